Context: an optimization exercise on an open-source flow, tuned for small area and few clock cycles. The choices shown serve that exercise and are no tape-out recipe. At most, simulation tests tie the RTL to the original design; equivalence was not proved. The runs stand in the order in which they began. Some may have run side by side, so a run need not build on the results above it, and the first need not be the original design. Some runs may be left out. An edit can pass the tests and still lose a function that they never use. Function not checked in runs 3 to 8, 10, 11 and 21: the RTL went through the layout flow alone. The clock cells of runs 17 to 21 come from the design's own scripts or RTL, not from TritonCTS. The clock input has no modelled driver; a real chip could not lean on it and would need a root buffer or a full tree. Power and IR drop assume default switching activity.

==> flow/design.v <==
`timescale 1ns/1ps
module fifo_hdl_verb #(
	parameter				DSIZE		= 8,
	parameter				DEPTH		= 16,
	parameter				ALMOST		= 3,
	parameter[DSIZE-1:0]	DEF_VALUE	= 0,
    parameter               FIRST_WORD_FALL_THROUGH = "ON"
)(
	input				wr_clk 			,
	input				wr_rst_n        ,
	input				wr_en           ,
	input [DSIZE-1:0]	wr_data         ,
	output[4:0]			wr_count        ,
	output				full            ,
	output				almost_full     ,
	input				rd_clk			,
	input				rd_rst_n        ,
	input				rd_en           ,
	output[DSIZE-1:0]	rd_data         ,
	output[4:0]			rd_count        ,
	output				empty           ,
	output				almost_empty
);
reg     inner_rd_en;
wire    rd_en_tri;
wire    buf_vld;
generate
if(FIRST_WORD_FALL_THROUGH=="ON")
    assign rd_en_tri = (rd_en && buf_vld) || inner_rd_en;
else
    assign rd_en_tri = rd_en;
endgenerate
localparam	RSIZE	= 	(DEPTH<16)?  4 :
						(DEPTH<32)?  5 :
      					(DEPTH<64)?  6 :
						(DEPTH<128)? 7 : 8;
reg	[RSIZE-1:0]	wr_point,rd_point;
wire	rst_n;
assign	rst_n	= wr_rst_n && rd_rst_n;
reg 	full_flag,empty_flag;
reg 	wr_step,rd_step;
reg [DEPTH-1:0]     rd_b_flag;
reg [DEPTH-1:0]     wr_b_flag;
always@(posedge wr_clk,negedge rst_n)begin
    if(~rst_n)  wr_b_flag   <= {DEPTH{1'b0}};
    else begin
        if(wr_en && !full_flag)begin
            if(wr_b_flag[wr_point] == rd_b_flag[wr_point])
                    wr_b_flag[wr_point] <= !wr_b_flag[wr_point];
            else    wr_b_flag[wr_point] <= wr_b_flag[wr_point];
        end else    wr_b_flag           <= wr_b_flag;
end end
always@(posedge rd_clk,negedge rst_n)begin
    if(~rst_n)  rd_b_flag   <= {DEPTH{1'b0}};
    else begin
        if(( rd_en_tri) && !empty_flag)begin
            if(rd_b_flag[rd_point] != wr_b_flag[rd_point])
                    rd_b_flag[rd_point] <= ~rd_b_flag[rd_point];
            else    rd_b_flag[rd_point] <= rd_b_flag[rd_point];
        end else    rd_b_flag           <= rd_b_flag;
end end
always@(posedge wr_clk,negedge rst_n)
	if(~rst_n)		wr_point	<= {RSIZE{1'b0}};
	else begin
		if(wr_en && !full_flag)begin
			if(wr_point == DEPTH-1)
					wr_point	<= {RSIZE{1'b0}};
			else	wr_point	<= wr_point + 1'b1;
		end else 	wr_point	<= wr_point;
	end
always@(posedge rd_clk,negedge rst_n)
	if(~rst_n)		rd_point	<= {RSIZE{1'b0}};
	else begin
		if(( rd_en_tri) && !empty_flag)begin
			if(rd_point == DEPTH-1)
					rd_point	<= {RSIZE{1'b0}};
			else	rd_point	<= rd_point + 1'b1;
		end else	rd_point	<= rd_point;
	end
always@(posedge wr_clk,negedge rst_n)
	if(~rst_n)		wr_step	<= 1'b0;
	else begin
		if(wr_point == DEPTH-1 && wr_en && !full_flag)
					wr_step	<= ~wr_step;
		else		wr_step	<= wr_step;
	end
always@(posedge rd_clk,negedge rst_n)
	if(~rst_n)		rd_step	<= 1'b0;
	else begin
		if(rd_point == DEPTH-1 && ( rd_en_tri) && !empty_flag)
					rd_step	<= ~rd_step;
		else		rd_step	<= rd_step;
	end
reg	[RSIZE-1:0]	next_wr_point;
always@(posedge wr_clk,negedge rst_n)
	if(~rst_n)		next_wr_point	<= {RSIZE{1'b0}}+1'b1;
	else begin
		if(wr_en &&   !full_flag)begin
			if(next_wr_point == DEPTH-1)
					next_wr_point	<= {RSIZE{1'b0}};
			else	next_wr_point	<= next_wr_point + 1'b1;
		end else 	next_wr_point	<= next_wr_point;
	end
reg	[RSIZE-1:0]	next_rd_point;
always@(posedge rd_clk,negedge rst_n)
	if(~rst_n)		next_rd_point	<= {RSIZE{1'b0}}+1'b1;
	else begin
		if(( rd_en_tri) &&   !empty_flag)begin
			if(next_rd_point == DEPTH-1)
					next_rd_point	<= {RSIZE{1'b0}};
			else	next_rd_point	<= next_rd_point + 1'b1;
		end else 	next_rd_point	<= next_rd_point;
	end
always@(posedge wr_clk,negedge rst_n)
	if(~rst_n)	full_flag	<= 1'b0;
    else begin
        if(wr_en && !full_flag)
                full_flag	<= wr_b_flag[next_wr_point] != rd_b_flag[next_wr_point];
        else    full_flag	<= wr_b_flag[wr_point] != rd_b_flag[wr_point];
    end
    always@(posedge rd_clk,negedge rst_n)
    	if(~rst_n)	empty_flag	<= 1'b1;
    	else begin
            if((rd_en_tri) && !empty_flag && FIRST_WORD_FALL_THROUGH=="ON")
                    empty_flag	<= rd_b_flag[next_rd_point] == wr_b_flag[next_rd_point];
         	else    empty_flag	<= rd_b_flag[rd_point] == wr_b_flag[rd_point];
        end
reg 	almost_full_flag,almost_empty_flag;
always@(posedge wr_clk,negedge rst_n)
	if(~rst_n)	almost_full_flag	<= 1'b0;
	else 		almost_full_flag	<= {wr_step^rd_step,wr_point} >= ((DEPTH-ALMOST) + rd_point);
always@(posedge rd_clk,negedge rst_n)
	if(~rst_n)	almost_empty_flag	<= 1'b1;
	else 		almost_empty_flag	<= {wr_step^rd_step,wr_point} <= (ALMOST+rd_point);
reg [DSIZE-1:0]	data [DEPTH-1:0];
always@(posedge wr_clk,negedge rst_n)begin:MEM_BLOCK
integer	II;
	if(~rst_n)begin
		for(II=0;II<DEPTH;II=II+1)
			data[II]	<= DEF_VALUE;
	end else begin
		if(wr_en && !full_flag)
				data[wr_point]	<= wr_data;
		else	data[wr_point]	<= data[wr_point];
end end
reg [DSIZE-1:0]		rd_data_reg;
always@(posedge rd_clk,negedge rst_n)
	if(~rst_n)		rd_data_reg	<= DEF_VALUE;
	else
    	if(rd_en)
                rd_data_reg	<= data[rd_point];
        else    rd_data_reg <= rd_data_reg;
reg [4:0]	wr_cnt_reg,rd_cnt_reg;
always@(posedge wr_clk,negedge rst_n)
	if(~rst_n)	wr_cnt_reg	<= 5'd0;
	else if(full_flag)
				wr_cnt_reg	<= DEPTH;
	else if(wr_step^rd_step)
				wr_cnt_reg	<= (DEPTH+wr_point)-rd_point;
	else		wr_cnt_reg	<= wr_point - rd_point;
always@(posedge rd_clk,negedge rst_n)
	if(~rst_n)	rd_cnt_reg	<= 5'd0;
	else if(empty_flag)
				rd_cnt_reg	<= 5'd0;
	else if(wr_step^rd_step)
				rd_cnt_reg	<= (DEPTH+wr_point)-rd_point;
	else		rd_cnt_reg	<= wr_point - rd_point;
logic[DSIZE-1:0]        ff_rd_data;
logic                   ff_rd_data_vld;
logic[9-1:0]            ff_rd_count;
logic                   ff_empty;
logic                   first_ff_vld_exec;
always@(posedge rd_clk,negedge rst_n)
    if(~rst_n)      ff_rd_data_vld  <= 1'b0;
    else begin
        case({ff_rd_data_vld,rd_en,!empty_flag})
        3'b000: ff_rd_data_vld  <= 1'b0;
        3'b001: ff_rd_data_vld  <= 1'b1;
        3'b010: ff_rd_data_vld  <= 1'b0;
        3'b011: ff_rd_data_vld  <= 1'b1;
        3'b100: ff_rd_data_vld  <= 1'b1;
        3'b101: ff_rd_data_vld  <= 1'b1;
        3'b110: ff_rd_data_vld  <= 1'b0;
        3'b111: ff_rd_data_vld  <= 1'b1;
        default:ff_rd_data_vld  <= 1'b0;
        endcase
    end
always@(posedge rd_clk,negedge rst_n)
    if(~rst_n)      first_ff_vld_exec  <= 1'b0;
    else begin
        case({ff_rd_data_vld,rd_en,!empty_flag})
        3'b000: first_ff_vld_exec  <= first_ff_vld_exec;
        3'b001: first_ff_vld_exec  <= 1'b1;
        3'b010: first_ff_vld_exec  <= first_ff_vld_exec;
        3'b011: first_ff_vld_exec  <= 1'b1;
        3'b100: first_ff_vld_exec  <= 1'b1;
        3'b101: first_ff_vld_exec  <= 1'b1;
        3'b110: first_ff_vld_exec  <= first_ff_vld_exec;
        3'b111: first_ff_vld_exec  <= 1'b1;
        default:first_ff_vld_exec  <= first_ff_vld_exec;
        endcase
    end
always@(posedge rd_clk,negedge rst_n)
    if(~rst_n)      ff_empty  <= 1'b1;
    else begin
        case({ff_rd_data_vld,rd_en,!empty_flag})
        3'b000: ff_empty  <= ~(1'b0) || 1'b0 ;   
        3'b001: ff_empty  <= ~(1'b1) || 1'b1 ;  
        3'b010: ff_empty  <= ~(1'b0) || 1'b0 ;  
        3'b011: ff_empty  <= ~(1'b1) || 1'b1 ;  
        3'b100: ff_empty  <= ~(1'b1) || 1'b0 ;  
        3'b101: ff_empty  <= ~(1'b1) || 1'b0 ;  
        3'b110: ff_empty  <= ~(1'b0) || 1'b0 ;  
        3'b111: ff_empty  <= ~(1'b1) || 1'b0 ;  
        default:ff_empty  <= ~(1'b0) || 1'b0 ;  
        endcase
    end
always@(posedge rd_clk,negedge rst_n)
    if(~rst_n)      ff_rd_data  <= 1'b0;
    else begin
        case({ff_rd_data_vld,rd_en,!empty_flag})
        3'b000: ff_rd_data  <= ff_rd_data;
        3'b001: ff_rd_data  <= data[rd_point];
        3'b010: ff_rd_data  <= ff_rd_data;
        3'b011: ff_rd_data  <= data[rd_point];
        3'b100: ff_rd_data  <= ff_rd_data;
        3'b101: ff_rd_data  <= ff_rd_data;
        3'b110: ff_rd_data  <= ff_rd_data;
        3'b111: ff_rd_data  <= data[rd_point];
        default:ff_rd_data  <= ff_rd_data;
        endcase
    end
generate
if(FIRST_WORD_FALL_THROUGH == "ON")
always@(posedge rd_clk,negedge rst_n)
    if(~rst_n)      inner_rd_en  <= 1'b0;
    else begin
        case({ff_rd_data_vld,rd_en,!empty_flag})
        3'b000: inner_rd_en  <= 1'b0;
        3'b001: inner_rd_en  <= 1'b1;
        3'b010: inner_rd_en  <= 1'b0;
        3'b011: inner_rd_en  <= 1'b1;
        3'b100: inner_rd_en  <= 1'b0;
        3'b101: inner_rd_en  <= 1'b0;
        3'b110: inner_rd_en  <= 1'b0;
        3'b111: inner_rd_en  <= 1'b0;
        default:inner_rd_en  <= 1'b0;
        endcase
    end
else
assign inner_rd_en = rd_en;
endgenerate
assign	rd_data	= ff_rd_data;
assign buf_vld = ff_rd_data_vld;
assign	full		= full_flag;
assign	empty		= FIRST_WORD_FALL_THROUGH=="OFF"? empty_flag : ff_empty;
assign	almost_full	= almost_full_flag;
assign	almost_empty= almost_empty_flag;
assign	rd_data		= FIRST_WORD_FALL_THROUGH=="OFF"? rd_data_reg : ff_rd_data;
assign	wr_count	= wr_cnt_reg;
assign	rd_count	= rd_cnt_reg;
endmodule
`timescale 1ns/1ps
module data_pipe_nto1 #(
    parameter   DSIZE   = 8,
    parameter   NSIZE   = 8
)(
    input                           clock,
    input                           rst_n,
    input [DSIZE*NSIZE-1:0]         wr_data,
    input                           wr_vld,
    output logic                    wr_ready,
    output logic[DSIZE-1:0]         rd_data,
    output logic                    rd_vld,
    input                           rd_ready
);
localparam CW = 3;    
logic [CW-1:0]              cnt;
logic [DSIZE*(NSIZE-1)-1:0] st;
logic                       empty;
logic [DSIZE*NSIZE-1:0]     sel;
assign empty    = (cnt == {CW{1'b0}});
assign wr_ready = empty && rd_ready && rst_n;
assign rd_vld   = !empty || (wr_vld && wr_ready);
assign sel      = {st, wr_data[DSIZE*NSIZE-1 -: DSIZE]};
assign rd_data  = sel[DSIZE*cnt +: DSIZE];
always @(posedge clock, negedge rst_n)
    if (!rst_n)                 cnt <= {CW{1'b0}};
    else if (empty) begin
        if (wr_vld && rd_ready) cnt <= NSIZE-1;
    end else if (rd_ready)      cnt <= cnt - 1'b1;
always @(posedge clock)
    if (empty) st <= wr_data[DSIZE*(NSIZE-1)-1:0];
endmodule
==> flow/run.sh <==
#!/bin/bash
# synth_recipe.tcl (not shown) runs the flow's synth.tcl, then flattens the netlist and writes it again
# the make line also repeats each setting of config.mk as NAME=value (left out here)
make -C /OpenROAD-flow-scripts/flow DESIGN_CONFIG=/design/flow/config.mk WORK_HOME=/design/flow/orfs CLKGATE_MAP_FILE= SYNTH_SCRIPT=/design/flow/synth_recipe.tcl finish
==> flow/config.mk <==
export PLATFORM = sky130hd
export DESIGN_NAME = data_pipe_nto1
export DESIGN_NICKNAME = data_pipe_nto1
export VERILOG_FILES = /design/flow/design.v
export SDC_FILE = /design/flow/constraint.sdc
export NUM_CORES = 4
export LEC_CHECK = 0
export CAP_MARGIN = 20
export CORE_MARGIN = 2
export CORE_UTILIZATION = 40
export PLACE_DENSITY = 0.6
export SLEW_MARGIN = 20
==> flow/constraint.sdc <==
create_clock -name core_clock -period 5.0 [get_ports {clock}]
set_input_delay 1.0000 -clock core_clock [delete_from_list [all_inputs] [get_ports {clock}]]
set_output_delay 1.0000 -clock core_clock [all_outputs]
set_load 0.01 [all_outputs]
==> results.json, run 1 <==
{
  "status": "complete, no violations",
  "portBuffers": 77,
  "critical_path_class": "flop to output pin",
  "diodes": 0,
  "worst-path-max-fanout": 18,
  "syn_area_um2": 2391,
  "worstMarginPinSlew_ns": 0.9814,
  "final-seq-area_um2": 1757,
  "cts_resized": 0,
  "ant_nets": 0,
  "synthArstFlopShare": 0.05085,
  "syn_inst": 120,
  "areaGrowthSynthToFinish_pct": 41.81,
  "clk_pin_slew_ns": 0.06,
  "synth_top_cell_by_area": "edfxtp_1",
  "routed_wl_um": 4692,
  "synth_common_cells": "edfxtp_1 (56), nand2_1 (25), mux4_1 (8), mux4_2 (8)",
  "holdBufCountCts": 0,
  "core_area_um2": 5851,
  "cpLargestDelayFamily": "flip-flops",
  "finish.utilization": 0.5796,
  "timing.hold.ws_ns": 0.8631,
  "reg2reg_setup_slack_ns": 2.55,
  "fin_nets": 274,
  "crit_arrival_ns": 2.75,
  "slew_violations": 0,
  "ys_ff_latch": 59,
  "grt_use_total": 0.1577,
  "row_count": 28,
  "ys_seq_area_frac": 0.7347,
  "slowest_delay_ns": 0.99,
  "finalSetupViolations": 0,
  "die-area_um2": 6612,
  "multi_input_area_um2": 576.8,
  "worstSetupEndpointType": "output pin",
  "routabilityCongestion": 0.7793,
  "grt_pass1_vias": 1538,
  "grt_pass1_wl_um": 7182,
  "antenna_found_initial": 0,
  "drive_gt1_frac": 0.1106,
  "p_per_area_nw_per_um2": 478.2,
  "htree_levels": 3,
  "start_kind": "flop",
  "synth_edf_count": 56,
  "slew_headroom": 0.3457,
  "synth.avg_cell_area_um2": 19.93,
  "synth_flop_cell": "edfxtp_1",
  "fp.dieH_um": 81.32,
  "final.setup.tns_ns": 0,
  "vias": 1383,
  "skew_ns": 0.003947,
  "crit_chain": "inv_1 > ha_1 > nand2b_1 > inv_2 > and3_1 > clkdlybuf4s50_1",
  "dr.pass1.iters": 4,
  "yosysUniqueCellTypes": 20,
  "period_minus_slack_ns": 3.749,
  "slowest_stage": "dfrtp_1",
  "place_inst": 268,
  "yosysTopAreaCellShare": 0.7033,
  "clock-root-buffer": "clkbuf_8",
  "max-clock-path-buffers": 2,
  "grt_max_degree": 49,
  "hold_violations": 0,
  "hold_class": "input pin to asynchronous set/reset pin",
  "tritoncts": "yes",
  "ir_drop_mv": 0.2522,
  "cts_sinks": 59,
  "start_util": 0.4087,
  "p_leak_uw": 0.001211,
  "vias_per_cell": 4.887,
  "yosysWarnings": 1,
  "numCtsBuffers": 9,
  "wl_per_cell_um": 16.58,
  "fin_crit_sh": 0.7499,
  "fmax_mhz": 266.7,
  "io_pins": 78,
  "fill_cells": 448,
  "first_iter_violations": 95,
  "ys_top_cells_by_area": "edfxtp_1 (70%), mux4_1 (8.8%), mux4_2 (7.5%)",
  "yosysMostFrequentCell": "edfxtp_1",
  "cts_setup_buffers": 0,
  "clk_latency_ns": 0.33,
  "die_w_um": 81.32,
  "required_ns": 4.00,
  "cap_violations": 0,
  "rsz0062_at_grt": "no",
  "drc": 0,
  "worst-path-buf-inv": 3,
  "final_cells": 283,
  "grt.overflow.total": 0
}
-- layout by cell type, fill, tap and decap left out --
master           Yosys  routed
mux4_1               8       8
clkinv_2             0       1
clkbuf_8             0       9
bufinv_16            0       1
nand3_1              1       1
ha_1                 2       2
clkdlybuf4s50_1      0      77
and3_1               1       1
inv_1                2       1
a21oi_1              2       2
a31oi_1              1       1
mux2i_1              1       1
buf_4                0       1
mux2_2               1       1
inv_2                0       1
mux4_2               8       8
dfrtp_1              3       3
clkinv_1             1       3
nand2_1             25      25
clkbuf_1             0       2
o21ai_1              1       1
edfxtp_1            56      56
and3_2               1       1
nand2b_1             1       1
-- worst paths after layout --
check / to / startpoint / cells after the start
max in group asynchronous: cnt[1]$_DFFE_PN0P_ / rst_n / 1
setup reg to reg: st[0]$_DFFE_PP_ / cnt[0]$_DFFE_PN0P_ / 5
min in group core_clock: cnt[1]$_DFFE_PN0P_ / cnt[1]$_DFFE_PN0P_ / 2
setup / recovery: wr_ready / cnt[0]$_DFFE_PN0P_ / 6
hold reg to reg: cnt[1]$_DFFE_PN0P_ / cnt[1]$_DFFE_PN0P_ / 2
hold / removal: cnt[2]$_DFFE_PN0P_ / rst_n / 1
-- where the power goes --
group	internal (uW)	leakage, uW	switching, uW	total, uW
registers	645	0.000544	88.1	733
logic	298	0.000579	197	495
clock network	223	0.0000882	171	394
total	1170	0.00121	456	1620
-- layer usage --
metal	global-route usage	wire, um	share of wire
met1	0.1864	1873	0.40
met5	0	0	0
met3	0.06556	549	0.12
met4	0.08644	96	0.020
met2	0.2443	2173	0.46
-- registers in the layout, indices dropped and copies added (netlist names) --
name	flops
cnt	3
st	56
-- worst register-to-register path: cells and delay by family (launching register included) --
kind / cells / cell delay, ns
fa+ha+maj: 1 / 0.21
simple gates: 1 / 0.10
flops: 1 / 0.74
buf+inv: 3 / 0.99
-- cells by family after synthesis --
group	after synthesis	synth area share
flops	59	0.7347
compound gates	4	0.008896
mux	18	0.1722
simple gates	29	0.04971
buf+inv	8	0.02407
fa+ha+maj	2	0.01046
-- final cells by class --
type / count / share of cell area
Timing Repair Buffer: 78 / 0.2295
Multi-Input combinational cell: 53 / 0.1701
Clock buffer: 11 / 0.03875
Clock inverter: 4 / 0.01255
Tap cell: 75 / 0.02768
Inverter: 3 / 0.003321
Sequential cell: 59 / 0.5181
-- metrics by stage --
step | setup slack [ns] | total power (uW) | cell area (um^2)
floorplan | 1.555 | 1030 | 2391
global placement | 1.462 | 1241 | 3217
detailed placement | 1.453 | 1251 | 3217
CTS | 1.155 | 1646 | 3391
global route | 0.9634 | 1713 | 3391
finish | 1.251 | 1622 | 3391
Testbench counts, summed over its fixed seeds: cycles 25,600.
==> run 2, diff against run 1 <==
==> flow/flow/run.sh (new file) <==
#!/bin/bash
set -o pipefail
cp standard.sh standard_sh_copy.log
export BUFFER_PORTS_ARGS="-buffer_cell sky130_fd_sc_hd__buf_1"
bash standard.sh > standard.log 2>&1
==> flow/standard.sh (new file) <==
#!/bin/bash
# synth_recipe.tcl (not shown) runs the flow's synth.tcl, then flattens the netlist and writes it again
# the make line also repeats each setting of config.mk as NAME=value (left out here)
make -C /OpenROAD-flow-scripts/flow DESIGN_CONFIG=/design/flow/config.mk WORK_HOME=/design/flow/orfs CLKGATE_MAP_FILE= SYNTH_SCRIPT=/design/flow/synth_recipe.tcl "${@:-finish}"
removed: flow/run.sh
==> results.json, run 2 <==
{
  "first_iter_violations": 65,
  "slew_violations": 0,
  "grt_pass1_wl_um": 6651,
  "grt_use_total": 0.1456,
  "fin_nets": 274,
  "grt.overflow.total": 0,
  "grt_max_degree": 56,
  "ys_ff_latch": 59,
  "power_uw": 1615,
  "crit_chain": "inv_1 > ha_1 > nand2b_1 > inv_2 > and3_1 > buf_1",
  "rsz0062_at_grt": "no",
  "yosysMostFrequentCell": "edfxtp_1",
  "start_util": 0.4087,
  "grt_pass1_vias": 1409,
  "clk_pin_slew_ns": 0.06,
  "dr.pass1.iters": 4,
  "r2r_cells": 5,
  "synth_flop_cell": "edfxtp_1",
  "drive_gt1_frac": 0.1196,
  "yosysUniqueCellTypes": 20,
  "antenna_found_initial": 0,
  "registers.top_by_ff_count": "st",
  "holdBufCountCts": 0,
  "top_usage_layer": "met2",
  "final_cell_mix": "buf_1 (77), edfxtp_1 (56), nand2_1 (25)",
  "status": "complete, no violations",
  "largest_register_ff_count": 56,
  "required_ns": 4.00,
  "routed_wl_um": 4244,
  "cts_sinks": 59,
  "routabilityCongestion": 0.7231,
  "row_count": 28,
  "skew_ns": 0.004771,
  "finish.utilization": 0.5073,
  "vias_per_cell": 4.831,
  "dp_hpwl_um": 2969,
  "die_w_um": 81.32,
  "reg2reg_setup_slack_ns": 2.70,
  "worstSetupEndpointType": "output pin",
  "syn_area_um2": 2391,
  "core_area_um2": 5851,
  "p_per_area_nw_per_um2": 544.1,
  "ys_seq_area_frac": 0.7347,
  "setup_ws_ns": 1.740,
  "yosysTopAreaCellShare": 0.7033,
  "finalSetupViolations": 0,
  "worst-path-max-fanout": 18,
  "drc": 0,
  "grt.met3_usage": 0.08778,
  "io_pins": 78,
  "synthArstFlopShare": 0.05085,
  "cts_resized": 0,
  "fmax_mhz": 306.7,
  "yosysWarnings": 1,
  "synth.avg_cell_area_um2": 19.93,
  "ir_drop_mv": 0.2749,
  "areaGrowthSynthToFinish_pct": 24.12,
  "p_leak_uw": 0.001024,
  "final_common_cell": "buf_1",
  "wl_per_cell_um": 14.94,
  "syn_inst": 120,
  "cts_setup_buffers": 0,
  "htree_levels": 3,
  "r2r_start": "cnt[0]$_DFFE_PN0P_",
  "crit_arrival_ns": 2.26,
  "hold_class": "input pin to asynchronous set/reset pin",
  "tritoncts": "yes",
  "cap_violations": 0,
  "vias": 1372,
  "fp.dieH_um": 81.32,
  "slowest_stage": "dfrtp_1",
  "synth_top_cell_by_area": "edfxtp_1",
  "die-area_um2": 6612,
  "synth_common_cells": "edfxtp_1 (56), nand2_1 (25), mux4_1 (8), mux4_2 (8)",
  "worstMarginPinSlew_ns": 0.9172,
  "ant_nets": 0,
  "diodes": 0,
  "slew_headroom": 0.3885,
  "start_kind": "flop",
  "period_minus_slack_ns": 3.260,
  "hold_violations": 0,
  "largestRegisters": "st: 56 flops, cnt: 3 flops",
  "place_ws_ns": 2.024,
  "r2r_end": "st[0]$_DFFE_PP_",
  "critical_path_class": "flop to output pin",
  "max-clock-path-buffers": 2,
  "ys_top_cells_by_area": "edfxtp_1 (70%), mux4_1 (8.8%), mux4_2 (7.5%)",
  "clk_latency_ns": 0.33,
  "portBuffers": 77,
  "fin_crit_sh": 0.6521,
  "slowest_delay_ns": 0.94,
  "use_met1": 0.1644,
  "numCtsBuffers": 9,
  "use_met2": 0.2303,
  "clock-root-buffer": "clkbuf_8",
  "synth_edf_count": 56,
  "final.setup.tns_ns": 0
}
[run 2: cell types whose count changed in the layout (fill, tap and decap cells not counted), sizes merged]
cell | before | now
bufinv | 1 | 3
clkinv | 4 | 2
buf | 1 | 78
clkdlybuf4s50 | 77 | 0
clkinvlp | 0 | 1
[run 2: critical path, delay by kind of cell (launching register included)]
family                   cells  cell delay [ns]
adder cells (fa/ha/maj)      1             0.27
buffers and inverters        3             0.40
AND/OR/NAND/NOR              2             0.33
flip-flops                   1             0.94
[run 2: power breakdown]
part	switching (uW)	internal (uW)
registers	82.9	645
logic	193	193
clock network	171	330
total	447	1170
[run 2: metal layers]
| metal | vias to the layer above | part of all wire |
|---|---|---|
| li1 | 649 | - |
| met4 | 0 | 0.012 |
| met1 | 648 | 0.41 |
| met2 | 69 | 0.47 |
| met3 | 6 | 0.11 |
| met5 | - | 0 |
[run 2: cell type report]
cell class,count,area (um^2)
timing repair buffer,78,296.5
tap,75,93.84
clock inverter,5,101.3
multi-input combinational,53,576.8
clock buffer,11,131.4
sequential,59,1757
fill,504,2883
inverter,3,11.26
[run 2: worst max path at each step]
stage	from	endpoint	slack (ns)
after detailed placement	cnt[0]$_DFFE_PN0P_	wr_ready	2.02
after global placement	cnt[0]$_DFFE_PN0P_	wr_ready	2.01
after CTS	cnt[0]$_DFFE_PN0P_	wr_ready	1.66
after global routing	cnt[0]$_DFFE_PN0P_	wr_ready	1.45
after floorplan	cnt[0]$_DFFE_PN0P_	wr_ready	1.55
final	cnt[0]$_DFFE_PN0P_	wr_ready	1.74
[run 2: cells by family after synthesis]
kind of cell	count (synthesis)	share of synthesized area
compound gates	4	0.008896
fa+ha+maj	2	0.01046
buf+inv	8	0.02407
flops	59	0.7347
mux	18	0.1722
simple gates	29	0.04971
[run 2: per-stage QoR]
step / area, um^2 / hold slack [ns] / instances
finish: 2968 / 0.5123 / 284
global route: 2968 / 0.4896 / 284
CTS: 2968 / 0.4841 / 284
detailed placement: 2735 / 0.8507 / 268
global placement: 2735 / 0.8571 / 268
floorplan: 2391 / 0.7044 / 120
==> run 3, diff against run 2 <==
--- a/flow/design.v
+++ b/flow/design.v
@@ -280,3 +280,3 @@
 logic                       empty;
-logic [DSIZE*NSIZE-1:0]     sel;
+logic [NSIZE-1:0]           oh;
 assign empty    = (cnt == {CW{1'b0}});
@@ -284,9 +284,18 @@
 assign rd_vld   = !empty || (wr_vld && wr_ready);
-assign sel      = {st, wr_data[DSIZE*NSIZE-1 -: DSIZE]};
-assign rd_data  = sel[DSIZE*cnt +: DSIZE];
+genvar K;
+generate for (K = 0; K < NSIZE; K++) begin : g_oh
+    assign oh[K] = (cnt == K);
+end endgenerate
+byte_sel #(.DSIZE(DSIZE), .NSIZE(NSIZE)) u_sel (
+    .oh     (oh),
+    .din    ({st, wr_data[DSIZE*NSIZE-1 -: DSIZE]}),
+    .dout   (rd_data)
+);
+logic [CW-1:0] cnt_nxt;
+assign cnt_nxt[0] = empty ? (wr_vld && rd_ready) : (cnt[0] ^ rd_ready);
+assign cnt_nxt[1] = empty ? (wr_vld && rd_ready) : (cnt[1] ^ (rd_ready && !cnt[0]));
+assign cnt_nxt[2] = empty ? (wr_vld && rd_ready) : (cnt[2] ^ (rd_ready && !cnt[0] && !cnt[1]));
 always @(posedge clock, negedge rst_n)
-    if (!rst_n)                 cnt <= {CW{1'b0}};
-    else if (empty) begin
-        if (wr_vld && rd_ready) cnt <= NSIZE-1;
-    end else if (rd_ready)      cnt <= cnt - 1'b1;
+    if (!rst_n) cnt <= {CW{1'b0}};
+    else        cnt <= cnt_nxt;
 always @(posedge clock)
@@ -294 +303,15 @@
 endmodule
+module byte_sel #(
+    parameter   DSIZE   = 8,
+    parameter   NSIZE   = 8
+)(
+    input  [NSIZE-1:0]          oh,
+    input  [DSIZE*NSIZE-1:0]    din,
+    output logic [DSIZE-1:0]    dout
+);
+always_comb begin
+    dout = {DSIZE{1'b0}};
+    for (int k = 0; k < NSIZE; k++)
+        dout = dout | (din[DSIZE*k +: DSIZE] & {DSIZE{oh[k]}});
+end
+endmodule
==> flow/flow/run.sh (replaced) <==
#!/bin/bash
export BUFFER_PORTS_ARGS="-buffer_cell sky130_fd_sc_hd__buf_1"
bash standard.sh > standard.log 2>&1
--- a/flow/config.mk
+++ b/flow/config.mk
@@ -10,3 +10,7 @@
 export CORE_UTILIZATION = 40
+export CTS_BUF_LIST = sky130_fd_sc_hd__clkbuf_4
+export CTS_CLUSTER_DIAMETER = 100
+export CTS_CLUSTER_SIZE = 30
 export PLACE_DENSITY = 0.6
 export SLEW_MARGIN = 20
+export SYNTH_HIERARCHICAL = 1
==> results.json, run 3 <==
{
  "routed_wl_um": 4593,
  "fin_crit_sh": 0.6938,
  "fp.dieH_um": 78.87,
  "slew_violations": 0,
  "yosysTopAreaCellShare": 0.7500,
  "fin_nets": 281,
  "cts_sinks": 59,
  "grt_pass1_wl_um": 6824,
  "period_minus_slack_ns": 3.469,
  "final_common_cell": "buf_1",
  "yosysMostFrequentCell": "edfxtp_1",
  "fmax_mhz": 288.3,
  "vias": 1448,
  "start_kind": "flop",
  "first_iter_violations": 120,
  "synth_flop_cell": "edfxtp_1",
  "worstMarginPinSlew_ns": 1.155,
  "grt_use_total": 0.1582,
  "drive_gt1_frac": 0.08372,
  "place_ws_ns": 1.997,
  "numCtsBuffers": 9,
  "yosysWarnings": 8,
  "routabilityCongestion": 0.7993,
  "required_ns": 4.00,
  "synth-compound-area-share": 0.1144,
  "dp_hpwl_um": 3314,
  "hold_class": "input pin to asynchronous set/reset pin",
  "synthSimpleGateAreaFrac": 0.06306,
  "syn_area_um2": 2242,
  "largest_register_ff_count": 56,
  "final_cell_mix": "buf_1 (77), edfxtp_1 (56), a22oi_1 (32)",
  "synthArstFlopShare": 0.05085,
  "vias_per_cell": 5.045,
  "clock-root-buffer": "clkbuf_4",
  "status": "complete, no violations",
  "worst-path-max-fanout": 8,
  "final.setup.tns_ns": 0,
  "tritoncts": "yes",
  "synth_top_cell_by_area": "edfxtp_1",
  "cap_violations": 0,
  "synth_edf_count": 56,
  "clk_pin_slew_ns": 0.09,
  "max-clock-path-buffers": 2,
  "skew_ns": 0.009517,
  "grt.overflow.total": 0,
  "setup_ws_ns": 1.531,
  "p_leak_uw": 0.0008550,
  "hold_violations": 0,
  "crit_arrival_ns": 2.47,
  "largestRegisters": "st: 56 flops, cnt: 3 flops",
  "drc": 0,
  "syn_inst": 130,
  "htree_levels": 3,
  "core_area_um2": 5473,
  "io_pins": 78,
  "cts_resized": 0,
  "areaGrowthSynthToFinish_pct": 21.60,
  "synth.avg_cell_area_um2": 17.25,
  "grt_pass1_vias": 1441,
  "slew_headroom": 0.2243,
  "ant_nets": 0,
  "synth_common_cells": "edfxtp_1 (56), a22oi_1 (32), nand4_1 (8)",
  "wl_per_cell_um": 16.00,
  "critical_path_class": "flop to output pin",
  "synth_xor_area_frac": 0,
  "start_util": 0.4097,
  "synth_top_family_by_area": "compound AO/OA/AOI/OAI gates",
  "cts_setup_buffers": 0,
  "antenna_found_initial": 0,
  "ys_top_cells_by_area": "edfxtp_1 (75%), a22oi_1 (11%), dfrtp_1 (3.3%)",
  "finalSetupViolations": 0,
  "p_per_area_nw_per_um2": 543.3,
  "holdBufCountCts": 0,
  "dr.pass1.iters": 4,
  "ir_drop_mv": 0.2379,
  "die-area_um2": 6220,
  "die_w_um": 78.87,
  "grt_max_degree": 46,
  "row_count": 27,
  "synthMuxAreaShare": 0.008929,
  "clk_latency_ns": 0.40,
  "ys_seq_area_frac": 0.7835,
  "rsz0062_at_grt": "no",
  "synthAdderAreaFrac": 0.01116,
  "portBuffers": 77,
  "registers.top_by_ff_count": "st",
  "worstSetupEndpointType": "output pin",
  "ys_ff_latch": 59,
  "diodes": 0,
  "yosysUniqueCellTypes": 19
}
==> run 3: changes by cell type after synthesis, sizes merged, moves of 2 or more <==
cell    delta
a22oi     +32
nand2     -22
mux4      -16
nand4      +8
clkbuf     +4
nor3       +4
and3       +3
a21oi      -2
==> run 3: final timing paths <==
check | endpoint | cells after the start | from | slack (ns)
worst max register to register | st[5]$_DFFE_PP_ | 2 | cnt[0]$_DFF_PN0_ | 3.47
min in group core_clock | cnt[2]$_DFF_PN0_ | 2 | cnt[2]$_DFF_PN0_ | 0.75
max in group asynchronous | cnt[1]$_DFF_PN0_ | 1 | rst_n | 4.38
worst min-delay path | cnt[2]$_DFF_PN0_ | 1 | rst_n | 0.43
worst min register to register | cnt[2]$_DFF_PN0_ | 2 | cnt[2]$_DFF_PN0_ | 0.75
worst max-delay path | rd_data[5] | 5 | cnt[0]$_DFF_PN0_ | 1.53
==> run 3: through the flow <==
step                cell area (um^2)  cells  hold slack, ns    util  total power, uW
floorplan                       2242    130          0.6479       -             1033
global placement                2601    272          0.7029  0.4753             1186
detailed placement              2601    272          0.7217  0.4753             1190
CTS                             2726    287          0.3946  0.4982             1502
global route                    2726    287          0.4215  0.4982             1569
finish                          2726    287          0.4279  0.4982             1481
==> run 3: kinds of logic after synthesis <==
kind of cell             after synthesis
flip-flops                            59
AO/OA/AOI/OAI                         34
AND/OR/NAND/NOR                       22
buffers and inverters                 11
multiplexers                           2
adder cells (fa/ha/maj)                2
==> run 3: where the power goes <==
| part | total (uW) | internal, uW | switching (uW) | leakage (uW) |
|---|---|---|---|---|
| registers | 736 | 682 | 53.9 | 0.000548 |
| clock network | 308 | 145 | 163 | 0.0000629 |
| logic | 437 | 152 | 285 | 0.000244 |
| total | 1480 | 980 | 502 | 0.000855 |
==> run 3: area by class of cell <==
cell class                 instances  area (um^2)
fill                             514         2746
sequential                        59         1757
tap                               72        90.09
clock inverter                     6        57.56
multi-input combinational         60        442.9
inverter                           2        7.507
clock buffer                       9        67.56
timing repair buffer              79        304.0
==> run 3: metal layers <==
| metal | vias to the layer above | GRT usage | wire [um] |
|---|---|---|---|
| met5 | - | 0 | 0 |
| met4 | 0 | 0.07414 | 88 |
| met3 | 8 | 0.07955 | 417 |
| met2 | 67 | 0.2359 | 2147 |
| met1 | 670 | 0.1923 | 1941 |
| li1 | 703 | - | - |
==> run 3: worst max-delay path, stage by stage (launching register included) <==
cell and delay (ns):
dfrtp_1 0.47, inv_1 0.13, nor3_1 0.94, a22oi_1 0.18, nand4_1 0.19, buf_1 0.17
==> run 4, diff against run 3 <==
==> flow/flow/run.sh (replaced) <==
#!/bin/bash
export BUFFER_PORTS_ARGS="-buffer_cell sky130_fd_sc_hd__buf_1"
export CTS_ARGS="-sink_clustering_enable -repair_clock_nets -dont_use_dummy_load"
bash standard.sh > standard.log 2>&1
--- a/flow/config.mk
+++ b/flow/config.mk
@@ -10,5 +10,2 @@
 export CORE_UTILIZATION = 40
-export CTS_BUF_LIST = sky130_fd_sc_hd__clkbuf_4
-export CTS_CLUSTER_DIAMETER = 100
-export CTS_CLUSTER_SIZE = 30
 export PLACE_DENSITY = 0.6
==> results.json, run 4 <==
{
  "slowest_delay_ns": 0.87,
  "holdBufCountCts": 0,
  "ir_drop_mv": 0.3099,
  "final_common_cell": "buf_1",
  "finalSetupViolations": 0,
  "die_w_um": 78.87,
  "portBuffers": 77,
  "largest_register_ff_count": 56,
  "final_cells": 281,
  "areaGrowthSynthToFinish_pct": 21.54,
  "ys_seq_area_frac": 0.7835,
  "grt_pass1_vias": 1419,
  "yosysMostFrequentCell": "edfxtp_1",
  "cap_violations": 0,
  "dp_hpwl_um": 3314,
  "routed_wl_um": 4581,
  "synth_edf_count": 56,
  "worstMarginPinSlew_ns": 1.052,
  "antenna_found_initial": 0,
  "synth.avg_cell_area_um2": 17.25,
  "syn_inst": 130,
  "dr.pass1.iters": 4,
  "crit_arrival_ns": 2.31,
  "setup_ws_ns": 1.694,
  "synth_top_cell_by_area": "edfxtp_1",
  "critical_path_class": "flop to output pin",
  "yosysWarnings": 8,
  "drive_gt1_frac": 0.06699,
  "grt_pass1_wl_um": 6844,
  "worstSetupEndpointType": "output pin",
  "finalInstanceArea_um2": 2725,
  "largestRegisters": "st: 56 flops, cnt: 3 flops",
  "tritoncts": "yes",
  "synthArstFlopShare": 0.05085,
  "core_area_um2": 5473,
  "wl_per_cell_um": 16.30,
  "slew_violations": 0,
  "status": "complete, no violations",
  "dpl_cell_area_um2": 2601,
  "yosysTopAreaCellShare": 0.7500,
  "registers.top_by_ff_count": "st",
  "final_cell_mix": "buf_1 (77), edfxtp_1 (56), a22oi_1 (32)",
  "hold_violations": 0,
  "required_ns": 4.00,
  "start_kind": "flop",
  "grt_max_degree": 46,
  "grt_use_total": 0.1567,
  "htree_levels": 3,
  "p_per_area_nw_per_um2": 543.6,
  "diodes": 0,
  "max-clock-path-buffers": 2,
  "slowest_stage": "nor3_1",
  "ys_ff_latch": 59,
  "fmax_mhz": 302.5,
  "clock-root-buffer": "clkbuf_8",
  "die-area_um2": 6220,
  "fin_nets": 281,
  "routabilityCongestion": 0.7993,
  "synth_flop_cell": "edfxtp_1",
  "synth_common_cells": "edfxtp_1 (56), a22oi_1 (32), nand4_1 (8)",
  "worst-path-max-fanout": 8,
  "place_ws_ns": 1.997,
  "row_count": 27,
  "cpLargestDelayFamily": "simple AND/OR/NAND/NOR gates",
  "cts_sinks": 59,
  "vias": 1433,
  "vias_per_cell": 5.100,
  "crit_chain": "inv_1 > nor3_1 > a22oi_1 > nand4_1 > buf_1",
  "ys_top_cells_by_area": "edfxtp_1 (75%), a22oi_1 (11%), dfrtp_1 (3.3%)",
  "yosysUniqueCellTypes": 19,
  "rsz0062_at_grt": "no",
  "skew_ns": 0.01926,
  "hold_class": "input pin to asynchronous set/reset pin",
  "numCtsBuffers": 9,
  "fin_crit_sh": 0.6612,
  "period_minus_slack_ns": 3.306,
  "grt.overflow.total": 0,
  "drc": 0,
  "fp.dieH_um": 78.87,
  "start_util": 0.4097,
  "timing.hold.ws_ns": 0.5123,
  "slew_headroom": 0.2930,
  "clk_pin_slew_ns": 0.04,
  "worst-path-buf-inv": 2,
  "ant_nets": 0,
  "cts_resized": 0,
  "syn_area_um2": 2242,
  "final.setup.tns_ns": 0,
  "first_iter_violations": 62,
  "p_leak_uw": 0.0008568,
  "cts_setup_buffers": 0,
  "clk_latency_ns": 0.33,
  "place_inst": 272,
  "io_pins": 78
}
-- run 4: cell counts after synthesis --
No cell type changed its count.
-- run 4: metrics by stage --
step                utilization  total power, uW
floorplan                     -             1033
global placement         0.4753             1186
detailed placement       0.4753             1190
CTS                      0.4979             1501
global route             0.4979             1567
finish                   0.4979             1481
-- run 4: power by group --
part           total (uW)  switching, uW  internal [uW]  leakage [uW]
sequential            738           54.0            684      0.000548
clock                 307            148            159     0.0000647
combinational         436            284            152      0.000244
total                1480            486            995      0.000857
-- run 4: layout make-up --
| type | count | area [um^2] |
|---|---|---|
| Multi-Input combinational cell | 60 | 442.9 |
| Clock buffer | 9 | 123.9 |
| Timing Repair Buffer | 79 | 304.0 |
| Fill cell | 507 | 2748 |
| Inverter | 2 | 7.507 |
| Tap cell | 72 | 90.09 |
| Sequential cell | 59 | 1757 |
-- run 4: cells by family (layout without fill, tap and decap cells) --
group / after synthesis / in the layout / synth area share
flops: 59 / 59 / 0.7835
compound gates: 34 / 34 / 0.1144
simple gates: 22 / 22 / 0.06306
buf+inv: 11 / 90 / 0.01897
fa+ha+maj: 2 / 2 / 0.01116
mux: 2 / 2 / 0.008929
-- run 4: metal layers --
layer  vias to the layer above  track usage  wire (um)
li1                        694            -          -
met1                       670       0.1963       1961
met2                        61       0.2427       2157
met3                         8      0.07273        397
met4                         0      0.05172         65
met5                         -            0          0
-- run 4: final timing paths --
check | slack [ns] | depth (start not counted) | startpoint | to
max in group asynchronous | 4.29 | 1 | rst_n | cnt[1]$_DFF_PN0_
hold reg to reg | 0.75 | 2 | cnt[2]$_DFF_PN0_ | cnt[2]$_DFF_PN0_
setup / recovery | 1.69 | 5 | cnt[0]$_DFF_PN0_ | rd_data[5]
setup reg to reg | 3.48 | 2 | cnt[0]$_DFF_PN0_ | st[43]$_DFFE_PP_
min in group core_clock | 0.75 | 2 | cnt[2]$_DFF_PN0_ | cnt[2]$_DFF_PN0_
hold / removal | 0.51 | 1 | rst_n | cnt[2]$_DFF_PN0_
-- run 4: worst reg2reg max path, delay by kind of cell (launching register included) --
family | cells | cell delay, ns
buffers and inverters | 1 | 0.48
DFF | 1 | 0.45
and+or+nand+nor | 1 | 0.21
==> run 5, diff against run 4 <==
==> flow/flow/run.sh (replaced) <==
#!/bin/bash
export BUFFER_PORTS_ARGS="-buffer_cell sky130_fd_sc_hd__buf_1"
export CTS_ARGS="-sink_clustering_enable -repair_clock_nets -dont_use_dummy_load -sink_clustering_size 64 -sink_clustering_max_diameter 500 -buf_list sky130_fd_sc_hd__clkbuf_8 -root_buf sky130_fd_sc_hd__clkbuf_8"
bash standard.sh > standard.log 2>&1
==> results.json, run 5 <==
{
  "status": "complete, no violations",
  "cts_setup_buffers": 0,
  "io_pins": 78,
  "grt_pass1_vias": 1419,
  "final_common_cell": "buf_1",
  "ant_nets": 0,
  "skew_ns": 0.01926,
  "row_count": 27,
  "synthAdderAreaFrac": 0.01116,
  "portBuffers": 77,
  "vias_per_cell": 5.100,
  "areaGrowthSynthToFinish_pct": 21.54,
  "rsz0062_at_grt": "no",
  "grt_use_total": 0.1567,
  "crit_arrival_ns": 2.31,
  "timing.hold.ws_ns": 0.5123,
  "synth_top_cell_by_area": "edfxtp_1",
  "dr.pass1.iters": 4,
  "drc": 0,
  "synth_edf_count": 56,
  "slew_violations": 0,
  "required_ns": 4.00,
  "ir_drop_mv": 0.3099,
  "slew_headroom": 0.2930,
  "final-seq-area_um2": 1757,
  "ys_top_cells_by_area": "edfxtp_1 (75%), a22oi_1 (11%), dfrtp_1 (3.3%)",
  "die-area_um2": 6220,
  "grt.overflow.total": 0,
  "largestRegisters": "st: 56 flops, cnt: 3 flops",
  "die_w_um": 78.87,
  "p_leak_uw": 0.0008568,
  "place_ws_ns": 1.997,
  "first_iter_violations": 62,
  "drive_gt1_frac": 0.06699,
  "synthSimpleGateAreaFrac": 0.06306,
  "antenna_found_initial": 0,
  "fin_crit_sh": 0.6612,
  "ys_ff_latch": 59,
  "final.setup.tns_ns": 0,
  "synth_common_cells": "edfxtp_1 (56), a22oi_1 (32), nand4_1 (8)",
  "finish.utilization": 0.4979,
  "hold_class": "input pin to asynchronous set/reset pin",
  "clk_pin_slew_ns": 0.04,
  "synth_xor_area_frac": 0,
  "start_util": 0.4097,
  "ys_seq_area_frac": 0.7835,
  "cap_violations": 0,
  "cts_resized": 0,
  "numCtsBuffers": 9,
  "clock-root-buffer": "clkbuf_8",
  "r2r_start": "cnt[0]$_DFF_PN0_",
  "routed_wl_um": 4581,
  "worstMarginPinSlew_ns": 1.052,
  "yosysTopAreaCellShare": 0.7500,
  "synthMuxAreaShare": 0.008929,
  "syn_inst": 130,
  "hold_violations": 0,
  "start_kind": "flop",
  "dp_hpwl_um": 3314,
  "registers.top_by_ff_count": "st",
  "yosysUniqueCellTypes": 19,
  "fp.dieH_um": 78.87,
  "reg2reg_setup_slack_ns": 3.48,
  "syn_area_um2": 2242,
  "worst-path-max-fanout": 8,
  "period_minus_slack_ns": 3.306,
  "synth_top_family_by_area": "compound AO/OA/AOI/OAI gates",
  "critical_path_class": "flop to output pin",
  "core_area_um2": 5473,
  "vias": 1433,
  "multi_input_area_um2": 442.9,
  "yosysMostFrequentCell": "edfxtp_1",
  "routabilityCongestion": 0.7993,
  "grt_max_degree": 46,
  "fin_nets": 281,
  "cts_sinks": 59,
  "worstSetupEndpointType": "output pin",
  "largest_register_ff_count": 56,
  "holdBufCountCts": 0,
  "synth_flop_cell": "edfxtp_1",
  "fill_cells": 507,
  "diodes": 0,
  "wl_per_cell_um": 16.30,
  "tritoncts": "yes",
  "synth.avg_cell_area_um2": 17.25,
  "grt_pass1_wl_um": 6844,
  "p_per_area_nw_per_um2": 543.6,
  "final_cell_mix": "buf_1 (77), edfxtp_1 (56), a22oi_1 (32)",
  "synth-compound-area-share": 0.1144,
  "setup_ws_ns": 1.694,
  "finalSetupViolations": 0,
  "fmax_mhz": 302.5,
  "yosysWarnings": 8,
  "clk_latency_ns": 0.33,
  "htree_levels": 3,
  "max-clock-path-buffers": 2,
  "critPathLaunch": "cnt[0]$_DFF_PN0_",
  "synthArstFlopShare": 0.05085,
  "power_uw": 1481
}
-- run 5: cell counts in the layout (fill, tap and decap cells not counted) --
No cell type changed its count.
-- run 5: final timing paths --
path                                    end  cells past startpoint
max                              rd_data[5]                      5
max in group asynchronous  cnt[1]$_DFF_PN0_                      1
min                        cnt[2]$_DFF_PN0_                      1
min reg2reg                cnt[2]$_DFF_PN0_                      2
min in group core_clock    cnt[2]$_DFF_PN0_                      2
max reg2reg                st[43]$_DFFE_PP_                      2
-- run 5: cell families (layout without fill, tap and decap cells) --
group / after synthesis / count (layout)
buf+inv: 11 / 90
simple gates: 22 / 22
mux: 2 / 2
fa+ha+maj: 2 / 2
flops: 59 / 59
compound gates: 34 / 34
-- run 5: metal layers --
| metal | vias to the layer above | wire [um] | track usage |
|---|---|---|---|
| li1 | 694 | - | - |
| met1 | 670 | 1961 | 0.1963 |
| met2 | 61 | 2157 | 0.2427 |
| met3 | 8 | 397 | 0.07273 |
| met4 | 0 | 65 | 0.05172 |
| met5 | - | 0 | 0 |
-- run 5: worst max-delay path: stages (launching register included) --
cell and delay, ns:
dfrtp_1 0.46, inv_1 0.14, nor3_1 0.87, a22oi_1 0.17
nand4_1 0.19, buf_1 0.17
-- run 5: where the power goes --
part           total [uW]  switching [uW]  internal [uW]
Combinational         436             284            152
Sequential            738            54.0            684
Clock                 307             148            159
-- run 5: layout make-up --
type / count / area share
Sequential cell: 59 / 0.6446
Multi-Input combinational cell: 60 / 0.1625
Clock buffer: 9 / 0.04545
Tap cell: 72 / 0.03306
Inverter: 2 / 0.002755
Timing Repair Buffer: 79 / 0.1116
-- run 5: metrics by stage --
stage | cells | area (um^2)
2_1_floorplan | 130 | 2242
3_3_place_gp | 272 | 2601
3_5_place_dp | 272 | 2601
4_1_cts | 281 | 2725
5_1_grt | 281 | 2725
6_report | 281 | 2725
==> run 6, diff against run 5 <==
==> flow/flow/run.sh (replaced) <==
#!/bin/bash
export BUFFER_PORTS_ARGS="-buffer_cell sky130_fd_sc_hd__buf_1"
export CTS_ARGS="-sink_clustering_enable -repair_clock_nets -dont_use_dummy_load -sink_clustering_size 32 -sink_clustering_max_diameter 200 -sink_clustering_levels 1 -buf_list sky130_fd_sc_hd__clkbuf_4 -root_buf sky130_fd_sc_hd__clkbuf_4"
bash standard.sh > standard.log 2>&1
==> results.json, run 6 <==
{
  "cts_setup_buffers": 0,
  "vias_per_cell": 5.117,
  "first_iter_violations": 114,
  "ys_ff_latch": 59,
  "hold_class": "input pin to asynchronous set/reset pin",
  "syn_area_um2": 2242,
  "core_area_um2": 5473,
  "slew_headroom": 0.2411,
  "die-area_um2": 6220,
  "routed_wl_um": 4554,
  "synth.avg_cell_area_um2": 17.25,
  "cap_violations": 0,
  "synth_flop_cell": "edfxtp_1",
  "registers.top_by_ff_count": "st",
  "cts_sinks": 59,
  "holdBufCountCts": 0,
  "areaGrowthSynthToFinish_pct": 19.03,
  "ys_seq_area_frac": 0.7835,
  "vias": 1438,
  "r2r_end": "st[43]$_DFFE_PP_",
  "power_switching_uw": 476.2,
  "required_ns": 4.00,
  "r2r_cells": 2,
  "yosysUniqueCellTypes": 19,
  "numCtsBuffers": 9,
  "clk_pin_slew_ns": 0.06,
  "fin_crit_sh": 0.6859,
  "drive_gt1_frac": 0.06699,
  "synthArstFlopShare": 0.05085,
  "dr.pass1.iters": 4,
  "r2r_start": "cnt[0]$_DFF_PN0_",
  "cpLargestDelayFamily": "simple AND/OR/NAND/NOR gates",
  "place_ws_ns": 1.997,
  "fp.dieH_um": 78.87,
  "worst-path-buf-inv": 2,
  "grt.overflow.total": 0,
  "htree_levels": 3,
  "comb_power_share": 0.313,
  "final.setup.tns_ns": 0,
  "grt_use_total": 0.1569,
  "crit_chain": "inv_1 > nor3_1 > a22oi_1 > nand4_1 > buf_1",
  "dp_hpwl_um": 3314,
  "status": "complete, no violations",
  "synth_top_cell_by_area": "edfxtp_1",
  "setup_ws_ns": 1.570,
  "ys_top_cells_by_area": "edfxtp_1 (75%), a22oi_1 (11%), dfrtp_1 (3.3%)",
  "routabilityCongestion": 0.7993,
  "p_int_uw": 917.8,
  "syn_inst": 130,
  "period_minus_slack_ns": 3.430,
  "hold_violations": 0,
  "reg2reg_setup_slack_ns": 3.48,
  "slowest_stage": "nor3_1",
  "worstMarginPinSlew_ns": 1.130,
  "max-clock-path-buffers": 2,
  "crit_arrival_ns": 2.43,
  "worstSetupEndpointType": "output pin",
  "slew_violations": 0,
  "ir_drop_mv": 0.2351,
  "grt_pass1_wl_um": 6782,
  "largest_register_ff_count": 56,
  "start_kind": "flop",
  "clock-root-buffer": "clkbuf_4",
  "synth_edf_count": 56,
  "portBuffers": 77,
  "yosysWarnings": 8,
  "skew_ns": 0.03121,
  "largestRegisters": "st: 56 flops, cnt: 3 flops",
  "final_cell_mix": "buf_1 (77), edfxtp_1 (56), a22oi_1 (32)",
  "diodes": 0,
  "final_common_cell": "buf_1",
  "ant_nets": 0,
  "start_util": 0.4097,
  "power_switching_share": 0.3416,
  "critical_path_class": "flop to output pin",
  "drc": 0,
  "finalSetupViolations": 0,
  "fin_nets": 281,
  "io_pins": 78,
  "yosysMostFrequentCell": "edfxtp_1",
  "worst-path-max-fanout": 8,
  "tritoncts": "yes",
  "clk_latency_ns": 0.40,
  "wl_per_cell_um": 16.21,
  "yosysTopAreaCellShare": 0.7500,
  "cts_resized": 0,
  "antenna_found_initial": 0,
  "clock_power_share": 0.159,
  "grt_max_degree": 46,
  "row_count": 27,
  "p_seq_frac": 0.528,
  "die_w_um": 78.87,
  "p_per_area_nw_per_um2": 522.3,
  "rsz0062_at_grt": "no",
  "fmax_mhz": 291.6,
  "synth_common_cells": "edfxtp_1 (56), a22oi_1 (32), nand4_1 (8)",
  "grt_pass1_vias": 1429,
  "p_leak_uw": 0.0008335,
  "slowest_delay_ns": 0.92
}
run 6: cell counts after synthesis:
No cell type changed its count.
run 6: power by group through the flow:
stage / Combinational (uW) / Sequential [uW] / Clock (uW)
detailed placement: 444 / 747 / 0
finish: 436 / 736 / 222
floorplan: 303 / 730 / 0
global route: 478 / 747 / 255
CTS: 445 / 737 / 234
global placement: 441 / 744 / 0
run 6: worst max-delay path by stage:
stage,cells after the start,end,slack (ns),from
after detailed placement,5,rd_data[5],2.00,cnt[0]$_DFF_PN0_
final,5,rd_data[5],1.57,cnt[0]$_DFF_PN0_
after floorplan,4,rd_data[6],1.46,cnt[0]$_DFF_PN0_
after CTS,5,rd_data[5],1.55,cnt[0]$_DFF_PN0_
after global placement,5,rd_data[5],2.03,cnt[0]$_DFF_PN0_
after global routing,5,rd_data[5],1.40,cnt[0]$_DFF_PN0_
run 6: kinds of logic (layout without fill, tap and decap cells):
kind of cell,after synthesis,after routing,share of synthesized area
compound gates,34,34,0.1144
fa+ha+maj,2,2,0.01116
buf+inv,11,90,0.01897
flops,59,59,0.7835
mux,2,2,0.008929
simple gates,22,22,0.06306
run 6: through the flow:
stage,instances,power [uW],hold WS (ns),area [um^2],util
4_1_cts,281,1415,0.4221,2669,0.4877
2_1_floorplan,130,1033,0.6479,2242,-
3_3_place_gp,272,1186,0.7029,2601,0.4753
5_1_grt,281,1480,0.4527,2669,0.4877
3_5_place_dp,272,1190,0.7217,2601,0.4753
6_report,281,1394,0.4478,2669,0.4877
run 6: area by class of cell:
| cell class | instances | area, um^2 |
|---|---|---|
| inverters | 2 | 7.507 |
| multi-input cells | 60 | 442.9 |
| well taps | 72 | 90.09 |
| repair buffers | 79 | 304.0 |
| clock buffers | 9 | 67.56 |
| fillers | 514 | 2804 |
| flip-flops and latches | 59 | 1757 |
run 6: routing by layer:
layer	share of wire	routed length [um]	global-route usage	up-vias
li1	-	-	-	695
met1	0.42	1909	0.1931	662
met2	0.46	2098	0.2333	70
met3	0.097	444	0.07955	11
met4	0.022	102	0.06897	0
met5	0	0	0	-
==> run 7, diff against run 6 <==
--- a/flow/design.v
+++ b/flow/design.v
@@ -311,7 +311,20 @@
 );
-always_comb begin
-    dout = {DSIZE{1'b0}};
-    for (int k = 0; k < NSIZE; k++)
-        dout = dout | (din[DSIZE*k +: DSIZE] & {DSIZE{oh[k]}});
-end
+genvar B;
+generate for (B = 0; B < DSIZE; B++) begin : g_bit
+    wire [NSIZE-1:0] d;
+    wire n0, n1, n2;
+    for (genvar K = 0; K < NSIZE; K++) begin : g_k
+        assign d[K] = din[DSIZE*K + B];
+    end
+    aoi222 u0 (.a(d[0]), .sa(oh[0]), .b(d[1]), .sb(oh[1]), .c(d[2]), .sc(oh[2]), .y(n0));
+    aoi222 u1 (.a(d[3]), .sa(oh[3]), .b(d[4]), .sb(oh[4]), .c(d[5]), .sc(oh[5]), .y(n1));
+    aoi222 u2 (.a(d[6]), .sa(oh[6]), .b(d[7]), .sb(oh[7]), .c(1'b0), .sc(1'b0), .y(n2));
+    assign dout[B] = !(n0 && n1 && n2);
+end endgenerate
+endmodule
+module aoi222 (
+    input   a, sa, b, sb, c, sc,
+    output  y
+);
+assign y = !((a && sa) || (b && sb) || (c && sc));
 endmodule
==> results.json, run 7 <==
{
  "synth-compound-area-share": 0.1163,
  "clock-root-buffer": "clkbuf_4",
  "vias_per_cell": 5.208,
  "fp.dieH_um": 78.26,
  "numCtsBuffers": 9,
  "required_ns": 4.00,
  "synthMuxAreaShare": 0.009075,
  "hold_violations": 0,
  "power_uw": 1379,
  "registers.top_by_ff_count": "st",
  "r2r_end": "st[4]$_DFFE_PP_",
  "rsz0062_at_grt": "no",
  "p_per_area_nw_per_um2": 505.2,
  "cts_setup_buffers": 0,
  "fin_nets": 289,
  "synth_top_cell_by_area": "edfxtp_1",
  "ir_drop_mv": 0.2028,
  "period_minus_slack_ns": 3.384,
  "die_w_um": 78.26,
  "fmax_mhz": 295.5,
  "largest_register_ff_count": 56,
  "final_cell_mix": "buf_1 (77), edfxtp_1 (56), a222oi_1 (24)",
  "dp_hpwl_um": 3579,
  "critical_path_class": "flop to output pin",
  "finalSetupViolations": 0,
  "largestRegisters": "st: 56 flops, cnt: 3 flops",
  "yosysMostFrequentCell": "edfxtp_1",
  "yosysWarnings": 7,
  "cts_sinks": 59,
  "io_pins": 78,
  "dr.pass1.iters": 6,
  "clk_pin_slew_ns": 0.08,
  "crit_arrival_ns": 2.38,
  "grt.overflow.total": 0,
  "drc": 0,
  "synth.avg_cell_area_um2": 19.18,
  "htree_levels": 3,
  "r2r_cells": 2,
  "grt_max_degree": 44,
  "final_common_cell": "buf_1",
  "grt_pass1_wl_um": 7500,
  "drive_gt1_frac": 0.07373,
  "grt_pass1_vias": 1553,
  "fin_crit_sh": 0.6768,
  "yosysUniqueCellTypes": 17,
  "synthArstFlopShare": 0.05085,
  "worstSetupEndpointType": "output pin",
  "synthAdderAreaFrac": 0.01134,
  "routabilityCongestion": 0.7860,
  "start_util": 0.4081,
  "wl_per_cell_um": 16.76,
  "ys_top_cells_by_area": "edfxtp_1 (76%), a222oi_1 (11%), dfrtp_1 (3.4%)",
  "final.setup.tns_ns": 0,
  "grt_use_total": 0.1712,
  "routed_wl_um": 4845,
  "antenna_found_initial": 0,
  "ys_seq_area_frac": 0.7964,
  "row_count": 27,
  "portBuffers": 77,
  "vias": 1505,
  "skew_ns": 0.01305,
  "cts_resized": 0,
  "synth_xor_area_frac": 0,
  "holdBufCountCts": 0,
  "worst-path-max-fanout": 8,
  "status": "complete, no violations",
  "slew_violations": 0,
  "cap_violations": 0,
  "areaGrowthSynthToFinish_pct": 23.71,
  "ys_ff_latch": 59,
  "worstMarginPinSlew_ns": 0.9424,
  "core_area_um2": 5405,
  "max-clock-path-buffers": 2,
  "r2r_start": "cnt[0]$_DFF_PN0_",
  "synth_flop_cell": "edfxtp_1",
  "synth_top_family_by_area": "compound AO/OA/AOI/OAI gates",
  "syn_area_um2": 2206,
  "hold_class": "input pin to asynchronous set/reset pin",
  "clk_latency_ns": 0.39,
  "synthSimpleGateAreaFrac": 0.05956,
  "slew_headroom": 0.3669,
  "syn_inst": 115,
  "p_leak_uw": 0.0008949,
  "reg2reg_setup_slack_ns": 3.45,
  "diodes": 0,
  "synth_edf_count": 56,
  "critPathLaunch": "cnt[0]$_DFF_PN0_",
  "die-area_um2": 6125,
  "cp-endpoint": "rd_data[1]",
  "synth_common_cells": "edfxtp_1 (56), a222oi_1 (24), nand3_1 (9)",
  "ant_nets": 0,
  "first_iter_violations": 154,
  "yosysTopAreaCellShare": 0.7623,
  "start_kind": "flop",
  "tritoncts": "yes"
}
[run 7: cell count changes after synthesis, sizes merged]
cell and delta:
buf -4, a222oi +24, clkbuf -4, nand4 -8, nand3 +8, a22oi -32
conb +1
[run 7: Yosys stat by module (local to each module, per instance), excerpt]
| module | cells inside | flops+latches | area (um^2) |
|---|---|---|---|
| data_pipe_nto1 | 82 | 59 | 1922 |
| aoi222 | 1 | 0 | 10.01 |
[run 7: logic make-up (layout without fill, tap and decap cells)]
kind of cell,count (synthesis),in the layout
compound gates,26,26
fa+ha+maj,2,2
buf+inv,3,90
flops,59,59
mux,2,2
other cells,1,16
simple gates,22,22
[run 7: worst min-delay path by stage]
stage                                  end  cells after the start
after floorplan           cnt[2]$_DFF_PN0_                      2
after global placement    cnt[2]$_DFF_PN0_                      2
after detailed placement  cnt[2]$_DFF_PN0_                      2
after CTS                 cnt[2]$_DFF_PN0_                      1
after global routing      cnt[2]$_DFF_PN0_                      1
final                     cnt[2]$_DFF_PN0_                      1
[run 7: final cells by class]
cell class	instances	area, um^2
Tap cell	72	90.09
Clock buffer	9	67.56
Timing Repair Buffer	79	304.0
Fill cell	511	2676
Multi-Input combinational cell	68	503.0
Inverter	2	7.507
Sequential cell	59	1757
[run 7: through the flow]
step	instance area (um^2)	hold WS [ns]	worst slack (ns)	util	std cells
6_report	2729	0.4499	1.616	0.5049	289
5_1_grt	2729	0.4549	1.453	0.5049	289
4_1_cts	2719	0.4379	1.555	0.5030	289
3_5_place_dp	2651	0.7262	1.984	0.4905	280
3_3_place_gp	2651	0.7050	2.006	0.4905	280
2_1_floorplan	2262	0.6479	1.374	-	130
[run 7: power by group]
part           switching, uW  total, uW  internal (uW)
Clock                    140        223           83.4
Combinational            261        409            147
Sequential              63.5        747            684
[run 7: worst max-delay path, stage by stage (launching register included)]
cell and delay (ns):
dfrtp_1 0.50, inv_1 0.15, nor3_1 0.79, a222oi_1 0.28
nand3_1 0.14, buf_1 0.16
[run 7: per-layer routing]
metal / routed length [um] / part of all wire / global-route usage
met1: 1997 / 0.41 / 0.2131
met2: 2358 / 0.49 / 0.2776
met3: 377 / 0.078 / 0.03793
met4: 112 / 0.023 / 0.09649
met5: 0 / 0 / 0
==> run 8, diff against run 7 <==
==> flow/flow/run.sh (replaced) <==
#!/bin/bash
export BUFFER_PORTS_ARGS="-buffer_cell sky130_fd_sc_hd__buf_1"
export CTS_ARGS="-sink_clustering_enable -repair_clock_nets -dont_use_dummy_load -sink_clustering_size 32 -sink_clustering_max_diameter 200 -sink_clustering_levels 1 -buf_list sky130_fd_sc_hd__clkbuf_2 -root_buf sky130_fd_sc_hd__clkbuf_4"
bash standard.sh > standard.log 2>&1
==> results.json, run 8 <==
{
  "crit_arrival_ns": 2.38,
  "fill_cells": 511,
  "period_minus_slack_ns": 3.384,
  "yosysMostFrequentCell": "edfxtp_1",
  "grt_pass1_vias": 1553,
  "critPathLaunch": "cnt[0]$_DFF_PN0_",
  "synth.avg_cell_area_um2": 19.18,
  "core_area_um2": 5405,
  "io_pins": 78,
  "p_leak_uw": 0.0008949,
  "synth_common_cells": "edfxtp_1 (56), a222oi_1 (24), nand3_1 (9)",
  "finalSetupViolations": 0,
  "fin_nets": 289,
  "p_per_area_nw_per_um2": 505.2,
  "clock-root-buffer": "clkbuf_4",
  "power_switching_uw": 464.7,
  "dp_hpwl_um": 3579,
  "die-area_um2": 6125,
  "rsz0062_at_grt": "no",
  "yosysWarnings": 7,
  "worst-path-buf-inv": 2,
  "status": "complete, no violations",
  "final_common_cell": "buf_1",
  "ys_top_cells_by_area": "edfxtp_1 (76%), a222oi_1 (11%), dfrtp_1 (3.4%)",
  "r2r_end": "st[4]$_DFFE_PP_",
  "fmax_mhz": 295.5,
  "cts_resized": 0,
  "ys_ff_latch": 59,
  "ir_drop_mv": 0.2028,
  "critical_path_class": "flop to output pin",
  "clk_pin_slew_ns": 0.08,
  "synthArstFlopShare": 0.05085,
  "tritoncts": "yes",
  "syn_area_um2": 2206,
  "required_ns": 4.00,
  "reg2reg_setup_slack_ns": 3.45,
  "start_kind": "flop",
  "antenna_found_initial": 0,
  "setup_ws_ns": 1.616,
  "grt_pass1_wl_um": 7500,
  "dr.pass1.iters": 6,
  "final.setup.tns_ns": 0,
  "slew_headroom": 0.3669,
  "max-clock-path-buffers": 2,
  "skew_ns": 0.01305,
  "hold_class": "input pin to asynchronous set/reset pin",
  "worstMarginPinSlew_ns": 0.9424,
  "routabilityCongestion": 0.7860,
  "drc": 0,
  "place_ws_ns": 1.984,
  "slew_violations": 0,
  "row_count": 27,
  "grt.overflow.total": 0,
  "synth_top_cell_by_area": "edfxtp_1",
  "slowest_delay_ns": 0.79,
  "synth_edf_count": 56,
  "clk_latency_ns": 0.39,
  "grt_max_degree": 44,
  "clock_power_share": 0.162,
  "syn_inst": 115,
  "r2r_start": "cnt[0]$_DFF_PN0_",
  "portBuffers": 77,
  "slowest_stage": "nor3_1",
  "fin_crit_sh": 0.6768,
  "comb_power_share": 0.296,
  "fp.dieH_um": 78.26,
  "diodes": 0,
  "worstSetupEndpointType": "output pin",
  "r2r_cells": 2,
  "vias_per_cell": 5.208,
  "numCtsBuffers": 9,
  "worst-path-max-fanout": 8,
  "yosysTopAreaCellShare": 0.7623,
  "synth_flop_cell": "edfxtp_1",
  "ys_seq_area_frac": 0.7964,
  "power_switching_share": 0.3370,
  "final_cell_mix": "buf_1 (77), edfxtp_1 (56), a222oi_1 (24)",
  "die_w_um": 78.26,
  "cap_violations": 0,
  "p_seq_frac": 0.542,
  "registers.top_by_ff_count": "st",
  "start_util": 0.4081,
  "crit_chain": "inv_1 > nor3_1 > a222oi_1 > nand3_1 > buf_1",
  "holdBufCountCts": 0,
  "cts_setup_buffers": 0,
  "ant_nets": 0,
  "cts_sinks": 59,
  "first_iter_violations": 154,
  "yosysUniqueCellTypes": 17,
  "p_int_uw": 914.1,
  "grt_use_total": 0.1712,
  "drive_gt1_frac": 0.07373,
  "hold_violations": 0,
  "routed_wl_um": 4845,
  "vias": 1505,
  "largest_register_ff_count": 56,
  "largestRegisters": "st: 56 flops, cnt: 3 flops",
  "htree_levels": 3,
  "cpLargestDelayFamily": "simple AND/OR/NAND/NOR gates",
  "areaGrowthSynthToFinish_pct": 23.71,
  "wl_per_cell_um": 16.76
}
[run 8: cell families (layout without fill, tap and decap cells)]
| kind of cell | Yosys count | count (layout) | synth area share |
|---|---|---|---|
| mux | 2 | 2 | 0.009076 |
| buf+inv | 3 | 90 | 0.005671 |
| simple gates | 22 | 22 | 0.05955 |
| other cells | 1 | 16 | 0.001700 |
| fa+ha+maj | 2 | 2 | 0.01134 |
| compound gates | 26 | 26 | 0.1163 |
| flops | 59 | 59 | 0.7964 |
[run 8: power groups by stage]
stage,Sequential (uW),Clock [uW],Combinational (uW)
3_3_place_gp,753,0,404
3_5_place_dp,755,0,408
2_1_floorplan,730,0,277
6_report,747,223,409
4_1_cts,745,234,408
5_1_grt,756,249,454
[run 8: cell type report]
class	count	area, um^2	share of cell area
multi-input cells	68	503.0	0.1843
flip-flops and latches	59	1757	0.6437
inverters	2	7.507	0.002751
repair buffers	79	304.0	0.1114
well taps	72	90.09	0.03301
clock buffers	9	67.56	0.02476
[run 8: layer usage]
metal,share of wire,track usage,up-vias
met1,0.41,0.2131,700
li1,-,-,713
met5,0,0,-
met4,0.023,0.09649,0
met2,0.49,0.2776,81
met3,0.078,0.03793,11
[run 8: how the worst max path moves through the flow]
stage                       to  slack [ns]  cells past startpoint
floorplan           rd_data[0]        1.37                      3
global placement    rd_data[6]        2.01                      5
detailed placement  rd_data[5]        1.98                      5
CTS                 rd_data[5]        1.55                      5
global route        rd_data[3]        1.45                      5
finish              rd_data[1]        1.62                      5
[run 8: metrics by stage]
stage	utilization	power [uW]	std cells	cell area, um^2	hold WS [ns]
detailed placement	0.4905	1163	280	2651	0.7262
global placement	0.4905	1157	280	2651	0.7050
finish	0.5049	1379	289	2729	0.4499
CTS	0.5030	1387	289	2719	0.4379
global route	0.5049	1460	289	2729	0.4549
floorplan	-	1007	130	2262	0.6479
[run 8: per-module statistics from Yosys, one instance, submodules excluded, excerpt]
module / flops+latches / cells inside
data_pipe_nto1: 59 / 82
aoi222: 0 / 1
==> run 9, diff against run 8 <==
--- a/flow/design.v
+++ b/flow/design.v
@@ -320,3 +320,3 @@
     aoi222 u1 (.a(d[3]), .sa(oh[3]), .b(d[4]), .sb(oh[4]), .c(d[5]), .sc(oh[5]), .y(n1));
-    aoi222 u2 (.a(d[6]), .sa(oh[6]), .b(d[7]), .sb(oh[7]), .c(1'b0), .sc(1'b0), .y(n2));
+    assign n2 = !((d[6] && oh[6]) || (d[7] && oh[7]));
     assign dout[B] = !(n0 && n1 && n2);
==> flow/flow/run.sh (replaced) <==
#!/bin/bash
export BUFFER_PORTS_ARGS="-buffer_cell sky130_fd_sc_hd__buf_1"
export CTS_ARGS="-sink_clustering_enable -repair_clock_nets -dont_use_dummy_load -sink_clustering_size 32 -sink_clustering_max_diameter 200 -sink_clustering_levels 1 -buf_list sky130_fd_sc_hd__clkbuf_4 -root_buf sky130_fd_sc_hd__clkbuf_4"
bash standard.sh > standard.log 2>&1
==> results.json, run 9 <==
{
  "status": "complete, no violations",
  "dr.pass1.iters": 7,
  "ys_seq_area_frac": 0.7932,
  "vias_per_cell": 5.308,
  "final_cell_mix": "buf_1 (77), edfxtp_1 (56), a222oi_1 (16)",
  "syn_area_um2": 2215,
  "die_w_um": 78.41,
  "rsz0062_at_grt": "no",
  "hold_violations": 0,
  "critical_path_class": "flop to output pin",
  "largest_register_ff_count": 56,
  "vias": 1449,
  "start_util": 0.4072,
  "required_ns": 4.00,
  "grt_pass1_vias": 1480,
  "finalInstanceArea_um2": 2649,
  "syn_inst": 116,
  "grt_max_degree": 31,
  "clock_power_share": 0.159,
  "dpl_cell_area_um2": 2581,
  "clock-root-buffer": "clkbuf_4",
  "yosysTopAreaCellShare": 0.7593,
  "slowest_delay_ns": 0.72,
  "first_iter_violations": 112,
  "yosysMostFrequentCell": "edfxtp_1",
  "synth_top_cell_by_area": "edfxtp_1",
  "p_leak_uw": 0.0008433,
  "ys_top_cells_by_area": "edfxtp_1 (76%), a222oi_1 (7.2%), dfrtp_1 (3.4%)",
  "dp_hpwl_um": 3464,
  "power_switching_share": 0.3442,
  "final_common_cell": "buf_1",
  "cpLargestDelayFamily": "simple AND/OR/NAND/NOR gates",
  "p_seq_frac": 0.524,
  "r2r_start": "cnt[1]$_DFF_PN0_",
  "start_kind": "flop",
  "power_switching_uw": 484.5,
  "ir_drop_mv": 0.2166,
  "numCtsBuffers": 9,
  "slowest_stage": "nor3_4",
  "yosysUniqueCellTypes": 19,
  "skew_ns": 0.02379,
  "cts_resized": 0,
  "diodes": 0,
  "registers.top_by_ff_count": "st",
  "yosysWarnings": 7,
  "fin_crit_sh": 0.7168,
  "tritoncts": "yes",
  "routed_wl_um": 4722,
  "core_area_um2": 5439,
  "die-area_um2": 6148,
  "cts_sinks": 59,
  "p_per_area_nw_per_um2": 531.5,
  "areaGrowthSynthToFinish_pct": 19.60,
  "fp.dieH_um": 78.41,
  "cts_setup_buffers": 0,
  "r2r_cells": 2,
  "grt_pass1_wl_um": 7203,
  "worstSetupEndpointType": "output pin",
  "final.setup.tns_ns": 0,
  "drc": 0,
  "synth_common_cells": "edfxtp_1 (56), a222oi_1 (16), nand3_1 (9)",
  "fmax_mhz": 279.0,
  "p_int_uw": 923.2,
  "finalSetupViolations": 0,
  "crit_arrival_ns": 2.58,
  "drive_gt1_frac": 0.07960,
  "hold_class": "input pin to asynchronous set/reset pin",
  "comb_power_share": 0.317,
  "fin_nets": 273,
  "ys_ff_latch": 59,
  "largestRegisters": "st: 56 flops, cnt: 3 flops",
  "slew_violations": 0,
  "htree_levels": 3,
  "max-clock-path-buffers": 2,
  "row_count": 27,
  "clk_latency_ns": 0.39,
  "ant_nets": 0,
  "io_pins": 78,
  "worst-path-max-fanout": 30,
  "wl_per_cell_um": 17.30,
  "grt.overflow.total": 0,
  "worstMarginPinSlew_ns": 0.9818,
  "synth_edf_count": 56,
  "antenna_found_initial": 0,
  "slew_headroom": 0.3404,
  "synthArstFlopShare": 0.05085,
  "worst-path-buf-inv": 2,
  "cap_violations": 0,
  "reg2reg_setup_slack_ns": 2.97,
  "r2r_end": "st[38]$_DFFE_PP_",
  "synth_flop_cell": "edfxtp_1",
  "crit_chain": "nor3_4 > buf_4 > a222oi_1 > nand3_1 > buf_1",
  "synth.avg_cell_area_um2": 19.09,
  "holdBufCountCts": 0,
  "grt_use_total": 0.1631,
  "portBuffers": 77,
  "period_minus_slack_ns": 3.584,
  "routabilityCongestion": 0.7960,
  "clk_pin_slew_ns": 0.08
}
[run 9: cell types whose count changed after synthesis, sizes merged]
cell / previous run / this run
a222oi: 24 / 16
conb: 1 / 0
buf: 1 / 3
a22oi: 0 / 8
[run 9: cells by family (layout without fill, tap and decap cells)]
kind of cell,count (synthesis),after routing,share of synthesized area
flops,59,59,0.7932
compound gates,26,26,0.1113
simple gates,22,22,0.05932
buf+inv,5,90,0.01582
fa+ha+maj,2,2,0.01130
mux,2,2,0.009040
[run 9: routing by layer]
| layer | up-vias | track usage | part of all wire |
|---|---|---|---|
| met3 | 12 | 0.04138 | 0.065 |
| met5 | - | 0 | 0 |
| met1 | 696 | 0.2020 | 0.40 |
| li1 | 678 | - | - |
| met4 | 0 | 0.1000 | 0.023 |
| met2 | 63 | 0.2578 | 0.51 |
[run 9: per-stage QoR]
step / worst slack, ns / hold slack [ns] / power, uW / std cells / utilization
6_report: 1.416 / 0.4351 / 1408 / 273 / 0.4870
5_1_grt: 1.180 / 0.4082 / 1507 / 273 / 0.4870
4_1_cts: 1.366 / 0.4124 / 1424 / 273 / 0.4870
3_5_place_dp: 1.783 / 0.7202 / 1200 / 264 / 0.4746
3_3_place_gp: 1.951 / 0.6781 / 1178 / 264 / 0.4746
2_1_floorplan: 1.374 / 0.6479 / 1042 / 116 / -
[run 9: worst register-to-register path: cells and delay by family, from the launching register on]
kind                   cells  cell delay, ns
AND/OR/NAND/NOR            1            0.72
buffers and inverters      1            0.48
flip-flops                 1            0.47
[run 9: worst max-delay path by stage]
stage | start | end | cells past startpoint
detailed placement | cnt[0]$_DFF_PN0_ | rd_data[5] | 5
CTS | cnt[1]$_DFF_PN0_ | rd_data[5] | 5
finish | cnt[1]$_DFF_PN0_ | rd_data[5] | 5
global placement | cnt[0]$_DFF_PN0_ | rd_data[4] | 5
floorplan | cnt[0]$_DFF_PN0_ | rd_data[0] | 3
global route | cnt[1]$_DFF_PN0_ | rd_data[5] | 5
[run 9: layout make-up]
| cell class | count | area, um^2 |
|---|---|---|
| fill | 486 | 2790 |
| sequential | 59 | 1757 |
| multi-input combinational | 52 | 422.9 |
| timing repair buffer | 79 | 304.0 |
| tap | 72 | 90.09 |
| clock buffer | 9 | 67.56 |
| inverter | 2 | 7.507 |
[run 9: modules after synthesis (local to each module, per instance), excerpt]
module	flops+latches	copies in the design	cells
aoi222	0	16	1
data_pipe_nto1	59	1	82
[run 9: power groups by stage]
stage | clock network, uW | logic [uW] | registers, uW
floorplan | 0 | 311 | 731
global placement | 0 | 438 | 740
detailed placement | 0 | 450 | 750
CTS | 235 | 451 | 739
global route | 255 | 502 | 750
finish | 224 | 446 | 738
Testbench counts for the RTL of run 9, summed over its fixed seeds: cycles 25,600.
==> run 10, diff against run 9 <==
--- a/flow/design.v
+++ b/flow/design.v
@@ -280,9 +280,17 @@
 logic                       empty;
+logic                       fire;
 logic [NSIZE-1:0]           oh;
-assign empty    = (cnt == {CW{1'b0}});
+logic [DSIZE*NSIZE-1:0]     bytes;
+assign empty    = oh[0];
 assign wr_ready = empty && rd_ready && rst_n;
 assign rd_vld   = !empty || (wr_vld && wr_ready);
+assign fire     = rd_vld && rd_ready;
 genvar K;
 generate for (K = 0; K < NSIZE; K++) begin : g_oh
-    assign oh[K] = (cnt == K);
+    assign oh[K] = (K & 4 ? cnt[2] : !cnt[2]) && (K & 2 ? cnt[1] : !cnt[1]) && (K & 1 ? cnt[0] : !cnt[0]);
+    if (K == 0) begin : g_pass
+        assign bytes[DSIZE*K +: DSIZE] = wr_data[DSIZE*NSIZE-1 -: DSIZE];
+    end else begin : g_st
+        assign bytes[DSIZE*K +: DSIZE] = st[DSIZE*(NSIZE-K)-1 -: DSIZE];
+    end
 end endgenerate
@@ -290,12 +298,10 @@
     .oh     (oh),
-    .din    ({st, wr_data[DSIZE*NSIZE-1 -: DSIZE]}),
+    .din    (bytes),
     .dout   (rd_data)
 );
-logic [CW-1:0] cnt_nxt;
-assign cnt_nxt[0] = empty ? (wr_vld && rd_ready) : (cnt[0] ^ rd_ready);
-assign cnt_nxt[1] = empty ? (wr_vld && rd_ready) : (cnt[1] ^ (rd_ready && !cnt[0]));
-assign cnt_nxt[2] = empty ? (wr_vld && rd_ready) : (cnt[2] ^ (rd_ready && !cnt[0] && !cnt[1]));
 always @(posedge clock, negedge rst_n)
-    if (!rst_n) cnt <= {CW{1'b0}};
-    else        cnt <= cnt_nxt;
+    if (!rst_n)     cnt <= {CW{1'b0}};
+    else            cnt <= {cnt[2] ^ (fire && cnt[1] && cnt[0]),
+                            cnt[1] ^ (fire && cnt[0]),
+                            cnt[0] ^ fire};
 always @(posedge clock)
==> results.json, run 10 <==
{
  "clk_pin_slew_ns": 0.07,
  "largest_register_ff_count": 56,
  "start_util": 0.4092,
  "yosysWarnings": 7,
  "status": "complete, no violations",
  "drc": 0,
  "start_kind": "flop",
  "core_area_um2": 5439,
  "syn_inst": 116,
  "crit_chain": "nor3b_1 > a222oi_1 > nand3_1 > buf_1",
  "period_minus_slack_ns": 3.443,
  "holdBufCountCts": 0,
  "antenna_found_initial": 0,
  "synth_flop_cell": "edfxtp_1",
  "grt_pass1_wl_um": 7210,
  "final-seq-area_um2": 1757,
  "r2r_cells": 2,
  "rsz0062_at_grt": "no",
  "yosysMostFrequentCell": "edfxtp_1",
  "synth.avg_cell_area_um2": 19.19,
  "vias_per_cell": 5.188,
  "slew_violations": 0,
  "areaGrowthSynthToFinish_pct": 18.38,
  "ant_nets": 0,
  "grt.overflow.total": 0,
  "p_leak_uw": 0.0008262,
  "worst-path-max-fanout": 11,
  "final.setup.tns_ns": 0,
  "portBuffers": 77,
  "yosysUniqueCellTypes": 20,
  "worstMarginPinSlew_ns": 1.121,
  "fin_nets": 269,
  "die_w_um": 78.60,
  "syn_area_um2": 2226,
  "worstSetupEndpointType": "output pin",
  "tritoncts": "yes",
  "multi_input_area_um2": 416.7,
  "skew_ns": 0.05276,
  "synth_top_cell_by_area": "edfxtp_1",
  "synth_edf_count": 56,
  "diodes": 0,
  "die-area_um2": 6177,
  "cpLargestDelayFamily": "simple AND/OR/NAND/NOR gates",
  "routabilityCongestion": 0.7531,
  "place_ws_ns": 1.933,
  "critical_path_class": "flop to output pin",
  "ys_top_cells_by_area": "edfxtp_1 (76%), a222oi_1 (7.2%), dfrtp_1 (3.4%)",
  "finalInstanceArea_um2": 2635,
  "max-clock-path-buffers": 2,
  "setup_ws_ns": 1.557,
  "finish.utilization": 0.4845,
  "yosysTopAreaCellShare": 0.7555,
  "p_per_area_nw_per_um2": 545.9,
  "finalSetupViolations": 0,
  "grt_max_degree": 30,
  "clk_latency_ns": 0.40,
  "dpl_cell_area_um2": 2567,
  "timing.hold.ws_ns": 0.4891,
  "largestRegisters": "st: 56 flops, cnt: 3 flops",
  "ir_drop_mv": 0.2605,
  "dr.pass1.iters": 5,
  "final_common_cell": "buf_1",
  "slew_headroom": 0.2513,
  "synthArstFlopShare": 0.05085,
  "dp_hpwl_um": 3308,
  "slowest_stage": "nor3b_1",
  "io_pins": 78,
  "hold_class": "input pin to asynchronous set/reset pin",
  "cts_setup_buffers": 0,
  "cts_sinks": 59,
  "hold_violations": 0,
  "grt_use_total": 0.1628,
  "ys_ff_latch": 59,
  "drive_gt1_frac": 0.08040,
  "grt_pass1_vias": 1505,
  "path_depth": 4,
  "crit_arrival_ns": 2.44,
  "registers.top_by_ff_count": "st",
  "fill_cells": 477,
  "fmax_mhz": 290.4,
  "htree_levels": 3,
  "slowest_delay_ns": 0.94,
  "synth_common_cells": "edfxtp_1 (56), a222oi_1 (16), nand3_1 (9)",
  "ys_seq_area_frac": 0.7892,
  "vias": 1406,
  "final_cell_mix": "buf_1 (77), edfxtp_1 (56), a222oi_1 (16)",
  "cts_resized": 0,
  "row_count": 27,
  "wl_per_cell_um": 16.57,
  "worst-path-buf-inv": 1,
  "required_ns": 4.00,
  "numCtsBuffers": 9,
  "first_iter_violations": 161,
  "fp.dieH_um": 78.60,
  "fin_crit_sh": 0.6887,
  "cap_violations": 0,
  "routed_wl_um": 4490,
  "clock-root-buffer": "clkbuf_4"
}
run 10: changes by cell type in the layout (fill, tap and decap cells not counted), sizes merged, moves of 2 or more:
cell	change
nor3b	+3
and3b	+2
nand2b	+2
nor3	-3
mux2i	-2
and3	-3
xnor2	+2
inv	-2
ha	-2
run 10: kinds of logic (layout without fill, tap and decap cells):
group           count (synthesis)  in the layout  share of synthesized area
buf+inv                         5             88                    0.02361
simple gates                   24             24                    0.07026
flops                          59             59                     0.7892
compound gates                 26             26                     0.1090
xor+xnor                        2              2                   0.007871
run 10: per-module statistics from Yosys, one instance, submodules excluded, a selection:
module,cell area [um^2],flip-flops and latches,times used,cells
aoi222,10.01,0,16,1
data_pipe_nto1,1933,59,1,82
run 10: path summary, 6_finish.rpt:
kind	from	endpoint	slack, ns
hold reg to reg	cnt[2]$_DFF_PN0_	cnt[2]$_DFF_PN0_	0.69
max in group asynchronous	rst_n	cnt[2]$_DFF_PN0_	4.27
min in group core_clock	cnt[2]$_DFF_PN0_	cnt[2]$_DFF_PN0_	0.69
hold / removal	rst_n	cnt[0]$_DFF_PN0_	0.49
setup / recovery	cnt[1]$_DFF_PN0_	rd_data[3]	1.56
setup reg to reg	cnt[1]$_DFF_PN0_	st[26]$_DFFE_PN_	3.28
run 10: layout make-up:
cell class                      instances  share of cell area
Clock buffer                            9             0.02564
Multi-Input combinational cell         52              0.1581
Sequential cell                        59              0.6667
Tap cell                               72             0.03419
Timing Repair Buffer                   79              0.1154
run 10: metrics by stage:
step | power, uW | cells
after floorplan | 1109 | 116
after global placement | 1226 | 262
after detailed placement | 1247 | 262
after CTS | 1460 | 271
after global routing | 1537 | 271
final | 1438 | 271
run 10: per-layer routing:
layer / share of wire / wire length (um) / GRT usage / vias up
li1: - / - / - / 668
met1: 0.40 / 1787 / 0.1872 / 671
met2: 0.52 / 2350 / 0.2624 / 65
met3: 0.076 / 342 / 0.08506 / 2
met4: 0.0020 / 9 / 0.05263 / 0
met5: 0 / 0 / 0 / -
run 10: power by group:
group | internal [uW] | leakage [uW] | total, uW | switching (uW)
sequential | 715 | 0.000554 | 787 | 72.6
clock | 83.1 | 0.0000414 | 212 | 129
combinational | 159 | 0.000231 | 439 | 280
total | 957 | 0.000826 | 1440 | 482
==> run 11, diff against run 10 <==
--- a/flow/design.v
+++ b/flow/design.v
@@ -306,4 +306,11 @@
                             cnt[0] ^ fire};
+logic                       ld, hd;
+logic [DSIZE*(NSIZE-1)-1:0] st_nxt;
+assign ld = empty;
+assign hd = !empty;
+generate for (K = 0; K < DSIZE*(NSIZE-1); K++) begin : g_hold
+    ao22 u_hold (.a(wr_data[K]), .sa(ld), .b(st[K]), .sb(hd), .y(st_nxt[K]));
+end endgenerate
 always @(posedge clock)
-    if (empty) st <= wr_data[DSIZE*(NSIZE-1)-1:0];
+    st <= st_nxt;
 endmodule
@@ -336 +343,7 @@
 endmodule
+module ao22 (
+    input   a, sa, b, sb,
+    output  y
+);
+assign y = (a && sa) || (b && sb);
+endmodule
==> results.json, run 11 <==
{
  "status": "complete, no violations",
  "path_depth": 5,
  "cpLargestDelayFamily": "simple AND/OR/NAND/NOR gates",
  "die-area_um2": 5989,
  "largestRegisters": "st: 56 flops, cnt: 3 flops",
  "ant_nets": 0,
  "grt.overflow.total": 0,
  "ys_seq_area_frac": 0.5552,
  "syn_area_um2": 2155,
  "syn_inst": 173,
  "skew_ns": 0.02105,
  "r2r_cells": 4,
  "crit_chain": "nor3_4 > buf_4 > a222oi_1 > nand3_1 > buf_1",
  "numCtsBuffers": 9,
  "portBuffers": 77,
  "vias": 1824,
  "final.setup.tns_ns": 0,
  "slowest_delay_ns": 0.61,
  "rsz0062_at_grt": "no",
  "htree_levels": 3,
  "io_pins": 78,
  "synth_edf_count": 0,
  "period_minus_slack_ns": 3.387,
  "synth_common_cells": "a22o_1 (56), dfxtp_1 (56), a222oi_1 (16)",
  "hold_class": "input pin to asynchronous set/reset pin",
  "p_per_area_nw_per_um2": 730.8,
  "tritoncts": "yes",
  "antenna_found_initial": 0,
  "die_w_um": 77.39,
  "multi_input_area_um2": 915.9,
  "drc": 0,
  "holdBufCountCts": 0,
  "hold_violations": 0,
  "diodes": 0,
  "fp.dieH_um": 77.39,
  "place_ws_ns": 1.966,
  "grt_pass1_wl_um": 8797,
  "fmax_mhz": 295.2,
  "final_cell_mix": "buf_1 (77), a22o_1 (56), dfxtp_1 (56)",
  "core_area_um2": 5140,
  "start_util": 0.4192,
  "slew_violations": 0,
  "final-seq-area_um2": 1196,
  "registers.top_by_ff_count": "st",
  "crit_arrival_ns": 2.39,
  "finalInstanceArea_um2": 2582,
  "largest_register_ff_count": 56,
  "yosysUniqueCellTypes": 22,
  "routabilityCongestion": 0.7477,
  "worstMarginPinSlew_ns": 0.9172,
  "wl_per_cell_um": 16.30,
  "clk_pin_slew_ns": 0.09,
  "routed_wl_um": 5331,
  "grt_use_total": 0.1883,
  "ir_drop_mv": 0.3232,
  "max-clock-path-buffers": 2,
  "clk_latency_ns": 0.37,
  "first_iter_violations": 171,
  "worstSetupEndpointType": "output pin",
  "cts_resized": 0,
  "ys_ff_latch": 59,
  "drive_gt1_frac": 0.08171,
  "cap_violations": 0,
  "setup_ws_ns": 1.613,
  "slew_headroom": 0.3872,
  "vias_per_cell": 5.578,
  "fin_crit_sh": 0.6774,
  "synth_top_cell_by_area": "dfxtp_1",
  "required_ns": 4.00,
  "dpl_cell_area_um2": 2505,
  "synthArstFlopShare": 0.05085,
  "dr.pass1.iters": 8,
  "row_count": 26,
  "fin_nets": 327,
  "power_uw": 1887,
  "cts_setup_buffers": 0,
  "grt_pass1_vias": 1787,
  "reg2reg_setup_slack_ns": 2.64,
  "synth_flop_cell": "dfxtp_1",
  "fill_cells": 513,
  "finish.utilization": 0.5024,
  "synth.avg_cell_area_um2": 12.45,
  "start_kind": "flop",
  "yosysTopAreaCellShare": 0.5203,
  "finalSetupViolations": 0,
  "dp_hpwl_um": 3702,
  "worst-path-buf-inv": 2,
  "worst-path-max-fanout": 29,
  "cts_sinks": 59,
  "yosysWarnings": 7,
  "areaGrowthSynthToFinish_pct": 19.86,
  "final_common_cell": "buf_1",
  "grt_max_degree": 37,
  "p_leak_uw": 0.001043,
  "clock-root-buffer": "clkbuf_4",
  "ys_top_cells_by_area": "dfxtp_1 (52%), a22o_1 (23%), a222oi_1 (7.4%)",
  "slowest_stage": "nor3_4",
  "critical_path_class": "flop to output pin"
}
[run 11: final timing paths]
path,startpoint,to
setup / recovery,cnt[0]$_DFF_PN0_,rd_data[7]
hold / removal,rst_n,cnt[1]$_DFF_PN0_
setup reg to reg,cnt[0]$_DFF_PN0_,st[39]$_DFF_P_
hold reg to reg,st[32]$_DFF_P_,st[32]$_DFF_P_
max in group asynchronous,rst_n,cnt[0]$_DFF_PN0_
min in group core_clock,st[32]$_DFF_P_,st[32]$_DFF_P_
[run 11: cells by family (layout without fill, tap and decap cells)]
kind of cell           Yosys count  in the layout  synth area share
buffers and inverters            6             90           0.02439
flip-flops                      59             59            0.5552
AO/OA/AOI/OAI                   82             82            0.3403
XOR/XNOR                         2              2          0.008132
AND/OR/NAND/NOR                 24             24           0.07201
[run 11: Yosys stat by module (local to each module, per instance), excerpt]
module	copies in the design	cell area, um^2	flops+latches
aoi222	16	10.01	0
data_pipe_nto1	1	1371	59
ao22	56	8.758	0
[run 11: power by group]
| group | internal (uW) | leakage, uW | total (uW) | switching, uW |
|---|---|---|---|---|
| clock network | 83.7 | 0.0000414 | 227 | 143 |
| logic | 380 | 0.000495 | 768 | 388 |
| registers | 722 | 0.000507 | 892 | 170 |
[run 11: routing by layer]
layer	share of wire	up-vias	track usage
li1	-	903	-
met1	0.50	864	0.2635
met2	0.43	55	0.2704
met3	0.061	2	0.06860
met4	0.0034	0	0.05893
met5	0	-	0
[run 11: through the flow]
step | hold slack, ns | cells
3_5_place_dp | 0.4555 | 318
6_report | 0.4739 | 327
4_1_cts | 0.4461 | 327
3_3_place_gp | 0.4573 | 318
5_1_grt | 0.4533 | 327
2_1_floorplan | 0.4418 | 173
[run 11: area by class of cell]
cell class | instances | area share
sequential | 59 | 0.4632
tap | 70 | 0.03391
clock buffer | 9 | 0.02616
multi-input combinational | 108 | 0.3547
timing repair buffer | 80 | 0.1206
inverter | 1 | 0.001453
==> run 12, diff against run 11 <==
--- a/flow/design.v
+++ b/flow/design.v
@@ -277,9 +277,11 @@
 localparam CW = 3;    
-logic [CW-1:0]              cnt;
-logic [DSIZE*(NSIZE-1)-1:0] st;
-logic                       empty;
-logic                       fire;
-logic [NSIZE-1:0]           oh;
-logic [DSIZE*NSIZE-1:0]     bytes;
-assign empty    = oh[0];
+localparam SW = DSIZE*(NSIZE-1);
+logic [CW-1:0]  cnt;
+logic [SW-1:0]  st;          
+logic [SW-1:0]  st_nxt;
+logic           inv;         
+logic           empty;
+logic           fire;
+logic           ld, sh, hd;
+assign empty    = (cnt == {CW{1'b0}});
 assign wr_ready = empty && rd_ready && rst_n;
@@ -287,16 +289,6 @@
 assign fire     = rd_vld && rd_ready;
-genvar K;
-generate for (K = 0; K < NSIZE; K++) begin : g_oh
-    assign oh[K] = (K & 4 ? cnt[2] : !cnt[2]) && (K & 2 ? cnt[1] : !cnt[1]) && (K & 1 ? cnt[0] : !cnt[0]);
-    if (K == 0) begin : g_pass
-        assign bytes[DSIZE*K +: DSIZE] = wr_data[DSIZE*NSIZE-1 -: DSIZE];
-    end else begin : g_st
-        assign bytes[DSIZE*K +: DSIZE] = st[DSIZE*(NSIZE-K)-1 -: DSIZE];
-    end
+generate for (genvar B = 0; B < DSIZE; B++) begin : g_out
+    out_bit u_out (.w(wr_data[DSIZE*(NSIZE-1) + B]), .s(st[SW-DSIZE + B]), .inv(inv),
+                   .pass(empty), .y(rd_data[B]));
 end endgenerate
-byte_sel #(.DSIZE(DSIZE), .NSIZE(NSIZE)) u_sel (
-    .oh     (oh),
-    .din    (bytes),
-    .dout   (rd_data)
-);
 always @(posedge clock, negedge rst_n)
@@ -306,32 +298,14 @@
                             cnt[0] ^ fire};
-logic                       ld, hd;
-logic [DSIZE*(NSIZE-1)-1:0] st_nxt;
 assign ld = empty;
-assign hd = !empty;
-generate for (K = 0; K < DSIZE*(NSIZE-1); K++) begin : g_hold
-    ao22 u_hold (.a(wr_data[K]), .sa(ld), .b(st[K]), .sb(hd), .y(st_nxt[K]));
-end endgenerate
-always @(posedge clock)
-    st <= st_nxt;
-endmodule
-module byte_sel #(
-    parameter   DSIZE   = 8,
-    parameter   NSIZE   = 8
-)(
-    input  [NSIZE-1:0]          oh,
-    input  [DSIZE*NSIZE-1:0]    din,
-    output logic [DSIZE-1:0]    dout
-);
-genvar B;
-generate for (B = 0; B < DSIZE; B++) begin : g_bit
-    wire [NSIZE-1:0] d;
-    wire n0, n1, n2;
-    for (genvar K = 0; K < NSIZE; K++) begin : g_k
-        assign d[K] = din[DSIZE*K + B];
-    end
-    aoi222 u0 (.a(d[0]), .sa(oh[0]), .b(d[1]), .sb(oh[1]), .c(d[2]), .sc(oh[2]), .y(n0));
-    aoi222 u1 (.a(d[3]), .sa(oh[3]), .b(d[4]), .sb(oh[4]), .c(d[5]), .sc(oh[5]), .y(n1));
-    assign n2 = !((d[6] && oh[6]) || (d[7] && oh[7]));
-    assign dout[B] = !(n0 && n1 && n2);
+assign sh = !empty && rd_ready;
+assign hd = !empty && !rd_ready;
+genvar K;
+generate for (K = 0; K < SW; K++) begin : g_st
+    aoi222 u_nxt (.a(wr_data[K]), .sa(ld), .b(st[(K+SW-DSIZE) % SW]), .sb(sh),
+                  .c(st[K]), .sc(hd), .y(st_nxt[K]));
 end endgenerate
+always @(posedge clock) begin
+    st  <= st_nxt;
+    inv <= empty || !inv;
+end
 endmodule
@@ -343,7 +317,7 @@
 endmodule
-module ao22 (
-    input   a, sa, b, sb,
+module out_bit (
+    input   w, s, inv, pass,
     output  y
 );
-assign y = (a && sa) || (b && sb);
+assign y = pass ? w : (s ^ inv);
 endmodule
==> results.json, run 12 <==
{
  "skew_ns": 0.01870,
  "ant_nets": 0,
  "reg2reg_setup_slack_ns": 2.98,
  "start_util": 0.4201,
  "p_per_area_nw_per_um2": 709.5,
  "yosysUniqueCellTypes": 15,
  "worstMarginPinSlew_ns": 0.5779,
  "period_minus_slack_ns": 2.880,
  "synth_top_cell_by_area": "dfxtp_1",
  "critical_path_class": "flop to output pin",
  "clock-root-buffer": "clkbuf_4",
  "fin_crit_sh": 0.5760,
  "finish.utilization": 0.5242,
  "worst-path-max-fanout": 52,
  "grt_max_degree": 57,
  "finalSetupViolations": 0,
  "registers.top_by_ff_count": "st",
  "grt.overflow.total": 0,
  "r2r_start": "cnt[1]$_DFF_PN0_",
  "cts_sinks": 60,
  "synth_flop_cell": "dfxtp_1",
  "comb_power_share": 0.353,
  "synthArstFlopShare": 0.05000,
  "core_area_um2": 4786,
  "drc": 0,
  "yosysTopAreaCellShare": 0.5675,
  "critPathLaunch": "cnt[1]$_DFF_PN0_",
  "holdBufCountCts": 0,
  "syn_inst": 153,
  "tritoncts": "yes",
  "final.setup.tns_ns": 0,
  "largest_register_ff_count": 56,
  "power_switching_uw": 639.9,
  "final_common_cell": "buf_1",
  "cts_setup_buffers": 0,
  "status": "complete, no violations",
  "yosysMostFrequentCell": "dfxtp_1",
  "largestRegisters": "st: 56 flops, cnt: 3 flops, inv: 1 flops",
  "fin_nets": 314,
  "antenna_found_initial": 0,
  "rsz0062_at_grt": "no",
  "hold_class": "flop to flop",
  "die-area_um2": 5610,
  "r2r_cells": 5,
  "cp-endpoint": "rd_data[1]",
  "vias_per_cell": 6.058,
  "cts_resized": 0,
  "grt_pass1_vias": 1609,
  "power_uw": 1780,
  "wl_per_cell_um": 15.81,
  "max-clock-path-buffers": 2,
  "first_iter_violations": 316,
  "clk_latency_ns": 0.38,
  "clk_pin_slew_ns": 0.09,
  "synth_common_cells": "dfxtp_1 (57), a222oi_1 (56), nand2_1 (10)",
  "vias": 1878,
  "routed_wl_um": 4902,
  "r2r_end": "st[28]$_DFF_P_",
  "timing.hold.ws_ns": 0.4230,
  "io_pins": 78,
  "power_switching_share": 0.3595,
  "slew_headroom": 0.6138,
  "slew_violations": 0,
  "cap_violations": 0,
  "ys_top_cells_by_area": "dfxtp_1 (57%), a222oi_1 (28%), xnor2_1 (3.9%)",
  "p_int_uw": 1140,
  "synth.avg_cell_area_um2": 13.14,
  "hold_violations": 0,
  "worstSetupEndpointType": "output pin",
  "ir_drop_mv": 0.3478,
  "clock_power_share": 0.126,
  "row_count": 25,
  "areaGrowthSynthToFinish_pct": 24.77,
  "dp_hpwl_um": 3078,
  "dr.pass1.iters": 7,
  "htree_levels": 3,
  "yosysWarnings": 7,
  "grt_pass1_wl_um": 7203,
  "drive_gt1_frac": 0.06584,
  "grt_use_total": 0.1728,
  "p_leak_uw": 0.0009055,
  "fmax_mhz": 347.2,
  "fp.dieH_um": 74.90,
  "p_seq_frac": 0.521,
  "portBuffers": 77,
  "numCtsBuffers": 9,
  "routabilityCongestion": 0.7565,
  "ys_seq_area_frac": 0.6049,
  "required_ns": 4.00,
  "die_w_um": 74.90,
  "final_cell_mix": "buf_1 (77), dfxtp_1 (57), a222oi_1 (56)",
  "diodes": 0,
  "ys_ff_latch": 60,
  "crit_arrival_ns": 1.88,
  "syn_area_um2": 2011,
  "synth_edf_count": 0,
  "start_kind": "flop"
}
==> run 12: changes by cell type in the layout (fill, tap and decap cells not counted), moves of 6 or more <==
cell	change
a22o_1	-56
a222oi_1	+40
nand2_1	+7
nand3_1	-7
o21ai_1	+7
xnor2_1	+7
a22oi_1	-6
==> run 12: cells by family (layout without fill, tap and decap cells) <==
family	after synthesis	count (layout)	synth area share
buffers and inverters	0	90	0
adder cells (fa/ha/maj)	1	1	0.006222
XOR/XNOR	10	10	0.04356
AND/OR/NAND/NOR	17	17	0.04295
AO/OA/AOI/OAI	65	65	0.3024
flip-flops	60	60	0.6049
==> run 12: worst min-delay path by stage <==
stage	end	from	depth (start not counted)	slack, ns
floorplan	st[10]$_DFF_P_	st[2]$_DFF_P_	1	0.42
global placement	st[36]$_DFF_P_	st[28]$_DFF_P_	1	0.43
detailed placement	st[40]$_DFF_P_	st[32]$_DFF_P_	1	0.43
CTS	st[27]$_DFF_P_	st[19]$_DFF_P_	1	0.42
global route	cnt[2]$_DFF_PN0_	rst_n	1	0.46
finish	st[27]$_DFF_P_	st[19]$_DFF_P_	1	0.42
==> run 12: stage by stage <==
stage               area [um^2]  setup WS [ns]  cells
global placement           2421          2.425    300
detailed placement         2441          2.407    301
CTS                        2509          2.093    310
floorplan                  2011          1.599    153
global route               2509          1.971    310
finish                     2509          2.120    310
==> run 12: layer usage <==
metal | track usage | part of all wire
met4 | 0.1012 | 0.0075
met1 | 0.2284 | 0.46
met5 | 0 | 0
met3 | 0.04284 | 0.075
met2 | 0.2563 | 0.45
==> run 12: layout make-up <==
cell class / instances / area, um^2
timing repair buffer: 81 / 331.6
fill: 454 / 2277
multi-input combinational: 93 / 809.5
sequential: 60 / 1216
clock buffer: 9 / 67.56
tap: 67 / 83.83
==> run 12: Yosys stat by module (local to each module, per instance) <==
module	cell area, um^2	cells inside	times used
data_pipe_nto1	1310	73	1
out_bit	17.52	3	8
aoi222	10.01	1	56
==> run 12: worst max-delay path, cell delays in order (launching register included) <==
cell and delay (ns):
dfrtp_1 0.44, nor3_4 0.21, buf_4 0.47, nand2_1 0.12, o21ai_1 0.09, buf_1 0.17
==> run 12: power groups by stage <==
stage | Combinational, uW | Clock (uW) | Sequential (uW)
3_3_place_gp | 613 | 0 | 933
4_1_cts | 634 | 234 | 924
5_1_grt | 704 | 250 | 957
6_report | 628 | 225 | 927
3_5_place_dp | 632 | 0 | 934
2_1_floorplan | 461 | 0 | 888
Testbench counts for the RTL of run 12, summed over its fixed seeds: cycles 25,600.
==> run 13, diff against run 12 <==
--- a/flow/config.mk
+++ b/flow/config.mk
@@ -7,3 +7,3 @@
 export LEC_CHECK = 0
-export CAP_MARGIN = 20
+export CAP_MARGIN = 0
 export CORE_MARGIN = 2
@@ -11,3 +11,3 @@
 export PLACE_DENSITY = 0.6
-export SLEW_MARGIN = 20
+export SLEW_MARGIN = 0
 export SYNTH_HIERARCHICAL = 1
==> results.json, run 13 <==
{
  "worstSetupEndpointType": "output pin",
  "registers.top_by_ff_count": "st",
  "clock_power_share": 0.126,
  "ys_top_cells_by_area": "dfxtp_1 (57%), a222oi_1 (28%), xnor2_1 (3.9%)",
  "synth_top_cell_by_area": "dfxtp_1",
  "fp.dieH_um": 74.90,
  "portBuffers": 77,
  "p_seq_frac": 0.524,
  "cts_sinks": 60,
  "final.setup.tns_ns": 0,
  "synthArstFlopShare": 0.05000,
  "drive_gt1_frac": 0.06198,
  "largest_register_ff_count": 56,
  "tritoncts": "yes",
  "status": "complete, no violations",
  "fin_nets": 313,
  "row_count": 25,
  "cap_violations": 0,
  "ir_drop_mv": 0.3040,
  "worst-path-buf-inv": 2,
  "grt.overflow.total": 0,
  "holdBufCountCts": 0,
  "slowest_stage": "buf_4",
  "slowest_delay_ns": 0.47,
  "die-area_um2": 5610,
  "antenna_found_initial": 0,
  "crit_arrival_ns": 1.87,
  "io_pins": 78,
  "largestRegisters": "st: 56 flops, cnt: 3 flops, inv: 1 flops",
  "die_w_um": 74.90,
  "drc": 0,
  "clock-root-buffer": "clkbuf_4",
  "fill_cells": 458,
  "worstMarginPinSlew_ns": 1.215,
  "skew_ns": 0.02271,
  "routed_wl_um": 4835,
  "grt_max_degree": 57,
  "core_area_um2": 4786,
  "diodes": 0,
  "yosysTopAreaCellShare": 0.5675,
  "start_kind": "flop",
  "dr.pass1.iters": 8,
  "period_minus_slack_ns": 2.875,
  "max-clock-path-buffers": 2,
  "synth_flop_cell": "dfxtp_1",
  "finish.utilization": 0.5200,
  "yosysUniqueCellTypes": 15,
  "clk_latency_ns": 0.37,
  "vias": 1813,
  "dp_hpwl_um": 3002,
  "cts_resized": 0,
  "areaGrowthSynthToFinish_pct": 23.77,
  "routabilityCongestion": 0.7565,
  "ys_ff_latch": 60,
  "hold_class": "flop to flop",
  "p_leak_uw": 0.0008963,
  "rsz0062_at_grt": "no",
  "syn_area_um2": 2011,
  "vias_per_cell": 5.867,
  "worst-path-max-fanout": 52,
  "hold_violations": 0,
  "p_int_uw": 1133,
  "critical_path_class": "flop to output pin",
  "yosysWarnings": 7,
  "synth_edf_count": 0,
  "syn_inst": 153,
  "synth_common_cells": "dfxtp_1 (57), a222oi_1 (56), nand2_1 (10)",
  "ys_seq_area_frac": 0.6049,
  "wl_per_cell_um": 15.65,
  "grt_use_total": 0.1731,
  "comb_power_share": 0.349,
  "grt_pass1_vias": 1629,
  "power_switching_share": 0.3585,
  "power_switching_uw": 633.2,
  "ant_nets": 0,
  "crit_chain": "nor3_4 > buf_4 > nand2_1 > o21ai_1 > buf_1",
  "htree_levels": 3,
  "fin_crit_sh": 0.5749,
  "required_ns": 4.00,
  "finalSetupViolations": 0,
  "numCtsBuffers": 9,
  "final_common_cell": "buf_1",
  "yosysMostFrequentCell": "dfxtp_1",
  "cts_setup_buffers": 0,
  "clk_pin_slew_ns": 0.09,
  "fmax_mhz": 347.9,
  "slew_violations": 0,
  "cpLargestDelayFamily": "buffers and inverters",
  "final_cell_mix": "buf_1 (77), dfxtp_1 (57), a222oi_1 (56)",
  "slew_headroom": 0.1883,
  "synth.avg_cell_area_um2": 13.14,
  "p_per_area_nw_per_um2": 709.8,
  "grt_pass1_wl_um": 7258,
  "first_iter_violations": 291,
  "start_util": 0.4201
}
==> run 13: power groups by stage <==
stage,Clock (uW),Combinational [uW],Sequential [uW]
after floorplan,0,461,888
after global placement,0,613,933
after detailed placement,0,624,931
after CTS,235,624,924
after global routing,252,692,957
final,223,617,926
==> run 13: Yosys stat by module, one instance, submodules excluded <==
module / cells inside / flops+latches / cell area, um^2
aoi222: 1 / 0 / 10.01
data_pipe_nto1: 73 / 60 / 1310
out_bit: 3 / 0 / 17.52
==> run 13: logic make-up (layout without fill, tap and decap cells) <==
kind of cell	count (synthesis)	after routing	share of synthesized area
buffers and inverters	0	89	0
AOI/OAI and AO/OA	65	65	0.3024
and+or+nand+nor	17	17	0.04295
DFF	60	60	0.6049
adders and majority gates	1	1	0.006222
xor gates and xnor gates	10	10	0.04356
==> run 13: final cells by class <==
cell class / instances / area [um^2] / area share
Multi-Input combinational cell: 93 / 809.5 / 0.3253
Clock buffer: 9 / 67.56 / 0.02715
Sequential cell: 60 / 1216 / 0.4887
Tap cell: 67 / 83.83 / 0.03369
Timing Repair Buffer: 80 / 311.5 / 0.1252
==> run 13: worst reg2reg max path: cells and delay by family, from the launching register on <==
| kind | cells | cell delay [ns] |
|---|---|---|
| compound gates | 1 | 0.23 |
| buf+inv | 1 | 0.29 |
| flops | 1 | 0.43 |
| simple gates | 2 | 1.04 |
==> run 13: worst paths after layout <==
kind | from | endpoint | slack, ns | cells after the start
max in group asynchronous | rst_n | cnt[2]$_DFF_PN0_ | 4.32 | 1
min in group asynchronous | rst_n | cnt[0]$_DFF_PN0_ | 0.48 | 1
hold reg to reg | st[34]$_DFF_P_ | st[42]$_DFF_P_ | 0.42 | 1
hold / removal | st[34]$_DFF_P_ | st[42]$_DFF_P_ | 0.42 | 1
setup / recovery | cnt[1]$_DFF_PN0_ | rd_data[3] | 2.13 | 5
setup reg to reg | cnt[1]$_DFF_PN0_ | st[11]$_DFF_P_ | 2.82 | 4
==> run 13: metrics by stage <==
step / hold slack (ns) / power [uW] / std cells / area (um^2) / setup WS, ns
2_1_floorplan: 0.4206 / 1349 / 153 / 2011 / 1.599
3_3_place_gp: 0.4286 / 1546 / 300 / 2421 / 2.425
3_5_place_dp: 0.4336 / 1555 / 300 / 2421 / 2.394
4_1_cts: 0.4220 / 1783 / 309 / 2489 / 2.060
5_1_grt: 0.4516 / 1901 / 309 / 2489 / 1.935
6_report: 0.4238 / 1766 / 309 / 2489 / 2.125
==> run 13: per-layer routing <==
metal / global-route usage / vias up / wire length, um
met1: 0.2319 / 855 / 2287
met4: 0.1052 / 0 / 74
met2: 0.2495 / 66 / 2178
li1: - / 886 / -
met5: 0 / - / 0
met3: 0.04552 / 6 / 295
==> run 14, diff against run 13 <==
--- a/flow/design.v
+++ b/flow/design.v
@@ -300,3 +300,3 @@
 assign sh = !empty && rd_ready;
-assign hd = !empty && !rd_ready;
+assign hd = !rd_ready;
 genvar K;
--- a/flow/config.mk
+++ b/flow/config.mk
@@ -7,3 +7,3 @@
 export LEC_CHECK = 0
-export CAP_MARGIN = 0
+export CAP_MARGIN = 20
 export CORE_MARGIN = 2
@@ -11,3 +11,3 @@
 export PLACE_DENSITY = 0.6
-export SLEW_MARGIN = 0
+export SLEW_MARGIN = 20
 export SYNTH_HIERARCHICAL = 1
==> results.json, run 14 <==
{
  "status": "complete, no violations",
  "vias": 1867,
  "dpl_cell_area_um2": 2436,
  "p_leak_uw": 0.0008979,
  "final_cell_mix": "buf_1 (77), dfxtp_1 (57), a222oi_1 (56)",
  "portBuffers": 77,
  "wl_per_cell_um": 15.56,
  "synth.avg_cell_area_um2": 13.11,
  "r2r_start": "cnt[1]$_DFF_PN0_",
  "skew_ns": 0.02099,
  "synthArstFlopShare": 0.05000,
  "start_kind": "flop",
  "multi_input_area_um2": 793.3,
  "first_iter_violations": 289,
  "io_pins": 78,
  "final.setup.tns_ns": 0,
  "drive_gt1_frac": 0.06173,
  "cts_resized": 0,
  "synth_xor_area_frac": 0.04367,
  "syn_inst": 153,
  "place_inst": 301,
  "fill_cells": 471,
  "yosysUniqueCellTypes": 15,
  "grt_pass1_wl_um": 7417,
  "routabilityCongestion": 0.6823,
  "hold_class": "flop to flop",
  "clk_pin_slew_ns": 0.09,
  "rsz0062_at_grt": "no",
  "r2r_cells": 5,
  "cts_sinks": 60,
  "fin_crit_sh": 0.5462,
  "largest_register_ff_count": 56,
  "core_area_um2": 4786,
  "die_w_um": 74.81,
  "crit_arrival_ns": 1.73,
  "min_to": "st[43]$_DFF_P_",
  "finalSetupViolations": 0,
  "synth_flop_cell": "dfxtp_1",
  "fin_nets": 314,
  "ys_seq_area_frac": 0.6064,
  "htree_levels": 3,
  "slowest_stage": "dfrtp_1",
  "slowest_delay_ns": 0.43,
  "final_common_cell": "buf_1",
  "synthSimpleGateAreaFrac": 0.03993,
  "final_cells": 310,
  "tritoncts": "yes",
  "die-area_um2": 5597,
  "worstMarginPinSlew_ns": 0.5887,
  "holdBufCountCts": 0,
  "numCtsBuffers": 9,
  "antenna_found_initial": 0,
  "timing.hold.ws_ns": 0.4258,
  "syn_area_um2": 2006,
  "fp.dieH_um": 74.81,
  "grt_use_total": 0.1761,
  "worstSetupEndpointType": "output pin",
  "synth_common_cells": "dfxtp_1 (57), a222oi_1 (56), nand2_1 (10)",
  "start_util": 0.4191,
  "required_ns": 4.00,
  "ys_ff_latch": 60,
  "row_count": 25,
  "dp_hpwl_um": 3022,
  "ant_nets": 0,
  "synth-compound-area-share": 0.3019,
  "fmax_mhz": 366.2,
  "registers.top_by_ff_count": "st",
  "slew_headroom": 0.6066,
  "clk_latency_ns": 0.39,
  "crit_chain": "nor3_4 > buf_4 > nand2_1 > o21ai_1 > buf_1",
  "worst-path-max-fanout": 38,
  "slew_violations": 0,
  "areaGrowthSynthToFinish_pct": 24.83,
  "max-clock-path-buffers": 2,
  "yosysWarnings": 7,
  "ys_top_cells_by_area": "dfxtp_1 (57%), a222oi_1 (28%), xnor2_1 (3.9%)",
  "cts_setup_buffers": 0,
  "reg2reg_setup_slack_ns": 3.23,
  "routed_wl_um": 4825,
  "hold_start": "st[35]$_DFF_P_",
  "cap_violations": 0,
  "clock-root-buffer": "clkbuf_4",
  "min_path_cells": 1,
  "dr.pass1.iters": 11,
  "finalInstanceArea_um2": 2504,
  "final-seq-area_um2": 1216,
  "critical_path_class": "flop to output pin",
  "worst-path-buf-inv": 2,
  "r2r_end": "st[15]$_DFF_P_",
  "grt.overflow.total": 0,
  "drc": 0,
  "grt_pass1_vias": 1656,
  "largestRegisters": "st: 56 flops, cnt: 3 flops, inv: 1 flops",
  "synth_top_family_by_area": "compound AO/OA/AOI/OAI gates",
  "period_minus_slack_ns": 2.731,
  "synthAdderAreaFrac": 0.006238,
  "yosysTopAreaCellShare": 0.5689,
  "critPathLaunch": "cnt[1]$_DFF_PN0_",
  "p_per_area_nw_per_um2": 688.8,
  "synth_top_cell_by_area": "dfxtp_1",
  "yosysMostFrequentCell": "dfxtp_1",
  "synth_edf_count": 0,
  "ir_drop_mv": 0.2783,
  "vias_per_cell": 6.023,
  "grt_max_degree": 58,
  "synthMuxAreaShare": 0,
  "hold_violations": 0,
  "diodes": 0,
  "cpLargestDelayFamily": "buffers and inverters"
}
==> run 14: cell count changes after synthesis, sizes merged <==
| cell | change |
|---|---|
| inv | +1 |
| a21boi | -1 |
| a21oi | +1 |
| nor2b | -1 |
==> run 14: per-module statistics from Yosys (local to each module, per instance) <==
module          cells inside  flops+latches  area (um^2)
aoi222                     1              0        10.01
data_pipe_nto1            73             60         1305
out_bit                    3              0        17.52
==> run 14: per-stage QoR <==
stage               power, uW  setup slack, ns    util
floorplan                1307            1.274       -
global placement         1489            2.383  0.5033
detailed placement       1510            2.436  0.5090
CTS                      1739            2.238  0.5231
global route             1852            2.125  0.5231
finish                   1725            2.269  0.5231
==> run 14: report_power, final <==
part | internal [uW] | switching [uW]
clock network | 83.4 | 143
registers | 745 | 180
logic | 291 | 281
==> run 14: kinds of logic (layout without fill, tap and decap cells) <==
group / after synthesis / after routing
flops: 60 / 60
simple gates: 16 / 16
compound gates: 65 / 65
fa+ha+maj: 1 / 1
xor+xnor: 10 / 10
buf+inv: 1 / 91
==> run 14: worst max path at each step <==
stage | endpoint | slack, ns | cells after the start
after global routing | rd_data[1] | 2.12 | 5
after global placement | st[11]$_DFF_P_ | 2.38 | 4
after detailed placement | wr_ready | 2.44 | 3
final | rd_data[4] | 2.27 | 5
after floorplan | st[0]$_DFF_P_ | 1.27 | 3
after CTS | rd_data[4] | 2.24 | 5
==> run 14: metal layers <==
metal,up-vias,wire length (um),GRT usage
li1,883,-,-
met1,895,2222,0.2319
met2,81,2140,0.2606
met3,8,392,0.06024
met4,0,70,0.08333
met5,-,0,0
==> run 14: area by class of cell <==
type,count,share of cell area
Inverter,1,0.001499
Sequential cell,60,0.4858
Timing Repair Buffer,81,0.1354
Tap cell,67,0.03348
Clock buffer,9,0.02699
Multi-Input combinational cell,92,0.3168
Testbench counts for the RTL of run 14, summed over its fixed seeds: cycles 25,600.
==> run 15, diff against run 14 <==
--- a/flow/config.mk
+++ b/flow/config.mk
@@ -7,7 +7,7 @@
 export LEC_CHECK = 0
-export CAP_MARGIN = 20
+export CAP_MARGIN = 0
 export CORE_MARGIN = 2
-export CORE_UTILIZATION = 40
-export PLACE_DENSITY = 0.6
-export SLEW_MARGIN = 20
+export CORE_UTILIZATION = 70
+export PLACE_DENSITY = 0.85
+export SLEW_MARGIN = 0
 export SYNTH_HIERARCHICAL = 1
==> results.json, run 15 <==
{
  "holdBufCountCts": 0,
  "max-clock-path-buffers": 2,
  "power_uw": 1727,
  "cts_sinks": 60,
  "slew_violations": 0,
  "synth_common_cells": "dfxtp_1 (57), a222oi_1 (56), nand2_1 (10)",
  "ys_top_cells_by_area": "dfxtp_1 (57%), a222oi_1 (28%), xnor2_1 (3.9%)",
  "period_minus_slack_ns": 2.773,
  "largest_register_ff_count": 56,
  "grt_use_total": 0.3219,
  "worst-path-max-fanout": 39,
  "skew_ns": 0.02128,
  "grt.overflow.total": 0,
  "yosysMostFrequentCell": "dfxtp_1",
  "required_ns": 4.00,
  "antenna_found_initial": 0,
  "timing.hold.ws_ns": 0.4343,
  "diodes": 0,
  "cap_violations": 0,
  "core_area_um2": 2734,
  "syn_inst": 153,
  "cts_setup_buffers": 0,
  "final.setup.tns_ns": 0,
  "synth_top_cell_by_area": "dfxtp_1",
  "tritoncts": "yes",
  "largestRegisters": "st: 56 flops, cnt: 3 flops, inv: 1 flops",
  "final_common_cell": "buf_1",
  "grt_max_degree": 59,
  "setup_ws_ns": 2.227,
  "finish.utilization": 0.8892,
  "crit_arrival_ns": 1.77,
  "finalSetupViolations": 0,
  "fin_nets": 313,
  "yosysWarnings": 7,
  "ys_ff_latch": 60,
  "p_per_area_nw_per_um2": 710.6,
  "rsz0062_at_grt": "no",
  "slew_headroom": 0.2384,
  "grt_pass1_wl_um": 7935,
  "dr.pass1.iters": 17,
  "vias_per_cell": 6.853,
  "first_iter_violations": 448,
  "synth.avg_cell_area_um2": 13.11,
  "clk_pin_slew_ns": 0.09,
  "registers.top_by_ff_count": "st",
  "routed_wl_um": 4924,
  "ys_seq_area_frac": 0.6064,
  "synth_flop_cell": "dfxtp_1",
  "die-area_um2": 3310,
  "clock-root-buffer": "clkbuf_4",
  "dp_hpwl_um": 3236,
  "grt_pass1_vias": 1746,
  "htree_levels": 3,
  "areaGrowthSynthToFinish_pct": 21.21,
  "numCtsBuffers": 9,
  "ant_nets": 0,
  "worstMarginPinSlew_ns": 1.140,
  "synthArstFlopShare": 0.05000,
  "worstSetupEndpointType": "output pin",
  "row_count": 19,
  "p_leak_uw": 0.0008891,
  "drc": 0,
  "fmax_mhz": 360.6,
  "portBuffers": 77,
  "final_cell_mix": "buf_1 (77), dfxtp_1 (57), a222oi_1 (56)",
  "cts_resized": 0,
  "start_util": 0.7336,
  "yosysUniqueCellTypes": 15,
  "drive_gt1_frac": 0.05785,
  "yosysTopAreaCellShare": 0.5689,
  "hold_class": "flop to flop",
  "place_ws_ns": 2.132,
  "fin_crit_sh": 0.5546,
  "status": "complete, no violations",
  "vias": 1871,
  "die_w_um": 57.53,
  "clk_latency_ns": 0.37,
  "synth_edf_count": 0,
  "fp.dieH_um": 57.53,
  "hold_violations": 0,
  "ir_drop_mv": 0.6473,
  "critical_path_class": "flop to output pin",
  "routabilityCongestion": 0.8022,
  "wl_per_cell_um": 18.04,
  "io_pins": 78,
  "start_kind": "flop",
  "syn_area_um2": 2006
}
## run 15: cell count changes in the layout (fill, tap and decap cells not counted)
cell      delta
clkinv_1     -1
buf_16       -1
inv_1        +1
## run 15: Yosys stat by module, one instance, submodules excluded
| module | flip-flops and latches | area [um^2] | times used |
|---|---|---|---|
| out_bit | 0 | 17.52 | 8 |
| aoi222 | 0 | 10.01 | 56 |
| data_pipe_nto1 | 60 | 1305 | 1 |
## run 15: layout make-up
type                    count  area [um^2]
clock buffers               9        67.56
fillers                   136        302.8
inverters                   1        3.754
multi-input cells          92        793.3
flip-flops and latches     60         1216
well taps                  31        38.79
repair buffers             80        311.5
## run 15: path summary, 6_finish.rpt
kind / start / end / slack (ns) / cells after the start
max in group asynchronous: rst_n / cnt[1]$_DFF_PN0_ / 4.35 / 1
worst max-delay path: cnt[1]$_DFF_PN0_ / rd_data[6] / 2.23 / 5
worst min register to register: st[31]$_DFF_P_ / st[39]$_DFF_P_ / 0.43 / 1
min in group asynchronous: rst_n / cnt[0]$_DFF_PN0_ / 0.45 / 1
worst max register to register: cnt[1]$_DFF_PN0_ / st[51]$_DFF_P_ / 2.83 / 4
worst min-delay path: st[31]$_DFF_P_ / st[39]$_DFF_P_ / 0.43 / 1
## run 15: critical path, cell delays in order, from the launching register on
cell	delay, ns
dfrtp_1	0.44
nor3_4	0.22
buf_4	0.38
nand2_1	0.10
o21ai_1	0.09
buf_1	0.16
## run 15: cell families (layout without fill, tap and decap cells)
logic type	Yosys count	count (layout)	share of synthesized area
flip-flops	60	60	0.6064
XOR/XNOR	10	10	0.04367
adder cells (fa/ha/maj)	1	1	0.006237
AND/OR/NAND/NOR	16	16	0.03993
buffers and inverters	1	90	0.001870
AO/OA/AOI/OAI	65	65	0.3019
## run 15: layer usage
| layer | GRT usage | part of all wire | vias to the layer above |
|---|---|---|---|
| met4 | 0.08970 | 0.0087 | 0 |
| met5 | 0 | 0 | - |
| met3 | 0.1315 | 0.096 | 4 |
| met2 | 0.5292 | 0.52 | 116 |
| li1 | - | - | 881 |
| met1 | 0.3905 | 0.37 | 870 |
## run 15: stage by stage
step / area [um^2] / std cells
after floorplan: 2006 / 153
after global placement: 2364 / 264
after detailed placement: 2364 / 264
after CTS: 2431 / 273
after global routing: 2431 / 273
final: 2431 / 273
## run 15: power by group
part	internal (uW)	total, uW	leakage (uW)	switching (uW)
sequential	745	937	0.000516	192
combinational	282	572	0.000332	290
clock	83.6	218	0.0000414	135
==> run 16, diff against run 15 <==
--- a/flow/config.mk
+++ b/flow/config.mk
@@ -9,4 +9,4 @@
 export CORE_MARGIN = 2
-export CORE_UTILIZATION = 70
-export PLACE_DENSITY = 0.85
+export CORE_UTILIZATION = 40
+export PLACE_DENSITY = 0.6
 export SLEW_MARGIN = 0
==> results.json, run 16 <==
{
  "slew_headroom": 0.2131,
  "areaGrowthSynthToFinish_pct": 23.46,
  "synth_top_cell_by_area": "dfxtp_1",
  "yosysUniqueCellTypes": 15,
  "diodes": 0,
  "ys_ff_latch": 60,
  "hold_violations": 0,
  "synth_flop_cell": "dfxtp_1",
  "routed_wl_um": 4812,
  "power_switching_share": 0.3510,
  "power_switching_uw": 600.1,
  "ys_seq_area_frac": 0.6064,
  "cts_sinks": 60,
  "cts_setup_buffers": 0,
  "final_common_cell": "buf_1",
  "start_kind": "flop",
  "tritoncts": "yes",
  "fin_nets": 313,
  "fmax_mhz": 366.2,
  "status": "complete, no violations",
  "yosysMostFrequentCell": "dfxtp_1",
  "p_per_area_nw_per_um2": 690.5,
  "required_ns": 4.00,
  "grt_use_total": 0.1750,
  "yosysWarnings": 7,
  "final.setup.tns_ns": 0,
  "largest_register_ff_count": 56,
  "slew_violations": 0,
  "r2r_start": "cnt[0]$_DFF_PN0_",
  "p_leak_uw": 0.0008854,
  "setup_ws_ns": 2.269,
  "period_minus_slack_ns": 2.731,
  "r2r_cells": 4,
  "ant_nets": 0,
  "final_cell_mix": "buf_1 (77), dfxtp_1 (57), a222oi_1 (56)",
  "portBuffers": 77,
  "synthArstFlopShare": 0.05000,
  "worstSetupEndpointType": "output pin",
  "start_util": 0.4191,
  "yosysTopAreaCellShare": 0.5689,
  "clk_latency_ns": 0.38,
  "synth_edf_count": 0,
  "registers.top_by_ff_count": "st",
  "holdBufCountCts": 0,
  "worst-path-max-fanout": 38,
  "syn_area_um2": 2006,
  "power_uw": 1710,
  "critical_path_class": "flop to output pin",
  "vias_per_cell": 6.097,
  "die_w_um": 74.81,
  "core_area_um2": 4786,
  "ir_drop_mv": 0.3131,
  "drive_gt1_frac": 0.05785,
  "routabilityCongestion": 0.6823,
  "rsz0062_at_grt": "no",
  "first_iter_violations": 308,
  "clock_power_share": 0.131,
  "antenna_found_initial": 0,
  "grt_pass1_wl_um": 7417,
  "comb_power_share": 0.329,
  "cp-endpoint": "rd_data[1]",
  "clock-root-buffer": "clkbuf_4",
  "syn_inst": 153,
  "vias": 1884,
  "crit_arrival_ns": 1.73,
  "die-area_um2": 5597,
  "htree_levels": 3,
  "dr.pass1.iters": 13,
  "max-clock-path-buffers": 2,
  "grt_max_degree": 58,
  "dp_hpwl_um": 2962,
  "p_int_uw": 1110,
  "wl_per_cell_um": 15.57,
  "worstMarginPinSlew_ns": 1.178,
  "numCtsBuffers": 9,
  "synth.avg_cell_area_um2": 13.11,
  "place_ws_ns": 2.374,
  "grt_pass1_vias": 1625,
  "reg2reg_setup_slack_ns": 2.95,
  "cts_resized": 0,
  "drc": 0,
  "largestRegisters": "st: 56 flops, cnt: 3 flops, inv: 1 flops",
  "fill_cells": 461,
  "p_seq_frac": 0.540,
  "fp.dieH_um": 74.81,
  "fin_crit_sh": 0.5462,
  "cap_violations": 0,
  "finish.utilization": 0.5174,
  "synth_common_cells": "dfxtp_1 (57), a222oi_1 (56), nand2_1 (10)",
  "hold_class": "flop to flop",
  "r2r_end": "st[15]$_DFF_P_",
  "critPathLaunch": "cnt[0]$_DFF_PN0_",
  "skew_ns": 0.02691,
  "ys_top_cells_by_area": "dfxtp_1 (57%), a222oi_1 (28%), xnor2_1 (3.9%)",
  "io_pins": 78,
  "clk_pin_slew_ns": 0.10,
  "finalSetupViolations": 0,
  "row_count": 25,
  "grt.overflow.total": 0
}
[run 16: per-stage QoR]
stage,hold slack (ns),cell area (um^2),std cells
floorplan,0.4206,2006,153
global placement,0.4264,2409,300
detailed placement,0.4327,2409,300
CTS,0.4321,2476,309
global route,0.4315,2476,309
finish,0.4315,2476,309
[run 16: cells by family after synthesis]
family / after synthesis / synth area share
flip-flops: 60 / 0.6064
adder cells (fa/ha/maj): 1 / 0.006237
buffers and inverters: 1 / 0.001870
XOR/XNOR: 10 / 0.04367
AND/OR/NAND/NOR: 16 / 0.03993
AO/OA/AOI/OAI: 65 / 0.3019
[run 16: area by class of cell]
cell class | instances | area, um^2 | area share
inverter | 1 | 3.754 | 0.001516
tap | 67 | 83.83 | 0.03386
clock buffer | 9 | 67.56 | 0.02729
multi-input combinational | 92 | 793.3 | 0.3204
sequential | 60 | 1216 | 0.4912
timing repair buffer | 80 | 311.5 | 0.1258
[run 16: Yosys stat by module (local to each module, per instance)]
| module | cell area, um^2 | cells inside | flops+latches |
|---|---|---|---|
| data_pipe_nto1 | 1305 | 73 | 60 |
| out_bit | 17.52 | 3 | 0 |
| aoi222 | 10.01 | 1 | 0 |
[run 16: metal layers]
metal | global-route usage | routed length, um | up-vias | part of all wire
met5 | 0 | 0 | - | 0
met4 | 0.05952 | 44 | 0 | 0.0091
met3 | 0.06961 | 428 | 6 | 0.089
met2 | 0.2606 | 2183 | 85 | 0.45
met1 | 0.2329 | 2155 | 912 | 0.45
li1 | - | - | 881 | -
[run 16: how the worst min path moves through the flow]
stage                        to            from  cells after the start
5_1_grt        cnt[2]$_DFF_PN0_           rst_n                      1
3_3_place_gp     st[37]$_DFF_P_  st[29]$_DFF_P_                      1
6_report         st[54]$_DFF_P_  st[46]$_DFF_P_                      1
3_5_place_dp     st[52]$_DFF_P_  st[44]$_DFF_P_                      1
2_1_floorplan    st[10]$_DFF_P_   st[2]$_DFF_P_                      1
4_1_cts          st[43]$_DFF_P_  st[35]$_DFF_P_                      1
[run 16: power groups by stage]
| stage | Combinational, uW | Sequential, uW | Clock [uW] |
|---|---|---|---|
| after floorplan | 422 | 885 | 0 |
| after global placement | 556 | 933 | 0 |
| after detailed placement | 565 | 930 | 0 |
| after CTS | 567 | 923 | 231 |
| after global routing | 628 | 957 | 251 |
| final | 562 | 923 | 225 |
[run 16: worst max-delay path: stages, from the launching register on]
cell     delay [ns]
dfrtp_1        0.43
nor3_4         0.18
buf_4          0.38
nand2_1        0.09
o21ai_1        0.09
buf_1          0.16
==> run 17, diff against run 16 <==
==> flow/flow/run.sh (replaced) <==
#!/bin/bash
export BUFFER_PORTS_ARGS="-buffer_cell sky130_fd_sc_hd__buf_1"
export PRE_CTS_TCL="$PWD/flow/cts_pre.tcl"
export CLK_ROOT_MASTER=sky130_fd_sc_hd__clkbuf_4
export CLK_LEAF_MASTER=sky130_fd_sc_hd__clkbuf_4
export CLK_GROUPS=6
bash standard.sh > standard.log 2>&1
==> flow/flow/cts_pre.tcl (new file) <==
# Sourced by ORFS cts.tcl just before clock_tree_synthesis (PRE_CTS_TCL).
# The design has about 60 clock sinks in a small area, so the clock tree is
# built here as two levels: one root buffer driving a few leaf buffers, each
# leaf at the centroid of a near equal share of the sinks (split by position).
# Every register sees the same number of buffers on its clock path.
# This replaces clock_tree_synthesis for this run.

rename clock_tree_synthesis orfs_clock_tree_synthesis

proc cts_center { iterms } {
  set sx 0
  set sy 0
  foreach it $iterms {
    set bbox [[$it getInst] getBBox]
    set sx [expr { $sx + ([$bbox xMin] + [$bbox xMax]) / 2 }]
    set sy [expr { $sy + ([$bbox yMin] + [$bbox yMax]) / 2 }]
  }
  set n [llength $iterms]
  return [list [expr { $sx / $n }] [expr { $sy / $n }]]
}

proc cts_coord { it axis } {
  set bbox [[$it getInst] getBBox]
  if { $axis == "x" } {
    return [expr { ([$bbox xMin] + [$bbox xMax]) / 2 }]
  }
  return [expr { ([$bbox yMin] + [$bbox yMax]) / 2 }]
}

# split a list of sink pins into n groups of near equal size by position,
# halving the count each time and alternating between y and x
proc cts_split { iterms n axis } {
  if { $n <= 1 } {
    return [list $iterms]
  }
  set keyed {}
  foreach it $iterms {
    lappend keyed [list [cts_coord $it $axis] $it]
  }
  set sorted {}
  foreach k [lsort -integer -index 0 $keyed] {
    lappend sorted [lindex $k 1]
  }
  set n1 [expr { $n / 2 }]
  set n2 [expr { $n - $n1 }]
  set cut [expr { ([llength $sorted] * $n1 + $n / 2) / $n }]
  set next [expr { $axis == "x" ? "y" : "x" }]
  return [concat \
    [cts_split [lrange $sorted 0 [expr { $cut - 1 }]] $n1 $next] \
    [cts_split [lrange $sorted $cut end] $n2 $next]]
}

proc cts_add_buffer { block master name in_net out_net loc } {
  set buf [odb::dbInst_create $block $master $name]
  [$buf findITerm A] connect $in_net
  [$buf findITerm X] connect $out_net
  $buf setLocation [lindex $loc 0] [lindex $loc 1]
  $buf setPlacementStatus PLACED
  return $buf
}

proc clock_tree_synthesis { args } {
  set db [ord::get_db]
  set block [ord::get_db_block]
  set root_master [$db findMaster $::env(CLK_ROOT_MASTER)]
  set leaf_master [$db findMaster $::env(CLK_LEAF_MASTER)]
  set groups $::env(CLK_GROUPS)
  set clk [$block findNet clock]
  set sinks [$clk getITerms]
  puts "clock tree: [llength $sinks] sinks, $groups leaf buffers"

  set root_net [odb::dbNet_create $block clknet_0_clock]
  $root_net setSigType CLOCK
  set i 0
  foreach group [cts_split $sinks $groups y] {
    set leaf_net [odb::dbNet_create $block clknet_1_${i}_clock]
    $leaf_net setSigType CLOCK
    foreach it $group {
      $it disconnect
      $it connect $leaf_net
    }
    cts_add_buffer $block $leaf_master clkbuf_1_${i}_clock $root_net $leaf_net \
      [cts_center $group]
    incr i
  }
  cts_add_buffer $block $root_master clkbuf_0_clock $clk $root_net [cts_center $sinks]
  global_connect
  set_propagated_clock [all_clocks]
}
--- a/flow/config.mk
+++ b/flow/config.mk
@@ -10,3 +10,3 @@
 export CORE_UTILIZATION = 40
-export PLACE_DENSITY = 0.6
+export PLACE_DENSITY = 0.45
 export SLEW_MARGIN = 0
==> results.json, run 17 <==
{
  "required_ns": 4.00,
  "cpLargestDelayFamily": "simple AND/OR/NAND/NOR gates",
  "core_area_um2": 4786,
  "synth-compound-area-share": 0.3019,
  "final.setup.tns_ns": 0,
  "routed_wl_um": 5050,
  "synth_xor_area_frac": 0.04367,
  "final_cells": 308,
  "largestRegisters": "st: 56 flops, cnt: 3 flops, inv: 1 flops",
  "slowest_delay_ns": 0.49,
  "drive_gt1_frac": 0.05394,
  "syn_area_um2": 2006,
  "worst-path-buf-inv": 2,
  "cts_resized": 0,
  "use_met2": 0.2911,
  "fin_nets": 312,
  "place_inst": 301,
  "die_w_um": 74.81,
  "dr.pass1.iters": 13,
  "clk_latency_ns": 0.38,
  "hold_class": "input pin to asynchronous set/reset pin",
  "slowest_stage": "nor3_4",
  "timing.hold.ws_ns": 0.4414,
  "grt.overflow.total": 0,
  "synth.avg_cell_area_um2": 13.11,
  "clk_pin_slew_ns": 0.10,
  "registers.top_by_ff_count": "st",
  "top_usage_layer": "met2",
  "syn_inst": 153,
  "yosysWarnings": 7,
  "crit_chain": "nor3_4 > buf_4 > nand2_1 > o21ai_1 > buf_1",
  "use_met1": 0.2170,
  "yosysTopAreaCellShare": 0.5689,
  "synth_common_cells": "dfxtp_1 (57), a222oi_1 (56), nand2_1 (10)",
  "antenna_found_initial": 0,
  "synthMuxAreaShare": 0,
  "synthSimpleGateAreaFrac": 0.03993,
  "worst-path-max-fanout": 26,
  "start_kind": "flop",
  "ys_top_cells_by_area": "dfxtp_1 (57%), a222oi_1 (28%), xnor2_1 (3.9%)",
  "synthArstFlopShare": 0.05000,
  "drc": 0,
  "status": "complete, no violations",
  "grt_pass1_vias": 1714,
  "skew_ns": 0.006487,
  "synth_top_cell_by_area": "dfxtp_1",
  "die-area_um2": 5597,
  "largest_register_ff_count": 56,
  "fmax_mhz": 331.4,
  "worstSetupEndpointType": "output pin",
  "fin_crit_sh": 0.6035,
  "io_pins": 78,
  "grt_max_degree": 58,
  "critical_path_class": "flop to output pin",
  "fp.dieH_um": 74.81,
  "crit_arrival_ns": 2.02,
  "diodes": 0,
  "start_util": 0.4191,
  "hold_violations": 0,
  "cap_violations": 0,
  "routabilityCongestion": 0.7598,
  "ys_seq_area_frac": 0.6064,
  "ant_nets": 0,
  "period_minus_slack_ns": 3.018,
  "portBuffers": 77,
  "row_count": 25,
  "synth_edf_count": 0,
  "grt.met3_usage": 0.02410,
  "p_per_area_nw_per_um2": 690.5,
  "synth_top_family_by_area": "compound AO/OA/AOI/OAI gates",
  "wl_per_cell_um": 16.40,
  "p_leak_uw": 0.0008814,
  "worstMarginPinSlew_ns": 1.182,
  "yosysMostFrequentCell": "dfxtp_1",
  "dp_hpwl_um": 3243,
  "ir_drop_mv": 0.3034,
  "final_cell_mix": "buf_1 (77), dfxtp_1 (57), a222oi_1 (56)",
  "areaGrowthSynthToFinish_pct": 23.08,
  "synth_flop_cell": "dfxtp_1",
  "finalSetupViolations": 0,
  "first_iter_violations": 261,
  "slew_violations": 0,
  "vias_per_cell": 5.984,
  "rsz0062_at_grt": "no",
  "final_common_cell": "buf_1",
  "yosysUniqueCellTypes": 15,
  "slew_headroom": 0.2102,
  "cts_setup_buffers": 0,
  "grt_use_total": 0.1661,
  "synthAdderAreaFrac": 0.006238,
  "grt_pass1_wl_um": 7562,
  "holdBufCountCts": 0,
  "vias": 1843,
  "ys_ff_latch": 60
}
==> run 17: per-layer routing <==
metal,part of all wire,vias to the layer above
met5,0,-
met2,0.48,77
met3,0.066,9
met4,0.017,0
met1,0.44,873
li1,-,884
==> run 17: stage by stage <==
step                  util  total power, uW  setup slack, ns  instance area (um^2)
global route        0.5158             1834            1.781                  2469
detailed placement  0.5048             1514            2.373                  2416
finish              0.5158             1704            1.982                  2469
global placement    0.5048             1476            2.421                  2416
floorplan                -             1307            1.274                  2006
CTS                 0.5158             1720            1.957                  2469
==> run 17: where the power goes <==
part           internal [uW]  leakage, uW  switching [uW]
Sequential               744     0.000516             186
Clock                   65.5    0.0000322             137
Combinational            286     0.000333             285
==> run 17: kinds of logic (layout without fill, tap and decap cells) <==
| logic type | count (synthesis) | count (layout) |
|---|---|---|
| fa+ha+maj | 1 | 1 |
| compound gates | 65 | 65 |
| xor+xnor | 10 | 10 |
| buf+inv | 1 | 89 |
| flops | 60 | 60 |
| simple gates | 16 | 16 |
==> run 17: worst paths after layout <==
check / from / endpoint / slack, ns / depth (start not counted)
setup / recovery: cnt[1]$_DFF_PN0_ / rd_data[2] / 1.98 / 5
min in group core_clock: st[34]$_DFF_P_ / st[42]$_DFF_P_ / 0.45 / 1
hold / removal: rst_n / cnt[2]$_DFF_PN0_ / 0.44 / 1
setup reg to reg: cnt[1]$_DFF_PN0_ / st[53]$_DFF_P_ / 2.87 / 4
hold reg to reg: st[34]$_DFF_P_ / st[42]$_DFF_P_ / 0.45 / 1
max in group asynchronous: rst_n / cnt[0]$_DFF_PN0_ / 4.37 / 1
==> run 17: layout make-up <==
cell class	instances	area, um^2
inverter	1	3.754
buffer	7	52.55
tap	67	83.83
timing repair buffer	81	319.1
sequential	60	1216
multi-input combinational	92	793.3
fill	453	2317
==> run 17: modules after synthesis (local to each module, per instance) <==
| module | copies in the design | cells inside | area (um^2) |
|---|---|---|---|
| out_bit | 8 | 3 | 17.52 |
| aoi222 | 56 | 1 | 10.01 |
| data_pipe_nto1 | 1 | 73 | 1305 |
==> run 18, diff against run 17 <==
--- a/flow/config.mk
+++ b/flow/config.mk
@@ -10,3 +10,3 @@
 export CORE_UTILIZATION = 40
-export PLACE_DENSITY = 0.45
+export PLACE_DENSITY = 0.6
 export SLEW_MARGIN = 0
==> results.json, run 18 <==
{
  "grt_pass1_wl_um": 7355,
  "top_layer_used": "met4",
  "hold_violations": 0,
  "drc": 0,
  "grt.overflow.total": 0,
  "r2r_end": "st[15]$_DFF_P_",
  "slew_headroom": 0.2063,
  "ys_ff_latch": 60,
  "wl_per_cell_um": 15.52,
  "largest_register_ff_count": 56,
  "final_cell_mix": "buf_1 (77), dfxtp_1 (57), a222oi_1 (56)",
  "fmax_mhz": 364.8,
  "crit_arrival_ns": 1.74,
  "synth_common_cells": "dfxtp_1 (57), a222oi_1 (56), nand2_1 (10)",
  "row_count": 25,
  "dr_wl_met2_um": 2120,
  "clk_pin_slew_ns": 0.10,
  "core_area_um2": 4786,
  "status": "complete, no violations",
  "syn_area_um2": 2006,
  "power_switching_share": 0.3541,
  "fill_cells": 458,
  "reg2reg_setup_slack_ns": 2.93,
  "antenna_found_initial": 0,
  "yosysWarnings": 7,
  "dp_hpwl_um": 2962,
  "period_minus_slack_ns": 2.741,
  "p_leak_uw": 0.0008762,
  "grt_use_total": 0.1603,
  "io_pins": 78,
  "yosysMostFrequentCell": "dfxtp_1",
  "ir_drop_mv": 0.2686,
  "synth_edf_count": 0,
  "rsz0062_at_grt": "no",
  "synth_top_cell_by_area": "dfxtp_1",
  "final_common_cell": "buf_1",
  "fin_nets": 311,
  "grt_max_degree": 58,
  "grt_pass1_vias": 1602,
  "vias_per_cell": 5.967,
  "routabilityCongestion": 0.6823,
  "ys_top_cells_by_area": "dfxtp_1 (57%), a222oi_1 (28%), xnor2_1 (3.9%)",
  "min_to": "st[20]$_DFF_P_",
  "dr.pass1.iters": 12,
  "start_util": 0.4191,
  "hold_class": "flop to flop",
  "place_inst": 300,
  "multi_input_area_um2": 793.3,
  "first_iter_violations": 286,
  "p_seq_frac": 0.547,
  "worstSetupEndpointType": "output pin",
  "cts_resized": 0,
  "required_ns": 4.00,
  "r2r_cells": 4,
  "die-area_um2": 5597,
  "ant_nets": 0,
  "skew_ns": 0.006465,
  "registers.top_by_ff_count": "st",
  "portBuffers": 77,
  "clk_latency_ns": 0.37,
  "areaGrowthSynthToFinish_pct": 22.71,
  "vias": 1832,
  "worst-path-max-fanout": 38,
  "drive_gt1_frac": 0.05000,
  "final.setup.tns_ns": 0,
  "place_ws_ns": 2.374,
  "critical_path_class": "flop to output pin",
  "r2r_start": "cnt[1]$_DFF_PN0_",
  "fin_crit_sh": 0.5482,
  "final_cells": 307,
  "largestRegisters": "st: 56 flops, cnt: 3 flops, inv: 1 flops",
  "ys_seq_area_frac": 0.6064,
  "slew_violations": 0,
  "worstMarginPinSlew_ns": 1.188,
  "yosysTopAreaCellShare": 0.5689,
  "synthArstFlopShare": 0.05000,
  "synth_flop_cell": "dfxtp_1",
  "power_switching_uw": 598.3,
  "p_per_area_nw_per_um2": 686.4,
  "cap_violations": 0,
  "min_path_cells": 1,
  "synth.avg_cell_area_um2": 13.11,
  "syn_inst": 153,
  "comb_power_share": 0.333,
  "p_int_uw": 1091,
  "routed_wl_um": 4765,
  "clock_power_share": 0.121,
  "met3WireLength_um": 375,
  "diodes": 0,
  "finalSetupViolations": 0,
  "final-seq-area_um2": 1216,
  "hold_start": "st[12]$_DFF_P_",
  "fp.dieH_um": 74.81,
  "cts_setup_buffers": 0,
  "wl_met1_um": 2244,
  "start_kind": "flop",
  "die_w_um": 74.81,
  "holdBufCountCts": 0,
  "yosysUniqueCellTypes": 15,
  "setup_ws_ns": 2.259
}
==> run 18: cell counts after synthesis <==
No cell type changed its count.
==> run 18: power by group through the flow <==
stage	clock network, uW	logic [uW]	registers [uW]
after CTS	212	568	922
after floorplan	0	422	885
after global placement	0	556	933
after global routing	224	629	956
after detailed placement	0	565	930
final	204	562	924
==> run 18: worst max-delay path by stage <==
| stage | startpoint | slack (ns) | to |
|---|---|---|---|
| final | cnt[1]$_DFF_PN0_ | 2.26 | rd_data[1] |
| after global routing | cnt[1]$_DFF_PN0_ | 2.12 | rd_data[2] |
| after CTS | cnt[1]$_DFF_PN0_ | 2.23 | rd_data[1] |
| after detailed placement | rd_ready | 2.37 | st[39]$_DFF_P_ |
| after global placement | rd_ready | 2.38 | st[11]$_DFF_P_ |
| after floorplan | rd_ready | 1.27 | st[0]$_DFF_P_ |
==> run 18: per-stage QoR <==
step           power, uW  cell area (um^2)  utilization  hold slack (ns)
6_report            1689              2461       0.5142           0.4469
3_5_place_dp        1495              2409       0.5033           0.4327
5_1_grt             1809              2461       0.5142           0.4527
2_1_floorplan       1307              2006            -           0.4206
4_1_cts             1702              2461       0.5142           0.4407
3_3_place_gp        1489              2409       0.5033           0.4264
==> run 18: area by class of cell <==
| class | count | area share |
|---|---|---|
| Tap cell | 67 | 0.03406 |
| Sequential cell | 60 | 0.4942 |
| Inverter | 1 | 0.001525 |
| Timing Repair Buffer | 80 | 0.1266 |
| Multi-Input combinational cell | 92 | 0.3223 |
| Buffer | 7 | 0.02135 |
==> run 18: per-module statistics from Yosys (local to each module, per instance) <==
| module | copies in the design | cells | flip-flops and latches |
|---|---|---|---|
| data_pipe_nto1 | 1 | 73 | 60 |
| aoi222 | 56 | 1 | 0 |
| out_bit | 8 | 3 | 0 |
==> run 18: critical path: stages, from the launching register on <==
cell     delay [ns]
dfrtp_1        0.44
nor3_4         0.20
buf_4          0.38
nand2_1        0.09
o21ai_1        0.09
buf_1          0.16
==> run 18: logic make-up after synthesis <==
group | count (synthesis) | synth area share
flip-flops | 60 | 0.6064
XOR/XNOR | 10 | 0.04367
adder cells (fa/ha/maj) | 1 | 0.006237
buffers and inverters | 1 | 0.001870
AND/OR/NAND/NOR | 16 | 0.03993
AO/OA/AOI/OAI | 65 | 0.3019
==> run 18: metal layers <==
metal  global-route usage  vias up
met5                    0        -
met4              0.02183        0
li1                     -      882
met2               0.2566       65
met3              0.02945        2
met1               0.2338      883
==> run 19, diff against run 18 <==
==> flow/flow/run.sh (replaced) <==
#!/bin/bash
export BUFFER_PORTS_ARGS="-buffer_cell sky130_fd_sc_hd__buf_1"
export PRE_CTS_TCL="$PWD/flow/cts_pre.tcl"
export CLK_ROOT_MASTER=sky130_fd_sc_hd__clkbuf_2
export CLK_LEAF_MASTER=sky130_fd_sc_hd__clkbuf_4
export CLK_GROUPS=5
bash standard.sh > standard.log 2>&1
==> results.json, run 19 <==
{
  "status": "complete, no violations",
  "clk_latency_ns": 0.38,
  "areaGrowthSynthToFinish_pct": 22.21,
  "finalSetupViolations": 0,
  "slew_headroom": 0.1986,
  "reg2reg_setup_slack_ns": 2.93,
  "yosysTopAreaCellShare": 0.5689,
  "setup_ws_ns": 2.237,
  "first_iter_violations": 323,
  "syn_inst": 153,
  "r2r_start": "cnt[1]$_DFF_PN0_",
  "final_common_cell": "buf_1",
  "row_count": 25,
  "drc": 0,
  "die_w_um": 74.81,
  "yosysUniqueCellTypes": 15,
  "finish.utilization": 0.5122,
  "synth_flop_cell": "dfxtp_1",
  "fp.dieH_um": 74.81,
  "fin_crit_sh": 0.5526,
  "top_usage_layer": "met2",
  "hold_violations": 0,
  "cap_violations": 0,
  "rsz0062_at_grt": "no",
  "skew_ns": 0.007553,
  "slowest_stage": "dfrtp_1",
  "use_met1": 0.2338,
  "routabilityCongestion": 0.6823,
  "synth_top_cell_by_area": "dfxtp_1",
  "grt_pass1_wl_um": 7369,
  "critical_path_class": "flop to output pin",
  "grt_use_total": 0.1606,
  "final_cells": 306,
  "start_util": 0.4191,
  "largest_register_ff_count": 56,
  "r2r_end": "st[15]$_DFF_P_",
  "place_ws_ns": 2.374,
  "crit_chain": "nor3_4 > buf_4 > nand2_1 > o21ai_1 > buf_1",
  "syn_area_um2": 2006,
  "synth_common_cells": "dfxtp_1 (57), a222oi_1 (56), nand2_1 (10)",
  "crit_arrival_ns": 1.76,
  "holdBufCountCts": 0,
  "synth_edf_count": 0,
  "yosysWarnings": 7,
  "final_cell_mix": "buf_1 (77), dfxtp_1 (57), a222oi_1 (56)",
  "grt.overflow.total": 0,
  "ys_top_cells_by_area": "dfxtp_1 (57%), a222oi_1 (28%), xnor2_1 (3.9%)",
  "drive_gt1_frac": 0.04603,
  "diodes": 0,
  "dp_hpwl_um": 2962,
  "p_per_area_nw_per_um2": 679.9,
  "final.setup.tns_ns": 0,
  "yosysMostFrequentCell": "dfxtp_1",
  "synth.avg_cell_area_um2": 13.11,
  "io_pins": 78,
  "ys_seq_area_frac": 0.6064,
  "grt_pass1_vias": 1601,
  "vias": 1825,
  "ir_drop_mv": 0.2751,
  "synthArstFlopShare": 0.05000,
  "portBuffers": 77,
  "worstSetupEndpointType": "output pin",
  "antenna_found_initial": 0,
  "cts_setup_buffers": 0,
  "dr.pass1.iters": 14,
  "core_area_um2": 4786,
  "clk_pin_slew_ns": 0.11,
  "required_ns": 4.00,
  "fin_nets": 310,
  "grt.met3_usage": 0.02811,
  "vias_per_cell": 5.964,
  "grt_max_degree": 58,
  "largestRegisters": "st: 56 flops, cnt: 3 flops, inv: 1 flops",
  "ant_nets": 0,
  "start_kind": "flop",
  "p_leak_uw": 0.0008711,
  "routed_wl_um": 4715,
  "worst-path-max-fanout": 38,
  "hold_class": "input pin to asynchronous set/reset pin",
  "place_inst": 300,
  "registers.top_by_ff_count": "st",
  "ys_ff_latch": 60,
  "use_met2": 0.2616,
  "die-area_um2": 5597,
  "fmax_mhz": 361.9,
  "r2r_cells": 4,
  "cts_resized": 0,
  "wl_per_cell_um": 15.41,
  "slowest_delay_ns": 0.44,
  "period_minus_slack_ns": 2.763,
  "slew_violations": 0,
  "worstMarginPinSlew_ns": 1.199
}
run 19: changes by cell type in the layout (fill, tap and decap cells not counted), sizes merged:
cell | previous run | this run
clkbuf | 7 | 6
run 19: cell families after synthesis:
kind of cell,count (synthesis),share of synthesized area
and+or+nand+nor,16,0.03993
DFF,60,0.6064
buffers and inverters,1,0.001870
AOI/OAI and AO/OA,65,0.3019
adders and majority gates,1,0.006237
xor gates and xnor gates,10,0.04367
run 19: how the worst max path moves through the flow:
stage / start / end / slack [ns]
2_1_floorplan: rd_ready / st[0]$_DFF_P_ / 1.27
3_3_place_gp: rd_ready / st[11]$_DFF_P_ / 2.38
3_5_place_dp: rd_ready / st[39]$_DFF_P_ / 2.37
4_1_cts: cnt[1]$_DFF_PN0_ / rd_data[1] / 2.20
5_1_grt: cnt[1]$_DFF_PN0_ / rd_data[2] / 2.07
6_report: cnt[1]$_DFF_PN0_ / rd_data[1] / 2.24
run 19: power by group:
part	switching, uW	total, uW	leakage (uW)	internal [uW]
Sequential	179	922	0.000516	744
Combinational	281	563	0.000328	281
Clock	129	181	0.0000272	52.1
Total	589	1670	0.000871	1080
run 19: per-stage QoR:
| step | hold WS (ns) | cell area [um^2] | power (uW) |
|---|---|---|---|
| after CTS | 0.4123 | 2451 | 1680 |
| after global placement | 0.4264 | 2409 | 1489 |
| after floorplan | 0.4206 | 2006 | 1307 |
| after detailed placement | 0.4327 | 2409 | 1495 |
| after global routing | 0.4083 | 2451 | 1793 |
| final | 0.4451 | 2451 | 1667 |
run 19: metal layers:
metal | routed length [um] | share of wire | vias up
met3 | 294 | 0.062 | 2
met4 | 20 | 0.0042 | 0
met1 | 2187 | 0.46 | 888
met2 | 2212 | 0.47 | 58
li1 | - | - | 877
met5 | 0 | 0 | -
run 19: modules after synthesis, one instance, submodules excluded:
module	flops+latches	cells inside
data_pipe_nto1	60	73
out_bit	0	3
aoi222	0	1
run 19: area by class of cell:
type | count | area (um^2)
Fill cell | 461 | 2335
Sequential cell | 60 | 1216
Multi-Input combinational cell | 92 | 793.3
Timing Repair Buffer | 80 | 311.5
Tap cell | 67 | 83.83
Buffer | 6 | 42.54
Inverter | 1 | 3.754
run 19: critical path, delay by kind of cell (launching register included):
| family | cells | cell delay (ns) |
|---|---|---|
| DFF | 1 | 0.44 |
| AOI/OAI and AO/OA | 1 | 0.09 |
| and+or+nand+nor | 2 | 0.30 |
| buffers and inverters | 2 | 0.54 |
==> run 20, diff against run 19 <==
--- a/flow/design.v
+++ b/flow/design.v
@@ -303,4 +303,8 @@
 generate for (K = 0; K < SW; K++) begin : g_st
-    aoi222 u_nxt (.a(wr_data[K]), .sa(ld), .b(st[(K+SW-DSIZE) % SW]), .sb(sh),
-                  .c(st[K]), .sc(hd), .y(st_nxt[K]));
+    if (K < DSIZE) begin : g_last
+        oai22  u_nxt (.a(wr_data[K]), .sa(hd), .b(st[K]), .sb(ld), .y(st_nxt[K]));
+    end else begin : g_mid
+        aoi222 u_nxt (.a(wr_data[K]), .sa(ld), .b(st[K-DSIZE]), .sb(sh),
+                      .c(st[K]), .sc(hd), .y(st_nxt[K]));
+    end
 end endgenerate
@@ -323 +327,7 @@
 endmodule
+module oai22 (
+    input   a, sa, b, sb,
+    output  y
+);
+assign y = !((a || sa) && (b || sb));
+endmodule
--- a/flow/flow/run.sh
+++ b/flow/flow/run.sh
@@ -5,3 +5,3 @@
 export CLK_LEAF_MASTER=sky130_fd_sc_hd__clkbuf_4
-export CLK_GROUPS=5
+export CLK_GROUPS=6
 bash standard.sh > standard.log 2>&1
==> results.json, run 20 <==
{
  "hold_class": "flop to flop",
  "r2r_start": "cnt[1]$_DFF_PN0_",
  "cap_violations": 0,
  "die-area_um2": 5518,
  "largestRegisters": "st: 56 flops, cnt: 3 flops, inv: 1 flops",
  "syn_inst": 153,
  "start_kind": "flop",
  "grt_max_degree": 63,
  "rsz0062_at_grt": "no",
  "synth.avg_cell_area_um2": 12.91,
  "final_common_cell": "buf_1",
  "dr_wl_met2_um": 2108,
  "start_util": 0.4155,
  "crit_arrival_ns": 2.08,
  "yosysTopAreaCellShare": 0.5776,
  "vias_per_cell": 5.787,
  "hold_start": "st[5]$_DFF_P_",
  "portBuffers": 77,
  "io_pins": 78,
  "clock_power_share": 0.118,
  "fmax_mhz": 325.0,
  "dr.pass1.iters": 8,
  "clk_pin_slew_ns": 0.09,
  "routed_wl_um": 4421,
  "dpl_cell_area_um2": 2376,
  "registers.top_by_ff_count": "st",
  "die_w_um": 74.28,
  "p_seq_frac": 0.548,
  "synth_flop_cell": "dfxtp_1",
  "r2r_end": "st[39]$_DFF_P_",
  "period_minus_slack_ns": 3.077,
  "top_layer_used": "met4",
  "final_cell_mix": "buf_1 (77), dfxtp_1 (57), a222oi_1 (48)",
  "diodes": 0,
  "synth_top_cell_by_area": "dfxtp_1",
  "slew_violations": 0,
  "finalSetupViolations": 0,
  "r2r_cells": 4,
  "grt_use_total": 0.1438,
  "first_iter_violations": 305,
  "synth_edf_count": 0,
  "fill_cells": 458,
  "finish.utilization": 0.5103,
  "grt_pass1_wl_um": 6555,
  "grt.overflow.total": 0,
  "holdBufCountCts": 0,
  "slew_headroom": 0.3175,
  "yosysWarnings": 7,
  "vias": 1765,
  "fin_nets": 309,
  "critical_path_class": "flop to output pin",
  "fp.dieH_um": 74.28,
  "drc": 0,
  "row_count": 25,
  "reg2reg_setup_slack_ns": 2.95,
  "setup_ws_ns": 1.923,
  "cts_resized": 0,
  "status": "complete, no violations",
  "grt_pass1_vias": 1455,
  "ys_seq_area_frac": 0.6156,
  "yosysUniqueCellTypes": 16,
  "ant_nets": 0,
  "p_per_area_nw_per_um2": 679.1,
  "core_area_um2": 4755,
  "power_switching_share": 0.3449,
  "p_leak_uw": 0.0008603,
  "hold_violations": 0,
  "worstMarginPinSlew_ns": 1.021,
  "wl_per_cell_um": 14.50,
  "drive_gt1_frac": 0.04622,
  "fin_crit_sh": 0.6154,
  "timing.hold.ws_ns": 0.4407,
  "ir_drop_mv": 0.3122,
  "required_ns": 4.00,
  "worst-path-max-fanout": 62,
  "min_to": "st[5]$_DFF_P_",
  "p_int_uw": 1079,
  "dp_hpwl_um": 2758,
  "antenna_found_initial": 0,
  "clk_latency_ns": 0.40,
  "routabilityCongestion": 0.7072,
  "yosysMostFrequentCell": "dfxtp_1",
  "synth_common_cells": "dfxtp_1 (57), a222oi_1 (48), nand2_1 (10)",
  "place_ws_ns": 2.160,
  "wl_met1_um": 1986,
  "cts_setup_buffers": 0,
  "ys_ff_latch": 60,
  "power_switching_uw": 568.3,
  "skew_ns": 0.008211,
  "synthArstFlopShare": 0.05000,
  "comb_power_share": 0.334,
  "largest_register_ff_count": 56,
  "areaGrowthSynthToFinish_pct": 22.80,
  "min_path_cells": 1,
  "finalInstanceArea_um2": 2426,
  "syn_area_um2": 1976,
  "worstSetupEndpointType": "output pin",
  "met3WireLength_um": 309,
  "final.setup.tns_ns": 0,
  "ys_top_cells_by_area": "dfxtp_1 (58%), a222oi_1 (24%), xnor2_1 (4.0%)"
}
[run 20: how the worst max path moves through the flow]
stage	from	to	slack [ns]	cells past startpoint
global route	cnt[1]$_DFF_PN0_	rd_data[3]	1.69	5
CTS	cnt[1]$_DFF_PN0_	rd_data[3]	1.87	5
finish	cnt[1]$_DFF_PN0_	rd_data[3]	1.92	5
floorplan	rd_ready	st[10]$_DFF_P_	1.53	3
global placement	rd_ready	st[39]$_DFF_P_	2.15	4
detailed placement	rd_ready	st[39]$_DFF_P_	2.16	4
[run 20: cells by family after synthesis]
family,Yosys count,synth area share
AO/OA/AOI/OAI,65,0.2913
flip-flops,60,0.6156
AND/OR/NAND/NOR,16,0.04054
XOR/XNOR,10,0.04433
buffers and inverters,1,0.001898
adder cells (fa/ha/maj),1,0.006332
[run 20: critical path, cell delays in order, from the launching register on]
cell and delay (ns):
dfrtp_1 0.44, nor3_4 0.57, buf_12 0.34, nand2_1 0.09, o21ai_1 0.07, buf_1 0.16
[run 20: routing by layer]
layer / track usage / vias to the layer above
met4: 0.01587 / 0
met3: 0.02575 / 2
met1: 0.2051 / 835
li1: - / 858
met2: 0.2381 / 70
met5: 0 / -
[run 20: final cells by class]
type	count	area, um^2	area share
plain buffers	7	50.05	0.02063
well taps	67	83.83	0.03455
inverters	1	3.754	0.001547
repair buffers	78	309.0	0.1274
flip-flops and latches	60	1216	0.5013
multi-input cells	92	763.2	0.3146
[run 20: modules after synthesis, one instance, submodules excluded]
module	area, um^2	cells inside	flops+latches
data_pipe_nto1	1305	73	60
out_bit	17.52	3	0
aoi222	10.01	1	0
oai22	6.256	1	0
[run 20: stage by stage]
| stage | instances | total power [uW] |
|---|---|---|
| 6_report | 305 | 1648 |
| 5_1_grt | 305 | 1770 |
| 4_1_cts | 305 | 1663 |
| 3_5_place_dp | 298 | 1469 |
| 3_3_place_gp | 298 | 1456 |
| 2_1_floorplan | 153 | 1285 |
[run 20: power by group through the flow]
stage                     sequential (uW)  combinational [uW]  clock, uW
final                                 903                 551        194
after global routing                  933                 613        224
after CTS                             901                 557        205
after detailed placement              913                 556          0
after global placement                910                 546          0
after floorplan                       876                 409          0
Testbench counts for the RTL of run 20, summed over its fixed seeds: cycles 25,600.
==> run 21, diff against run 20 <==
--- a/flow/design.v
+++ b/flow/design.v
@@ -285,3 +285,5 @@
 logic           ld, sh, hd;
-assign empty    = (cnt == {CW{1'b0}});
+logic           empty_st;
+is_zero u_empty    (.v(cnt), .z(empty));
+is_zero u_empty_st (.v(cnt), .z(empty_st));
 assign wr_ready = empty && rd_ready && rst_n;
@@ -298,3 +300,3 @@
                             cnt[0] ^ fire};
-assign ld = empty;
+assign ld = empty_st;
 assign sh = !empty && rd_ready;
@@ -333 +335,7 @@
 endmodule
+module is_zero (
+    input   [2:0]   v,
+    output          z
+);
+assign z = (v == 3'd0);
+endmodule
==> results.json, run 21 <==
{
  "first_iter_violations": 257,
  "p_per_area_nw_per_um2": 679.5,
  "vias_per_cell": 5.775,
  "slew_headroom": 0.2654,
  "grt_pass1_vias": 1477,
  "routabilityCongestion": 0.6700,
  "portBuffers": 77,
  "final.setup.tns_ns": 0,
  "die-area_um2": 5577,
  "ys_top_cells_by_area": "dfxtp_1 (57%), a222oi_1 (24%), dfrtp_1 (3.8%)",
  "clock_power_share": 0.117,
  "registers.top_by_ff_count": "st",
  "status": "complete, no violations",
  "start_kind": "flop",
  "comb_power_share": 0.335,
  "slowest_delay_ns": 0.91,
  "ys_seq_area_frac": 0.6086,
  "worst-path-max-fanout": 21,
  "row_count": 25,
  "diodes": 0,
  "worst-path-buf-inv": 1,
  "final_common_cell": "buf_1",
  "holdBufCountCts": 0,
  "cts_resized": 0,
  "drive_gt1_frac": 0.05833,
  "cpMostUsedCell": "nand2_1",
  "start_util": 0.4175,
  "period_minus_slack_ns": 3.328,
  "cts_setup_buffers": 0,
  "power_switching_share": 0.3494,
  "yosysTopAreaCellShare": 0.5711,
  "fin_nets": 311,
  "cpLargestDelayFamily": "simple AND/OR/NAND/NOR gates",
  "yosysUniqueCellTypes": 17,
  "core_area_um2": 4786,
  "synthArstFlopShare": 0.05000,
  "ys_ff_latch": 60,
  "required_ns": 4.00,
  "vias": 1773,
  "grt_pass1_wl_um": 6748,
  "dr.pass1.iters": 14,
  "final_cell_mix": "buf_1 (77), dfxtp_1 (57), a222oi_1 (48)",
  "fmax_mhz": 300.5,
  "p_int_uw": 1080,
  "synth_top_cell_by_area": "dfxtp_1",
  "yosysMostFrequentCell": "dfxtp_1",
  "yosysWarnings": 7,
  "largestRegisters": "st: 56 flops, cnt: 3 flops, inv: 1 flops",
  "slowest_stage": "nor3_2",
  "hold_class": "flop to flop",
  "dp_hpwl_um": 2809,
  "hold_violations": 0,
  "finalSetupViolations": 0,
  "routed_wl_um": 4428,
  "synth_common_cells": "dfxtp_1 (57), a222oi_1 (48), nand2_1 (10)",
  "crit_arrival_ns": 2.33,
  "ir_drop_mv": 0.2728,
  "worstMarginPinSlew_ns": 1.096,
  "io_pins": 78,
  "cap_violations": 0,
  "antenna_found_initial": 0,
  "wl_per_cell_um": 14.42,
  "fin_crit_sh": 0.6656,
  "synth_flop_cell": "dfxtp_1",
  "synth_edf_count": 0,
  "slew_violations": 0,
  "ant_nets": 0,
  "place_ws_ns": 2.066,
  "crit_chain": "nor3_2 > and3_1 > nand2_1 > nand2_1 > buf_1",
  "skew_ns": 0.003876,
  "clk_pin_slew_ns": 0.10,
  "p_leak_uw": 0.0008674,
  "largest_register_ff_count": 56,
  "rsz0062_at_grt": "no",
  "syn_area_um2": 1998,
  "drc": 0,
  "grt_use_total": 0.1476,
  "areaGrowthSynthToFinish_pct": 22.23,
  "syn_inst": 155,
  "clk_latency_ns": 0.39,
  "power_switching_uw": 579.9,
  "die_w_um": 74.68,
  "grt_max_degree": 59,
  "worstSetupEndpointType": "output pin",
  "grt.overflow.total": 0,
  "synth.avg_cell_area_um2": 12.89,
  "fp.dieH_um": 74.68,
  "critical_path_class": "flop to output pin",
  "p_seq_frac": 0.548,
  "setup_ws_ns": 1.672
}
[run 21: cell count changes after synthesis]
cell	change
nor2_1	+1
a21oi_1	-1
nand3_1	-1
a21boi_4	+1
nor3_4	-1
xnor2_1	-1
xor2_1	+1
nor3_2	+2
nor2_2	+1
[run 21: stage by stage]
stage | power [uW] | instances | instance area [um^2] | hold slack, ns | util
3_5_place_dp | 1479 | 300 | 2392 | 0.4282 | 0.4999
4_1_cts | 1677 | 307 | 2442 | 0.4108 | 0.5103
5_1_grt | 1791 | 307 | 2442 | 0.4241 | 0.5103
6_report | 1660 | 307 | 2442 | 0.4375 | 0.5103
2_1_floorplan | 1294 | 155 | 1998 | 0.4113 | -
3_3_place_gp | 1471 | 300 | 2392 | 0.4225 | 0.4999
[run 21: layer usage]
layer,track usage,share of wire
met1,0.2218,0.47
met2,0.2311,0.45
met3,0.01874,0.063
met4,0.02778,0.012
met5,0,0
[run 21: layout make-up]
cell class	count	area [um^2]
buffer	7	50.05
fill	443	2344
inverter	1	3.754
multi-input combinational	94	792.0
sequential	60	1216
tap	67	83.83
timing repair buffer	78	296.5
[run 21: logic make-up (layout without fill, tap and decap cells)]
group,after synthesis,in the layout,share of synthesized area
buffers and inverters,1,86,0.001877
and+or+nand+nor,18,18,0.04447
adders and majority gates,1,1,0.006261
DFF,60,60,0.6086
xor gates and xnor gates,10,10,0.04384
AOI/OAI and AO/OA,65,65,0.2949
[run 21: path summary, 6_finish.rpt]
path                                  start          endpoint  slack, ns  cells after the start
setup / recovery           cnt[1]$_DFF_PN0_            rd_vld       1.67                      5
hold / removal                st[7]$_DFF_P_     st[7]$_DFF_P_       0.44                      1
setup reg to reg           cnt[1]$_DFF_PN0_    st[46]$_DFF_P_       2.75                      3
hold reg to reg               st[7]$_DFF_P_     st[7]$_DFF_P_       0.44                      1
max in group asynchronous             rst_n  cnt[1]$_DFF_PN0_       4.31                      1
min in group asynchronous             rst_n  cnt[0]$_DFF_PN0_       0.46                      1
[run 21: power groups by stage]
stage / clock network, uW / registers [uW] / logic, uW
after floorplan: 0 / 877 / 417
after global placement: 0 / 914 / 557
after detailed placement: 0 / 922 / 557
after CTS: 209 / 909 / 560
after global routing: 227 / 941 / 623
final: 195 / 909 / 556
[run 21: per-module statistics from Yosys, one instance, submodules excluded]
module	area (um^2)	flops+latches	times used
aoi222	10.01	0	48
is_zero	10.01	0	2
out_bit	17.52	0	8
data_pipe_nto1	1308	60	1
oai22	6.256	0	8

## afterwards: timing with drivers on the ports
How much do the figures lean on ideal ports? The routed layouts below were timed once more, with nothing changed but the port constraints.
Step 1 (the two cells are an assumption about what drives the block):
set clk [get_ports {clock}]
set_driving_cell -lib_cell sky130_fd_sc_hd__clkbuf_16 $clk
set_driving_cell -lib_cell sky130_fd_sc_hd__buf_2 [delete_from_list [all_inputs] $clk]
Step 2 also shifts input and output timing later by t, the mid clock arrival at the registers, as if the neighbouring blocks saw the same clock.
a / b / c = ideal ports / drivers / drivers and shift; a / b = the first two.
run	shift t [ns]	setup WS [ns]	worst setup path at the end	slew at the worst register clock pin (ns)	pins driven straight from the clock port
run 1	0.352	1.251 / 1.227 / 1.439	input to output	0.06 / 0.06	1
run 2	0.352	1.740 / 1.714 / 2.066	register to output	0.06 / 0.06	1
run 3	0.416	1.531 / 1.507 / 1.923	register to output	0.10 / 0.10	1
run 4	0.350	1.694 / 1.668 / 2.017	register to output	0.06 / 0.06	1
run 5	0.350	1.694 / 1.668 / 2.017	register to output	0.06 / 0.06	1
run 6	0.411	1.570 / 1.546 / 1.958	register to output	0.10 / 0.10	1
run 7	0.401	1.616 / 1.592 / 1.993	register to output	0.09 / 0.09	1
run 8	0.401	1.616 / 1.592 / 1.993	register to output	0.09 / 0.09	1
run 9	0.404	1.416 / 1.393 / 1.797	register to output	0.10 / 0.10	1
run 10	0.394	1.557 / 1.533 / 1.928	register to output	0.11 / 0.11	1
run 11	0.386	1.613 / 1.589 / 1.975	register to output	0.10 / 0.10	1
run 12	0.393	2.120 / 2.096 / 2.388	input to output	0.09 / 0.09	1
run 13	0.387	2.125 / 2.101 / 2.375	input to output	0.09 / 0.09	1
run 14	0.402	2.269 / 2.245 / 2.421	input to output	0.09 / 0.09	1
run 15	0.387	2.227 / 2.201 / 2.033	input to register	0.10 / 0.10	1
run 16	0.389	2.269 / 2.245 / 2.395	input to register	0.10 / 0.10	1
run 17	0.397	1.982 / 1.957 / 2.345	input to register	0.11 / 0.11	1
run 18	0.390	2.259 / 2.234 / 2.382	input to register	0.10 / 0.10	1
run 19	0.404	2.237 / 2.213 / 2.383	input to register	0.12 / 0.12	1
run 20	0.415	1.923 / 1.899 / 2.140	input to register	0.10 / 0.10	1
run 21	0.414	1.672 / 1.648 / 2.062	register to output	0.10 / 0.10	1
After both steps setup and hold are still met in every run listed. The setup slack of run 15, which loses most, moves by -0.026 ns with the drivers and by -0.194 ns with both steps.
